This design comes from an exercise in tuning for small area and a short achievable clock period on the open sky130 flow, not from production work.
At most, simulation tests tie the RTL to the original design; equivalence was not proved.
Runs are listed by start time; runs that overlapped did not see each other's results, and the first one shown may already differ from the original design.
Some runs may be left out. An edit can pass the tests and still lose a function that they never use.
Only the layout flow was run in runs 4, 5, 7, 9 and 15; the RTL was not checked for function there.
The flow treats the clock pin as an ideal source, which a real chip does not have.
Power and IR drop assume default switching activity.

File: flow/run.sh
#!/bin/bash
# synth_recipe.tcl (not shown) runs the flow's synth.tcl, then flattens the netlist and writes it again
# the make line also repeats each setting of config.mk as NAME=value (left out here)
make -C /OpenROAD-flow-scripts/flow DESIGN_CONFIG=/design/flow/config.mk WORK_HOME=/design/flow/orfs CLKGATE_MAP_FILE= SYNTH_SCRIPT=/design/flow/synth_recipe.tcl finish
File: flow/config.mk
export PLATFORM = sky130hd
export DESIGN_NAME = self_purging_adder
export DESIGN_NICKNAME = self_purging_adder
export VERILOG_FILES = /design/flow/design.v
export SDC_FILE = /design/flow/constraint.sdc
export NUM_CORES = 4
export LEC_CHECK = 0
export CAP_MARGIN = 20
export CORE_MARGIN = 2
export CORE_UTILIZATION = 40
export SLEW_MARGIN = 20
File: flow/design.v
`timescale 1ns / 1ps
module full_adder(
    in1, in2, cin, sum, cout);
    input in1, in2, cin;
    output sum, cout;
    wire xor_in1in2;
    wire and_in1in2;
    wire and_in1in2cin;
    xor g1 (xor_in1in2, in1, in2);    
    xor g2 (sum, xor_in1in2, cin);    
    and g3 (and_in1in2, in1, in2); 
    and g4 (and_in1in2cin,xor_in1in2, cin); 
    or  g5 (cout, and_in1in2, and_in1in2cin);
endmodule
`timescale 1ns / 1ps
module jk_ff(
    clk, J, K, Q);
    input clk, J, K;
    output Q;
    reg Q;
always @ (posedge(clk))
    begin
        case({J,K})
        2'b00: Q<=Q;
        2'b01: Q<=0;
        2'b10: Q<=1;
        2'b11: Q<=~Q;
        default : Q<=0;    
        endcase
    end
endmodule
`timescale 1ns / 1ps
module voter(
    in, out);
    parameter N=6;
    parameter THR=4;   
    input [N-1:0] in;
    output out;
    integer k;
    reg [7:0] cnt;
    always @(*) begin
        cnt = 0;
        for (k=0; k<N; k=k+1)
            cnt = cnt + in[k];
    end
    assign out =(cnt<THR)? 0:1;
endmodule
`timescale 1ns / 1ps
module self_purging_full_adder(
    clk, in1, in2, cin, J, sum, cout);
    parameter N=6;
    parameter THR=4;   
    input [N-1:0] in1, in2, cin;
    input J, clk;
    output sum, cout;
    wire [N-1:0] sum_, cout_;
    wire [N-1:0] sum__, cout__;
    wire [N-1:0] Q, K, Ec, Es;
    genvar i;
    generate
        for (i=0; i<N; i=i+1)  begin         
            full_adder fa(in1[i], in2[i], cin[i], sum_[i], cout_[i]);
            jk_ff jk_ff_m (clk, J, K[i], Q[i]);             
            and g1 (sum__[i] ,sum_[i], Q[i]);
            and g2 (cout__[i] ,cout_[i], Q[i]);
            xor g3 (Es[i], sum__[i], sum);
            xor g4 (Ec[i], cout__[i], cout);
            or  g5 (K[i], Ec[i], Es[i]);
            end
    endgenerate
    voter #(.N(N), .THR(THR)) voter_sum (sum__, sum);
    voter #(.N(N), .THR(THR)) voter_cout (cout__, cout);
endmodule
`timescale 1ns / 1ps
module self_purging_adder(
    clk, in1, in2, cin, J, sum, cout);
    parameter adder_width=32;
    parameter N=6;    
    parameter THR=4;   
    input [N*adder_width-1:0] in1; 
    input [N*adder_width-1:0] in2;     
    input [N-1:0] cin;
    input clk, J;
    output [adder_width-1:0] sum; 
    output cout;
    wire [adder_width:0] cout_; 
    assign cout_[0]=cin[0]; 
    genvar i, k;
    generate
        for (i=0; i<adder_width; i=i+1) begin : bit_
            wire [N-1:0] a, b, c;
            for (k=0; k<N; k=k+1) begin : mod_
                assign a[k] = in1[k*adder_width+i];
                assign b[k] = in2[k*adder_width+i];
            end
            if (i == 0) begin : c0
                assign c = cin;
            end else begin : cn
                assign c = {N{cout_[i]}};
            end
            self_purging_full_adder #(.N(N), .THR(THR)) fa(clk, a, b, c, J, sum[i], cout_[i+1]);
        end
    endgenerate
    assign cout=cout_[adder_width]; 
endmodule
File: flow/constraint.sdc
create_clock -name core_clock -period 110.0 [get_ports {clk}]
set_input_delay 22.0000 -clock core_clock [delete_from_list [all_inputs] [get_ports {clk}]]
set_output_delay 22.0000 -clock core_clock [all_outputs]
set_load 0.01 [all_outputs]
==> impl_metrics.csv, run 1 <==
group,metric,value,unit
grt,grt_pass1_vias,24281,
clock_network,cts-root-buf,"clkbuf_16",
worst_setup_path,cp.required,88.00,ns
clock_network,cts.sinks,192,
placement,numPortBuffers,424,
synth,synth_top_area_share,22.87,%
detailed_routing,dr_wl_met2,38380,um
grt,grt_first_pass_wirelength,122300,um
clock_network,clk_path_buf_depth,2,
synth,synth_top_area_cell,"fa_1",
synth,synthTopCellsByCount,"xnor2_1 (455), nand2_1 (343), fa_1 (320)",
synth,ys_seq_area_share,20.58,%
detailed_routing,wl_met3,3369,um
worst_setup_path,cpPeakStageDelay,0.56,ns
synth,synth.most_common_cell,"xnor2_1",
sta,tightest_slew,1.015,ns
die,initial_core_util,40.22,%
clock_network,cts_made_buffers,17,
cells_and_area,syn2layout_area_growth,33.29,%
sta,drv_slew,0,
synth,synth_edf_count,192,
synth,syn_inst,2832,
cells_and_area,final_cells,4511,
synth,synth_seq_cells,192,
sta,setup_viol,0,
detailed_routing,drtPass1Iterations,5,
sta,hold_viol,0,
grt,grt_max_degree,171,
detailed_routing,wl,76150,um
cells_and_area,largest_reg_flops,192,
clock_network,cts_tree,"done",
worst_setup_path,worst_setup_path_end_kind,"primary output",
die,io_pins,425,
grt,overflow,0,
worst_setup_path,cp_top_family,"adder cells",
worst_setup_path,path_buf_inv,38,
die,core-area,0.06966,mm2
grt,antenna_found_initial,27,
worst_setup_path,crit_type,"input pin to primary output",
sta,max_slew_margin,32.31,%
placement,dp_hpwl,61090,um
pwr,p_leak,14.93,nW
grt,gr-usage-all-layers,21.22,%
pwr,ir_worst_vdd,0.007957,mV
worst_setup_path,crit_arrival,85.81,ns
detailed_routing,avgRoutedWirePerCell,16.88,um
detailed_routing,antenna_left,0,
synth,synthDistinctLibCells,47,
cells_and_area,reg_top3,"bit_.fa.genblk1.jk_ff_m.Q x192",
detailed_routing,drc_errors,0,
clock_network,path_clk_slew,0.09,ns
worst_hold_path,min_path_type,"register to register",
clock_network,clk_latency,0.51,ns
pwr,total_power,0.4441,mW
synth,synth_area_leaders,"fa_1 (23%), edfxtp_1 (21%), xnor2_1 (14%), o2111a_1 (5.7%), nand2_1 (4.6%)",
synth,syn_avg_cell_area,9.893,um2
die,rows,97,
flow_run,maxCapViolCount,0,
sta,fin_crit,107.81,ns
die,die_height,268.7,um
sta,clock.fmax,0.009275,GHz
placement,gp_congestion,0.8782,
die,dieArea,0.07218,mm2
detailed_routing,top_layer_used,"met5",
cells_and_area,final_nets,4322,
worst_setup_path,critPathMaxFanout,5,
synth,synthArstFlopShare,0,%
detailed_routing,drt-met1-wl,31930,um
worst_setup_path,startpoint_type,"input pin",
detailed_routing,drt_iter0_markers,970,
worst_setup_path,crit_slowest_cell,"fa_1",
cells_and_area,top_register,"bit_.fa.genblk1.jk_ff_m.Q",
sta,post-route-period-util,98.01,%
pwr,power_density,11.89,mW/mm2
detailed_routing,vias,23038,
synth,syn_nets,3608,
cells_and_area,drive_gt1_share,21.35,%
synth,ys.flop_type,"edfxtp_1",
synth,ys_warn_count,2,
placement,placed_cells,4414,
worst_setup_path,crit_top_cell,"fa_2",
detailed_routing,vias_per_cell,5.107,
outcome,status,"no timing/DRC/antenna violations",
sta,skew,0.02408,ns
clock_network,htree_levels,4,
synth,syn_area,0.02802,mm2
die,fp.dieW,268.7,um
worst register-to-register path: cells and delay by family (launching register included):
family / cells / cell delay [ns]
simple gates: 33 / 5.56
xor+xnor: 1 / 0.10
flops: 1 / 0.44
fa+ha+maj: 124 / 47.34
buf+inv: 36 / 4.18
compound gates: 32 / 6.24
report_power, final:
group          internal (mW)  switching [mW]
clock                 0.0321          0.0370
combinational          0.126           0.119
sequential             0.109          0.0214
metal layers:
metal	vias up	global-route usage, %
li1	11127	-
met1	11345	25.52
met2	391	37.29
met3	143	4.502
met4	32	7.733
met5	-	0
per-stage QoR:
stage                     instance area (um2)  hold WS [ns]  worst slack [ns]   TNS, ns  util, %
after global routing                    37340        0.6480          -0.06425  -0.06651    53.59
after detailed placement                35440        0.6165            -5.195    -14.32    50.87
after global placement                  35440        0.5994            -3.713    -8.952    50.87
after CTS                               36830        0.6270           0.04125         0    52.87
after floorplan                         28220        0.5829            -9.514    -34.18        -
final                                   37340        0.6236             2.187         0    53.60
logic make-up (layout without fill, tap and decap cells):
| logic type | Yosys count | in the layout | synth area share (%) |
|---|---|---|---|
| AND/OR/NAND/NOR | 1027 | 1027 | 19.97 |
| XOR/XNOR | 460 | 460 | 14.38 |
| buffers and inverters | 416 | 1143 | 6.846 |
| adder cells (fa/ha/maj) | 384 | 384 | 25.72 |
| AO/OA/AOI/OAI | 353 | 353 | 12.50 |
| flip-flops | 192 | 192 | 20.58 |
| other | 0 | 12 | 0 |
layout make-up:
type                            count  area, um2
Fill cell                        6188      32320
Multi-Input combinational cell   2224      21330
Timing Repair Buffer              856       7503
Sequential cell                   192       5766
Tap cell                          940       1176
Inverter                          255      965.9
Clock buffer                       17      425.4
Clock inverter                     15      150.1
Antenna cell                       12      30.03
what timing repair did:
action,CTS,global route
endpoints found under the setup margin,4,3
setup buffers,37,16
pin swaps,74,82
hold buffers,0,0
gates resized for setup,148,82
gates cloned,0,0
final timing paths:
path / cells past startpoint / startpoint / endpoint / slack, ns
worst max-delay path: 227 / in1[96] / cout / 2.19
worst min-delay path: 1 / bit_[21].fa.genblk1[1].jk_ff_m.Q$_DFFE_PP_ / bit_[21].fa.genblk1[1].jk_ff_m.Q$_DFFE_PP_ / 0.62
worst max register to register: 226 / bit_[0].fa.genblk1[3].jk_ff_m.Q$_DFFE_PP_ / bit_[31].fa.genblk1[1].jk_ff_m.Q$_DFFE_PP_ / 45.94
worst min register to register: 1 / bit_[21].fa.genblk1[1].jk_ff_m.Q$_DFFE_PP_ / bit_[21].fa.genblk1[1].jk_ff_m.Q$_DFFE_PP_ / 0.62
cell usage in the layout, fill, tap and decap left out, types with 29 or more instances in the layout:
cell type / n
nand2_1: 342
xnor2_1: 455
a21oi_1: 36
or3_1: 181
edfxtp_1: 192
fa_2: 100
and2_1: 128
clkdlybuf4s50_1: 420
inv_1: 222
o2111a_1: 141
buf_4: 430
nor2_1: 35
inv_2: 30
nor2b_1: 60
fa_1: 220
ha_1: 35
nand3_1: 46
nand3b_1: 128
ha_4: 29
==> run 2, diff against run 1 <==
==> flow/design.v (replaced) <==
module self_purging_adder(clk, in1, in2, cin, J, sum, cout);
    parameter W = 32;
    parameter N = 6;
    input clk, J;
    input [N*W-1:0] in1, in2;
    input [N-1:0] cin;
    output [W-1:0] sum;
    output cout;
    function th4;   
        input [5:0] v;
        reg s1, m1, s2, m2;
        begin
            s1 = v[0] ^ v[1] ^ v[2];
            m1 = (v[0] & v[1]) | (v[2] & (v[0] | v[1]));
            s2 = v[3] ^ v[4] ^ v[5];
            m2 = (v[3] & v[4]) | (v[5] & (v[3] | v[4]));
            th4 = (m1 & m2) | ((m1 | m2) & s1 & s2);
        end
    endfunction
    reg  [N*W-1:0] E;
    wire [W:0] C;
    wire [W-1:0] G, P;
    wire [N*W-1:0] M;
    genvar i, k;
    generate
        for (i = 0; i < W; i = i + 1) begin : bit_
            wire [N-1:0] a, b, e, c, s, co;
            for (k = 0; k < N; k = k + 1) begin : mod_
                assign a[k] = in1[k*W+i];
                assign b[k] = in2[k*W+i];
                assign e[k] = E[k*W+i];
                assign c[k] = (i == 0) ? cin[k] : C[i];
                assign s[k] = a[k] ^ b[k] ^ c[k];
                assign co[k] = (a[k] & b[k]) | (c[k] & (a[k] ^ b[k]));
                assign M[k*W+i] = (s[k] == sum[i]) & (co[k] == C[i+1]);
            end
            if (i == 0) begin : b0
                assign sum[i] = th4(e & s);
                assign C[i+1] = th4(e & co);
                assign G[i] = C[i+1];
                assign P[i] = C[i+1];
            end else begin : bn
                wire S0 = th4(e & (a ^ b));
                wire S1 = th4(e & ~(a ^ b));
                assign G[i] = th4(e & a & b);
                assign P[i] = th4(e & (a | b));
                assign C[i+1] = C[i] ? P[i] : G[i];
                assign sum[i] = C[i] ? S1 : S0;
            end
        end
    endgenerate
    assign C[0] = cin[0];
    assign cout = C[W];
    integer j;
    always @(posedge clk)
        for (j = 0; j < N*W; j = j + 1)
            E[j] <= E[j] ? M[j] : J;
endmodule
==> impl_metrics.csv, run 2 <==
group,metric,value,unit
sta,drv_slew,0,
cells_and_area,mostFrequentLayoutCells,"inv_1 (481), fa_1 (444), clkdlybuf4s50_1 (424)",
clock_network,hold_buffers,0,
worst_setup_path,cp_top_family,"simple AND/OR/NAND/NOR gates",
synth,synthArstFlopShare,0,%
clock_network,path_clk_slew,0.07,ns
clock_network,clk_latency,0.49,ns
worst_hold_path,whs_endpoint,"E[177]$_DFF_P_",
die,dieArea,0.07791,mm2
sta,rsz0062_at_grt,"false",
cells_and_area,largest_reg_flops,192,
sta,fin_crit,53.07,ns
synth,synth_top_area_cell,"fa_1",
worst_setup_path,crit_slowest_cell,"nand4_1",
synth,synthTopCellsByCount,"inv_1 (482), fa_1 (444), nand3_1 (276)",
clock_network,ctsResizeCount,0,
cells_and_area,final_nets,4833,
sta,post-route-period-util,48.25,%
placement,gp_congestion,0.8447,
cells_and_area,final_util,48.48,%
cells_and_area,nFillCells,7228,
pwr,total_power,0.4398,mW
cells_and_area,reg_top3,"E x192",
worst_setup_path,crit_top_cell,"and2_1",
synth,ys.flop_type,"dfxtp_1",
worst_setup_path,crit_arrival,31.07,ns
worst_setup_path,startpoint_type,"input pin",
worst_setup_path,cpPeakStageDelay,0.80,ns
sta,clock.fmax,0.01884,GHz
pwr,ir_worst_vdd,0.009695,mV
worst_setup_path,cp.required,88.00,ns
pwr,seqPwrFrac,28.5,%
die,core-area,0.07470,mm2
worst_setup_path,worst_setup_path_end_kind,"primary output",
clock_network,cts_tree,"done",
worst_setup_path,crit_type,"input pin to primary output",
synth,synth_edf_count,0,
cells_and_area,syn2layout_area_growth,19.61,%
detailed_routing,antenna_left,0,
sta,tightest_slew,1.028,ns
clock_network,cts_setup_buffers,0,
detailed_routing,avgRoutedWirePerCell,15.77,um
die,fp.dieW,279.1,um
worst_hold_path,min_from,"E[177]$_DFF_P_",
grt,gr-usage-all-layers,20.09,%
synth,syn_avg_cell_area,8.887,um2
worst_setup_path,critPathMaxFanout,20,
pwr,p_clk_share,16.3,%
worst_setup_path,path_buf_inv,5,
worst_hold_path,min_path_cells,1,
pwr,power_frac_comb,55.1,%
synth,synth_top_area_share,29.36,%
pwr,p_leak,15.80,nW
clock_network,clk_path_buf_depth,2,
clock_network,htree_levels,4,
clock_network,cts-root-buf,"clkbuf_16",
worst_setup_path,r2r-start,"E[64]$_DFF_P_",
worst_hold_path,min_path_type,"register to register",
sta,skew,0.01596,ns
placement,dp_hpwl,63830,um
placement,numPortBuffers,424,
worst_setup_path,startpoint,"in1[64]",
synth,syn_nets,4429,
detailed_routing,drtPass1Iterations,5,
worst_setup_path,r2r_slack,101.35,ns
detailed_routing,drt_iter0_markers,882,
cells_and_area,top_register,"E",
synth,syn_inst,3407,
cells_and_area,drive_gt1_share,2.458,%
placement,place_worst_setup_slack,56.91,ns
synth,synth_area_leaders,"fa_1 (29%), dfxtp_1 (13%), ha_1 (7.7%), xor2_1 (7.1%), inv_1 (6.0%)",
outcome,status,"no timing/DRC/antenna violations",
grt,grt_max_degree,76,
cells_and_area,final_cells,4796,
sta,max_slew_margin,31.23,%
worst_setup_path,r2r_cells,23,
pwr,p_sw,0.1905,mW
placement,placed_cells,4761,
synth,ys_seq_area_share,12.69,%
synth,syn_area,0.03028,mm2
sta,fin_ws,56.93,ns
clock_network,cts.sinks,192,
pwr,power_density,12.14,mW/mm2
pwr,p_sw_share,43.32,%
grt,antenna_found_initial,14,
detailed_routing,drc_errors,0,
cells_and_area,final_common_cell,"inv_1",
synth,synth.most_common_cell,"inv_1",
synth,synthDistinctLibCells,59,
sta,fin_tns_setup,0,ns
clock_network,cts_made_buffers,17,
detailed_routing,vias,22793,
detailed_routing,vias_per_cell,4.753,
die,initial_core_util,40.53,%
grt,grt_first_pass_wirelength,124600,um
sta,hold_viol,0,
grt,overflow,0,
pwr,cell_internal_pwr,0.2493,mW
die,rows,100,
sta,setup_viol,0,
synth,synth_seq_cells,192,
die,die_height,279.1,um
grt,grt_pass1_vias,24034,
die,io_pins,425,
synth,ys_warn_count,1,
worst_setup_path,regToRegEndpoint,"E[86]$_DFF_P_",
detailed_routing,wl,75640,um
flow_run,maxCapViolCount,0,
-- run 2: area by class of cell --
type                       instances  area (um2)  share of cell area [%]
antenna                            3       7.507                 0.02073
inverter                         482        1814                   5.010
clock inverter                    14       180.2                  0.4975
timing repair buffer             438        4349                   12.01
tap                              969        1212                   3.348
multi-input combinational       2680       24380                   67.32
sequential                       192        3844                   10.61
clock buffer                      18       429.2                   1.185
-- run 2: power groups by stage --
stage / Sequential [mW] / Combinational [mW] / Clock (mW)
4_1_cts: 0.126 / 0.247 / 0.0749
5_1_grt: 0.132 / 0.282 / 0.0767
6_report: 0.125 / 0.243 / 0.0719
3_3_place_gp: 0.127 / 0.242 / 0
3_5_place_dp: 0.127 / 0.244 / 0
2_1_floorplan: 0.117 / 0.176 / 0
-- run 2: logic make-up (layout without fill, tap and decap cells) --
kind of cell / Yosys count / in the layout / synth area share, %
AND/OR/NAND/NOR: 1236 / 1236 / 22.33
adder cells (fa/ha/maj): 693 / 693 / 39.13
buffers and inverters: 535 / 952 / 6.827
XOR/XNOR: 384 / 384 / 11.11
AO/OA/AOI/OAI: 311 / 311 / 5.752
flip-flops: 192 / 192 / 12.69
multiplexers: 56 / 56 / 2.161
other: 0 / 3 / 0
-- run 2: how the worst max path moves through the flow --
stage | to | slack [ns] | cells past startpoint
CTS | cout | 56.90 | 25
floorplan | sum[30] | 60.38 | 24
detailed placement | cout | 56.91 | 25
global route | cout | 56.20 | 25
global placement | cout | 57.11 | 25
finish | cout | 56.93 | 25
-- run 2: worst reg2reg max path, cell delays in order (launching register included) --
cell,delay [ns]
dfxtp_1,0.34
and2_1,0.16
fa_1,0.54
nor2b_1,0.15
maj3_2,0.52
mux2i_4,0.42
buf_4,0.35
nor4_1,0.13
a2111oi_2,0.48
and2_1,0.19
buf_4,0.27
o211ai_1,0.18
and2_1,0.42
o211ai_1,0.52
nand3_1,0.17
nand2_1,0.71
mux2_2,0.66
mux2_1,0.57
mux2_1,0.60
inv_1,0.33
fa_1,0.50
xnor2_1,0.16
nand3_1,0.09
o21ai_0,0.08
-- run 2: metal layers --
layer,up-vias,track usage [%],routed length (um)
met4,22,5.707,1479
met5,-,0,140
met3,88,4.293,3801
met1,10754,25.72,33570
met2,341,34.08,36650
li1,11588,-,-
-- run 2: per-stage QoR --
step / hold slack [ns] / instance area (um2)
floorplan: 0.4616 / 30280
global placement: 0.4947 / 35600
detailed placement: 0.4954 / 35600
CTS: 0.5158 / 36210
global route: 0.5311 / 36210
finish: 0.5119 / 36210
==> run 3, diff against run 2 <==
==> flow/flow/run.sh (new file) <==
#!/bin/bash
# Standard ORFS layout (standard.sh), with the port buffers that
# global placement inserts on every input and output made sky130 buf_1
# cells instead of the default choice.
set -euo pipefail
export BUFFER_PORTS_ARGS="-buffer_cell sky130_fd_sc_hd__buf_1"
bash standard.sh "$@" > standard_flow.log 2>&1
==> flow/standard.sh (new file) <==
#!/bin/bash
# synth_recipe.tcl (not shown) runs the flow's synth.tcl, then flattens the netlist and writes it again
# the make line also repeats each setting of config.mk as NAME=value (left out here)
make -C /OpenROAD-flow-scripts/flow DESIGN_CONFIG=/design/flow/config.mk WORK_HOME=/design/flow/orfs CLKGATE_MAP_FILE= SYNTH_SCRIPT=/design/flow/synth_recipe.tcl "${@:-finish}"
removed: flow/run.sh
==> impl_metrics.csv, run 3 <==
group,metric,value,unit
placement,place_worst_setup_slack,57.37,ns
cells_and_area,finalInstanceArea,0.03365,mm2
clock_network,ctsResizeCount,0,
flow_run,maxCapViolCount,0,
worst_setup_path,cp.depth,24,
detailed_routing,vias,23059,
cells_and_area,drive_gt1_share,2.534,%
detailed_routing,avgRoutedWirePerCell,15.50,um
grt,gr-usage-all-layers,19.80,%
cells_and_area,final_common_cell,"inv_1",
worst_setup_path,cp.required,88.00,ns
worst_setup_path,startpoint,"in1[64]",
cells_and_area,final_nets,4837,
grt,grt_first_pass_wirelength,123000,um
sta,setup_viol,0,
worst_setup_path,r2r-start,"E[64]$_DFF_P_",
die,rows,100,
synth,synth_seq_cells,192,
synth,synthDistinctLibCells,59,
synth,synth-xor-area-share,11.11,%
pwr,p_clk_share,17.3,%
synth,syn_area,0.03028,mm2
worst_setup_path,r2r_slack,101.49,ns
synth,synth_edf_count,0,
sta,hold_viol,0,
pwr,p_leak,14.69,nW
synth,synthTopCellsByCount,"inv_1 (482), fa_1 (444), nand3_1 (276)",
synth,synth_top_area_cell,"fa_1",
synth,synth_fa_ha_area_share,39.13,%
pwr,power_density,12.82,mW/mm2
clock_network,cts_setup_buffers,0,
pwr,seqPwrFrac,29.2,%
synth,synth_top_family_by_area,"adder cells",
worst_setup_path,path_buf_inv,4,
synth,syn_nets,4429,
sta,rsz0062_at_grt,"false",
synth,synth_top_area_share,29.36,%
cells_and_area,syn2layout_area_growth,11.15,%
grt,grt_pass1_vias,23921,
worst_setup_path,critPathMaxFanout,21,
clock_network,cts_tree,"done",
synth,syn_inst,3407,
sta,max_slew_margin,28.88,%
placement,dp_hpwl,62640,um
worst_setup_path,crit_path_cell_trace,"buf_1 > fa_1 > and2_1 > fa_1 > nor2b_1 > maj3_2 > mux2i_4 > buf_4 > nand4b_1 > o2111a_1 > and2_1 > o211ai_1 > and2_1 > a211o_1 > and2_4 > a211oi_2 > nor3_1 > o21a_1 > nor3_1 > or3_1 > nand4_1 > mux2i_2 > inv_1 > buf_1",
detailed_routing,wl,74590,um
sta,tightest_slew,1.037,ns
sta,fin_tns_setup,0,ns
worst_setup_path,regToRegEndpoint,"E[191]$_DFF_P_",
clock_network,cts-root-buf,"clkbuf_16",
worst_setup_path,crit_top_cell,"and2_1",
sta,skew,0.02732,ns
grt,grt_max_degree,82,
die,initial_core_util,40.53,%
worst_setup_path,cp_top_family,"simple AND/OR/NAND/NOR gates",
worst_setup_path,startpoint_type,"input pin",
synth,synth_compound_area_share,5.752,%
synth,ys_seq_area_share,12.69,%
synth,synth-simple-area-share,22.33,%
clock_network,cts.sinks,192,
sta,post-route-period-util,47.67,%
sta,drv_slew,0,
pwr,p_sw,0.1904,mW
clock_network,htree_levels,4,
worst_hold_path,min_path_type,"register to register",
placement,postPlaceCellArea,0.03298,mm2
detailed_routing,drc_errors,0,
synth,synth_area_leaders,"fa_1 (29%), dfxtp_1 (13%), ha_1 (7.7%), xor2_1 (7.1%), inv_1 (6.0%)",
pwr,p_sw_share,44.12,%
worst_hold_path,min_from,"E[177]$_DFF_P_",
worst_setup_path,crit_slowest_cell,"nand4_1",
detailed_routing,drtPass1Iterations,5,
synth,synth.most_common_cell,"inv_1",
worst_setup_path,cpPeakStageDelay,0.80,ns
cells_and_area,reg_top3,"E x192",
synth,syn_avg_cell_area,8.887,um2
cells_and_area,mostFrequentLayoutCells,"inv_1 (481), fa_1 (444), buf_1 (424)",
synth,synthArstFlopShare,0,%
clock_network,cts_made_buffers,17,
cells_and_area,final_cells,4813,
synth,synthMuxAreaShare,2.161,%
worst_setup_path,worst_setup_path_end_kind,"primary output",
synth,ys.flop_type,"dfxtp_1",
die,io_pins,425,
clock_network,clk_path_buf_depth,2,
pwr,ir_worst_vdd,0.01024,mV
placement,numPortBuffers,424,
pwr,power_frac_comb,53.5,%
pwr,cell_internal_pwr,0.2412,mW
worst_setup_path,worstSetupEndpoint,"cout",
detailed_routing,antenna_left,0,
die,core-area,0.07470,mm2
placement,placed_cells,4765,
cells_and_area,top_register,"E",
die,fp.dieW,279.1,um
detailed_routing,drt_iter0_markers,996,
clock_network,clk_latency,0.52,ns
grt,antenna_found_initial,23,
sta,fin_crit,52.44,ns
sta,hold_ws,0.5124,ns
die,dieArea,0.07791,mm2
placement,gp_congestion,0.8557,
clock_network,hold_buffers,0,
grt,overflow,0,
detailed_routing,vias_per_cell,4.791,
die,die_height,279.1,um
outcome,status,"no timing/DRC/antenna violations",
cells_and_area,largest_reg_flops,192,
worst_setup_path,crit_arrival,30.44,ns
worst_setup_path,r2r_cells,22,
synth,ys_warn_count,1,
clock_network,path_clk_slew,0.08,ns
sta,clock.fmax,0.01907,GHz
worst_setup_path,crit_type,"input pin to primary output",
sta,fin_ws,57.56,ns
-- run 3: layout make-up --
| cell class | instances | area (um2) |
|---|---|---|
| clock buffer | 21 | 460.4 |
| multi-input combinational | 2680 | 24380 |
| clock inverter | 11 | 178.9 |
| fill | 7406 | 41040 |
| tap | 969 | 1212 |
| antenna | 16 | 40.04 |
| sequential | 192 | 3844 |
| inverter | 482 | 1814 |
| timing repair buffer | 442 | 1727 |
-- run 3: how the worst min path moves through the flow --
stage                                 to  slack (ns)  cells past startpoint
after floorplan             E[0]$_DFF_P_        0.46                      1
after global placement    E[177]$_DFF_P_        0.49                      1
after detailed placement  E[177]$_DFF_P_        0.49                      1
after CTS                 E[177]$_DFF_P_        0.52                      1
after global routing      E[128]$_DFF_P_        0.53                      1
final                     E[177]$_DFF_P_        0.51                      1
-- run 3: cells by family (layout without fill, tap and decap cells) --
logic type,after synthesis,after routing
other,0,16
XOR/XNOR,384,384
AND/OR/NAND/NOR,1236,1236
flip-flops,192,192
adder cells (fa/ha/maj),693,693
buffers and inverters,535,956
multiplexers,56,56
AO/OA/AOI/OAI,311,311
-- run 3: through the flow --
stage / total power [mW] / util [%]
floorplan: 0.2925 / -
global placement: 0.3570 / 44.15
detailed placement: 0.3599 / 44.15
CTS: 0.4394 / 45.00
global route: 0.4822 / 45.05
finish: 0.4316 / 45.06
-- run 3: per-layer routing --
metal	global-route usage [%]	part of all wire [%]
met5	0	0.12
met3	4.184	4.9
met1	25.23	45
met2	33.56	48
met4	6.052	2.1
-- run 3: power groups by stage --
stage / Clock, mW / Sequential (mW) / Combinational (mW)
final: 0.0746 / 0.126 / 0.231
after global routing: 0.0795 / 0.132 / 0.271
after CTS: 0.0782 / 0.126 / 0.235
after detailed placement: 0 / 0.127 / 0.232
after global placement: 0 / 0.128 / 0.229
after floorplan: 0 / 0.117 / 0.176
==> run 4, diff against run 3 <==
==> flow/design.v (replaced) <==
module spa_xor2(a, b, y);
    input a, b;
    output y;
    assign y = a ^ b;
endmodule
module spa_xnor2(a, b, y);
    input a, b;
    output y;
    assign y = ~(a ^ b);
endmodule
module spa_and2(a, b, y);
    input a, b;
    output y;
    assign y = a & b;
endmodule
module spa_and3(a, b, c, y);
    input a, b, c;
    output y;
    assign y = a & b & c;
endmodule
module spa_andn(a, b, y);
    input a, b;
    output y;
    assign y = a & ~b;
endmodule
module spa_nor2(a, b, y);
    input a, b;
    output y;
    assign y = ~(a | b);
endmodule
module spa_fa(a, b, c, s, co);
    input a, b, c;
    output s, co;
    assign s = a ^ b ^ c;
    assign co = (a & b) | (c & (a ^ b));
endmodule
module spa_a211o(a, b, c, d, y);
    input a, b, c, d;
    output y;
    assign y = a | b | (c & d);
endmodule
module spa_maj3(a, b, c, y);
    input a, b, c;
    output y;
    assign y = (a & b) | (c & (a | b));
endmodule
module spa_a222oi(a1, a2, b1, b2, c1, c2, y);
    input a1, a2, b1, b2, c1, c2;
    output y;
    assign y = ~((a1 & a2) | (b1 & b2) | (c1 & c2));
endmodule
module spa_mux2i(a0, a1, s, y);
    input a0, a1, s;
    output y;
    assign y = ~(s ? a1 : a0);
endmodule
module spa_mux2(a0, a1, s, y);
    input a0, a1, s;
    output y;
    assign y = s ? a1 : a0;
endmodule
module self_purging_full_adder(a, b, e, C, Cn, Jn, G, P, sum, en);
    input [5:0] a, b, e;
    input C, Cn;            
    input Jn;               
    output G, P, sum;
    output [5:0] en;        
    wire [5:0] x, h, l, z, y, nm;
    wire [1:0] sh, mh, sl, ml, sz, mz, sp, mp, kh, kl, kp, kz;
    wire S0, S1;
    genvar k, g;
    generate
        for (k = 0; k < 6; k = k + 1) begin : m
            spa_xor2 ux(.a(a[k]), .b(b[k]), .y(x[k]));
            spa_and3 uh(.a(e[k]), .b(a[k]), .c(b[k]), .y(h[k]));     
            spa_and2 ul(.a(e[k]), .b(x[k]), .y(l[k]));               
            spa_andn uz(.a(e[k]), .b(x[k]), .y(z[k]));               
        end
        for (g = 0; g < 2; g = g + 1) begin : grp
            spa_fa fh(.a(h[3*g]), .b(h[3*g+1]), .c(h[3*g+2]), .s(sh[g]), .co(mh[g]));
            spa_fa fl(.a(l[3*g]), .b(l[3*g+1]), .c(l[3*g+2]), .s(sl[g]), .co(ml[g]));
            spa_fa fz(.a(z[3*g]), .b(z[3*g+1]), .c(z[3*g+2]), .s(sz[g]), .co(mz[g]));
            spa_xor2  ps(.a(sh[g]), .b(sl[g]), .y(sp[g]));
            spa_a211o pm(.a(mh[g]), .b(ml[g]), .c(sh[g]), .d(sl[g]), .y(mp[g]));
        end
    endgenerate
    wire [3:0] ss;
    spa_and2 tg0(.a(sh[0]), .b(sh[1]), .y(ss[0]));
    spa_and2 tg1(.a(sp[0]), .b(sp[1]), .y(ss[1]));
    spa_and2 tg2(.a(sl[0]), .b(sl[1]), .y(ss[2]));
    spa_and2 tg3(.a(sz[0]), .b(sz[1]), .y(ss[3]));
    spa_maj3 vg(.a(mh[0]), .b(mh[1]), .c(ss[0]), .y(G));
    spa_maj3 vp(.a(mp[0]), .b(mp[1]), .c(ss[1]), .y(P));
    spa_maj3 v0(.a(ml[0]), .b(ml[1]), .c(ss[2]), .y(S0));
    spa_maj3 v1(.a(mz[0]), .b(mz[1]), .c(ss[3]), .y(S1));
    spa_mux2 vs(.a0(S0), .a1(S1), .s(C), .y(sum));
    wire eq, cc, t0, t1, t2;
    spa_xnor2 te(.a(sum), .b(C), .y(eq));
    spa_xnor2 tc(.a(C), .b(Cn), .y(cc));
    spa_and2  u2(.a(eq), .b(Cn), .y(t2));
    spa_andn  u0(.a(eq), .b(Cn), .y(t0));
    spa_andn  u1(.a(cc), .b(eq), .y(t1));
    generate
        for (k = 0; k < 6; k = k + 1) begin : sw
            wire n0;
            spa_nor2   un(.a(h[k]), .b(l[k]), .y(n0));              
            spa_a222oi ua(.a1(t2), .a2(h[k]), .b1(t1), .b2(l[k]), .c1(t0), .c2(n0), .y(nm[k]));
            spa_mux2i  ue(.a0(Jn), .a1(nm[k]), .s(e[k]), .y(en[k]));
        end
    endgenerate
endmodule
module self_purging_adder(clk, in1, in2, cin, J, sum, cout);
    parameter W = 32;
    parameter N = 6;
    input clk, J;
    input [N*W-1:0] in1, in2;
    input [N-1:0] cin;
    output [W-1:0] sum;
    output cout;
    function th4;   
        input [5:0] v;
        reg [1:0] c1, c2;
        begin
            c1 = v[0] + v[1] + v[2];
            c2 = v[3] + v[4] + v[5];
            th4 = (c1[1] & c2[1]) | ((c1[1] | c2[1]) & c1[0] & c2[0]);
        end
    endfunction
    reg  [N*W-1:0] E;        
    wire [N*W-1:0] En;
    wire [W:0] C;            
    wire [W-1:0] G, P;
    wire Jn = ~J;
    genvar i, k, l;
    generate
        for (i = 0; i < W; i = i + 1) begin : bit_
            wire [N-1:0] a, b, e, en;
            for (k = 0; k < N; k = k + 1) begin : mod_
                assign a[k] = in1[k*W+i];
                assign b[k] = in2[k*W+i];
                assign e[k] = E[k*W+i];
                assign En[k*W+i] = en[k];
            end
            if (i == 0) begin : b0
                wire [N-1:0] s = a ^ b ^ cin;
                wire [N-1:0] co = (a & b) | (cin & (a ^ b));
                assign sum[0] = th4(e & s);
                assign G[0] = th4(e & co);
                assign P[0] = 1'b0;
                for (k = 0; k < N; k = k + 1) begin : m0
                    assign en[k] = e[k] ? ((s[k] == sum[0]) & (co[k] == C[1])) : J;
                end
            end else begin : bn
                self_purging_full_adder fa(.a(a), .b(b), .e(e), .C(C[i]), .Cn(C[i+1]),
                    .Jn(Jn), .G(G[i]), .P(P[i]), .sum(sum[i]), .en(en));
            end
        end
        wire [W-1:0] gg [0:5];
        wire [W-1:0] pp [0:5];
        assign gg[0] = G;
        assign pp[0] = P;
        for (l = 0; l < 5; l = l + 1) begin : lvl
            for (i = 0; i < W; i = i + 1) begin : col
                if ((i >> l) & 1) begin : cmb
                    localparam integer J0 = ((i >> l) << l) - 1;
                    assign gg[l+1][i] = gg[l][i] | (pp[l][i] & gg[l][J0]);
                    assign pp[l+1][i] = pp[l][i] & pp[l][J0];
                end else begin : pas
                    assign gg[l+1][i] = gg[l][i];
                    assign pp[l+1][i] = pp[l][i];
                end
            end
        end
    endgenerate
    assign C[0] = cin[0];
    assign C[W:1] = gg[5];
    assign cout = C[W];
    always @(posedge clk)
        E <= En;
endmodule
==> flow/flow/run.sh (replaced) <==
#!/bin/bash
# Standard ORFS layout (standard.sh) with two changes:
#  - the port buffers that global placement puts on every input and output
#    are sky130 buf_1 cells instead of the default choice;
#  - right after floorplanning, every logic cell that synthesis sized above
#    drive 1 is set back to its drive-1 version (downsize.tcl); the later
#    repair steps size up again where slew, load or timing need it.
set -euo pipefail
here=$(pwd)
export BUFFER_PORTS_ARGS="-buffer_cell sky130_fd_sc_hd__buf_1"
export POST_FLOORPLAN_TCL="$here/flow/downsize.tcl"
bash standard.sh "$@" > standard_flow.log 2>&1
==> flow/flow/downsize.tcl (new file) <==
# Set every combinational logic cell above drive 1 to its drive-1 version.
# Flip-flops, buffers and clock cells are left as they are.
set db [ord::get_db]
set block [[$db getChip] getBlock]
set n 0
set saved 0.0
foreach inst [$block getInsts] {
  set m [$inst getMaster]
  set name [$m getName]
  if { ![regexp {^(sky130_fd_sc_hd__([a-z0-9]+))_([0-9]+)$} $name -> base fn drive] } { continue }
  if { $drive <= 1 } { continue }
  if { [regexp {^(df|edf|sdf|dl|buf|clk|tap|fill|decap|conb|diode|dly|ebuf|einv|probe|lpflow)} $fn] } { continue }
  set new [$db findMaster ${base}_1]
  if { $new == "NULL" } { continue }
  set saved [expr { $saved + ([$m getWidth] - [$new getWidth]) * [$m getHeight] / 1e6 }]
  $inst swapMaster $new
  incr n
}
puts "downsize.tcl: $n cells set to drive 1, [format %.1f $saved] um2 less"
--- a/flow/config.mk
+++ b/flow/config.mk
@@ -10,2 +10,4 @@
 export CORE_UTILIZATION = 40
 export SLEW_MARGIN = 20
+export SYNTH_HIERARCHICAL = 1
+export SYNTH_MINIMUM_KEEP_SIZE = 0
==> impl_metrics.csv, run 4 <==
group,metric,value,unit
synth,synth_area_leaders,"fa_1 (16%), dfxtp_1 (15%), nor2b_4 (14%), and2_1 (8.8%), xor2_1 (8.7%)",
grt,gr-usage-all-layers,19.83,%
detailed_routing,vias,19914,
cells_and_area,reg_top3,"E x192",
die,dieArea,0.06410,mm2
worst_setup_path,cp.required,88.00,ns
sta,post-route-period-util,44.18,%
synth,synth_top_family_by_area,"simple AND/OR/NAND/NOR gates",
die,fp.dieW,253.2,um
synth,syn_inst,2381,
detailed_routing,wl,64050,um
grt,overflow,0,
clock_network,hold_buffers,0,
sta,max_slew_margin,34.02,%
synth,synth_seq_cells,192,
grt,grt_first_pass_wirelength,102200,um
synth,synth_fa_ha_area_share,21.42,%
cells_and_area,mostFrequentLayoutCells,"buf_1 (424), and2_1 (350), nor2b_1 (250)",
pwr,power_density,25.45,mW/mm2
die,initial_core_util,40.32,%
cells_and_area,seqCellArea,0.003844,mm2
cells_and_area,nFillCells,6157,
sta,skew,0.01367,ns
cells_and_area,top_register,"E",
sta,fin_tns_setup,0,ns
flow_run,maxCapViolCount,0,
clock_network,clk_path_buf_depth,2,
detailed_routing,drt_iter0_markers,1683,
worst_setup_path,path_buf_inv,2,
placement,dp_hpwl,52770,um
cells_and_area,final_common_cell,"buf_1",
sta,hold_viol,0,
pwr,ir_worst_vdd,0.01394,mV
sta,tightest_slew,0.9897,ns
synth,synthArstFlopShare,0,%
sta,hold_ws,0.4863,ns
cells_and_area,final_nets,3415,
grt,grt_pass1_vias,20358,
worst_setup_path,cp_top_family,"compound AO/OA/AOI/OAI gates",
outcome,status,"no timing/DRC/antenna violations",
cells_and_area,syn2layout_area_growth,4.660,%
grt,antenna_found_initial,23,
detailed_routing,avgRoutedWirePerCell,17.38,um
sta,setup_viol,0,
detailed_routing,drtPass1Iterations,7,
synth,synth_edf_count,0,
synth,ys.flop_type,"dfxtp_1",
worst_hold_path,min_path_type,"register to register",
synth,synth_compound_area_share,11.34,%
clock_network,htree_levels,4,
placement,numPortBuffers,424,
cells_and_area,multiInputGateArea,0.01883,mm2
clock_network,cts.sinks,192,
synth,syn_avg_cell_area,10.43,um2
grt,grt_max_degree,82,
synth,syn_nets,2969,
worst_setup_path,crit_arrival,26.59,ns
clock_network,cts-root-buf,"clkbuf_16",
synth,synth-xor-area-share,11.35,%
die,io_pins,425,
synth,synthMuxAreaShare,9.370,%
pwr,total_power,0.6615,mW
worst_setup_path,critPathMaxFanout,7,
synth,synthDistinctLibCells,38,
clock_network,ctsResizeCount,0,
synth,synthTopCellsByCount,"and2_1 (350), nor2b_4 (248), xor2_1 (248)",
clock_network,cts_made_buffers,17,
synth,ys_seq_area_share,15.48,%
worst_setup_path,crit_path_cell_trace,"buf_1 > xor2_1 > and2_1 > fa_1 > xor2_1 > and2_1 > maj3_1 > a21oi_1 > o21ai_0 > a221oi_1 > nor2_1 > a21oi_1 > o21ai_1 > a21o_1 > mux2_1 > buf_1",
pwr,p_leak,11.19,nW
die,core-area,0.06160,mm2
cells_and_area,drive_gt1_share,1.268,%
placement,gp_congestion,0.8946,
synth,synth_top_area_share,15.80,%
cells_and_area,largest_reg_flops,192,
die,die_height,253.2,um
detailed_routing,vias_per_cell,5.403,
cells_and_area,final_util,42.20,%
clock_network,path_clk_slew,0.08,ns
worst_setup_path,startpoint_type,"input pin",
die,rows,91,
detailed_routing,antenna_left,0,
clock_network,clk_latency,0.51,ns
synth,ys_warn_count,7,
synth,syn_area,0.02484,mm2
worst_setup_path,worst_setup_path_end_kind,"primary output",
sta,drv_slew,0,
synth,synth_top_area_cell,"fa_1",
clock_network,cts_setup_buffers,0,
sta,rsz0062_at_grt,"false",
sta,clock.fmax,0.02058,GHz
worst_setup_path,crit_slowest_cell,"a221oi_1",
synth,synth-simple-area-share,30.95,%
worst_setup_path,cpPeakStageDelay,0.50,ns
sta,fin_crit,48.59,ns
clock_network,cts_tree,"done",
detailed_routing,drc_errors,0,
worst_setup_path,crit_type,"input pin to primary output",
synth,synth.most_common_cell,"and2_1",
[run 4: changes by cell type after synthesis, moves of 170 or more]
cell | before | now
and2_1 | 98 | 350
ha_1 | 186 | 0
a222oi_1 | 0 | 186
nand3_1 | 276 | 10
nand2_1 | 181 | 11
inv_1 | 482 | 4
fa_1 | 444 | 196
o21ai_0 | 200 | 11
nor2b_1 | 235 | 2
nand2b_1 | 261 | 4
nor2b_4 | 0 | 248
[run 4: path summary, 6_finish.rpt]
path	depth (start not counted)	to	slack, ns	startpoint
max	16	sum[29]	61.41	in1[145]
min	1	E[112]$_DFF_P_	0.49	E[112]$_DFF_P_
max reg2reg	18	E[19]$_DFF_P_	104.52	E[65]$_DFF_P_
min reg2reg	1	E[112]$_DFF_P_	0.49	E[112]$_DFF_P_
[run 4: per-layer routing]
| metal | wire length [um] | track usage [%] | vias to the layer above | share of wire [%] |
|---|---|---|---|---|
| met3 | 4835 | 5.510 | 111 | 7.5 |
| met1 | 26280 | 23.30 | 9514 | 41 |
| met4 | 1707 | 7.371 | 28 | 2.7 |
| met2 | 31040 | 34.32 | 636 | 48 |
| met5 | 188 | 0 | - | 0.29 |
| li1 | - | - | 9625 | - |
[run 4: final cells by class]
| cell class | count | area share [%] |
|---|---|---|
| inverters | 4 | 0.07701 |
| diodes | 9 | 0.08664 |
| clock inverters | 12 | 0.6065 |
| well taps | 837 | 4.029 |
| repair buffers | 428 | 6.238 |
| multi-input cells | 2184 | 72.42 |
| flip-flops and latches | 192 | 14.79 |
| clock buffers | 20 | 1.757 |
[run 4: per-module statistics from Yosys, one instance, submodules excluded, a selection]
module | copies in the design | cells inside | area, um2
spa_fa | 186 | 1 | 20.02
spa_andn | 248 | 1 | 13.76
self_purging_adder | 1 | 335 | 4862
spa_nor2 | 186 | 1 | 3.754
spa_mux2i | 186 | 1 | 10.01
spa_xor2 | 248 | 1 | 8.758
spa_and2 | 341 | 1 | 6.256
spa_a222oi | 186 | 1 | 10.01
spa_maj3 | 124 | 1 | 11.26
[run 4: power by group]
part / total [mW] / switching [mW] / internal (mW) / leakage [nW]
sequential: 0.144 / 0.0348 / 0.109 / 1.62
clock: 0.0710 / 0.0339 / 0.0372 / 0.305
combinational: 0.447 / 0.225 / 0.222 / 9.26
total: 0.661 / 0.294 / 0.367 / 11.2
[run 4: worst register-to-register path: stages (launching register included)]
cell and delay [ns]:
dfxtp_1 0.39, and3_1 0.25, fa_1 0.50, xor2_1 0.16, and2_1 0.16, maj3_1 0.38
a31o_1 0.24, o21ai_1 0.31, o211ai_1 0.16, buf_4 0.20, a31o_1 0.26, or2_1 0.35
a21o_1 0.33, a21o_1 0.33, mux2_1 0.39, xnor2_1 0.16, and2_1 0.25, a222oi_1 0.38
mux2i_1 0.12
[run 4: cell families after synthesis]
group,count (synthesis)
AND/OR/NAND/NOR,1016
multiplexers,217
XOR/XNOR,322
flip-flops,192
AO/OA/AOI/OAI,309
buffers and inverters,5
adder cells (fa/ha/maj),320
[run 4: metrics by stage]
step,setup slack [ns],std cells,cell area (um2)
2_1_floorplan,62.04,2381,24840
3_3_place_gp,61.23,3645,25360
3_5_place_dp,61.26,3645,25360
4_1_cts,61.23,3677,25970
5_1_grt,60.93,3682,25980
6_report,61.41,3686,25990
==> run 5, diff against run 4 <==
--- a/flow/design.v
+++ b/flow/design.v
@@ -60,4 +60,9 @@
     assign y = s ? a1 : a0;
 endmodule
+module spa_o21ai(a1, a2, b1, y);
+    input a1, a2, b1;
+    output y;
+    assign y = ~((a1 | a2) & b1);
+endmodule
 module self_purging_full_adder(a, b, e, C, Cn, Jn, G, P, sum, en);
     input [5:0] a, b, e;
@@ -104,7 +109,7 @@
         for (k = 0; k < 6; k = k + 1) begin : sw
             wire n0;
-            spa_nor2   un(.a(h[k]), .b(l[k]), .y(n0));              
+            spa_andn   un(.a(z[k]), .b(h[k]), .y(n0));               
             spa_a222oi ua(.a1(t2), .a2(h[k]), .b1(t1), .b2(l[k]), .c1(t0), .c2(n0), .y(nm[k]));
-            spa_mux2i  ue(.a0(Jn), .a1(nm[k]), .s(e[k]), .y(en[k]));
+            spa_o21ai  ue(.a1(e[k]), .a2(Jn), .b1(nm[k]), .y(en[k]));
         end
     endgenerate
==> flow/flow/run.sh (replaced) <==
#!/bin/bash
# Standard ORFS layout (standard.sh) with these changes:
#  - the port buffers that global placement puts on every input and output
#    are sky130 buf_1 cells instead of the default choice;
#  - right after floorplanning, every logic cell is set to the smallest
#    version of its function (downsize.tcl); the later repair steps size up
#    again where slew, load or timing need it;
#  - clock tree synthesis uses clkbuf_4/clkbuf_8 buffers and no dummy loads.
# Each step's full log is in orfs/logs/; make's own output is in
# standard_flow.log.
set -euo pipefail
here=$(pwd)
export BUFFER_PORTS_ARGS="-buffer_cell sky130_fd_sc_hd__buf_1"
export POST_FLOORPLAN_TCL="$here/flow/downsize.tcl"
export CTS_ARGS="-sink_clustering_enable -repair_clock_nets -dont_use_dummy_load -buf_list {sky130_fd_sc_hd__clkbuf_4 sky130_fd_sc_hd__clkbuf_8} -root_buf sky130_fd_sc_hd__clkbuf_8"
bash standard.sh "$@" > standard_flow.log 2>&1
==> flow/flow/downsize.tcl (replaced) <==
# Area recovery after synthesis: set every combinational logic cell to the
# smallest-area version of its function (among equal areas, the strongest).
# Flip-flops, buffers and clock cells are left as they are; the later repair
# steps size cells up again where slew, load or timing need it.
set db [ord::get_db]
set block [[$db getChip] getBlock]
set best [dict create]
foreach lib [$db getLibs] {
  foreach m [$lib getMasters] {
    set name [$m getName]
    if { ![regexp {^(sky130_fd_sc_hd__[a-z0-9]+)_([0-9]+)$} $name -> base drive] } { continue }
    set area [expr { [$m getWidth] * [$m getHeight] }]
    if { [dict exists $best $base] } {
      lassign [dict get $best $base] barea bdrive
      if { $area > $barea || ($area == $barea && $drive <= $bdrive) } { continue }
    }
    dict set best $base [list $area $drive $m]
  }
}
set dont_use {}
if { [info exists ::env(DONT_USE_CELLS)] } { set dont_use $::env(DONT_USE_CELLS) }
set n 0
set saved 0.0
foreach inst [$block getInsts] {
  set m [$inst getMaster]
  set name [$m getName]
  if { ![regexp {^(sky130_fd_sc_hd__([a-z0-9]+))_([0-9]+)$} $name -> base fn drive] } { continue }
  if { [regexp {^(df|edf|sdf|dl|buf|clk|tap|fill|decap|conb|diode|dly|ebuf|einv|probe|lpflow)} $fn] } { continue }
  if { ![dict exists $best $base] } { continue }
  lassign [dict get $best $base] barea bdrive new
  if { $new == $m } { continue }
  if { [lsearch -exact $dont_use [$new getName]] >= 0 } { continue }
  set old_area [expr { [$m getWidth] * [$m getHeight] }]
  if { $barea >= $old_area } { continue }
  set saved [expr { $saved + ($old_area - $barea) / 1e6 }]
  $inst swapMaster $new
  incr n
}
puts "downsize.tcl: $n cells set to a smaller version, [format %.1f $saved] um2 less"
--- a/flow/config.mk
+++ b/flow/config.mk
@@ -8,5 +8,5 @@
 export CAP_MARGIN = 20
 export CORE_MARGIN = 2
-export CORE_UTILIZATION = 40
+export CORE_UTILIZATION = 60
 export SLEW_MARGIN = 20
 export SYNTH_HIERARCHICAL = 1
==> impl_metrics.csv, run 5 <==
group,metric,value,unit
outcome,status,"no timing/DRC/antenna violations",
worst_setup_path,crit_type,"input pin to primary output",
sta,setup_viol,0,
synth,synth_edf_count,0,
clock_network,cts.sinks,192,
worst_setup_path,startpoint_type,"input pin",
synth,ys_warn_count,7,
placement,numPortBuffers,424,
worst_hold_path,min_path_type,"register to register",
pwr,power_density,20.83,mW/mm2
die,rows,75,
sta,clock.fmax,0.02057,GHz
synth,synth.most_common_cell,"nor2b_4",
sta,hold_ws,0.4538,ns
cells_and_area,final_common_cell,"nor2b_1",
cells_and_area,top_register,"E",
clock_network,path_clk_slew,0.08,ns
worst_setup_path,critPathMaxFanout,9,
pwr,p_sw_share,44.51,%
grt,grt_first_pass_wirelength,99190,um
placement,gp_congestion,0.9269,
clock_network,cts_setup_buffers,0,
detailed_routing,drtPass1Iterations,9,
detailed_routing,drt_iter0_markers,2005,
cells_and_area,final_util,58.86,%
clock_network,cts_tree,"done",
clock_network,ctsResizeCount,0,
detailed_routing,avgRoutedWirePerCell,18.22,um
sta,fin_ws,61.38,ns
sta,fin_tns_setup,0,ns
synth,synth_seq_cells,192,
cells_and_area,drive_gt1_share,2.054,%
cells_and_area,nFillCells,3890,
die,fp.dieW,211.2,um
placement,placed_cells,3346,
cells_and_area,finalInstanceArea,0.02480,mm2
detailed_routing,antenna_left,0,
worst_setup_path,worst_setup_path_end_kind,"primary output",
detailed_routing,vias_per_cell,5.874,
worst_setup_path,path_buf_inv,2,
clock_network,clk_path_buf_depth,2,
sta,hold_viol,0,
flow_run,maxCapViolCount,0,
clock_network,hold_buffers,0,
placement,postPlaceCellArea,0.02451,mm2
sta,drv_slew,0,
synth,syn_avg_cell_area,10.82,um2
detailed_routing,wl,61640,um
synth,synth_top_area_share,23.18,%
placement,place_worst_setup_slack,61.40,ns
die,io_pins,425,
clock_network,clk_latency,0.59,ns
cells_and_area,mostFrequentLayoutCells,"nor2b_1 (436), buf_1 (424), and2_1 (350)",
grt,grt_pass1_vias,20180,
synth,synth_area_leaders,"nor2b_4 (23%), fa_1 (15%), dfxtp_1 (15%), and2_1 (8.5%), xor2_1 (8.4%)",
pwr,power_frac_comb,66.0,%
worst_setup_path,crit_slowest_cell,"fa_1",
synth,syn_nets,2969,
placement,dp_hpwl,50440,um
cells_and_area,final_cells,3384,
cells_and_area,largest_reg_flops,192,
synth,ys_seq_area_share,14.92,%
synth,syn_area,0.02577,mm2
sta,fin_crit,48.62,ns
sta,post-route-period-util,44.20,%
sta,rsz0062_at_grt,"false",
die,initial_core_util,61.16,%
pwr,p_clk_share,7.9,%
synth,ys.flop_type,"dfxtp_1",
grt,grt_max_degree,113,
sta,max_slew_margin,33.42,%
synth,syn_inst,2381,
pwr,seqPwrFrac,26.1,%
clock_network,htree_levels,4,
die,core-area,0.04213,mm2
synth,synthTopCellsByCount,"nor2b_4 (434), and2_1 (350), xor2_1 (248)",
sta,tightest_slew,0.9987,ns
pwr,p_sw,0.2299,mW
grt,overflow,0,
worst_setup_path,crit_path_cell_trace,"buf_1 > xor2_1 > and2_1 > fa_1 > xor2_1 > and2_1 > maj3_1 > a31o_2 > o21ai_1 > o211ai_1 > a31o_2 > or2_1 > a21o_1 > a21o_1 > mux2_2 > buf_1",
cells_and_area,final_nets,3414,
pwr,total_power,0.5166,mW
die,die_height,211.2,um
synth,synth_top_area_cell,"nor2b_4",
grt,gr-usage-all-layers,27.85,%
detailed_routing,vias,19876,
worst_setup_path,cp.required,88.00,ns
pwr,p_leak,10.57,nW
die,dieArea,0.04462,mm2
cells_and_area,syn2layout_area_growth,-3.763,%
worst_setup_path,cp_top_family,"compound AO/OA/AOI/OAI gates",
worst_setup_path,crit_arrival,26.62,ns
clock_network,cts_made_buffers,17,
cells_and_area,reg_top3,"E x192",
pwr,ir_worst_vdd,0.01132,mV
synth,synthDistinctLibCells,37,
worst_setup_path,cpPeakStageDelay,0.48,ns
sta,skew,0.02644,ns
pwr,cell_internal_pwr,0.2867,mW
synth,synthArstFlopShare,0,%
clock_network,cts-root-buf,"clkbuf_8",
detailed_routing,drc_errors,0,
grt,antenna_found_initial,27,
==> run 5: kinds of logic (layout without fill, tap and decap cells) <==
logic type	Yosys count	after routing	synth area share [%]
and+or+nand+nor	1016	1016	37.06
AOI/OAI and AO/OA	495	495	14.54
xor gates and xnor gates	322	322	10.94
adders and majority gates	320	320	20.65
DFF	192	192	14.92
muxes	31	31	1.806
buffers and inverters	5	448	0.08739
other	0	21	0
==> run 5: final timing paths <==
kind,from,cells after the start,endpoint,slack (ns)
worst min-delay path,E[21]$_DFF_P_,1,E[21]$_DFF_P_,0.45
worst max register to register,E[97]$_DFF_P_,17,E[79]$_DFF_P_,104.37
worst min register to register,E[21]$_DFF_P_,1,E[21]$_DFF_P_,0.45
worst max-delay path,in1[65],16,sum[19],61.38
==> run 5: per-module statistics from Yosys (local to each module, per instance), a selection <==
module | flops+latches | area (um2) | times used
spa_a211o | 0 | 8.758 | 62
spa_a222oi | 0 | 10.01 | 186
spa_and2 | 0 | 6.256 | 341
spa_fa | 0 | 20.02 | 186
spa_o21ai | 0 | 5.005 | 186
spa_xnor2 | 0 | 8.758 | 62
==> run 5: per-layer routing <==
layer / global-route usage, % / wire [um] / part of all wire, %
met4: 12.17 / 2023 / 3.3
met1: 34.36 / 26350 / 43
met5: 0 / 101 / 0.16
met2: 46.15 / 28810 / 47
met3: 6.913 / 4352 / 7.1
==> run 5: layout make-up <==
type | instances | area, um2 | area share (%)
well taps | 539 | 674.4 | 2.719
clock buffers | 17 | 234.0 | 0.9435
inverters | 4 | 20.02 | 0.08073
repair buffers | 427 | 1614 | 6.509
multi-input cells | 2184 | 18360 | 74.04
flip-flops and latches | 192 | 3844 | 15.50
diodes | 21 | 52.55 | 0.2119
==> run 5: power groups by stage <==
stage / clock network [mW] / logic, mW / registers (mW)
global route: 0.0447 / 0.383 / 0.142
floorplan: 0 / 0.345 / 0.131
CTS: 0.0430 / 0.341 / 0.135
finish: 0.0407 / 0.341 / 0.135
global placement: 0 / 0.329 / 0.134
detailed placement: 0 / 0.338 / 0.136
==> run 6, diff against run 5 <==
--- a/flow/design.v
+++ b/flow/design.v
@@ -65,20 +65,31 @@
     assign y = ~((a1 | a2) & b1);
 endmodule
-module self_purging_full_adder(a, b, e, C, Cn, Jn, G, P, sum, en);
+module spa_a22o(a1, a2, b1, b2, y);
+    input a1, a2, b1, b2;
+    output y;
+    assign y = (a1 & a2) | (b1 & b2);
+endmodule
+module spa_lt4(m1, s1, m2, s2, y);
+    input m1, s1, m2, s2;
+    output y;
+    wire w;
+    spa_a22o  uw(.a1(m1), .a2(m2), .b1(s1), .b2(s2), .y(w));
+    spa_o21ai uy(.a1(m1), .a2(m2), .b1(w), .y(y));
+endmodule
+module self_purging_full_adder(a, b, e, C, Cn, Jn, nG, nP, sum, en);
     input [5:0] a, b, e;
     input C, Cn;            
     input Jn;               
-    output G, P, sum;
+    output nG, nP, sum;     
     output [5:0] en;        
-    wire [5:0] x, h, l, z, y, nm;
-    wire [1:0] sh, mh, sl, ml, sz, mz, sp, mp, kh, kl, kp, kz;
-    wire S0, S1;
+    wire [5:0] h, l, z, q, nm;
+    wire [1:0] sh, mh, sl, ml, sz, mz, sp, mp;
     genvar k, g;
     generate
         for (k = 0; k < 6; k = k + 1) begin : m
-            spa_xor2 ux(.a(a[k]), .b(b[k]), .y(x[k]));
-            spa_and3 uh(.a(e[k]), .b(a[k]), .c(b[k]), .y(h[k]));     
-            spa_and2 ul(.a(e[k]), .b(x[k]), .y(l[k]));               
-            spa_andn uz(.a(e[k]), .b(x[k]), .y(z[k]));               
+            spa_and3  uh(.a(e[k]), .b(a[k]), .c(b[k]), .y(h[k]));
+            spa_o21ai uq(.a1(a[k]), .a2(b[k]), .b1(e[k]), .y(q[k]));   
+            spa_nor2  ul(.a(q[k]), .b(h[k]), .y(l[k]));
+            spa_andn  uz(.a(e[k]), .b(l[k]), .y(z[k]));               
         end
         for (g = 0; g < 2; g = g + 1) begin : grp
@@ -90,26 +101,20 @@
         end
     endgenerate
-    wire [3:0] ss;
-    spa_and2 tg0(.a(sh[0]), .b(sh[1]), .y(ss[0]));
-    spa_and2 tg1(.a(sp[0]), .b(sp[1]), .y(ss[1]));
-    spa_and2 tg2(.a(sl[0]), .b(sl[1]), .y(ss[2]));
-    spa_and2 tg3(.a(sz[0]), .b(sz[1]), .y(ss[3]));
-    spa_maj3 vg(.a(mh[0]), .b(mh[1]), .c(ss[0]), .y(G));
-    spa_maj3 vp(.a(mp[0]), .b(mp[1]), .c(ss[1]), .y(P));
-    spa_maj3 v0(.a(ml[0]), .b(ml[1]), .c(ss[2]), .y(S0));
-    spa_maj3 v1(.a(mz[0]), .b(mz[1]), .c(ss[3]), .y(S1));
-    spa_mux2 vs(.a0(S0), .a1(S1), .s(C), .y(sum));
-    wire eq, cc, t0, t1, t2;
-    spa_xnor2 te(.a(sum), .b(C), .y(eq));
-    spa_xnor2 tc(.a(C), .b(Cn), .y(cc));
-    spa_and2  u2(.a(eq), .b(Cn), .y(t2));
-    spa_andn  u0(.a(eq), .b(Cn), .y(t0));
-    spa_andn  u1(.a(cc), .b(eq), .y(t1));
+    wire nS0, nS1;
+    spa_lt4 vg(.m1(mh[0]), .s1(sh[0]), .m2(mh[1]), .s2(sh[1]), .y(nG));
+    spa_lt4 vp(.m1(mp[0]), .s1(sp[0]), .m2(mp[1]), .s2(sp[1]), .y(nP));
+    spa_lt4 v0(.m1(ml[0]), .s1(sl[0]), .m2(ml[1]), .s2(sl[1]), .y(nS0));
+    spa_lt4 v1(.m1(mz[0]), .s1(sz[0]), .m2(mz[1]), .s2(sz[1]), .y(nS1));
+    spa_mux2i vs(.a0(nS0), .a1(nS1), .s(C), .y(sum));
+    wire ne, cx, t0, t1, t2;
+    spa_xor2 te(.a(sum), .b(C), .y(ne));
+    spa_xor2 tc(.a(C), .b(Cn), .y(cx));
+    spa_andn u2(.a(Cn), .b(ne), .y(t2));
+    spa_nor2 u0(.a(ne), .b(Cn), .y(t0));
+    spa_andn u1(.a(ne), .b(cx), .y(t1));
     generate
         for (k = 0; k < 6; k = k + 1) begin : sw
-            wire n0;
-            spa_andn   un(.a(z[k]), .b(h[k]), .y(n0));               
-            spa_a222oi ua(.a1(t2), .a2(h[k]), .b1(t1), .b2(l[k]), .c1(t0), .c2(n0), .y(nm[k]));
-            spa_o21ai  ue(.a1(e[k]), .a2(Jn), .b1(nm[k]), .y(en[k]));
+            spa_a222oi ua(.a1(t2), .a2(h[k]), .b1(t1), .b2(l[k]), .c1(t0), .c2(q[k]), .y(nm[k]));
+            spa_mux2i  ue(.a0(Jn), .a1(nm[k]), .s(e[k]), .y(en[k]));
         end
     endgenerate
@@ -157,6 +162,9 @@
                 end
             end else begin : bn
+                wire nG, nP;
+                assign G[i] = ~nG;
+                assign P[i] = ~nP;
                 self_purging_full_adder fa(.a(a), .b(b), .e(e), .C(C[i]), .Cn(C[i+1]),
-                    .Jn(Jn), .G(G[i]), .P(P[i]), .sum(sum[i]), .en(en));
+                    .Jn(Jn), .nG(nG), .nP(nP), .sum(sum[i]), .en(en));
             end
         end
==> impl_metrics.csv, run 6 <==
group,metric,value,unit
outcome,status,"no timing/DRC/antenna violations",
synth,synth_area_leaders,"fa_1 (18%), dfxtp_1 (17%), nor2b_4 (15%), mux2i_1 (9.7%), a222oi_1 (8.3%)",
sta,max_slew_margin,35.94,%
clock_network,cts_setup_buffers,0,
worst_setup_path,critPathMaxFanout,7,
detailed_routing,vias,19811,
pwr,ir_worst_vdd,0.01462,mV
worst_setup_path,r2r_slack,103.71,ns
detailed_routing,vias_per_cell,6.291,
grt,grt_pass1_vias,19298,
cells_and_area,reg_top3,"E x192",
clock_network,ctsResizeCount,0,
synth,syn_area,0.02235,mm2
worst_hold_path,min_path_type,"register to register",
sta,hold_viol,0,
synth,synthTopCellsByCount,"o21ai_1 (312), nor2b_4 (248), nor2_1 (224)",
cells_and_area,largest_reg_flops,192,
clock_network,path_clk_slew,0.09,ns
worst_setup_path,path_buf_inv,3,
clock_network,clk_latency,0.51,ns
synth,synth.most_common_cell,"o21ai_1",
cells_and_area,finalInstanceArea,0.02299,mm2
synth,ys.flop_type,"dfxtp_1",
worst_hold_path,min_from,"E[110]$_DFF_P_",
worst_setup_path,r2r-start,"E[129]$_DFF_P_",
detailed_routing,antenna_left,0,
clock_network,htree_levels,4,
detailed_routing,avgRoutedWirePerCell,18.36,um
synth,ys_warn_count,7,
die,initial_core_util,61.05,%
worst_setup_path,cp.depth,17,
sta,hold_ws,0.4925,ns
detailed_routing,drtPass1Iterations,9,
cells_and_area,mostFrequentLayoutCells,"buf_1 (424), o21ai_1 (313), nor2b_1 (251)",
flow_run,maxCapViolCount,0,
sta,tightest_slew,0.9508,ns
worst_setup_path,startpoint,"in2[129]",
detailed_routing,drc_errors,0,
grt,gr-usage-all-layers,29.50,%
detailed_routing,wl,57800,um
synth,synthArstFlopShare,0,%
clock_network,cts-root-buf,"clkbuf_8",
worst_setup_path,regToRegEndpoint,"E[159]$_DFF_P_",
die,fp.dieW,197.0,um
worst_hold_path,min_path_cells,1,
worst_setup_path,cp_top_family,"compound AO/OA/AOI/OAI gates",
grt,grt_max_degree,117,
worst_setup_path,worst_setup_path_end_kind,"primary output",
cells_and_area,drive_gt1_share,1.168,%
synth,syn_avg_cell_area,10.13,um2
worst_setup_path,worstSetupEndpoint,"sum[31]",
sta,drv_slew,0,
placement,postPlaceCellArea,0.02269,mm2
synth,syn_nets,2794,
die,die_height,197.0,um
synth,synth_edf_count,0,
clock_network,cts.sinks,192,
sta,skew,0.03417,ns
die,rows,70,
placement,numPortBuffers,424,
die,core-area,0.03661,mm2
sta,clock.fmax,0.02035,GHz
synth,synth_top_area_share,17.56,%
cells_and_area,final_util,62.80,%
worst_setup_path,cpPeakStageDelay,0.66,ns
clock_network,cts_tree,"done",
clock_network,cts_made_buffers,17,
clock_network,clk_path_buf_depth,2,
cells_and_area,top_register,"E",
cells_and_area,final_nets,3243,
worst_setup_path,crit_arrival,27.13,ns
sta,fin_ws,60.87,ns
worst_setup_path,cp.required,88.00,ns
sta,fin_crit,49.13,ns
grt,antenna_found_initial,31,
sta,setup_viol,0,
synth,ys_seq_area_share,17.20,%
grt,grt_first_pass_wirelength,93150,um
die,dieArea,0.03881,mm2
placement,place_worst_setup_slack,60.84,ns
worst_setup_path,crit_slowest_cell,"a211oi_1",
synth,synth_seq_cells,192,
worst_setup_path,r2r_cells,19,
cells_and_area,final_common_cell,"buf_1",
clock_network,hold_buffers,0,
sta,fin_tns_setup,0,ns
placement,gp_congestion,0.9469,
cells_and_area,syn2layout_area_growth,2.860,%
worst_setup_path,crit_path_cell_trace,"buf_1 > and3_1 > nor2_1 > fa_1 > a211o_1 > a22o_1 > o21ai_1 > nand4b_1 > a41oi_1 > a211oi_1 > inv_2 > a21oi_1 > o21ai_1 > a211oi_1 > o21ai_0 > mux2i_1 > buf_1",
pwr,p_leak,10.31,nW
placement,dp_hpwl,46770,um
synth,synthDistinctLibCells,52,
worst_setup_path,startpoint_type,"input pin",
detailed_routing,drt_iter0_markers,1891,
die,io_pins,425,
sta,post-route-period-util,44.66,%
sta,rsz0062_at_grt,"false",
synth,synth_top_area_cell,"fa_1",
synth,syn_inst,2206,
worst_setup_path,crit_type,"input pin to primary output",
grt,overflow,0,
pwr,power_density,35.08,mW/mm2
[run 6: how the worst min path moves through the flow]
stage	endpoint	slack (ns)
CTS	E[87]$_DFF_P_	0.49
global placement	E[172]$_DFF_P_	0.47
global route	E[141]$_DFF_P_	0.51
detailed placement	E[87]$_DFF_P_	0.48
finish	E[110]$_DFF_P_	0.49
floorplan	E[128]$_DFF_P_	0.45
[run 6: per-layer routing]
layer,vias up,GRT usage (%),part of all wire (%)
met5,-,0,0.20
met4,18,12.87,3.5
met3,116,7.598,8.7
met2,690,48.97,47
met1,9403,36.29,41
li1,9584,-,-
[run 6: worst reg2reg max path, cell delays in order, from the launching register on]
cell      delay, ns
dfxtp_1        0.36
and3_1         0.23
nor2_1         0.29
fa_1           0.53
a211o_1        0.31
a22o_1         0.21
o21ai_1        0.10
nand4b_1       0.16
a41oi_1        0.21
a211oi_1       0.66
inv_2          0.23
a21oi_1        0.37
o21ai_1        0.24
a211oi_1       0.50
o21ai_0        0.40
mux2i_1        0.40
xor2_1         0.26
nor2b_1        0.47
a222oi_1       0.15
mux2i_1        0.16
[run 6: per-module statistics from Yosys, one instance, submodules excluded, a selection]
module / copies in the design / cells / cell area (um2) / flops+latches
self_purging_adder: 1 / 346 / 4935 / 192
spa_a211o: 62 / 1 / 8.758 / 0
spa_a222oi: 186 / 1 / 10.01 / 0
spa_a22o: 124 / 1 / 8.758 / 0
spa_and3: 186 / 1 / 6.256 / 0
spa_andn: 248 / 1 / 13.76 / 0
spa_fa: 186 / 1 / 20.02 / 0
spa_mux2i: 217 / 1 / 10.01 / 0
spa_nor2: 217 / 1 / 3.754 / 0
spa_o21ai: 310 / 1 / 5.005 / 0
spa_xor2: 124 / 1 / 8.758 / 0
[run 6: power breakdown]
| group | leakage [nW] | total [mW] | switching, mW | internal [mW] |
|---|---|---|---|---|
| Combinational | 8.57 | 0.621 | 0.332 | 0.289 |
| Clock | 0.122 | 0.0384 | 0.0247 | 0.0137 |
| Sequential | 1.62 | 0.147 | 0.0368 | 0.110 |
[run 6: cell families (layout without fill, tap and decap cells)]
group / count (synthesis) / after routing / share of synthesized area (%)
other cells: 0 / 28 / 0
fa+ha+maj: 197 / 197 / 17.60
buf+inv: 22 / 469 / 0.3863
flops: 192 / 192 / 17.20
xor+xnor: 136 / 136 / 5.329
simple gates: 699 / 699 / 25.35
mux: 217 / 217 / 9.718
compound gates: 743 / 743 / 24.42
[run 6: cell type report]
| cell class | instances | area, um2 |
|---|---|---|
| multi-input cells | 1992 | 16520 |
| diodes | 28 | 70.07 |
| repair buffers | 432 | 1652 |
| fillers | 3335 | 13620 |
| flip-flops and latches | 192 | 3844 |
| well taps | 468 | 585.6 |
| inverters | 20 | 80.08 |
| clock buffers | 17 | 234.0 |
[run 6: stage by stage]
| stage | total power [mW] | std cells |
|---|---|---|
| floorplan | 0.7115 | 2206 |
| global placement | 0.7443 | 3104 |
| detailed placement | 0.7605 | 3104 |
| CTS | 0.8036 | 3121 |
| global route | 0.8927 | 3138 |
| finish | 0.8064 | 3149 |
==> run 7, diff against run 6 <==
--- a/flow/design.v
+++ b/flow/design.v
@@ -77,4 +77,19 @@
     spa_o21ai uy(.a1(m1), .a2(m2), .b1(w), .y(y));
 endmodule
+module spa_inv(a, y);
+    input a;
+    output y;
+    assign y = ~a;
+endmodule
+module spa_nand2(a, b, y);
+    input a, b;
+    output y;
+    assign y = ~(a & b);
+endmodule
+module spa_a21oi(a1, a2, b1, y);
+    input a1, a2, b1;
+    output y;
+    assign y = ~((a1 & a2) | b1);
+endmodule
 module self_purging_full_adder(a, b, e, C, Cn, Jn, nG, nP, sum, en);
     input [5:0] a, b, e;
@@ -141,6 +156,7 @@
     wire [W:0] C;            
     wire [W-1:0] G, P;
+    wire [W-1:1] nG, nP;
     wire Jn = ~J;
-    genvar i, k, l;
+    genvar i, k;
     generate
         for (i = 0; i < W; i = i + 1) begin : bit_
@@ -162,32 +178,234 @@
                 end
             end else begin : bn
-                wire nG, nP;
-                assign G[i] = ~nG;
-                assign P[i] = ~nP;
                 self_purging_full_adder fa(.a(a), .b(b), .e(e), .C(C[i]), .Cn(C[i+1]),
-                    .Jn(Jn), .nG(nG), .nP(nP), .sum(sum[i]), .en(en));
-            end
-        end
-        wire [W-1:0] gg [0:5];
-        wire [W-1:0] pp [0:5];
-        assign gg[0] = G;
-        assign pp[0] = P;
-        for (l = 0; l < 5; l = l + 1) begin : lvl
-            for (i = 0; i < W; i = i + 1) begin : col
-                if ((i >> l) & 1) begin : cmb
-                    localparam integer J0 = ((i >> l) << l) - 1;
-                    assign gg[l+1][i] = gg[l][i] | (pp[l][i] & gg[l][J0]);
-                    assign pp[l+1][i] = pp[l][i] & pp[l][J0];
-                end else begin : pas
-                    assign gg[l+1][i] = gg[l][i];
-                    assign pp[l+1][i] = pp[l][i];
-                end
+                    .Jn(Jn), .nG(nG[i]), .nP(nP[i]), .sum(sum[i]), .en(en));
             end
         end
     endgenerate
     assign C[0] = cin[0];
-    assign C[W:1] = gg[5];
+    spa_prefix pfx(.G0(G[0]), .nG(nG), .nP(nP), .C(C[W:1]));
     assign cout = C[W];
     always @(posedge clk)
         E <= En;
 endmodule
+module spa_prefix(G0, nG, nP, C);
+    input G0;
+    input [31:1] nG, nP;
+    output [31:0] C;
+    wire w1, w3, w5, w7, w9, w11, w13, w15, w17, w19, w21, w23;
+    wire w25, w27, w29, w31, w33, w35, w37, w39, w41, w43, w45, w47;
+    wire w49, w51, w53, w55, w57, w59, w61, w63, w65, w67, w69, w71;
+    wire w73, w75, w77, w79, w81, w83, w85, w87, w89, w91, w93, w95;
+    wire w97, w99, w101, w103, w105, w107, w109, w111, w113, w115, w117, w119;
+    wire w121, w123, w125, w127, w129, w131, w133, w135, w137, w139, w141, w143;
+    wire w145, w147, w149, w151, w153, w155, w157, w159, w161, w163, w165, w167;
+    wire w169, w171, w173, w175, w177, w179, w181, w183, w185, w187, w189, w191;
+    wire w193, w195, w197, w199, w201, w203, w205, w207, w209, w211, w213, w215;
+    wire w217, w219, w221, w223, w225, w227, w229, w231, w233, w235, w237, w239;
+    wire w241, w243, w245, w247, w249, w251, w253, w255, w257, w259, w261, w263;
+    wire w265, w267, w269, w271, w273, w275, w277, w279, w281, w283, w285, w287;
+    wire w289, w291, w293, w295, w297, w299, w301, w303, w305, w307, w309, w311;
+    wire w313, w315, w317, w319, w321, w323, w325, w327, w329, w331, w333, w335;
+    wire w337;
+    spa_inv u2(.a(G0), .y(w1));
+    spa_o21ai u4(.a1(nP[1]), .a2(w1), .b1(nG[1]), .y(w3));
+    spa_o21ai u6(.a1(nP[3]), .a2(nG[2]), .b1(nG[3]), .y(w5));
+    spa_nor2 u8(.a(nP[3]), .b(nP[2]), .y(w7));
+    spa_o21ai u10(.a1(nP[5]), .a2(nG[4]), .b1(nG[5]), .y(w9));
+    spa_nor2 u12(.a(nP[5]), .b(nP[4]), .y(w11));
+    spa_o21ai u14(.a1(nP[7]), .a2(nG[6]), .b1(nG[7]), .y(w13));
+    spa_nor2 u16(.a(nP[7]), .b(nP[6]), .y(w15));
+    spa_o21ai u18(.a1(nP[9]), .a2(nG[8]), .b1(nG[9]), .y(w17));
+    spa_nor2 u20(.a(nP[9]), .b(nP[8]), .y(w19));
+    spa_o21ai u22(.a1(nP[11]), .a2(nG[10]), .b1(nG[11]), .y(w21));
+    spa_nor2 u24(.a(nP[11]), .b(nP[10]), .y(w23));
+    spa_o21ai u26(.a1(nP[13]), .a2(nG[12]), .b1(nG[13]), .y(w25));
+    spa_nor2 u28(.a(nP[13]), .b(nP[12]), .y(w27));
+    spa_o21ai u30(.a1(nP[15]), .a2(nG[14]), .b1(nG[15]), .y(w29));
+    spa_nor2 u32(.a(nP[15]), .b(nP[14]), .y(w31));
+    spa_o21ai u34(.a1(nP[17]), .a2(nG[16]), .b1(nG[17]), .y(w33));
+    spa_nor2 u36(.a(nP[17]), .b(nP[16]), .y(w35));
+    spa_o21ai u38(.a1(nP[19]), .a2(nG[18]), .b1(nG[19]), .y(w37));
+    spa_nor2 u40(.a(nP[19]), .b(nP[18]), .y(w39));
+    spa_o21ai u42(.a1(nP[21]), .a2(nG[20]), .b1(nG[21]), .y(w41));
+    spa_nor2 u44(.a(nP[21]), .b(nP[20]), .y(w43));
+    spa_o21ai u46(.a1(nP[23]), .a2(nG[22]), .b1(nG[23]), .y(w45));
+    spa_nor2 u48(.a(nP[23]), .b(nP[22]), .y(w47));
+    spa_o21ai u50(.a1(nP[25]), .a2(nG[24]), .b1(nG[25]), .y(w49));
+    spa_nor2 u52(.a(nP[25]), .b(nP[24]), .y(w51));
+    spa_o21ai u54(.a1(nP[27]), .a2(nG[26]), .b1(nG[27]), .y(w53));
+    spa_nor2 u56(.a(nP[27]), .b(nP[26]), .y(w55));
+    spa_o21ai u58(.a1(nP[29]), .a2(nG[28]), .b1(nG[29]), .y(w57));
+    spa_nor2 u60(.a(nP[29]), .b(nP[28]), .y(w59));
+    spa_o21ai u62(.a1(nP[31]), .a2(nG[30]), .b1(nG[31]), .y(w61));
+    spa_nor2 u64(.a(nP[31]), .b(nP[30]), .y(w63));
+    spa_inv u66(.a(w3), .y(w65));
+    spa_o21ai u68(.a1(nP[2]), .a2(w65), .b1(nG[2]), .y(w67));
+    spa_a21oi u70(.a1(w7), .a2(w3), .b1(w5), .y(w69));
+    spa_inv u72(.a(w9), .y(w71));
+    spa_inv u74(.a(w11), .y(w73));
+    spa_o21ai u76(.a1(nP[6]), .a2(w71), .b1(nG[6]), .y(w75));
+    spa_nor2 u78(.a(nP[6]), .b(w73), .y(w77));
+    spa_a21oi u80(.a1(w15), .a2(w9), .b1(w13), .y(w79));
+    spa_nand2 u82(.a(w15), .b(w11), .y(w81));
+    spa_inv u84(.a(w17), .y(w83));
+    spa_inv u86(.a(w19), .y(w85));
+    spa_o21ai u88(.a1(nP[10]), .a2(w83), .b1(nG[10]), .y(w87));
+    spa_nor2 u90(.a(nP[10]), .b(w85), .y(w89));
+    spa_a21oi u92(.a1(w23), .a2(w17), .b1(w21), .y(w91));
+    spa_nand2 u94(.a(w23), .b(w19), .y(w93));
+    spa_inv u96(.a(w25), .y(w95));
+    spa_inv u98(.a(w27), .y(w97));
+    spa_o21ai u100(.a1(nP[14]), .a2(w95), .b1(nG[14]), .y(w99));
+    spa_nor2 u102(.a(nP[14]), .b(w97), .y(w101));
+    spa_a21oi u104(.a1(w31), .a2(w25), .b1(w29), .y(w103));
+    spa_nand2 u106(.a(w31), .b(w27), .y(w105));
+    spa_inv u108(.a(w33), .y(w107));
+    spa_inv u110(.a(w35), .y(w109));
+    spa_o21ai u112(.a1(nP[18]), .a2(w107), .b1(nG[18]), .y(w111));
+    spa_nor2 u114(.a(nP[18]), .b(w109), .y(w113));
+    spa_a21oi u116(.a1(w39), .a2(w33), .b1(w37), .y(w115));
+    spa_nand2 u118(.a(w39), .b(w35), .y(w117));
+    spa_inv u120(.a(w41), .y(w119));
+    spa_inv u122(.a(w43), .y(w121));
+    spa_o21ai u124(.a1(nP[22]), .a2(w119), .b1(nG[22]), .y(w123));
+    spa_nor2 u126(.a(nP[22]), .b(w121), .y(w125));
+    spa_a21oi u128(.a1(w47), .a2(w41), .b1(w45), .y(w127));
+    spa_nand2 u130(.a(w47), .b(w43), .y(w129));
+    spa_inv u132(.a(w49), .y(w131));
+    spa_inv u134(.a(w51), .y(w133));
+    spa_o21ai u136(.a1(nP[26]), .a2(w131), .b1(nG[26]), .y(w135));
+    spa_nor2 u138(.a(nP[26]), .b(w133), .y(w137));
+    spa_a21oi u140(.a1(w55), .a2(w49), .b1(w53), .y(w139));
+    spa_nand2 u142(.a(w55), .b(w51), .y(w141));
+    spa_inv u144(.a(w57), .y(w143));
+    spa_inv u146(.a(w59), .y(w145));
+    spa_o21ai u148(.a1(nP[30]), .a2(w143), .b1(nG[30]), .y(w147));
+    spa_nor2 u150(.a(nP[30]), .b(w145), .y(w149));
+    spa_a21oi u152(.a1(w63), .a2(w57), .b1(w61), .y(w151));
+    spa_nand2 u154(.a(w63), .b(w59), .y(w153));
+    spa_o21ai u156(.a1(nP[4]), .a2(w69), .b1(nG[4]), .y(w155));
+    spa_inv u158(.a(w69), .y(w157));
+    spa_a21oi u160(.a1(w11), .a2(w157), .b1(w9), .y(w159));
+    spa_a21oi u162(.a1(w77), .a2(w157), .b1(w75), .y(w161));
+    spa_o21ai u164(.a1(w81), .a2(w69), .b1(w79), .y(w163));
+    spa_o21ai u166(.a1(nP[12]), .a2(w91), .b1(nG[12]), .y(w165));
+    spa_nor2 u168(.a(nP[12]), .b(w93), .y(w167));
+    spa_inv u170(.a(w91), .y(w169));
+    spa_inv u172(.a(w93), .y(w171));
+    spa_a21oi u174(.a1(w27), .a2(w169), .b1(w25), .y(w173));
+    spa_nand2 u176(.a(w27), .b(w171), .y(w175));
+    spa_a21oi u178(.a1(w101), .a2(w169), .b1(w99), .y(w177));
+    spa_nand2 u180(.a(w101), .b(w171), .y(w179));
+    spa_o21ai u182(.a1(w105), .a2(w91), .b1(w103), .y(w181));
+    spa_nor2 u184(.a(w105), .b(w93), .y(w183));
+    spa_o21ai u186(.a1(nP[20]), .a2(w115), .b1(nG[20]), .y(w185));
+    spa_nor2 u188(.a(nP[20]), .b(w117), .y(w187));
+    spa_inv u190(.a(w115), .y(w189));
+    spa_inv u192(.a(w117), .y(w191));
+    spa_a21oi u194(.a1(w43), .a2(w189), .b1(w41), .y(w193));
+    spa_nand2 u196(.a(w43), .b(w191), .y(w195));
+    spa_a21oi u198(.a1(w125), .a2(w189), .b1(w123), .y(w197));
+    spa_nand2 u200(.a(w125), .b(w191), .y(w199));
+    spa_o21ai u202(.a1(w129), .a2(w115), .b1(w127), .y(w201));
+    spa_nor2 u204(.a(w129), .b(w117), .y(w203));
+    spa_o21ai u206(.a1(nP[28]), .a2(w139), .b1(nG[28]), .y(w205));
+    spa_nor2 u208(.a(nP[28]), .b(w141), .y(w207));
+    spa_inv u210(.a(w139), .y(w209));
+    spa_inv u212(.a(w141), .y(w211));
+    spa_a21oi u214(.a1(w59), .a2(w209), .b1(w57), .y(w213));
+    spa_nand2 u216(.a(w59), .b(w211), .y(w215));
+    spa_a21oi u218(.a1(w149), .a2(w209), .b1(w147), .y(w217));
+    spa_nand2 u220(.a(w149), .b(w211), .y(w219));
+    spa_o21ai u222(.a1(w153), .a2(w139), .b1(w151), .y(w221));
+    spa_nor2 u224(.a(w153), .b(w141), .y(w223));
+    spa_inv u226(.a(w163), .y(w225));
+    spa_o21ai u228(.a1(nP[8]), .a2(w225), .b1(nG[8]), .y(w227));
+    spa_a21oi u230(.a1(w19), .a2(w163), .b1(w17), .y(w229));
+    spa_a21oi u232(.a1(w89), .a2(w163), .b1(w87), .y(w231));
+    spa_o21ai u234(.a1(w93), .a2(w225), .b1(w91), .y(w233));
+    spa_a21oi u236(.a1(w167), .a2(w163), .b1(w165), .y(w235));
+    spa_o21ai u238(.a1(w175), .a2(w225), .b1(w173), .y(w237));
+    spa_o21ai u240(.a1(w179), .a2(w225), .b1(w177), .y(w239));
+    spa_a21oi u242(.a1(w183), .a2(w163), .b1(w181), .y(w241));
+    spa_inv u244(.a(w201), .y(w243));
+    spa_inv u246(.a(w203), .y(w245));
+    spa_o21ai u248(.a1(nP[24]), .a2(w243), .b1(nG[24]), .y(w247));
+    spa_nor2 u250(.a(nP[24]), .b(w245), .y(w249));
+    spa_a21oi u252(.a1(w51), .a2(w201), .b1(w49), .y(w251));
+    spa_nand2 u254(.a(w51), .b(w203), .y(w253));
+    spa_a21oi u256(.a1(w137), .a2(w201), .b1(w135), .y(w255));
+    spa_nand2 u258(.a(w137), .b(w203), .y(w257));
+    spa_o21ai u260(.a1(w141), .a2(w243), .b1(w139), .y(w259));
+    spa_nor2 u262(.a(w141), .b(w245), .y(w261));
+    spa_a21oi u264(.a1(w207), .a2(w201), .b1(w205), .y(w263));
+    spa_nand2 u266(.a(w207), .b(w203), .y(w265));
+    spa_o21ai u268(.a1(w215), .a2(w243), .b1(w213), .y(w267));
+    spa_nor2 u270(.a(w215), .b(w245), .y(w269));
+    spa_o21ai u272(.a1(w219), .a2(w243), .b1(w217), .y(w271));
+    spa_nor2 u274(.a(w219), .b(w245), .y(w273));
+    spa_a21oi u276(.a1(w223), .a2(w201), .b1(w221), .y(w275));
+    spa_nand2 u278(.a(w223), .b(w203), .y(w277));
+    spa_o21ai u280(.a1(nP[16]), .a2(w241), .b1(nG[16]), .y(w279));
+    spa_inv u282(.a(w241), .y(w281));
+    spa_a21oi u284(.a1(w35), .a2(w281), .b1(w33), .y(w283));
+    spa_a21oi u286(.a1(w113), .a2(w281), .b1(w111), .y(w285));
+    spa_o21ai u288(.a1(w117), .a2(w241), .b1(w115), .y(w287));
+    spa_a21oi u290(.a1(w187), .a2(w281), .b1(w185), .y(w289));
+    spa_o21ai u292(.a1(w195), .a2(w241), .b1(w193), .y(w291));
+    spa_o21ai u294(.a1(w199), .a2(w241), .b1(w197), .y(w293));
+    spa_a21oi u296(.a1(w203), .a2(w281), .b1(w201), .y(w295));
+    spa_a21oi u298(.a1(w249), .a2(w281), .b1(w247), .y(w297));
+    spa_o21ai u300(.a1(w253), .a2(w241), .b1(w251), .y(w299));
+    spa_o21ai u302(.a1(w257), .a2(w241), .b1(w255), .y(w301));
+    spa_a21oi u304(.a1(w261), .a2(w281), .b1(w259), .y(w303));
+    spa_o21ai u306(.a1(w265), .a2(w241), .b1(w263), .y(w305));
+    spa_a21oi u308(.a1(w269), .a2(w281), .b1(w267), .y(w307));
+    spa_a21oi u310(.a1(w273), .a2(w281), .b1(w271), .y(w309));
+    spa_o21ai u312(.a1(w277), .a2(w241), .b1(w275), .y(w311));
+    spa_inv u314(.a(w159), .y(w313));
+    spa_inv u316(.a(w161), .y(w315));
+    spa_inv u318(.a(w229), .y(w317));
+    spa_inv u320(.a(w231), .y(w319));
+    spa_inv u322(.a(w235), .y(w321));
+    spa_inv u324(.a(w283), .y(w323));
+    spa_inv u326(.a(w285), .y(w325));
+    spa_inv u328(.a(w289), .y(w327));
+    spa_inv u330(.a(w295), .y(w329));
+    spa_inv u332(.a(w297), .y(w331));
+    spa_inv u334(.a(w303), .y(w333));
+    spa_inv u336(.a(w307), .y(w335));
+    spa_inv u338(.a(w309), .y(w337));
+    assign C[0] = G0;
+    assign C[1] = w3;
+    assign C[2] = w67;
+    assign C[3] = w157;
+    assign C[4] = w155;
+    assign C[5] = w313;
+    assign C[6] = w315;
+    assign C[7] = w163;
+    assign C[8] = w227;
+    assign C[9] = w317;
+    assign C[10] = w319;
+    assign C[11] = w233;
+    assign C[12] = w321;
+    assign C[13] = w237;
+    assign C[14] = w239;
+    assign C[15] = w281;
+    assign C[16] = w279;
+    assign C[17] = w323;
+    assign C[18] = w325;
+    assign C[19] = w287;
+    assign C[20] = w327;
+    assign C[21] = w291;
+    assign C[22] = w293;
+    assign C[23] = w329;
+    assign C[24] = w331;
+    assign C[25] = w299;
+    assign C[26] = w301;
+    assign C[27] = w333;
+    assign C[28] = w305;
+    assign C[29] = w335;
+    assign C[30] = w337;
+    assign C[31] = w311;
+endmodule
--- a/flow/flow/downsize.tcl
+++ b/flow/flow/downsize.tcl
@@ -1,6 +1,8 @@
-# Area recovery after synthesis: set every combinational logic cell to the
-# smallest-area version of its function (among equal areas, the strongest).
+# Area recovery after synthesis: set each combinational logic cell to the
+# smallest-area version of its function (among equal areas, the strongest),
+# unless the cell is on a path within $margin ns of the worst setup slack.
 # Flip-flops, buffers and clock cells are left as they are; the later repair
 # steps size cells up again where slew, load or timing need it.
+set margin 1.0
 set db [ord::get_db]
 set block [[$db getChip] getBlock]
@@ -20,5 +22,8 @@
 set dont_use {}
 if { [info exists ::env(DONT_USE_CELLS)] } { set dont_use $::env(DONT_USE_CELLS) }
+set wns [expr { [sta::worst_slack_cmd max] * 1e9 }]
+puts "downsize.tcl: worst setup slack before [format %.3f $wns] ns"
 set n 0
+set kept 0
 set saved 0.0
 foreach inst [$block getInsts] {
@@ -33,7 +38,14 @@
   set old_area [expr { [$m getWidth] * [$m getHeight] }]
   if { $barea >= $old_area } { continue }
+  set slack 1e30
+  foreach pin [get_pins -of_objects [get_cells [$inst getName]]] {
+    set s [get_property $pin slack_max]
+    if { $s != "INF" && $s < $slack } { set slack $s }
+  }
+  if { $slack < $wns + $margin } { incr kept; continue }
   set saved [expr { $saved + ($old_area - $barea) / 1e6 }]
   $inst swapMaster $new
   incr n
 }
-puts "downsize.tcl: $n cells set to a smaller version, [format %.1f $saved] um2 less"
+set wns2 [expr { [sta::worst_slack_cmd max] * 1e9 }]
+puts "downsize.tcl: $n cells set to a smaller version, [format %.1f $saved] um2 less; $kept near-critical cells kept; worst setup slack after [format %.3f $wns2] ns"
==> impl_metrics.csv, run 7 <==
group,metric,value,unit
clock_network,htree_levels,4,
synth,synth.most_common_cell,"o21ai_1",
cells_and_area,syn2layout_area_growth,1.754,%
worst_setup_path,path_buf_inv,5,
detailed_routing,drc_errors,0,
clock_network,cts_made_buffers,17,
worst_setup_path,crit_type,"input pin to primary output",
detailed_routing,antenna_left,0,
cells_and_area,mostFrequentLayoutCells,"buf_1 (424), o21ai_1 (357), nor2_1 (250)",
sta,clock.fmax,0.02022,GHz
sta,rsz0062_at_grt,"false",
pwr,total_power,0.8120,mW
synth,synth_top_area_cell,"fa_1",
synth,synthDistinctLibCells,25,
synth,synth-simple-area-share,24.91,%
sta,fin_tns_setup,0,ns
grt,grt_max_degree,124,
worst_setup_path,cp.required,88.00,ns
sta,hold_viol,0,
detailed_routing,drt_iter0_markers,1846,
detailed_routing,avgRoutedWirePerCell,18.11,um
cells_and_area,nFillCells,3451,
placement,gp_congestion,0.9137,
synth,synth_top_family_by_area,"simple AND/OR/NAND/NOR gates",
die,fp.dieW,199.4,um
die,initial_core_util,60.81,%
sta,skew,0.01993,ns
worst_setup_path,crit_slowest_cell,"inv_1",
placement,numPortBuffers,424,
sta,fin_crit,49.45,ns
placement,postPlaceCellArea,0.02301,mm2
grt,antenna_found_initial,30,
detailed_routing,drtPass1Iterations,10,
worst_setup_path,cpPeakStageDelay,0.77,ns
placement,dp_hpwl,47340,um
grt,grt_first_pass_wirelength,92760,um
flow_run,maxCapViolCount,0,
grt,overflow,0,
worst_setup_path,worst_setup_path_end_kind,"primary output",
worst_setup_path,critPathMaxFanout,14,
cells_and_area,finalInstanceArea,0.02331,mm2
worst_hold_path,min_path_type,"register to register",
clock_network,cts.sinks,192,
die,dieArea,0.03975,mm2
clock_network,clk_latency,0.52,ns
sta,drv_slew,0,
sta,hold_ws,0.4910,ns
die,core-area,0.03767,mm2
clock_network,cts_tree,"done",
clock_network,path_clk_slew,0.10,ns
placement,placed_cells,3217,
synth,synth_top_area_share,17.13,%
grt,gr-usage-all-layers,29.25,%
synth,syn_avg_cell_area,9.890,um2
synth,synth_fa_ha_area_share,17.17,%
cells_and_area,final_nets,3313,
synth,syn_inst,2316,
worst_setup_path,crit_path_cell_trace,"buf_1 > fa_1 > and2_1 > fa_1 > nor2b_1 > maj3_1 > inv_1 > o21ai_1 > a21oi_2 > o21ai_2 > a21oi_2 > inv_1 > a21oi_2 > inv_1 > mux2i_1 > buf_1",
grt,grt_pass1_vias,19086,
die,rows,71,
synth,synth-xor-area-share,4.971,%
synth,synthTopCellsByCount,"o21ai_1 (358), nor2_1 (250), nor2b_4 (248)",
detailed_routing,wl,59020,um
sta,setup_viol,0,
sta,post-route-period-util,44.95,%
synth,ys_warn_count,7,
detailed_routing,vias_per_cell,6.202,
synth,ys.flop_type,"dfxtp_1",
pwr,p_leak,10.35,nW
outcome,status,"no timing/DRC/antenna violations",
cells_and_area,final_cells,3258,
clock_network,clk_path_buf_depth,2,
sta,max_slew_margin,32.25,%
clock_network,cts_setup_buffers,0,
synth,synthMuxAreaShare,9.483,%
sta,tightest_slew,1.016,ns
pwr,power_density,34.84,mW/mm2
cells_and_area,final_common_cell,"buf_1",
clock_network,ctsResizeCount,0,
synth,synth_edf_count,0,
cells_and_area,reg_top3,"E x192",
worst_setup_path,cp_top_family,"compound AO/OA/AOI/OAI gates",
synth,syn_area,0.02290,mm2
cells_and_area,drive_gt1_share,1.910,%
synth,ys_seq_area_share,16.78,%
synth,synth_compound_area_share,24.81,%
synth,synth_seq_cells,192,
synth,synthArstFlopShare,0,%
synth,syn_nets,2904,
worst_setup_path,startpoint_type,"input pin",
clock_network,cts-root-buf,"clkbuf_8",
die,die_height,199.4,um
cells_and_area,largest_reg_flops,192,
pwr,ir_worst_vdd,0.01589,mV
worst_setup_path,crit_arrival,27.45,ns
die,io_pins,425,
clock_network,hold_buffers,0,
synth,synth_area_leaders,"fa_1 (17%), dfxtp_1 (17%), nor2b_4 (15%), mux2i_1 (9.5%), a222oi_1 (8.1%)",
detailed_routing,vias,20207,
worst_setup_path,r2r_slack,103.84,ns
cells_and_area,top_register,"E",
## run 7: through the flow
step                      worst slack, ns  utilization (%)
after CTS                           60.55            61.72
after global placement              60.66            61.09
after detailed placement            60.55            61.09
after floorplan                     62.73                -
final                               60.55            61.88
after global routing                60.13            61.81
## run 7: logic make-up after synthesis
| kind of cell | after synthesis |
|---|---|
| AO/OA/AOI/OAI | 776 |
| AND/OR/NAND/NOR | 726 |
| multiplexers | 217 |
| adder cells (fa/ha/maj) | 197 |
| flip-flops | 192 |
| XOR/XNOR | 130 |
| buffers and inverters | 78 |
## run 7: power by group
group / switching [mW] / internal, mW / total (mW)
Clock: 0.0255 / 0.0137 / 0.0392
Sequential: 0.0361 / 0.110 / 0.146
Combinational: 0.337 / 0.289 / 0.627
## run 7: layout make-up
class / instances / area, um2 / area share, %
Antenna cell: 24 / 60.06 / 0.2577
Clock buffer: 17 / 234.0 / 1.004
Inverter: 42 / 162.7 / 0.6979
Multi-Input combinational cell: 2046 / 16760 / 71.91
Sequential cell: 192 / 3844 / 16.49
Tap cell: 511 / 639.4 / 2.743
Timing Repair Buffer: 426 / 1607 / 6.893
## run 7: modules after synthesis, one instance, submodules excluded, excerpt
module / area (um2) / times used
spa_a22o: 8.758 / 124
self_purging_adder: 4394 / 1
spa_nand2: 3.754 / 17
spa_prefix: 240.2 / 1
spa_nor2: 3.754 / 249
spa_o21ai: 5.005 / 358
spa_inv: 3.754 / 40
spa_and3: 6.256 / 186
spa_a222oi: 10.01 / 186
spa_a21oi: 8.758 / 32
spa_xor2: 8.758 / 124
spa_andn: 13.76 / 248
spa_a211o: 8.758 / 62
spa_fa: 20.02 / 186
spa_mux2i: 10.01 / 217
## run 7: per-layer routing
layer | global-route usage [%] | wire [um] | vias to the layer above
li1 | - | - | 9784
met1 | 36.50 | 24690 | 9658
met2 | 47.84 | 27160 | 649
met3 | 7.747 | 5179 | 96
met4 | 12.48 | 1858 | 20
met5 | 0 | 132 | -
## run 7: worst paths after layout
kind / cells after the start / start / endpoint
max: 16 / in1[96] / sum[21]
min: 1 / E[128]$_DFF_P_ / E[128]$_DFF_P_
max reg2reg: 17 / E[96]$_DFF_P_ / E[85]$_DFF_P_
min reg2reg: 1 / E[128]$_DFF_P_ / E[128]$_DFF_P_
==> run 8, diff against run 7 <==
==> flow/design.v: back to that of run 6 <==
--- a/flow/flow/downsize.tcl
+++ b/flow/flow/downsize.tcl
@@ -4,5 +4,5 @@
 # Flip-flops, buffers and clock cells are left as they are; the later repair
 # steps size cells up again where slew, load or timing need it.
-set margin 1.0
+set margin 2.5
 set db [ord::get_db]
 set block [[$db getChip] getBlock]
==> impl_metrics.csv, run 8 <==
group,metric,value,unit
outcome,status,"no timing/DRC/antenna violations",
detailed_routing,drtPass1Iterations,14,
worst_setup_path,r2r-start,"E[65]$_DFF_P_",
worst_setup_path,r2r_slack,104.14,ns
worst_hold_path,min_path_cells,1,
synth,synth_area_leaders,"fa_1 (18%), dfxtp_1 (17%), nor2b_4 (15%), mux2i_1 (9.7%), a222oi_1 (8.3%)",
worst_setup_path,worst_setup_path_end_kind,"primary output",
detailed_routing,vias_per_cell,6.403,
clock_network,path_clk_slew,0.09,ns
worst_hold_path,min_path_type,"register to register",
die,rows,70,
die,core-area,0.03661,mm2
worst_hold_path,min_from,"E[96]$_DFF_P_",
synth,syn_nets,2794,
worst_setup_path,cpPeakStageDelay,0.53,ns
synth,synth_edf_count,0,
sta,post-route-period-util,44.26,%
clock_network,cts_tree,"done",
sta,clock.fmax,0.02054,GHz
die,die_height,197.0,um
grt,antenna_found_initial,23,
synth,synth_top_area_share,17.56,%
cells_and_area,mostFrequentLayoutCells,"buf_1 (424), o21ai_1 (312), nor2b_1 (251)",
detailed_routing,antenna_left,0,
clock_network,cts.sinks,192,
worst_setup_path,crit_path_cell_trace,"buf_1 > and3_1 > nor2_1 > fa_1 > a211o_1 > a22o_1 > o21ai_1 > nand4b_1 > a41oi_1 > a211oi_2 > inv_2 > a21oi_2 > o21ai_1 > a211oi_1 > o21ai_0 > mux2i_1 > buf_1",
die,initial_core_util,61.05,%
flow_run,maxCapViolCount,0,
sta,tightest_slew,1.045,ns
detailed_routing,drt_iter0_markers,1785,
synth,synthDistinctLibCells,52,
clock_network,hold_buffers,0,
pwr,ir_worst_vdd,0.01637,mV
synth,ys_seq_area_share,17.20,%
pwr,p_leak,10.32,nW
die,fp.dieW,197.0,um
cells_and_area,top_register,"E",
worst_setup_path,crit_type,"input pin to primary output",
worst_setup_path,regToRegEndpoint,"E[127]$_DFF_P_",
grt,overflow,0,
synth,syn_avg_cell_area,10.13,um2
sta,max_slew_margin,29.58,%
detailed_routing,wl,58760,um
cells_and_area,largest_reg_flops,192,
worst_setup_path,critPathMaxFanout,7,
cells_and_area,final_common_cell,"buf_1",
sta,hold_viol,0,
sta,fin_tns_setup,0,ns
clock_network,clk_path_buf_depth,2,
synth,syn_area,0.02235,mm2
sta,setup_viol,0,
cells_and_area,final_nets,3240,
pwr,power_density,35.47,mW/mm2
synth,synthTopCellsByCount,"o21ai_1 (312), nor2b_4 (248), nor2_1 (224)",
synth,synthArstFlopShare,0,%
synth,syn_inst,2206,
worst_setup_path,crit_arrival,26.69,ns
clock_network,htree_levels,4,
grt,grt_max_degree,123,
sta,rsz0062_at_grt,"false",
cells_and_area,reg_top3,"E x192",
worst_hold_path,whs_endpoint,"E[96]$_DFF_P_",
synth,synth_top_area_cell,"fa_1",
worst_setup_path,startpoint_type,"input pin",
synth,synth.most_common_cell,"o21ai_1",
cells_and_area,drive_gt1_share,1.283,%
worst_setup_path,crit_slowest_cell,"fa_1",
worst_setup_path,path_buf_inv,3,
synth,synth_seq_cells,192,
detailed_routing,vias,20073,
die,io_pins,425,
clock_network,clk_latency,0.50,ns
sta,drv_slew,0,
grt,grt_first_pass_wirelength,92770,um
grt,gr-usage-all-layers,29.49,%
clock_network,cts_made_buffers,17,
sta,fin_crit,48.69,ns
placement,dp_hpwl,47700,um
sta,skew,0.02444,ns
detailed_routing,avgRoutedWirePerCell,18.74,um
clock_network,cts-root-buf,"clkbuf_8",
die,dieArea,0.03881,mm2
synth,ys_warn_count,7,
cells_and_area,syn2layout_area_growth,2.810,%
clock_network,ctsResizeCount,0,
detailed_routing,drc_errors,0,
placement,postPlaceCellArea,0.02270,mm2
worst_setup_path,cp_top_family,"compound AO/OA/AOI/OAI gates",
cells_and_area,finalInstanceArea,0.02298,mm2
worst_setup_path,cp.required,88.00,ns
worst_setup_path,r2r_cells,19,
placement,gp_congestion,0.9176,
synth,ys.flop_type,"dfxtp_1",
clock_network,cts_setup_buffers,0,
grt,grt_pass1_vias,19013,
placement,numPortBuffers,424,
run 8: through the flow:
stage / utilization (%) / cells / total power, mW / worst slack, ns / hold WS, ns
finish: 62.76 / 3135 / 0.8150 / 61.31 / 0.4939
detailed placement: 62.00 / 3101 / 0.7656 / 61.37 / 0.4796
floorplan: - / 2206 / 0.7115 / 61.86 / 0.4535
CTS: 62.64 / 3118 / 0.8098 / 61.37 / 0.4982
global placement: 62.00 / 3101 / 0.7486 / 61.56 / 0.4739
global route: 62.72 / 3128 / 0.8947 / 61.00 / 0.5085
run 8: worst max-delay path by stage:
stage,start,cells after the start,endpoint,slack [ns]
finish,in2[65],17,sum[31],61.31
detailed placement,in2[129],17,sum[31],61.37
floorplan,in2[38],14,sum[11],61.86
global route,in2[5],17,sum[31],61.00
global placement,in2[5],17,sum[31],61.56
CTS,in2[65],17,sum[31],61.37
run 8: routing by layer:
layer	global-route usage (%)	wire, um
met1	37.64	24650
met4	11.61	1831
met5	0	99
met3	7.101	5006
met2	48.33	27170
run 8: logic make-up (layout without fill, tap and decap cells):
family	after synthesis	after routing	synth area share [%]
xor gates and xnor gates	136	136	5.329
adders and majority gates	197	197	17.60
and+or+nand+nor	699	699	25.35
muxes	217	217	9.718
DFF	192	192	17.20
buffers and inverters	22	466	0.3863
other	0	17	0
AOI/OAI and AO/OA	743	743	24.42
run 8: cell type report:
cell class	count	area [um2]
multi-input combinational	1992	16560
fill	3361	13630
sequential	192	3844
timing repair buffer	429	1629
tap	468	585.6
clock buffer	17	234.0
inverter	20	80.08
antenna	17	42.54
run 8: worst reg2reg max path, delay by kind of cell, from the launching register on:
kind / cells / cell delay, ns
AO/OA/AOI/OAI: 10 / 2.97
AND/OR/NAND/NOR: 4 / 0.85
flip-flops: 1 / 0.36
XOR/XNOR: 1 / 0.27
buffers and inverters: 1 / 0.18
multiplexers: 2 / 0.56
adder cells (fa/ha/maj): 1 / 0.53
run 8: per-module statistics from Yosys, one instance, submodules excluded, a selection:
module / cells / area [um2] / flops+latches / copies in the design
spa_a222oi: 1 / 10.01 / 0 / 186
spa_mux2i: 1 / 10.01 / 0 / 217
spa_a22o: 1 / 8.758 / 0 / 124
spa_xor2: 1 / 8.758 / 0 / 124
spa_nor2: 1 / 3.754 / 0 / 217
spa_and3: 1 / 6.256 / 0 / 186
spa_a211o: 1 / 8.758 / 0 / 62
spa_o21ai: 1 / 5.005 / 0 / 310
spa_andn: 1 / 13.76 / 0 / 248
run 8: report_power, final:
group / internal, mW / switching [mW] / total (mW)
Sequential: 0.110 / 0.0369 / 0.147
Combinational: 0.290 / 0.339 / 0.629
Clock: 0.0137 / 0.0251 / 0.0388
==> run 9, diff against run 8 <==
--- a/flow/design.v
+++ b/flow/design.v
@@ -77,9 +77,16 @@
     spa_o21ai uy(.a1(m1), .a2(m2), .b1(w), .y(y));
 endmodule
-module self_purging_full_adder(a, b, e, C, Cn, Jn, nG, nP, sum, en);
+module spa_ge4n(m1, s1, m2, s2, y);
+    input m1, s1, m2, s2;
+    output y;
+    wire w;
+    spa_a211o uw(.a(s1), .b(s2), .c(m1), .d(m2), .y(w));
+    spa_o21ai uy(.a1(m1), .a2(m2), .b1(w), .y(y));
+endmodule
+module self_purging_full_adder(a, b, e, C, Cn, Jn, nG, P, sum, en);
     input [5:0] a, b, e;
     input C, Cn;            
     input Jn;               
-    output nG, nP, sum;     
+    output nG, P, sum;      
     output [5:0] en;        
     wire [5:0] h, l, z, q, nm;
@@ -97,11 +104,10 @@
             spa_fa fl(.a(l[3*g]), .b(l[3*g+1]), .c(l[3*g+2]), .s(sl[g]), .co(ml[g]));
             spa_fa fz(.a(z[3*g]), .b(z[3*g+1]), .c(z[3*g+2]), .s(sz[g]), .co(mz[g]));
-            spa_xor2  ps(.a(sh[g]), .b(sl[g]), .y(sp[g]));
-            spa_a211o pm(.a(mh[g]), .b(ml[g]), .c(sh[g]), .d(sl[g]), .y(mp[g]));
+            spa_fa fp(.a(q[3*g]), .b(q[3*g+1]), .c(q[3*g+2]), .s(sp[g]), .co(mp[g]));
         end
     endgenerate
     wire nS0, nS1;
     spa_lt4 vg(.m1(mh[0]), .s1(sh[0]), .m2(mh[1]), .s2(sh[1]), .y(nG));
-    spa_lt4 vp(.m1(mp[0]), .s1(sp[0]), .m2(mp[1]), .s2(sp[1]), .y(nP));
+    spa_ge4n vp(.m1(mp[0]), .s1(sp[0]), .m2(mp[1]), .s2(sp[1]), .y(P));
     spa_lt4 v0(.m1(ml[0]), .s1(sl[0]), .m2(ml[1]), .s2(sl[1]), .y(nS0));
     spa_lt4 v1(.m1(mz[0]), .s1(sz[0]), .m2(mz[1]), .s2(sz[1]), .y(nS1));
@@ -162,9 +168,8 @@
                 end
             end else begin : bn
-                wire nG, nP;
+                wire nG;
                 assign G[i] = ~nG;
-                assign P[i] = ~nP;
                 self_purging_full_adder fa(.a(a), .b(b), .e(e), .C(C[i]), .Cn(C[i+1]),
-                    .Jn(Jn), .nG(nG), .nP(nP), .sum(sum[i]), .en(en));
+                    .Jn(Jn), .nG(nG), .P(P[i]), .sum(sum[i]), .en(en));
             end
         end
--- a/flow/flow/downsize.tcl
+++ b/flow/flow/downsize.tcl
@@ -4,5 +4,5 @@
 # Flip-flops, buffers and clock cells are left as they are; the later repair
 # steps size cells up again where slew, load or timing need it.
-set margin 2.5
+set margin 1.0
 set db [ord::get_db]
 set block [[$db getChip] getBlock]
==> impl_metrics.csv, run 9 <==
group,metric,value,unit
sta,fin_tns_setup,0,ns
cells_and_area,final_nets,3251,
die,fp.dieW,198.1,um
sta,tightest_slew,1.012,ns
outcome,status,"no timing/DRC/antenna violations",
worst_setup_path,crit_type,"input pin to primary output",
pwr,power_frac_comb,74.8,%
pwr,seqPwrFrac,20.2,%
clock_network,cts_setup_buffers,0,
synth,synthMuxAreaShare,9.607,%
worst_setup_path,cpPeakStageDelay,0.76,ns
cells_and_area,nFillCells,3344,
sta,fin_ws,61.65,ns
clock_network,path_clk_slew,0.08,ns
clock_network,cts_tree,"done",
clock_network,clk_latency,0.52,ns
worst_hold_path,min_path_type,"register to register",
pwr,ir_worst_vdd,0.01393,mV
die,initial_core_util,60.45,%
synth,synth_top_area_share,22.84,%
synth,synth_top_area_cell,"fa_1",
synth,synth.most_common_cell,"o21ai_1",
grt,grt_first_pass_wirelength,95680,um
detailed_routing,antenna_left,0,
synth,synthTopCellsByCount,"o21ai_1 (314), fa_1 (258), nor2b_4 (248)",
pwr,cell_internal_pwr,0.3723,mW
grt,grt_max_degree,110,
synth,ys_warn_count,7,
detailed_routing,drc_errors,0,
pwr,p_clk_share,5.1,%
pwr,p_leak,9.969,nW
sta,clock.fmax,0.02068,GHz
worst_setup_path,crit_arrival,26.35,ns
grt,gr-usage-all-layers,30.94,%
clock_network,htree_levels,4,
synth,synth_fa_ha_area_share,22.89,%
worst_setup_path,r2r_slack,104.48,ns
detailed_routing,wl,61050,um
worst_setup_path,startpoint_type,"input pin",
cells_and_area,syn2layout_area_growth,2.861,%
cells_and_area,final_common_cell,"buf_1",
placement,postPlaceCellArea,0.02299,mm2
cells_and_area,largest_reg_flops,192,
synth,ys_seq_area_share,17.00,%
clock_network,clk_path_buf_depth,2,
synth,synth_seq_cells,192,
clock_network,cts-root-buf,"clkbuf_8",
pwr,p_sw,0.3756,mW
cells_and_area,reg_top3,"E x192",
placement,numPortBuffers,424,
grt,antenna_found_initial,18,
worst_setup_path,critPathMaxFanout,8,
grt,grt_pass1_vias,19132,
detailed_routing,vias_per_cell,6.297,
synth,syn_avg_cell_area,10.48,um2
synth,synth-simple-area-share,25.41,%
clock_network,ctsResizeCount,0,
synth,synth_edf_count,0,
die,core-area,0.03740,mm2
worst_setup_path,cp.required,88.00,ns
sta,max_slew_margin,31.83,%
detailed_routing,vias,19672,
clock_network,hold_buffers,0,
die,rows,71,
synth,synth_top_family_by_area,"simple AND/OR/NAND/NOR gates",
synth,synthDistinctLibCells,50,
synth,synthArstFlopShare,0,%
worst_setup_path,crit_slowest_cell,"o21ai_0",
pwr,p_sw_share,50.22,%
synth,syn_inst,2158,
placement,place_worst_setup_slack,61.62,ns
synth,synth_compound_area_share,21.76,%
synth,synth_area_leaders,"fa_1 (23%), dfxtp_1 (17%), nor2b_4 (15%), mux2i_1 (9.6%), a222oi_1 (8.2%)",
worst_setup_path,worst_setup_path_end_kind,"primary output",
sta,setup_viol,0,
clock_network,cts_made_buffers,17,
placement,dp_hpwl,50990,um
sta,drv_slew,0,
placement,gp_congestion,0.9527,
clock_network,cts.sinks,192,
synth,syn_area,0.02261,mm2
synth,syn_nets,2808,
sta,skew,0.02921,ns
sta,rsz0062_at_grt,"false",
cells_and_area,finalInstanceArea,0.02326,mm2
sta,post-route-period-util,43.96,%
sta,fin_crit,48.35,ns
detailed_routing,avgRoutedWirePerCell,19.54,um
die,die_height,198.1,um
die,dieArea,0.03925,mm2
cells_and_area,top_register,"E",
synth,ys.flop_type,"dfxtp_1",
worst_setup_path,crit_path_cell_trace,"buf_1 > fa_1 > and2_1 > fa_1 > o2111ai_1 > a31o_2 > nor2_1 > nor4_2 > o21ai_1 > a21boi_1 > o21ai_0 > mux2i_1 > buf_1",
cells_and_area,drive_gt1_share,1.578,%
detailed_routing,drtPass1Iterations,10,
synth,synth-xor-area-share,2.867,%
cells_and_area,mostFrequentLayoutCells,"buf_1 (424), o21ai_1 (314), fa_1 (258)",
detailed_routing,drt_iter0_markers,2127,
grt,overflow,0,
sta,hold_viol,0,
die,io_pins,425,
pwr,power_density,32.16,mW/mm2
flow_run,maxCapViolCount,0,
run 9: cell types whose count changed after synthesis, moves of 6 or more:
| cell | change |
|---|---|
| a21oi_1 | -7 |
| inv_1 | +6 |
| a211o_1 | -31 |
| fa_1 | +62 |
| xor2_1 | -62 |
| o21a_1 | -7 |
| nand2_1 | +7 |
| a22o_1 | -31 |
run 9: through the flow:
stage	utilization, %	std cells	total power [mW]	hold WS [ns]
3_5_place_dp	61.46	3093	0.7017	0.4827
4_1_cts	62.09	3110	0.7436	0.4968
3_3_place_gp	61.46	3093	0.6894	0.4748
2_1_floorplan	-	2158	0.6393	0.4535
6_report	62.18	3124	0.7479	0.4929
5_1_grt	62.15	3119	0.8271	0.5031
run 9: kinds of logic (layout without fill, tap and decap cells):
kind of cell	Yosys count	in the layout
adder cells (fa/ha/maj)	259	259
multiplexers	217	217
buffers and inverters	27	468
flip-flops	192	192
AND/OR/NAND/NOR	712	712
XOR/XNOR	74	74
other	0	14
AO/OA/AOI/OAI	677	677
run 9: metal layers:
metal / global-route usage, % / vias up / wire length [um]
li1: - / 9264 / -
met1: 40.26 / 9377 / 25090
met2: 49.47 / 895 / 27670
met3: 7.733 / 124 / 6068
met4: 12.25 / 12 / 2137
met5: 0 / - / 80
run 9: cell type report:
class	count	area [um2]	area share (%)
well taps	511	639.4	2.749
inverters	25	98.84	0.4250
clock buffers	17	234.0	1.006
repair buffers	426	1607	6.908
flip-flops and latches	192	3844	16.53
multi-input cells	1939	16800	72.23
diodes	14	35.03	0.1506
run 9: modules after synthesis (local to each module, per instance), a selection:
module / cells inside / cell area [um2] / times used / flops+latches
spa_a22o: 1 / 8.758 / 93 / 0
spa_andn: 1 / 13.76 / 248 / 0
spa_mux2i: 1 / 10.01 / 217 / 0
spa_o21ai: 1 / 5.005 / 310 / 0
spa_xor2: 1 / 8.758 / 62 / 0
spa_fa: 1 / 20.02 / 248 / 0
spa_a222oi: 1 / 10.01 / 186 / 0
self_purging_adder: 360 / 5039 / 1 / 192
spa_a211o: 1 / 8.758 / 31 / 0
spa_and3: 1 / 6.256 / 186 / 0
spa_nor2: 1 / 3.754 / 217 / 0
run 9: worst max-delay path, delay by kind of cell:
family | cells | cell delay, ns
AOI/OAI and AO/OA | 5 | 2.20
buffers and inverters | 2 | 0.30
and+or+nand+nor | 3 | 0.41
adders and majority gates | 2 | 1.06
muxes | 1 | 0.38
run 9: power by group through the flow:
stage / Clock, mW / Combinational (mW) / Sequential [mW]
after floorplan: 0 / 0.497 / 0.142
after global placement: 0 / 0.539 / 0.151
after detailed placement: 0 / 0.550 / 0.152
after CTS: 0.0399 / 0.554 / 0.150
after global routing: 0.0416 / 0.629 / 0.157
final: 0.0380 / 0.559 / 0.151
run 9: final timing paths:
| kind | start | end | cells past startpoint |
|---|---|---|---|
| setup reg to reg | E[38]$_DFF_P_ | E[78]$_DFF_P_ | 15 |
| hold / removal | E[189]$_DFF_P_ | E[189]$_DFF_P_ | 1 |
| setup / recovery | in1[96] | sum[14] | 13 |
| hold reg to reg | E[189]$_DFF_P_ | E[189]$_DFF_P_ | 1 |
==> run 10, diff against run 9 <==
--- a/flow/design.v
+++ b/flow/design.v
@@ -77,16 +77,9 @@
     spa_o21ai uy(.a1(m1), .a2(m2), .b1(w), .y(y));
 endmodule
-module spa_ge4n(m1, s1, m2, s2, y);
-    input m1, s1, m2, s2;
-    output y;
-    wire w;
-    spa_a211o uw(.a(s1), .b(s2), .c(m1), .d(m2), .y(w));
-    spa_o21ai uy(.a1(m1), .a2(m2), .b1(w), .y(y));
-endmodule
-module self_purging_full_adder(a, b, e, C, Cn, Jn, nG, P, sum, en);
+module self_purging_full_adder(a, b, e, C, Cn, Jn, nG, nP, sum, en);
     input [5:0] a, b, e;
     input C, Cn;            
     input Jn;               
-    output nG, P, sum;      
+    output nG, nP, sum;     
     output [5:0] en;        
     wire [5:0] h, l, z, q, nm;
@@ -104,10 +97,11 @@
             spa_fa fl(.a(l[3*g]), .b(l[3*g+1]), .c(l[3*g+2]), .s(sl[g]), .co(ml[g]));
             spa_fa fz(.a(z[3*g]), .b(z[3*g+1]), .c(z[3*g+2]), .s(sz[g]), .co(mz[g]));
-            spa_fa fp(.a(q[3*g]), .b(q[3*g+1]), .c(q[3*g+2]), .s(sp[g]), .co(mp[g]));
+            spa_xor2  ps(.a(sh[g]), .b(sl[g]), .y(sp[g]));
+            spa_a211o pm(.a(mh[g]), .b(ml[g]), .c(sh[g]), .d(sl[g]), .y(mp[g]));
         end
     endgenerate
     wire nS0, nS1;
     spa_lt4 vg(.m1(mh[0]), .s1(sh[0]), .m2(mh[1]), .s2(sh[1]), .y(nG));
-    spa_ge4n vp(.m1(mp[0]), .s1(sp[0]), .m2(mp[1]), .s2(sp[1]), .y(P));
+    spa_lt4 vp(.m1(mp[0]), .s1(sp[0]), .m2(mp[1]), .s2(sp[1]), .y(nP));
     spa_lt4 v0(.m1(ml[0]), .s1(sl[0]), .m2(ml[1]), .s2(sl[1]), .y(nS0));
     spa_lt4 v1(.m1(mz[0]), .s1(sz[0]), .m2(mz[1]), .s2(sz[1]), .y(nS1));
@@ -168,8 +162,9 @@
                 end
             end else begin : bn
-                wire nG;
+                wire nG, nP;
                 assign G[i] = ~nG;
+                assign P[i] = ~nP;
                 self_purging_full_adder fa(.a(a), .b(b), .e(e), .C(C[i]), .Cn(C[i+1]),
-                    .Jn(Jn), .nG(nG), .P(P[i]), .sum(sum[i]), .en(en));
+                    .Jn(Jn), .nG(nG), .nP(nP), .sum(sum[i]), .en(en));
             end
         end
==> flow/flow/run.sh (replaced) <==
#!/bin/bash
# Standard ORFS layout (standard.sh) with these changes:
#  - the port buffers that global placement puts on every input and output
#    are sky130 buf_1 cells instead of the default choice;
#  - right after floorplanning, logic cells off the near-critical paths are
#    set to the smallest version of their function (downsize.tcl);
#  - clock tree synthesis uses clkbuf_4/clkbuf_8 buffers and no dummy loads;
#  - after clock tree synthesis, repair_timing sizes up the slowest paths
#    (post_cts.tcl), aiming at more setup slack than the standard flow does.
# Each step's full log is in orfs/logs/; make's own output is in
# standard_flow.log.
set -euo pipefail
here=$(pwd)
export BUFFER_PORTS_ARGS="-buffer_cell sky130_fd_sc_hd__buf_1"
export POST_FLOORPLAN_TCL="$here/flow/downsize.tcl"
export CTS_ARGS="-sink_clustering_enable -repair_clock_nets -dont_use_dummy_load -buf_list {sky130_fd_sc_hd__clkbuf_4 sky130_fd_sc_hd__clkbuf_8} -root_buf sky130_fd_sc_hd__clkbuf_8"
export POST_CTS_TCL="$here/flow/post_cts.tcl"
bash standard.sh "$@" > standard_flow.log 2>&1
==> flow/flow/post_cts.tcl (new file) <==
# Setup repair on the slowest paths: the design's clock leaves tens of ns of
# slack, so the standard repair does nothing; here repair_timing is asked for
# $target ns of slack, which makes it size up (and if need be buffer) the
# cells of the slowest paths, then the placement is legalised again.
set target 62.5
estimate_parasitics -placement
puts "post_cts.tcl: worst setup slack before [format %.3f [expr {[sta::worst_slack_cmd max] * 1e9}]] ns"
repair_timing -setup -setup_margin $target -sequence "sizeup,swap,buffer" -skip_last_gasp -verbose
detailed_placement
check_placement -verbose
estimate_parasitics -placement
puts "post_cts.tcl: worst setup slack after [format %.3f [expr {[sta::worst_slack_cmd max] * 1e9}]] ns"
report_design_area
==> impl_metrics.csv, run 10 <==
group,metric,value,unit
outcome,status,"no timing/DRC/antenna violations",
die,fp.dieW,197.0,um
pwr,ir_worst_vdd,0.01634,mV
detailed_routing,vias_per_cell,6.424,
sta,fin_tns_setup,0,ns
die,io_pins,425,
detailed_routing,wl,61140,um
synth,synth-xor-area-share,5.329,%
sta,hold_viol,0,
die,core-area,0.03661,mm2
cells_and_area,top_register,"E",
synth,syn_avg_cell_area,10.13,um2
grt,grt_max_degree,123,
synth,syn_nets,2794,
pwr,total_power,0.8681,mW
worst_setup_path,startpoint_type,"input pin",
worst_setup_path,cpPeakStageDelay,0.48,ns
pwr,power_density,35.48,mW/mm2
worst_setup_path,worst_setup_path_end_kind,"primary output",
cells_and_area,final_nets,3310,
worst_setup_path,r2r_slack,104.84,ns
die,rows,70,
synth,synth_edf_count,0,
worst_setup_path,r2r-start,"E[65]$_DFF_P_",
synth,syn_area,0.02235,mm2
worst_setup_path,r2r_cells,21,
worst_setup_path,critPathMaxFanout,4,
sta,skew,0.02785,ns
detailed_routing,vias,20589,
cells_and_area,nFillCells,3202,
synth,synthArstFlopShare,0,%
synth,ys_warn_count,7,
clock_network,clk_latency,0.50,ns
worst_setup_path,crit_arrival,25.75,ns
cells_and_area,syn2layout_area_growth,9.478,%
grt,grt_first_pass_wirelength,97110,um
worst_setup_path,regToRegEndpoint,"E[190]$_DFF_P_",
sta,clock.fmax,0.02094,GHz
synth,synthMuxAreaShare,9.718,%
detailed_routing,avgRoutedWirePerCell,19.08,um
placement,dp_hpwl,47700,um
detailed_routing,drt_iter0_markers,1912,
sta,hold_ws,0.4921,ns
synth,synth_top_area_share,17.56,%
cells_and_area,mostFrequentLayoutCells,"buf_1 (391), o21ai_1 (290), nor2b_1 (251)",
worst_setup_path,startpoint,"in2[33]",
sta,tightest_slew,1.023,ns
synth,synth_seq_cells,192,
cells_and_area,largest_reg_flops,192,
sta,max_slew_margin,31.77,%
sta,fin_crit,47.75,ns
synth,ys_seq_area_share,17.20,%
worst_setup_path,crit_slowest_cell,"fa_1",
placement,numPortBuffers,424,
cells_and_area,final_common_cell,"buf_1",
worst_hold_path,min_path_type,"register to register",
synth,synthDistinctLibCells,52,
synth,synth_top_area_cell,"fa_1",
die,initial_core_util,61.05,%
clock_network,cts.sinks,192,
worst_setup_path,worstSetupEndpoint,"sum[30]",
detailed_routing,drc_errors,0,
grt,gr-usage-all-layers,30.88,%
synth,synthTopCellsByCount,"o21ai_1 (312), nor2b_4 (248), nor2_1 (224)",
clock_network,cts_tree,"done",
grt,antenna_found_initial,25,
flow_run,maxCapViolCount,0,
sta,setup_viol,0,
sta,post-route-period-util,43.41,%
synth,synth_top_family_by_area,"simple AND/OR/NAND/NOR gates",
synth,syn_inst,2206,
synth,synth_compound_area_share,24.42,%
cells_and_area,seqCellArea,0.003844,mm2
worst_setup_path,crit_type,"input pin to primary output",
detailed_routing,drtPass1Iterations,8,
synth,synth_fa_ha_area_share,17.60,%
die,dieArea,0.03881,mm2
worst_setup_path,cp.required,88.00,ns
synth,ys.flop_type,"dfxtp_1",
sta,drv_slew,0,
synth,synth-simple-area-share,25.35,%
worst_setup_path,crit_path_cell_trace,"buf_1 > o21ai_1 > nor2_2 > fa_1 > a211o_1 > a22o_1 > o21ai_2 > nand4b_1 > a41oi_2 > a211oi_4 > inv_2 > a21oi_4 > o21ai_4 > a211oi_2 > buf_4 > clkinvlp_4 > mux2i_2 > buf_2",
grt,overflow,0,
cells_and_area,multiInputGateArea,0.01740,mm2
sta,rsz0062_at_grt,"false",
synth,synth.most_common_cell,"o21ai_1",
clock_network,path_clk_slew,0.09,ns
placement,gp_congestion,0.9176,
cells_and_area,reg_top3,"E x192",
detailed_routing,antenna_left,0,
synth,synth_area_leaders,"fa_1 (18%), dfxtp_1 (17%), nor2b_4 (15%), mux2i_1 (9.7%), a222oi_1 (8.3%)",
die,die_height,197.0,um
pwr,p_leak,10.88,nW
cells_and_area,drive_gt1_share,10.74,%
grt,grt_pass1_vias,19863,
run 10: cell count changes in the layout (fill, tap and decap cells not counted), moves of 19 or more:
cell     delta
a22o_1     +31
xor2_1     +62
buf_4      +74
o21ai_1    -24
nor2_1     -62
a211o_1    +31
nor2_4     +19
nor2_2     +44
fa_1       -63
buf_1      -33
and3_4     +26
and3_1     -32
run 10: worst max-delay path: cells and delay by family:
kind | cells | cell delay [ns]
buffers and inverters | 5 | 0.68
AND/OR/NAND/NOR | 2 | 0.27
adder cells (fa/ha/maj) | 1 | 0.48
AO/OA/AOI/OAI | 9 | 2.04
multiplexers | 1 | 0.26
run 10: logic make-up after synthesis:
group,count (synthesis)
AOI/OAI and AO/OA,743
and+or+nand+nor,699
adders and majority gates,197
DFF,192
muxes,217
xor gates and xnor gates,136
buffers and inverters,22
run 10: metal layers:
metal / track usage (%) / routed length (um) / vias up
li1: - / - / 9716
met1: 38.37 / 24840 / 9922
met2: 51.55 / 28720 / 800
met3: 7.392 / 5242 / 131
met4: 12.84 / 2205 / 20
met5: 0 / 133 / -
run 10: worst min path at each step:
stage / start / endpoint / cells past startpoint
5_1_grt: E[15]$_DFF_P_ / E[15]$_DFF_P_ / 1
2_1_floorplan: E[128]$_DFF_P_ / E[128]$_DFF_P_ / 1
3_3_place_gp: E[158]$_DFF_P_ / E[158]$_DFF_P_ / 1
3_5_place_dp: E[96]$_DFF_P_ / E[96]$_DFF_P_ / 1
6_report: E[96]$_DFF_P_ / E[96]$_DFF_P_ / 1
run 10: layout make-up:
type	count	share of cell area, %
Clock buffer	17	0.9562
Inverter	20	0.3426
Timing Repair Buffer	499	9.322
Antenna cell	17	0.1739
Tap cell	468	2.393
Multi-Input combinational cell	1992	71.10
Sequential cell	192	15.71
run 10: through the flow:
step | instance area [um2] | worst slack (ns) | utilization (%) | instances
floorplan | 22350 | 61.86 | - | 2206
global placement | 22700 | 61.56 | 62.00 | 3101
detailed placement | 22700 | 61.37 | 62.00 | 3101
global route | 24460 | 62.08 | 66.81 | 3201
finish | 24470 | 62.25 | 66.84 | 3205
run 10: report_power, final:
group          switching (mW)  internal [mW]  total [mW]
Sequential             0.0383          0.110       0.148
Combinational           0.364          0.317       0.681
Clock                  0.0252         0.0137      0.0389
run 10: modules after synthesis (local to each module, per instance), excerpt:
module              cells  times used  flip-flops and latches  area, um2
self_purging_adder    346           1                     192       4935
spa_a211o               1          62                       0      8.758
spa_a222oi              1         186                       0      10.01
spa_a22o                1         124                       0      8.758
spa_and3                1         186                       0      6.256
spa_andn                1         248                       0      13.76
spa_fa                  1         186                       0      20.02
spa_nor2                1         217                       0      3.754
spa_o21ai               1         310                       0      5.005
spa_xor2                1         124                       0      8.758
==> run 11, diff against run 10 <==
--- a/flow/flow/post_cts.tcl
+++ b/flow/flow/post_cts.tcl
@@ -3,8 +3,8 @@
 # $target ns of slack, which makes it size up (and if need be buffer) the
 # cells of the slowest paths, then the placement is legalised again.
-set target 62.5
+set target 62.0
 estimate_parasitics -placement
 puts "post_cts.tcl: worst setup slack before [format %.3f [expr {[sta::worst_slack_cmd max] * 1e9}]] ns"
-repair_timing -setup -setup_margin $target -sequence "sizeup,swap,buffer" -skip_last_gasp -verbose
+repair_timing -setup -setup_margin $target -sequence "sizeup,swap" -skip_last_gasp -verbose
 detailed_placement
 check_placement -verbose
==> impl_metrics.csv, run 11 <==
group,metric,value,unit
synth,synth_area_leaders,"fa_1 (18%), dfxtp_1 (17%), nor2b_4 (15%), mux2i_1 (9.7%), a222oi_1 (8.3%)",
grt,busiest_layer,"met2",
synth,ys.flop_type,"dfxtp_1",
synth,synthDistinctLibCells,52,
die,fp.dieW,197.0,um
grt,antenna_found_initial,24,
grt,overflow,0,
synth,syn_avg_cell_area,10.13,um2
synth,ys_seq_area_share,17.20,%
sta,post-route-period-util,43.86,%
detailed_routing,vias_per_cell,6.417,
sta,max_slew_margin,32.12,%
clock_network,path_clk_slew,0.09,ns
worst_hold_path,min_from,"E[96]$_DFF_P_",
worst_setup_path,r2r-start,"E[5]$_DFF_P_",
placement,numPortBuffers,424,
detailed_routing,drc_errors,0,
die,core-area,0.03661,mm2
cells_and_area,final_nets,3240,
sta,rsz0062_at_grt,"false",
pwr,p_leak,10.35,nW
die,rows,70,
die,initial_core_util,61.05,%
worst_setup_path,crit_path_cell_trace,"buf_1 > and3_1 > nor2_2 > fa_1 > a211o_1 > a22o_1 > o21ai_1 > or4_4 > nor2_2 > a211oi_4 > inv_4 > a21oi_4 > o41ai_4 > inv_1 > o21ai_4 > mux2i_2 > buf_2",
cells_and_area,mostFrequentLayoutCells,"buf_1 (422), o21ai_1 (313), nor2b_1 (251)",
placement,gp_congestion,0.9176,
grt,grt_max_degree,123,
detailed_routing,antenna_left,0,
grt,grt_pass1_vias,19132,
synth,synth_top_area_share,17.56,%
die,dieArea,0.03881,mm2
worst_setup_path,crit_slowest_cell,"o41ai_4",
detailed_routing,vias,20117,
sta,fin_crit,48.25,ns
synth,synth_edf_count,0,
placement,dp_hpwl,47700,um
cells_and_area,reg_top3,"E x192",
cells_and_area,drive_gt1_share,3.321,%
detailed_routing,avgRoutedWirePerCell,18.78,um
clock_network,cts_tree,"done",
synth,syn_nets,2794,
detailed_routing,wl,58870,um
die,io_pins,425,
sta,hold_viol,0,
synth,ys_warn_count,7,
cells_and_area,syn2layout_area_growth,3.807,%
sta,skew,0.02677,ns
synth,syn_inst,2206,
sta,hold_ws,0.4939,ns
flow_run,maxCapViolCount,0,
cells_and_area,largest_reg_flops,192,
pwr,ir_worst_vdd,0.01642,mV
worst_setup_path,cpPeakStageDelay,0.74,ns
synth,synth_top_area_cell,"fa_1",
worst_setup_path,startpoint_type,"input pin",
synth,syn_area,0.02235,mm2
sta,setup_viol,0,
cells_and_area,final_common_cell,"buf_1",
detailed_routing,drt_iter0_markers,1998,
grt,use_met3,7.118,%
worst_setup_path,crit_type,"input pin to primary output",
cells_and_area,top_register,"E",
pwr,power_density,35.45,mW/mm2
detailed_routing,drtPass1Iterations,9,
synth,synthTopCellsByCount,"o21ai_1 (312), nor2b_4 (248), nor2_1 (224)",
sta,drv_slew,0,
synth,synth.most_common_cell,"o21ai_1",
grt,grtUsageMet2,48.68,%
sta,tightest_slew,1.014,ns
sta,fin_tns_setup,0,ns
worst_setup_path,critPathMaxFanout,8,
synth,synthArstFlopShare,0,%
grt,grt_first_pass_wirelength,93270,um
worst_setup_path,cp.required,88.00,ns
grt,gr-usage-all-layers,29.64,%
outcome,status,"no timing/DRC/antenna violations",
synth,synth_seq_cells,192,
worst_setup_path,crit_arrival,26.25,ns
cells_and_area,nFillCells,3344,
worst_hold_path,min_path_type,"register to register",
clock_network,clk_latency,0.50,ns
worst_setup_path,startpoint,"in2[5]",
worst_setup_path,crit_top_cell,"nor2_2",
clock_network,cts.sinks,192,
cells_and_area,final_cells,3135,
placement,placed_cells,3101,
worst_setup_path,worst_setup_path_end_kind,"primary output",
grt,grt_use_met1,37.73,%
die,die_height,197.0,um
sta,clock.fmax,0.02073,GHz
-- run 11: cell counts after synthesis --
No cell type changed its count.
-- run 11: routing by layer --
metal,vias up,part of all wire [%]
met5,-,0.17
met4,16,3.1
met3,117,8.9
met2,776,46
met1,9645,42
li1,9563,-
-- run 11: area by class of cell --
class                   instances  area [um2]  share of cell area, %
diodes                         17       42.54                 0.1834
inverters                      20       82.58                 0.3559
flip-flops and latches        192        3844                  16.57
well taps                     468       585.6                  2.524
clock buffers                  17       234.0                  1.008
repair buffers                429        1632                  7.032
multi-input cells            1992       16780                  72.33
-- run 11: critical path, delay by kind of cell --
| family | cells | cell delay, ns |
|---|---|---|
| mux | 1 | 0.31 |
| simple gates | 4 | 1.04 |
| fa+ha+maj | 1 | 0.60 |
| compound gates | 7 | 1.68 |
| buf+inv | 4 | 0.61 |
-- run 11: per-module statistics from Yosys (local to each module, per instance), a selection --
| module | cells | flops+latches | times used | area, um2 |
|---|---|---|---|---|
| self_purging_adder | 346 | 192 | 1 | 4935 |
| spa_a211o | 1 | 0 | 62 | 8.758 |
| spa_a22o | 1 | 0 | 124 | 8.758 |
| spa_andn | 1 | 0 | 248 | 13.76 |
| spa_fa | 1 | 0 | 186 | 20.02 |
| spa_mux2i | 1 | 0 | 217 | 10.01 |
| spa_o21ai | 1 | 0 | 310 | 5.005 |
| spa_xor2 | 1 | 0 | 124 | 8.758 |
-- run 11: worst paths after layout --
path / endpoint / slack [ns] / cells after the start
min reg2reg: E[96]$_DFF_P_ / 0.49 / 1
max reg2reg: E[117]$_DFF_P_ / 104.51 / 19
max: sum[21] / 61.75 / 17
min: E[96]$_DFF_P_ / 0.49 / 1
-- run 11: cells by family (layout without fill, tap and decap cells) --
logic type               count (synthesis)  in the layout  share of synthesized area (%)
AND/OR/NAND/NOR                        699            699                          25.35
multiplexers                           217            217                          9.718
buffers and inverters                   22            466                         0.3863
adder cells (fa/ha/maj)                197            197                          17.60
AO/OA/AOI/OAI                          743            743                          24.42
XOR/XNOR                               136            136                          5.329
flip-flops                             192            192                          17.20
other                                    0             17                              0
-- run 11: report_power, final --
part           total (mW)  leakage (nW)  switching [mW]  internal, mW
logic               0.637          8.61           0.344         0.293
clock network      0.0388         0.122          0.0250        0.0137
registers           0.147          1.62          0.0369         0.110
total               0.822          10.4           0.406         0.417
-- run 11: metrics by stage --
step	power (mW)	cell area, um2	setup WS (ns)	utilization (%)
2_1_floorplan	0.7115	22350	61.86	-
3_3_place_gp	0.7486	22700	61.56	62.00
3_5_place_dp	0.7656	22700	61.37	62.00
5_1_grt	0.9021	23190	61.52	63.33
6_report	0.8224	23200	61.75	63.37
==> run 12, diff against run 11 <==
==> flow/flow/run.sh (replaced) <==
#!/bin/bash
# Standard ORFS layout (standard.sh) with these changes:
#  - the port buffers that global placement puts on every input and output
#    are sky130 buf_1 cells instead of the default choice;
#  - right after floorplanning, every logic cell is set to the smallest
#    version of its function (downsize.tcl); the later repair steps size up
#    again where slew, load or timing need it;
#  - clock tree synthesis uses clkbuf_4/clkbuf_8 buffers and no dummy loads.
# Each step's full log is in orfs/logs/; make's own output is in
# standard_flow.log.
set -euo pipefail
here=$(pwd)
export BUFFER_PORTS_ARGS="-buffer_cell sky130_fd_sc_hd__buf_1"
export POST_FLOORPLAN_TCL="$here/flow/downsize.tcl"
export CTS_ARGS="-sink_clustering_enable -repair_clock_nets -dont_use_dummy_load -buf_list {sky130_fd_sc_hd__clkbuf_4 sky130_fd_sc_hd__clkbuf_8} -root_buf sky130_fd_sc_hd__clkbuf_8 -sink_clustering_size 24"
bash standard.sh "$@" > standard_flow.log 2>&1
removed: flow/flow/post_cts.tcl
==> impl_metrics.csv, run 12 <==
group,metric,value,unit
sta,rsz0062_at_grt,"false",
worst_setup_path,crit_type,"input pin to primary output",
die,initial_core_util,61.05,%
sta,skew,0.02444,ns
cells_and_area,syn2layout_area_growth,2.810,%
clock_network,cts.sinks,192,
synth,synth_top_area_cell,"fa_1",
worst_setup_path,r2r-start,"E[65]$_DFF_P_",
cells_and_area,largest_reg_flops,192,
cells_and_area,nFillCells,3361,
cells_and_area,top_register,"E",
die,rows,70,
outcome,status,"no timing/DRC/antenna violations",
placement,gp_congestion,0.9176,
worst_setup_path,crit_arrival,26.69,ns
cells_and_area,final_nets,3240,
worst_hold_path,min_path_type,"register to register",
clock_network,ctsResizeCount,0,
sta,fin_crit,48.69,ns
synth,syn_avg_cell_area,10.13,um2
detailed_routing,avgRoutedWirePerCell,18.74,um
die,io_pins,425,
detailed_routing,antenna_left,0,
sta,tightest_slew,1.045,ns
worst_setup_path,startpoint_type,"input pin",
pwr,p_sw,0.4011,mW
worst_hold_path,min_from,"E[96]$_DFF_P_",
grt,overflow,0,
pwr,power_density,35.47,mW/mm2
cells_and_area,final_common_cell,"buf_1",
worst_setup_path,startpoint,"in2[65]",
synth,synth_top_area_share,17.56,%
die,core-area,0.03661,mm2
pwr,p_clk_share,4.8,%
die,fp.dieW,197.0,um
cells_and_area,reg_top3,"E x192",
grt,grt_first_pass_wirelength,92770,um
pwr,seqPwrFrac,18.0,%
detailed_routing,drc_errors,0,
synth,synth.most_common_cell,"o21ai_1",
synth,synth_seq_cells,192,
clock_network,htree_levels,4,
pwr,p_leak,10.32,nW
synth,syn_area,0.02235,mm2
sta,hold_ws,0.4939,ns
grt,gr-usage-all-layers,29.49,%
cells_and_area,mostFrequentLayoutCells,"buf_1 (424), o21ai_1 (312), nor2b_1 (251)",
placement,numPortBuffers,424,
synth,synthArstFlopShare,0,%
sta,drv_slew,0,
sta,fin_tns_setup,0,ns
sta,setup_viol,0,
pwr,ir_worst_vdd,0.01637,mV
detailed_routing,drtPass1Iterations,14,
sta,hold_viol,0,
pwr,power_frac_comb,77.2,%
synth,synth_area_leaders,"fa_1 (18%), dfxtp_1 (17%), nor2b_4 (15%), mux2i_1 (9.7%), a222oi_1 (8.3%)",
grt,grt_pass1_vias,19013,
die,dieArea,0.03881,mm2
sta,clock.fmax,0.02054,GHz
detailed_routing,wl,58760,um
clock_network,clk_path_buf_depth,2,
cells_and_area,seqCellArea,0.003844,mm2
clock_network,cts_setup_buffers,0,
synth,ys_seq_area_share,17.20,%
worst_setup_path,worst_setup_path_end_kind,"primary output",
sta,post-route-period-util,44.26,%
cells_and_area,drive_gt1_share,1.283,%
pwr,cell_internal_pwr,0.4139,mW
clock_network,path_clk_slew,0.09,ns
synth,ys.flop_type,"dfxtp_1",
detailed_routing,vias_per_cell,6.403,
flow_run,maxCapViolCount,0,
synth,syn_inst,2206,
placement,dp_hpwl,47700,um
cells_and_area,multiInputGateArea,0.01656,mm2
synth,synth_edf_count,0,
synth,syn_nets,2794,
synth,synthDistinctLibCells,52,
synth,synthTopCellsByCount,"o21ai_1 (312), nor2b_4 (248), nor2_1 (224)",
sta,max_slew_margin,29.58,%
pwr,p_sw_share,49.21,%
clock_network,clk_latency,0.50,ns
clock_network,cts-root-buf,"clkbuf_8",
grt,antenna_found_initial,23,
grt,grt_max_degree,123,
synth,ys_warn_count,7,
detailed_routing,drt_iter0_markers,1785,
worst_setup_path,cp.required,88.00,ns
clock_network,hold_buffers,0,
worst_setup_path,critPathMaxFanout,7,
detailed_routing,vias,20073,
clock_network,cts_made_buffers,17,
die,die_height,197.0,um
clock_network,cts_tree,"done",
==> run 12: logic make-up after synthesis <==
family                   Yosys count  synth area share (%)
XOR/XNOR                         136                 5.329
adder cells (fa/ha/maj)          197                 17.60
flip-flops                       192                 17.20
AO/OA/AOI/OAI                    743                 24.42
AND/OR/NAND/NOR                  699                 25.35
buffers and inverters             22                0.3863
multiplexers                     217                 9.718
==> run 12: worst max-delay path, cell delays in order <==
cell and delay, ns:
buf_1 0.08, and3_1 0.24, nor2_1 0.26, fa_1 0.53, a211o_1 0.30, a22o_1 0.23, o21ai_1 0.11, nand4b_1 0.17
a41oi_1 0.17, a211oi_2 0.37, inv_2 0.18, a21oi_2 0.30, o21ai_1 0.24, a211oi_1 0.47, o21ai_0 0.40, mux2i_1 0.43
buf_1 0.19
==> run 12: per-module statistics from Yosys, one instance, submodules excluded, excerpt <==
module	times used	area, um2
spa_a22o	124	8.758
spa_a211o	62	8.758
spa_mux2i	217	10.01
spa_xor2	124	8.758
spa_fa	186	20.02
spa_nor2	217	3.754
spa_a222oi	186	10.01
self_purging_adder	1	4935
spa_o21ai	310	5.005
spa_andn	248	13.76
spa_and3	186	6.256
==> run 12: final timing paths <==
check                        end  slack [ns]  cells after the start
hold / removal     E[96]$_DFF_P_        0.49                      1
hold reg to reg    E[96]$_DFF_P_        0.49                      1
setup reg to reg  E[127]$_DFF_P_      104.14                     19
setup / recovery         sum[31]       61.31                     17
==> run 12: layout make-up <==
| type | instances | area share, % |
|---|---|---|
| multi-input cells | 1992 | 72.08 |
| flip-flops and latches | 192 | 16.73 |
| well taps | 468 | 2.548 |
| diodes | 17 | 0.1851 |
| clock buffers | 17 | 1.018 |
| inverters | 20 | 0.3485 |
| repair buffers | 429 | 7.090 |
==> run 12: per-stage QoR <==
stage / instance area [um2] / util (%) / total power, mW / cells / setup slack (ns)
finish: 22980 / 62.76 / 0.8150 / 3135 / 61.31
global route: 22960 / 62.72 / 0.8947 / 3128 / 61.00
CTS: 22930 / 62.64 / 0.8098 / 3118 / 61.37
detailed placement: 22700 / 62.00 / 0.7656 / 3101 / 61.37
global placement: 22700 / 62.00 / 0.7486 / 3101 / 61.56
floorplan: 22350 / - / 0.7115 / 2206 / 61.86
==> run 12: power by group through the flow <==
stage,clock [mW],combinational [mW],sequential [mW]
final,0.0388,0.629,0.147
after floorplan,0,0.569,0.142
after CTS,0.0406,0.623,0.147
after detailed placement,0,0.618,0.148
after global routing,0.0426,0.699,0.154
after global placement,0,0.603,0.146
==> run 12: layer usage <==
| layer | GRT usage, % | routed length [um] | up-vias |
|---|---|---|---|
| met5 | 0 | 99 | - |
| met4 | 11.61 | 1831 | 16 |
| met3 | 7.101 | 5006 | 116 |
| met2 | 48.33 | 27170 | 717 |
| met1 | 37.64 | 24650 | 9666 |
| li1 | - | - | 9558 |
==> run 13, diff against run 12 <==
--- a/flow/flow/run.sh
+++ b/flow/flow/run.sh
@@ -13,4 +13,4 @@
 export BUFFER_PORTS_ARGS="-buffer_cell sky130_fd_sc_hd__buf_1"
 export POST_FLOORPLAN_TCL="$here/flow/downsize.tcl"
-export CTS_ARGS="-sink_clustering_enable -repair_clock_nets -dont_use_dummy_load -buf_list {sky130_fd_sc_hd__clkbuf_4 sky130_fd_sc_hd__clkbuf_8} -root_buf sky130_fd_sc_hd__clkbuf_8 -sink_clustering_size 24"
+export CTS_ARGS="-sink_clustering_enable -repair_clock_nets -dont_use_dummy_load -buf_list {sky130_fd_sc_hd__clkbuf_4 sky130_fd_sc_hd__clkbuf_8} -root_buf sky130_fd_sc_hd__clkbuf_8"
 bash standard.sh "$@" > standard_flow.log 2>&1
==> impl_metrics.csv, run 13 <==
group,metric,value,unit
sta,skew,0.02444,ns
clock_network,cts.sinks,192,
placement,gp_congestion,0.9176,
grt,grtUsageMet2,48.33,%
die,die_height,197.0,um
synth,synth_edf_count,0,
grt,grt_max_degree,123,
grt,busiest_layer,"met2",
placement,dp_hpwl,47700,um
worst_setup_path,critPathMaxFanout,7,
placement,numPortBuffers,424,
sta,clock.fmax,0.02054,GHz
grt,gr-usage-all-layers,29.49,%
clock_network,ctsResizeCount,0,
grt,use_met3,7.101,%
cells_and_area,reg_top3,"E x192",
pwr,p_leak,10.32,nW
pwr,total_power,0.8150,mW
worst_setup_path,startpoint_type,"input pin",
synth,synth_top_family_by_area,"simple AND/OR/NAND/NOR gates",
worst_setup_path,cpPeakStageDelay,0.53,ns
clock_network,cts-root-buf,"clkbuf_8",
detailed_routing,drtPass1Iterations,14,
grt,grt_first_pass_wirelength,92770,um
sta,hold_viol,0,
cells_and_area,final_nets,3240,
sta,post-route-period-util,44.26,%
die,initial_core_util,61.05,%
sta,fin_crit,48.69,ns
sta,drv_slew,0,
die,io_pins,425,
worst_setup_path,cp.required,88.00,ns
synth,synthTopCellsByCount,"o21ai_1 (312), nor2b_4 (248), nor2_1 (224)",
detailed_routing,drc_errors,0,
die,fp.dieW,197.0,um
detailed_routing,vias_per_cell,6.403,
grt,antenna_found_initial,23,
synth,synth_area_leaders,"fa_1 (18%), dfxtp_1 (17%), nor2b_4 (15%), mux2i_1 (9.7%), a222oi_1 (8.3%)",
detailed_routing,drt_iter0_markers,1785,
clock_network,cts_made_buffers,17,
synth,synth-xor-area-share,5.329,%
worst_setup_path,crit_slowest_cell,"fa_1",
die,dieArea,0.03881,mm2
flow_run,maxCapViolCount,0,
grt,grt_use_met1,37.64,%
synth,syn_nets,2794,
synth,synth_top_area_share,17.56,%
synth,synthArstFlopShare,0,%
synth,ys_warn_count,7,
die,core-area,0.03661,mm2
synth,synth.most_common_cell,"o21ai_1",
sta,fin_tns_setup,0,ns
cells_and_area,syn2layout_area_growth,2.810,%
sta,max_slew_margin,29.58,%
clock_network,hold_buffers,0,
synth,ys_seq_area_share,17.20,%
cells_and_area,top_register,"E",
synth,synthMuxAreaShare,9.718,%
sta,fin_ws,61.31,ns
synth,synth_seq_cells,192,
cells_and_area,largest_reg_flops,192,
cells_and_area,final_common_cell,"buf_1",
synth,synth_compound_area_share,24.42,%
detailed_routing,antenna_left,0,
synth,synth_fa_ha_area_share,17.60,%
synth,syn_inst,2206,
clock_network,clk_latency,0.50,ns
worst_setup_path,crit_type,"input pin to primary output",
cells_and_area,mostFrequentLayoutCells,"buf_1 (424), o21ai_1 (312), nor2b_1 (251)",
pwr,power_density,35.47,mW/mm2
cells_and_area,final_util,62.76,%
synth,ys.flop_type,"dfxtp_1",
sta,tightest_slew,1.045,ns
clock_network,htree_levels,4,
sta,rsz0062_at_grt,"false",
grt,grt_pass1_vias,19013,
synth,syn_area,0.02235,mm2
clock_network,clk_path_buf_depth,2,
detailed_routing,vias,20073,
clock_network,path_clk_slew,0.09,ns
cells_and_area,nFillCells,3361,
synth,syn_avg_cell_area,10.13,um2
grt,overflow,0,
clock_network,cts_setup_buffers,0,
worst_setup_path,worst_setup_path_end_kind,"primary output",
clock_network,cts_tree,"done",
synth,synthDistinctLibCells,52,
die,rows,70,
synth,synth_top_area_cell,"fa_1",
sta,setup_viol,0,
worst_setup_path,crit_path_cell_trace,"buf_1 > and3_1 > nor2_1 > fa_1 > a211o_1 > a22o_1 > o21ai_1 > nand4b_1 > a41oi_1 > a211oi_2 > inv_2 > a21oi_2 > o21ai_1 > a211oi_1 > o21ai_0 > mux2i_1 > buf_1",
pwr,ir_worst_vdd,0.01637,mV
cells_and_area,drive_gt1_share,1.283,%
detailed_routing,wl,58760,um
placement,place_worst_setup_slack,61.37,ns
outcome,status,"no timing/DRC/antenna violations",
worst_setup_path,crit_arrival,26.69,ns
detailed_routing,avgRoutedWirePerCell,18.74,um
synth,synth-simple-area-share,25.35,%
worst_hold_path,min_path_type,"register to register",
==> run 13: cell counts after synthesis <==
No cell type changed its count.
==> run 13: cell type report <==
class	count	area (um2)	share of cell area (%)
flip-flops and latches	192	3844	16.73
multi-input cells	1992	16560	72.08
diodes	17	42.54	0.1851
repair buffers	429	1629	7.090
well taps	468	585.6	2.548
clock buffers	17	234.0	1.018
inverters	20	80.08	0.3485
==> run 13: cell families after synthesis <==
| logic type | after synthesis |
|---|---|
| multiplexers | 217 |
| AO/OA/AOI/OAI | 743 |
| flip-flops | 192 |
| AND/OR/NAND/NOR | 699 |
| XOR/XNOR | 136 |
| buffers and inverters | 22 |
| adder cells (fa/ha/maj) | 197 |
==> run 13: worst paths after layout <==
path / slack [ns] / depth (start not counted) / endpoint / from
max reg2reg: 104.14 / 19 / E[127]$_DFF_P_ / E[65]$_DFF_P_
max: 61.31 / 17 / sum[31] / in2[65]
min reg2reg: 0.49 / 1 / E[96]$_DFF_P_ / E[96]$_DFF_P_
min: 0.49 / 1 / E[96]$_DFF_P_ / E[96]$_DFF_P_
==> run 13: modules after synthesis, one instance, submodules excluded, a selection <==
module              cell area [um2]  flip-flops and latches  times used
spa_a22o                      8.758                       0         124
spa_a211o                     8.758                       0          62
spa_and3                      6.256                       0         186
spa_fa                        20.02                       0         186
self_purging_adder             4935                     192           1
spa_xor2                      8.758                       0         124
==> run 13: report_power, final <==
part | internal, mW | total [mW] | switching [mW]
clock | 0.0137 | 0.0388 | 0.0251
combinational | 0.290 | 0.629 | 0.339
sequential | 0.110 | 0.147 | 0.0369
==> run 13: metrics by stage <==
stage / cells / hold WS (ns) / area [um2]
after global routing: 3128 / 0.5085 / 22960
after global placement: 3101 / 0.4739 / 22700
final: 3135 / 0.4939 / 22980
after CTS: 3118 / 0.4982 / 22930
after detailed placement: 3101 / 0.4796 / 22700
after floorplan: 2206 / 0.4535 / 22350
==> run 13: metal layers <==
| metal | share of wire [%] | up-vias |
|---|---|---|
| li1 | - | 9558 |
| met1 | 42 | 9666 |
| met2 | 46 | 717 |
| met3 | 8.5 | 116 |
| met4 | 3.1 | 16 |
| met5 | 0.17 | - |
==> run 13: worst max-delay path: cells and delay by family <==
kind,cells,cell delay (ns)
AO/OA/AOI/OAI,9,2.59
AND/OR/NAND/NOR,3,0.67
adder cells (fa/ha/maj),1,0.53
buffers and inverters,3,0.45
multiplexers,1,0.43
==> run 14, diff against run 13 <==
--- a/flow/config.mk
+++ b/flow/config.mk
@@ -8,5 +8,5 @@
 export CAP_MARGIN = 20
 export CORE_MARGIN = 2
-export CORE_UTILIZATION = 60
+export CORE_UTILIZATION = 70
 export SLEW_MARGIN = 20
 export SYNTH_HIERARCHICAL = 1
==> impl_metrics.csv, run 14 <==
group,metric,value,unit
detailed_routing,drtPass1Iterations,9,
worst_setup_path,critPathMaxFanout,7,
detailed_routing,avgRoutedWirePerCell,18.87,um
synth,syn_area,0.02235,mm2
die,die_height,182.7,um
cells_and_area,syn2layout_area_growth,2.541,%
grt,antenna_found_initial,26,
sta,post-route-period-util,44.35,%
sta,fin_tns_setup,0,ns
synth,synthDistinctLibCells,52,
placement,gp_congestion,0.9341,
sta,rsz0062_at_grt,"false",
cells_and_area,finalInstanceArea,0.02292,mm2
worst_setup_path,cp.required,88.00,ns
detailed_routing,vias,20338,
worst_setup_path,r2r_cells,19,
sta,hold_ws,0.4937,ns
cells_and_area,nFillCells,2552,
synth,synthArstFlopShare,0,%
cells_and_area,multiInputGateArea,0.01656,mm2
worst_setup_path,path_buf_inv,3,
sta,hold_viol,0,
sta,tightest_slew,0.9760,ns
die,rows,65,
cells_and_area,final_nets,3241,
synth,synth_seq_cells,192,
synth,synth_top_area_share,17.56,%
clock_network,ctsResizeCount,0,
grt,grt_first_pass_wirelength,93700,um
detailed_routing,wl,58080,um
synth,syn_inst,2206,
worst_setup_path,cpPeakStageDelay,0.53,ns
worst_setup_path,worst_setup_path_end_kind,"primary output",
synth,synth_edf_count,0,
cells_and_area,final_common_cell,"buf_1",
synth,ys_seq_area_share,17.20,%
clock_network,cts_setup_buffers,0,
worst_setup_path,regToRegEndpoint,"E[63]$_DFF_P_",
pwr,p_leak,10.32,nW
cells_and_area,top_register,"E",
die,io_pins,425,
worst_setup_path,crit_slowest_cell,"a211oi_1",
die,core-area,0.03147,mm2
synth,synth_area_leaders,"fa_1 (18%), dfxtp_1 (17%), nor2b_4 (15%), mux2i_1 (9.7%), a222oi_1 (8.3%)",
clock_network,cts.sinks,192,
sta,setup_viol,0,
clock_network,path_clk_slew,0.08,ns
detailed_routing,vias_per_cell,6.608,
grt,grt_max_degree,110,
detailed_routing,drc_errors,0,
grt,overflow,0,
cells_and_area,reg_top3,"E x192",
cells_and_area,drive_gt1_share,1.283,%
grt,gr-usage-all-layers,34.29,%
pwr,ir_worst_vdd,0.01899,mV
worst_setup_path,crit_path_cell_trace,"buf_1 > and3_1 > nor2_1 > fa_1 > a211o_1 > a22o_1 > o21ai_1 > nand4b_1 > a41oi_1 > a211oi_2 > inv_2 > a21oi_2 > o21ai_1 > a211oi_1 > o21ai_0 > mux2i_1 > buf_1",
pwr,power_density,35.70,mW/mm2
cells_and_area,largest_reg_flops,192,
worst_hold_path,min_path_type,"register to register",
synth,syn_nets,2794,
synth,synthTopCellsByCount,"o21ai_1 (312), nor2b_4 (248), nor2_1 (224)",
cells_and_area,final_util,72.82,%
sta,skew,0.02638,ns
clock_network,cts_tree,"done",
worst_setup_path,crit_type,"input pin to primary output",
sta,fin_crit,48.79,ns
grt,grt_pass1_vias,20069,
clock_network,cts-root-buf,"clkbuf_8",
worst_setup_path,r2r_slack,104.05,ns
worst_setup_path,startpoint,"in2[129]",
flow_run,maxCapViolCount,0,
outcome,status,"no timing/DRC/antenna violations",
worst_setup_path,startpoint_type,"input pin",
sta,clock.fmax,0.02050,GHz
worst_setup_path,r2r-start,"E[33]$_DFF_P_",
synth,synth.most_common_cell,"o21ai_1",
detailed_routing,drt_iter0_markers,2326,
clock_network,htree_levels,4,
synth,synth_top_area_cell,"fa_1",
worst_setup_path,cp.depth,17,
worst_setup_path,cp_top_family,"compound AO/OA/AOI/OAI gates",
placement,dp_hpwl,46990,um
placement,postPlaceCellArea,0.02262,mm2
clock_network,clk_path_buf_depth,2,
die,dieArea,0.03337,mm2
worst_setup_path,crit_arrival,26.79,ns
clock_network,hold_buffers,0,
synth,ys_warn_count,7,
cells_and_area,seqCellArea,0.003844,mm2
die,initial_core_util,71.01,%
die,fp.dieW,182.7,um
clock_network,clk_latency,0.51,ns
sta,drv_slew,0,
detailed_routing,antenna_left,0,
worst_setup_path,worstSetupEndpoint,"sum[31]",
synth,ys.flop_type,"dfxtp_1",
clock_network,cts_made_buffers,17,
pwr,total_power,0.8183,mW
cells_and_area,mostFrequentLayoutCells,"buf_1 (424), o21ai_1 (312), nor2b_1 (251)",
placement,numPortBuffers,424,
synth,syn_avg_cell_area,10.13,um2
sta,max_slew_margin,34.38,%
-- run 14: cell count changes in the layout (fill, tap and decap cells not counted) --
cell / before / now
buf_4: 5 / 6
diode_2: 17 / 25
o31ai_1: 1 / 2
o31ai_2: 1 / 0
-- run 14: worst min path at each step --
| stage | start | end | depth (start not counted) | slack [ns] |
|---|---|---|---|---|
| 6_report | E[172]$_DFF_P_ | E[172]$_DFF_P_ | 1 | 0.49 |
| 5_1_grt | E[7]$_DFF_P_ | E[7]$_DFF_P_ | 1 | 0.51 |
| 4_1_cts | E[4]$_DFF_P_ | E[4]$_DFF_P_ | 1 | 0.49 |
| 3_5_place_dp | E[4]$_DFF_P_ | E[4]$_DFF_P_ | 1 | 0.48 |
| 3_3_place_gp | E[84]$_DFF_P_ | E[84]$_DFF_P_ | 1 | 0.47 |
| 2_1_floorplan | E[128]$_DFF_P_ | E[128]$_DFF_P_ | 1 | 0.45 |
-- run 14: metal layers --
| layer | up-vias | global-route usage [%] | routed length [um] |
|---|---|---|---|
| li1 | 9592 | - | - |
| met5 | - | 0 | 97 |
| met1 | 9730 | 41.72 | 22970 |
| met3 | 130 | 7.703 | 5261 |
| met2 | 872 | 58.65 | 27510 |
| met4 | 14 | 14.45 | 2239 |
-- run 14: metrics by stage --
stage | std cells | worst slack, ns
2_1_floorplan | 2206 | 61.86
3_3_place_gp | 3036 | 61.37
3_5_place_dp | 3036 | 61.24
4_1_cts | 3053 | 61.23
5_1_grt | 3069 | 60.89
6_report | 3078 | 61.21
-- run 14: Yosys stat by module (local to each module, per instance), excerpt --
module              flops+latches  copies in the design  cell area (um2)
self_purging_adder            192                     1             4935
spa_fa                          0                   186            20.02
spa_andn                        0                   248            13.76
spa_a222oi                      0                   186            10.01
spa_mux2i                       0                   217            10.01
spa_a211o                       0                    62            8.758
spa_a22o                        0                   124            8.758
spa_xor2                        0                   124            8.758
spa_and3                        0                   186            6.256
spa_o21ai                       0                   310            5.005
spa_nor2                        0                   217            3.754
-- run 14: logic make-up after synthesis --
family / count (synthesis) / synth area share (%)
compound gates: 743 / 24.42
simple gates: 699 / 25.35
mux: 217 / 9.718
fa+ha+maj: 197 / 17.60
flops: 192 / 17.20
xor+xnor: 136 / 5.329
buf+inv: 22 / 0.3863
-- run 14: where the power goes --
| part | switching, mW | internal (mW) |
|---|---|---|
| Clock | 0.0253 | 0.0137 |
| Combinational | 0.341 | 0.291 |
| Sequential | 0.0370 | 0.110 |
| Total | 0.404 | 0.415 |
-- run 14: area by class of cell --
type	instances	share of cell area, %
timing repair buffer	430	7.141
sequential	192	16.77
tap	402	2.195
multi-input combinational	1992	72.25
inverter	20	0.3494
antenna	25	0.2730
clock buffer	17	1.021
-- run 14: worst reg2reg max path, stage by stage, from the launching register on --
cell,delay [ns]
dfxtp_1,0.35
and3_1,0.21
nor2_1,0.24
fa_1,0.51
a211o_1,0.31
a22o_1,0.24
o21ai_1,0.13
nand4b_1,0.17
a41oi_1,0.17
a211oi_2,0.44
inv_2,0.20
a21oi_2,0.33
o21ai_1,0.26
a211oi_1,0.53
o21ai_0,0.42
mux2i_1,0.34
xor2_1,0.24
nor2b_1,0.46
a222oi_1,0.14
mux2i_1,0.17
==> run 15, diff against run 14 <==
--- a/flow/design.v
+++ b/flow/design.v
@@ -141,6 +141,7 @@
     wire [W:0] C;            
     wire [W-1:0] G, P;
+    wire [W-1:1] nG, nP;
     wire Jn = ~J;
-    genvar i, k, l;
+    genvar i, k;
     generate
         for (i = 0; i < W; i = i + 1) begin : bit_
@@ -162,17 +163,27 @@
                 end
             end else begin : bn
-                wire nG, nP;
-                assign G[i] = ~nG;
-                assign P[i] = ~nP;
                 self_purging_full_adder fa(.a(a), .b(b), .e(e), .C(C[i]), .Cn(C[i+1]),
-                    .Jn(Jn), .nG(nG), .nP(nP), .sum(sum[i]), .en(en));
+                    .Jn(Jn), .nG(nG[i]), .nP(nP[i]), .sum(sum[i]), .en(en));
             end
         end
-        wire [W-1:0] gg [0:5];
-        wire [W-1:0] pp [0:5];
-        assign gg[0] = G;
-        assign pp[0] = P;
+    endgenerate
+    assign C[0] = cin[0];
+    spa_prefix pfx(.G0(G[0]), .nG(nG), .nP(nP), .C(C[W:1]));
+    assign cout = C[W];
+    always @(posedge clk)
+        E <= En;
+endmodule
+module spa_prefix(G0, nG, nP, C);
+    input G0;
+    input [31:1] nG, nP;
+    output [31:0] C;
+    wire [31:0] gg [0:5];
+    wire [31:0] pp [0:5];
+    assign gg[0] = {~nG, G0};
+    assign pp[0] = {~nP, 1'b0};
+    genvar i, l;
+    generate
         for (l = 0; l < 5; l = l + 1) begin : lvl
-            for (i = 0; i < W; i = i + 1) begin : col
+            for (i = 0; i < 32; i = i + 1) begin : col
                 if ((i >> l) & 1) begin : cmb
                     localparam integer J0 = ((i >> l) << l) - 1;
@@ -186,8 +197,4 @@
         end
     endgenerate
-    assign C[0] = cin[0];
-    assign C[W:1] = gg[5];
-    assign cout = C[W];
-    always @(posedge clk)
-        E <= En;
-endmodule
+    assign C = gg[5];
+endmodule
--- a/flow/config.mk
+++ b/flow/config.mk
@@ -8,5 +8,5 @@
 export CAP_MARGIN = 20
 export CORE_MARGIN = 2
-export CORE_UTILIZATION = 70
+export CORE_UTILIZATION = 60
 export SLEW_MARGIN = 20
 export SYNTH_HIERARCHICAL = 1
==> impl_metrics.csv, run 15 <==
group,metric,value,unit
pwr,p_leak,10.33,nW
grt,grt_pass1_vias,19152,
detailed_routing,avgRoutedWirePerCell,18.42,um
clock_network,clk_path_buf_depth,2,
synth,synth_top_area_cell,"fa_1",
synth,synth_seq_cells,192,
synth,synth-simple-area-share,25.38,%
pwr,ir_worst_vdd,0.01529,mV
detailed_routing,drc_errors,0,
cells_and_area,final_nets,3245,
detailed_routing,vias_per_cell,6.335,
die,die_height,197.2,um
detailed_routing,drt_iter0_markers,1900,
worst_setup_path,cp_top_family,"compound AO/OA/AOI/OAI gates",
synth,synth_compound_area_share,24.65,%
grt,antenna_found_initial,28,
cells_and_area,finalInstanceArea,0.02301,mm2
synth,synth-xor-area-share,5.085,%
cells_and_area,drive_gt1_share,1.281,%
die,fp.dieW,197.2,um
cells_and_area,top_register,"E",
synth,synthDistinctLibCells,47,
placement,numPortBuffers,424,
synth,ys.flop_type,"dfxtp_1",
synth,syn_nets,2801,
worst_setup_path,crit_type,"input pin to primary output",
synth,synthMuxAreaShare,9.700,%
clock_network,cts_tree,"done",
worst_setup_path,crit_slowest_cell,"o41ai_4",
synth,synth_edf_count,0,
cells_and_area,final_common_cell,"buf_1",
placement,dp_hpwl,46790,um
grt,gr-usage-all-layers,29.29,%
flow_run,maxCapViolCount,0,
worst_setup_path,crit_arrival,27.09,ns
die,rows,70,
worst_setup_path,startpoint_type,"input pin",
die,core-area,0.03670,mm2
die,io_pins,425,
clock_network,path_clk_slew,0.07,ns
synth,synth_top_area_share,17.52,%
cells_and_area,mostFrequentLayoutCells,"buf_1 (424), o21ai_1 (313), nor2b_1 (250)",
sta,rsz0062_at_grt,"false",
synth,syn_area,0.02239,mm2
sta,hold_viol,0,
clock_network,clk_latency,0.51,ns
clock_network,ctsResizeCount,0,
die,dieArea,0.03888,mm2
synth,synth.most_common_cell,"o21ai_1",
die,initial_core_util,61.02,%
synth,syn_avg_cell_area,10.12,um2
clock_network,cts.sinks,192,
worst_hold_path,min_from,"E[185]$_DFF_P_",
detailed_routing,drtPass1Iterations,8,
worst_hold_path,min_path_type,"register to register",
sta,post-route-period-util,44.63,%
detailed_routing,antenna_left,0,
clock_network,htree_levels,4,
worst_setup_path,cpPeakStageDelay,0.80,ns
worst_setup_path,path_buf_inv,3,
grt,grt_first_pass_wirelength,92500,um
worst_setup_path,startpoint,"in1[96]",
placement,gp_congestion,0.9105,
worst_setup_path,worst_setup_path_end_kind,"primary output",
synth,synthTopCellsByCount,"o21ai_1 (313), nor2b_4 (248), nor2_1 (225)",
outcome,status,"no timing/DRC/antenna violations",
sta,drv_slew,0,
sta,hold_ws,0.4919,ns
grt,overflow,0,
sta,max_slew_margin,35.35,%
sta,clock.fmax,0.02037,GHz
synth,synth_top_family_by_area,"simple AND/OR/NAND/NOR gates",
sta,setup_viol,0,
cells_and_area,syn2layout_area_growth,2.777,%
clock_network,hold_buffers,0,
pwr,total_power,0.8093,mW
synth,syn_inst,2213,
cells_and_area,reg_top3,"E x192",
clock_network,cts_setup_buffers,0,
placement,postPlaceCellArea,0.02271,mm2
synth,synthArstFlopShare,0,%
worst_setup_path,r2r-start,"E[142]$_DFF_P_",
detailed_routing,wl,58000,um
worst_setup_path,cp.required,88.00,ns
synth,synth_fa_ha_area_share,17.57,%
clock_network,cts_made_buffers,17,
sta,fin_crit,49.09,ns
sta,skew,0.02904,ns
worst_setup_path,critPathMaxFanout,10,
worst_setup_path,crit_path_cell_trace,"buf_1 > fa_1 > and2_1 > fa_1 > nor2b_1 > maj3_1 > inv_1 > o21a_1 > o22ai_1 > a31o_2 > nor2_2 > o41ai_4 > a31oi_1 > o21ai_1 > mux2i_1 > buf_1",
sta,fin_tns_setup,0,ns
grt,grt_max_degree,113,
synth,ys_warn_count,8,
sta,tightest_slew,0.9697,ns
synth,ys_seq_area_share,17.16,%
synth,synth_area_leaders,"fa_1 (18%), dfxtp_1 (17%), nor2b_4 (15%), mux2i_1 (9.7%), a222oi_1 (8.3%)",
clock_network,cts-root-buf,"clkbuf_8",
cells_and_area,largest_reg_flops,192,
detailed_routing,vias,19950,
pwr,power_density,35.17,mW/mm2
## run 15: cell types whose count changed in the layout (fill, tap and decap cells not counted), sizes merged, moves of 3 or more
cell / delta
xnor2: -6
a21boi: +3
o21ai: -8
nor3: +11
a21oi: -4
nand3: -6
o21a: +10
o32ai: +6
nand4b: -3
nand2: +9
inv: -3
## run 15: cell type report
cell class	count	area, um2
multi-input combinational	1999	16580
fill	3354	13680
sequential	192	3844
timing repair buffer	430	1637
tap	468	585.6
clock buffer	17	234.0
inverter	17	68.82
antenna	26	65.06
## run 15: per-stage QoR
step	worst slack (ns)	std cells	utilization, %
after floorplan	62.05	2213	-
after global placement	61.09	3106	61.88
after detailed placement	60.92	3106	61.88
after CTS	60.89	3123	62.52
after global routing	60.59	3139	62.65
final	60.91	3149	62.71
## run 15: path summary, 6_finish.rpt
path / end / slack (ns) / cells past startpoint
setup / recovery: sum[31] / 60.91 / 16
hold / removal: E[185]$_DFF_P_ / 0.49 / 1
setup reg to reg: E[95]$_DFF_P_ / 104.11 / 17
hold reg to reg: E[185]$_DFF_P_ / 0.49 / 1
## run 15: per-layer routing
| layer | wire [um] | global-route usage (%) | part of all wire, % | vias up |
|---|---|---|---|---|
| li1 | - | - | - | 9586 |
| met1 | 23420 | 35.77 | 40 | 9600 |
| met2 | 27670 | 49.20 | 48 | 650 |
| met3 | 4798 | 7.427 | 8.3 | 104 |
| met4 | 2057 | 12.39 | 3.5 | 10 |
| met5 | 53 | 0 | 0.091 | - |
## run 15: cell families (layout without fill, tap and decap cells)
logic type	Yosys count	in the layout
compound gates	747	747
simple gates	708	708
mux	217	217
fa+ha+maj	197	197
flops	192	192
xor+xnor	130	130
buf+inv	22	464
other cells	0	26
## run 15: power breakdown
part / internal (mW) / switching [mW] / total (mW) / leakage, nW
Combinational: 0.289 / 0.334 / 0.623 / 8.59
Clock: 0.0137 / 0.0257 / 0.0395 / 0.122
Sequential: 0.110 / 0.0364 / 0.146 / 1.62
Total: 0.413 / 0.397 / 0.809 / 10.3
## run 15: modules after synthesis, one instance, submodules excluded, excerpt
module              cell area, um2  flip-flops and latches  cells
spa_prefix                   583.1                       0     98
spa_mux2i                    10.01                       0      1
spa_nor2                     3.754                       0      1
spa_a222oi                   10.01                       0      1
spa_o21ai                    5.005                       0      1
spa_a211o                    8.758                       0      1
spa_andn                     13.76                       0      1
spa_fa                       20.02                       0      1
spa_xor2                     8.758                       0      1
self_purging_adder            4394                     192    255
spa_and3                     6.256                       0      1
spa_a22o                     8.758                       0      1
==> run 16, diff against run 15 <==
--- a/flow/design.v
+++ b/flow/design.v
@@ -141,7 +141,6 @@
     wire [W:0] C;            
     wire [W-1:0] G, P;
-    wire [W-1:1] nG, nP;
     wire Jn = ~J;
-    genvar i, k;
+    genvar i, k, l;
     generate
         for (i = 0; i < W; i = i + 1) begin : bit_
@@ -163,27 +162,17 @@
                 end
             end else begin : bn
+                wire nG, nP;
+                assign G[i] = ~nG;
+                assign P[i] = ~nP;
                 self_purging_full_adder fa(.a(a), .b(b), .e(e), .C(C[i]), .Cn(C[i+1]),
-                    .Jn(Jn), .nG(nG[i]), .nP(nP[i]), .sum(sum[i]), .en(en));
+                    .Jn(Jn), .nG(nG), .nP(nP), .sum(sum[i]), .en(en));
             end
         end
-    endgenerate
-    assign C[0] = cin[0];
-    spa_prefix pfx(.G0(G[0]), .nG(nG), .nP(nP), .C(C[W:1]));
-    assign cout = C[W];
-    always @(posedge clk)
-        E <= En;
-endmodule
-module spa_prefix(G0, nG, nP, C);
-    input G0;
-    input [31:1] nG, nP;
-    output [31:0] C;
-    wire [31:0] gg [0:5];
-    wire [31:0] pp [0:5];
-    assign gg[0] = {~nG, G0};
-    assign pp[0] = {~nP, 1'b0};
-    genvar i, l;
-    generate
+        wire [W-1:0] gg [0:5];
+        wire [W-1:0] pp [0:5];
+        assign gg[0] = G;
+        assign pp[0] = P;
         for (l = 0; l < 5; l = l + 1) begin : lvl
-            for (i = 0; i < 32; i = i + 1) begin : col
+            for (i = 0; i < W; i = i + 1) begin : col
                 if ((i >> l) & 1) begin : cmb
                     localparam integer J0 = ((i >> l) << l) - 1;
@@ -197,4 +186,8 @@
         end
     endgenerate
-    assign C = gg[5];
+    assign C[0] = cin[0];
+    assign C[W:1] = gg[5];
+    assign cout = C[W];
+    always @(posedge clk)
+        E <= En;
 endmodule
==> flow/flow/run.sh (replaced) <==
#!/bin/bash
# Standard ORFS layout (standard.sh) with these changes:
#  - the port buffers that global placement puts on every input and output
#    are sky130 buf_1 cells instead of the default choice;
#  - right after floorplanning, logic cells off the near-critical paths are
#    set to the smallest version of their function (downsize.tcl); the later
#    repair steps size up again where slew, load or timing need it;
#  - clock tree synthesis uses clkbuf_4/clkbuf_8 buffers and no dummy loads;
#  - after clock tree synthesis, repair_timing works on the top-level logic
#    only (the carry network that all bits share), aiming at more setup
#    slack than the standard flow does (post_cts.tcl).
# Each step's full log is in orfs/logs/; make's own output is in
# standard_flow.log.
set -euo pipefail
here=$(pwd)
export BUFFER_PORTS_ARGS="-buffer_cell sky130_fd_sc_hd__buf_1"
export POST_FLOORPLAN_TCL="$here/flow/downsize.tcl"
export CTS_ARGS="-sink_clustering_enable -repair_clock_nets -dont_use_dummy_load -buf_list {sky130_fd_sc_hd__clkbuf_4 sky130_fd_sc_hd__clkbuf_8} -root_buf sky130_fd_sc_hd__clkbuf_8"
export POST_CTS_TCL="$here/flow/post_cts.tcl"
bash standard.sh "$@" > standard_flow.log 2>&1
==> flow/flow/post_cts.tcl (new file) <==
# Setup repair of the shared carry network. The design's clock leaves tens
# of ns of slack, so the standard repair does nothing. Here every cell inside
# the per-bit modules (hierarchical names, with '/'), the port buffers and the
# clock tree are held fixed, and repair_timing is asked for $target ns of
# slack: it can only size up or buffer the top-level logic (the carry
# prefix network and bit 0), which all the slowest paths go through.
set target 63.0
estimate_parasitics -placement
puts "post_cts.tcl: worst setup slack before [format %.3f [expr {[sta::worst_slack_cmd max] * 1e9}]] ns"
set block [ord::get_db_block]
set held {}
foreach inst [$block getInsts] {
  set name [$inst getName]
  set m [[$inst getMaster] getName]
  if { [string first "/" $name] >= 0 || [string match "input*" $name] || [string match "output*" $name]
       || [string match "*clkbuf*" $m] || [string match "*dfxtp*" $m] || [string match "*tapvpwrvgnd*" $m] } {
    lappend held $inst
    $inst setDoNotTouch 1
  }
}
puts "post_cts.tcl: [llength $held] cells held fixed"
repair_timing -setup -setup_margin $target -sequence "sizeup,swap,buffer" -skip_last_gasp -verbose
foreach inst $held { $inst setDoNotTouch 0 }
detailed_placement
check_placement -verbose
estimate_parasitics -placement
puts "post_cts.tcl: worst setup slack after [format %.3f [expr {[sta::worst_slack_cmd max] * 1e9}]] ns"
report_design_area
==> impl_metrics.csv, run 16 <==
group,metric,value,unit
detailed_routing,drt_iter0_markers,2022,
sta,fin_crit,47.82,ns
synth,ys.flop_type,"dfxtp_1",
pwr,p_leak,10.74,nW
grt,gr-usage-all-layers,30.70,%
detailed_routing,vias_per_cell,6.397,
worst_setup_path,regToRegEndpoint,"E[190]$_DFF_P_",
sta,tightest_slew,1.019,ns
cells_and_area,reg_top3,"E x192",
worst_setup_path,cpPeakStageDelay,0.53,ns
synth,synth_top_area_share,17.56,%
worst_setup_path,r2r_slack,104.83,ns
flow_run,maxCapViolCount,0,
synth,syn_avg_cell_area,10.13,um2
synth,syn_inst,2206,
grt,grt_max_degree,123,
detailed_routing,antenna_left,0,
synth,synthArstFlopShare,0,%
worst_hold_path,whs_endpoint,"E[96]$_DFF_P_",
worst_setup_path,r2r-start,"E[65]$_DFF_P_",
worst_setup_path,crit_slowest_cell,"or4b_4",
clock_network,cts.sinks,192,
pwr,total_power,0.8606,mW
sta,setup_viol,0,
clock_network,path_clk_slew,0.09,ns
cells_and_area,top_register,"E",
sta,drv_slew,0,
synth,syn_area,0.02235,mm2
synth,synth-xor-area-share,5.329,%
die,die_height,197.0,um
sta,hold_viol,0,
sta,clock.fmax,0.02091,GHz
synth,synth_seq_cells,192,
detailed_routing,drc_errors,0,
sta,max_slew_margin,31.80,%
placement,gp_congestion,0.9176,
detailed_routing,avgRoutedWirePerCell,18.98,um
synth,synth.most_common_cell,"o21ai_1",
worst_hold_path,min_from,"E[96]$_DFF_P_",
cells_and_area,final_nets,3301,
synth,synthDistinctLibCells,52,
grt,overflow,0,
outcome,status,"no timing/DRC/antenna violations",
cells_and_area,syn2layout_area_growth,8.005,%
die,io_pins,425,
synth,synth_compound_area_share,24.42,%
synth,synth_top_family_by_area,"simple AND/OR/NAND/NOR gates",
clock_network,clk_latency,0.51,ns
placement,numPortBuffers,424,
synth,synthMuxAreaShare,9.718,%
worst_setup_path,critPathMaxFanout,4,
cells_and_area,final_common_cell,"buf_1",
die,dieArea,0.03881,mm2
die,initial_core_util,61.05,%
worst_hold_path,min_path_type,"register to register",
die,rows,70,
worst_setup_path,r2r_cells,21,
worst_setup_path,crit_arrival,25.82,ns
synth,synth_area_leaders,"fa_1 (18%), dfxtp_1 (17%), nor2b_4 (15%), mux2i_1 (9.7%), a222oi_1 (8.3%)",
synth,ys_warn_count,7,
pwr,ir_worst_vdd,0.01629,mV
worst_setup_path,worst_setup_path_end_kind,"primary output",
clock_network,cts_tree,"done",
worst_hold_path,min_path_cells,1,
worst_setup_path,path_buf_inv,5,
grt,grt_pass1_vias,19751,
grt,antenna_found_initial,29,
synth,synth_edf_count,0,
detailed_routing,wl,60780,um
worst_setup_path,cp_top_family,"simple AND/OR/NAND/NOR gates",
worst_setup_path,crit_path_cell_trace,"buf_1 > and3_1 > nor2_1 > fa_1 > xor2_1 > a22o_1 > o21ai_1 > nor2_2 > or4b_4 > o22ai_4 > a21oi_4 > o41ai_4 > buf_4 > buf_6 > inv_1 > o21ai_4 > mux2i_2 > buf_1",
synth,syn_nets,2794,
pwr,power_density,35.65,mW/mm2
worst_setup_path,cp.required,88.00,ns
cells_and_area,drive_gt1_share,8.004,%
synth,synthTopCellsByCount,"o21ai_1 (312), nor2b_4 (248), nor2_1 (224)",
die,core-area,0.03661,mm2
synth,synth-simple-area-share,25.35,%
worst_setup_path,crit_top_cell,"buf_1",
worst_setup_path,startpoint_type,"input pin",
cells_and_area,largest_reg_flops,192,
synth,synth_fa_ha_area_share,17.60,%
sta,fin_tns_setup,0,ns
die,fp.dieW,197.0,um
cells_and_area,nFillCells,3239,
synth,synth_top_area_cell,"fa_1",
detailed_routing,vias,20484,
cells_and_area,mostFrequentLayoutCells,"buf_1 (424), o21ai_1 (304), nor2b_1 (251)",
sta,post-route-period-util,43.47,%
sta,rsz0062_at_grt,"false",
worst_setup_path,crit_type,"input pin to primary output",
synth,ys_seq_area_share,17.20,%
placement,dp_hpwl,47700,um
detailed_routing,drtPass1Iterations,8,
grt,grt_first_pass_wirelength,96400,um
sta,skew,0.02921,ns
## run 16: layout make-up
| class | instances | area, um2 | area share, % |
|---|---|---|---|
| Clock buffer | 17 | 234.0 | 0.9693 |
| Multi-Input combinational cell | 1992 | 17220 | 71.32 |
| Tap cell | 468 | 585.6 | 2.426 |
| Inverter | 20 | 86.33 | 0.3576 |
| Timing Repair Buffer | 490 | 2117 | 8.770 |
| Sequential cell | 192 | 3844 | 15.92 |
| Antenna cell | 23 | 57.56 | 0.2384 |
## run 16: worst max-delay path by stage
stage / start / endpoint / depth (start not counted)
after detailed placement: in2[129] / sum[31] / 17
after global placement: in2[5] / sum[31] / 17
after global routing: in2[143] / sum[26] / 17
after floorplan: in2[38] / sum[11] / 14
final: in2[111] / sum[21] / 18
## run 16: cell families (layout without fill, tap and decap cells)
kind of cell             count (synthesis)  count (layout)
buffers and inverters                   22             527
other                                    0              23
AND/OR/NAND/NOR                        699             699
adder cells (fa/ha/maj)                197             197
AO/OA/AOI/OAI                          743             743
flip-flops                             192             192
multiplexers                           217             217
XOR/XNOR                               136             136
## run 16: power breakdown
group | internal (mW) | leakage [nW] | switching, mW
Clock | 0.0137 | 0.122 | 0.0251
Sequential | 0.110 | 1.62 | 0.0372
Combinational | 0.311 | 9.00 | 0.363
Total | 0.435 | 10.7 | 0.425
## run 16: through the flow
stage	setup WS, ns	hold slack (ns)	instance area (um2)	utilization (%)	instances
floorplan	61.86	0.4535	22350	-	2206
global placement	61.56	0.4739	22700	62.00	3101
detailed placement	61.37	0.4796	22700	62.00	3101
global route	61.97	0.5124	24120	65.87	3193
finish	62.18	0.4921	24140	65.94	3202
## run 16: per-module statistics from Yosys, one instance, submodules excluded, a selection
module | flip-flops and latches | cells | area [um2] | times used
self_purging_adder | 192 | 346 | 4935 | 1
spa_andn | 0 | 1 | 13.76 | 248
spa_a222oi | 0 | 1 | 10.01 | 186
spa_a22o | 0 | 1 | 8.758 | 124
spa_xor2 | 0 | 1 | 8.758 | 124
spa_a211o | 0 | 1 | 8.758 | 62
spa_and3 | 0 | 1 | 6.256 | 186
spa_o21ai | 0 | 1 | 5.005 | 310
spa_nor2 | 0 | 1 | 3.754 | 217
## run 16: metal layers
metal  track usage, %  part of all wire (%)  vias up
met5                0                  0.20        -
met4            13.37                   3.4       18
met3            7.580                   8.7      128
met2            50.84                    47      778
met1            38.12                    41     9861
li1                 -                     -     9699
==> run 17, diff against run 16 <==
--- a/flow/flow/run.sh
+++ b/flow/flow/run.sh
@@ -7,7 +7,6 @@
 #    repair steps size up again where slew, load or timing need it;
 #  - clock tree synthesis uses clkbuf_4/clkbuf_8 buffers and no dummy loads;
-#  - after clock tree synthesis, repair_timing works on the top-level logic
-#    only (the carry network that all bits share), aiming at more setup
-#    slack than the standard flow does (post_cts.tcl).
+#  - after clock tree synthesis, a short setup repair sizes up the cells of
+#    the slowest paths (post_cts.tcl).
 # Each step's full log is in orfs/logs/; make's own output is in
 # standard_flow.log.
@@ -16,5 +15,5 @@
 export BUFFER_PORTS_ARGS="-buffer_cell sky130_fd_sc_hd__buf_1"
 export POST_FLOORPLAN_TCL="$here/flow/downsize.tcl"
+export POST_CTS_TCL="$here/flow/post_cts.tcl"
 export CTS_ARGS="-sink_clustering_enable -repair_clock_nets -dont_use_dummy_load -buf_list {sky130_fd_sc_hd__clkbuf_4 sky130_fd_sc_hd__clkbuf_8} -root_buf sky130_fd_sc_hd__clkbuf_8"
-export POST_CTS_TCL="$here/flow/post_cts.tcl"
 bash standard.sh "$@" > standard_flow.log 2>&1
==> flow/flow/post_cts.tcl (replaced) <==
set gain 0.3
estimate_parasitics -placement
set wns [expr {[sta::worst_slack_cmd max] * 1e9}]
puts "post_cts.tcl: worst setup slack before [format %.3f $wns] ns"
repair_timing -setup -setup_margin [expr {$wns + $gain}] -sequence "sizeup,swap" -skip_last_gasp -verbose
detailed_placement
check_placement -verbose
estimate_parasitics -placement
puts "post_cts.tcl: worst setup slack after [format %.3f [expr {[sta::worst_slack_cmd max] * 1e9}]] ns"
report_design_area
==> impl_metrics.csv, run 17 <==
group,metric,value,unit
synth,syn_nets,2794,
sta,setup_viol,0,
die,rows,70,
pwr,ir_worst_vdd,0.01636,mV
pwr,cell_internal_pwr,0.4145,mW
placement,dp_hpwl,47700,um
grt,grt_use_met1,37.65,%
sta,drv_slew,0,
grt,use_met3,7.153,%
synth,synth_top_area_share,17.56,%
worst_hold_path,min_path_type,"register to register",
detailed_routing,avgRoutedWirePerCell,18.77,um
pwr,p_sw_share,49.27,%
sta,post-route-period-util,44.03,%
die,die_height,197.0,um
sta,rsz0062_at_grt,"false",
die,fp.dieW,197.0,um
grt,antenna_found_initial,23,
clock_network,path_clk_slew,0.09,ns
die,core-area,0.03661,mm2
cells_and_area,top_register,"E",
grt,gr-usage-all-layers,29.55,%
pwr,power_frac_comb,77.3,%
worst_setup_path,cp.required,88.00,ns
sta,clock.fmax,0.02065,GHz
sta,tightest_slew,1.044,ns
die,initial_core_util,61.05,%
synth,synthTopCellsByCount,"o21ai_1 (312), nor2b_4 (248), nor2_1 (224)",
synth,synth_area_leaders,"fa_1 (18%), dfxtp_1 (17%), nor2b_4 (15%), mux2i_1 (9.7%), a222oi_1 (8.3%)",
cells_and_area,final_nets,3240,
cells_and_area,final_common_cell,"buf_1",
placement,place_worst_setup_slack,61.37,ns
die,dieArea,0.03881,mm2
synth,synth_top_area_cell,"fa_1",
synth,ys.flop_type,"dfxtp_1",
synth,syn_inst,2206,
worst_setup_path,worst_setup_path_end_kind,"primary output",
sta,fin_crit,48.43,ns
grt,grt_first_pass_wirelength,92980,um
grt,overflow,0,
cells_and_area,reg_top3,"E x192",
detailed_routing,drt_iter0_markers,1977,
synth,syn_area,0.02235,mm2
worst_setup_path,critPathMaxFanout,7,
worst_setup_path,startpoint_type,"input pin",
synth,ys_seq_area_share,17.20,%
synth,syn_avg_cell_area,10.13,um2
sta,fin_ws,61.57,ns
synth,synthDistinctLibCells,52,
clock_network,clk_latency,0.50,ns
detailed_routing,vias_per_cell,6.402,
grt,grt_pass1_vias,19070,
synth,ys_warn_count,7,
detailed_routing,wl,58830,um
detailed_routing,antenna_left,0,
outcome,status,"no timing/DRC/antenna violations",
placement,gp_congestion,0.9176,
synth,synth.most_common_cell,"o21ai_1",
synth,synthArstFlopShare,0,%
placement,numPortBuffers,424,
cells_and_area,drive_gt1_share,1.585,%
worst_setup_path,r2r_slack,104.36,ns
cells_and_area,largest_reg_flops,192,
worst_setup_path,crit_arrival,26.43,ns
sta,skew,0.02565,ns
synth,synth_edf_count,0,
pwr,p_sw,0.4025,mW
pwr,power_density,35.47,mW/mm2
sta,fin_tns_setup,0,ns
detailed_routing,drtPass1Iterations,9,
grt,grt_max_degree,123,
cells_and_area,mostFrequentLayoutCells,"buf_1 (424), o21ai_1 (315), nor2b_1 (251)",
cells_and_area,syn2layout_area_growth,3.073,%
synth,synth_seq_cells,192,
sta,max_slew_margin,29.68,%
pwr,p_leak,10.33,nW
detailed_routing,drc_errors,0,
clock_network,cts.sinks,192,
detailed_routing,vias,20069,
flow_run,maxCapViolCount,0,
die,io_pins,425,
grt,grtUsageMet2,48.49,%
grt,busiest_layer,"met2",
pwr,seqPwrFrac,18.0,%
clock_network,cts_tree,"done",
sta,hold_viol,0,
cells_and_area,final_util,62.93,%
pwr,p_clk_share,4.7,%
worst_setup_path,crit_type,"input pin to primary output",
[run 17: cell type report]
| cell class | count | area [um2] |
|---|---|---|
| antenna | 17 | 42.54 |
| sequential | 192 | 3844 |
| clock buffer | 17 | 234.0 |
| tap | 468 | 585.6 |
| inverter | 20 | 80.08 |
| timing repair buffer | 429 | 1629 |
| multi-input combinational | 1992 | 16620 |
| fill | 3348 | 13570 |
[run 17: logic make-up after synthesis]
logic type / synth area share, %
flops: 17.20
fa+ha+maj: 17.60
compound gates: 24.42
simple gates: 25.35
xor+xnor: 5.329
buf+inv: 0.3863
mux: 9.718
[run 17: worst paths after layout]
kind                            cells past startpoint        endpoint            from
worst max-delay path                               17         sum[11]        in2[133]
worst min-delay path                                1   E[96]$_DFF_P_   E[96]$_DFF_P_
worst max register to register                     19  E[171]$_DFF_P_  E[102]$_DFF_P_
worst min register to register                      1   E[96]$_DFF_P_   E[96]$_DFF_P_
[run 17: metal layers]
layer  part of all wire, %  vias up  wire [um]
met2                    46      712      27220
met3                   8.6      117       5078
li1                      -     9560          -
met5                  0.17        -         99
met1                    42     9664      24630
met4                   3.1       16       1806
[run 17: critical path, stage by stage]
cell      delay [ns]
buf_1           0.08
and3_1          0.21
nor2_1          0.23
fa_1            0.51
xor2_1          0.19
a22o_1          0.14
o21ai_1         0.15
or4_4           0.53
nor2_1          0.12
a211oi_2        0.12
o21ai_0         0.84
inv_1           0.09
o21ai_0         0.19
buf_4           0.19
a21bo_2         0.23
mux2i_1         0.37
buf_1           0.21
[run 17: per-stage QoR]
step | hold WS (ns) | cells | total power, mW | cell area (um2)
5_1_grt | 0.5085 | 3128 | 0.8969 | 23020
6_report | 0.4952 | 3135 | 0.8170 | 23040
3_5_place_dp | 0.4796 | 3101 | 0.7656 | 22700
3_3_place_gp | 0.4739 | 3101 | 0.7486 | 22700
2_1_floorplan | 0.4535 | 2206 | 0.7115 | 22350
[run 17: power groups by stage]
stage,sequential (mW),combinational [mW],clock [mW]
floorplan,0.142,0.569,0
global placement,0.146,0.603,0
detailed placement,0.148,0.618,0
global route,0.154,0.701,0.0426
finish,0.147,0.631,0.0387
[run 17: modules after synthesis, one instance, submodules excluded, excerpt]
| module | flops+latches | copies in the design |
|---|---|---|
| spa_mux2i | 0 | 217 |
| spa_a211o | 0 | 62 |
| spa_xor2 | 0 | 124 |
| spa_and3 | 0 | 186 |
| spa_a22o | 0 | 124 |
| spa_nor2 | 0 | 217 |
| spa_andn | 0 | 248 |
| spa_o21ai | 0 | 310 |
| spa_a222oi | 0 | 186 |
| self_purging_adder | 192 | 1 |
| spa_fa | 0 | 186 |

-- separate check: timing with driven ports --
Ports are ideal in the flow. The routed layouts listed here were re-timed in OpenROAD.
Step 1: set_driving_cell puts a clkbuf_16 on clk and a buf_2 on each other input, an assumption about the parent block.
Step 2 moves the port delays by t, midway between the first and last clock arrival at a register: inputs arrive t later, outputs are due t later. That takes back most of the time a late clock gives input paths.
Slacks: ideal ports / drivers / drivers and shift; pairs: ideal ports / drivers.
run	shift t [ns]	slack for setup (ns)	worst register clock-pin slew, ns	worst data-port slew with drivers (ns)	cell pins on the clock port's net
run 1	0.557	2.187 / 2.163 / 2.163	0.10 / 0.10	0.12	1
run 2	0.549	56.930 / 56.907 / 56.907	0.09 / 0.09	0.15	1
run 3	0.579	57.560 / 57.541 / 57.541	0.10 / 0.10	0.16	1
run 4	0.563	61.406 / 61.381 / 61.381	0.08 / 0.08	0.09	1
run 5	0.636	61.378 / 61.354 / 61.354	0.11 / 0.11	0.11	1
run 6	0.550	60.870 / 60.845 / 60.845	0.11 / 0.11	0.11	1
run 7	0.566	60.552 / 60.529 / 60.529	0.10 / 0.10	0.11	1
run 8	0.538	61.310 / 61.255 / 61.255	0.10 / 0.10	0.11	1
run 9	0.559	61.646 / 61.622 / 61.622	0.11 / 0.11	0.13	1
run 10	0.541	62.254 / 62.206 / 62.206	0.11 / 0.11	0.12	1
run 11	0.540	61.753 / 61.732 / 61.732	0.10 / 0.10	0.11	1
run 12	0.538	61.310 / 61.255 / 61.255	0.10 / 0.10	0.11	1
run 13	0.538	61.310 / 61.255 / 61.255	0.10 / 0.10	0.11	1
run 14	0.551	61.213 / 61.136 / 61.136	0.10 / 0.10	0.12	1
run 15	0.551	60.908 / 60.885 / 60.885	0.10 / 0.10	0.11	1
run 16	0.543	62.178 / 62.124 / 62.124	0.10 / 0.10	0.11	1
run 17	0.538	61.566 / 61.545 / 61.545	0.10 / 0.10	0.11	1
After both steps every run listed still meets setup and hold. For run 14, which loses most, drivers alone change the setup slack by -0.077 ns; drivers and shift together by -0.077 ns.
